From an optimization exercise on the open Yosys and OpenROAD flow, aimed at small area; shortcuts taken in it are not production practice.
The RTL was checked by simulation tests, not by an equivalence proof against the original design.
Runs are listed by start time; runs that overlapped did not see each other's results, and the first one shown may already differ from the original design.
Not every run is shown, and edits may drop behaviour that the tests do not exercise.
Power and IR drop assume default switching activity. No driver is modelled on the clock port, so clocking that relies on it looks cheaper here than on a real chip.

### config.mk
export PLATFORM = sky130hd
export DESIGN_NAME = AXI_LITE_UART
export DESIGN_NICKNAME = AXI_LITE_UART
export VERILOG_FILES = /design/flow/design.v
export SDC_FILE = /design/flow/constraint.sdc
export NUM_CORES = 4
export LEC_CHECK = 0
export CAP_MARGIN = 20
export CORE_MARGIN = 2
export CORE_UTILIZATION = 40
export PLACE_DENSITY = 0.6
export SLEW_MARGIN = 20
### constraint.sdc
create_clock -name core_clock -period 10.0 [get_ports {clk}]
set_input_delay 2.0000 -clock core_clock [delete_from_list [all_inputs] [get_ports {clk}]]
set_output_delay 2.0000 -clock core_clock [all_outputs]
set_load 0.01 [all_outputs]
### design.v
`timescale 1ns/1ps
module BAUDGEN
(
	input			clk,
	input			a_resetn,
	input		[3:0]	baudrate,
	output	wire		b_tick
);
	reg	[15:0]	current_count;
	wire	[15:0]	next_count;
	reg	[15:0]	prescalar;
	always @(posedge clk or negedge a_resetn) begin
		if(~a_resetn)
			current_count <= 16'd0;
		else
			current_count <= next_count;
	end
	always @(*) begin
		case(baudrate)
			4'h0	: prescalar = 16'd650;	 
			4'h1	: prescalar = 16'd324;	 
			4'h2	: prescalar = 16'd216;	 
			4'h3	: prescalar = 16'd162;	 
			4'h4	: prescalar = 16'd107;	 
			4'h5	: prescalar = 16'd80; 	 
			4'h6	: prescalar = 16'd53; 	 
			4'h7	: prescalar = 16'd26; 	 
			4'h8	: prescalar = 16'd12; 	 
			4'h9	: prescalar = 16'd10; 	 
			4'ha	: prescalar = 16'd6;  	 
			default	: prescalar = 16'd650;	 
		endcase
	end
	assign next_count = (current_count < prescalar) ? (current_count + 16'd1) : 16'd0;
	assign b_tick = (current_count == prescalar) ? 1'b1 : 1'b0;
endmodule
`timescale 1ns/1ps
module FIFO #(parameter DWIDTH=8, AWIDTH=5)(
	input				clk,
	input				a_resetn,
	input				rd,
	input				wr,
	input		[DWIDTH - 1:0]	w_data,
	output	wire			empty,
	output	wire			full,
	output	reg	[DWIDTH - 1:0]	r_data
);
	reg	[AWIDTH-1:0]	wr_ptr;
	reg	[AWIDTH-1:0]	rd_ptr;
	enum reg [1:0] {EMPTY, PARTIAL, FULL} current_state, next_state;
	reg [DWIDTH - 1:0] fifo_mem [2**AWIDTH - 1:0];
	wire [AWIDTH - 1:0] wr_ptr_next, rd_ptr_next;
	wire mem_wr_valid;
	wire [DWIDTH - 1:0] mem_dout;
	always @(posedge clk or negedge a_resetn) begin
		if(~a_resetn)	current_state <= EMPTY;
		else	current_state <= next_state;
	end
	always @(*) begin
		case(current_state)
			EMPTY	:	next_state = (wr == 1'b1) ? PARTIAL : EMPTY;
			PARTIAL	:	begin
						if(wr == 1'b1 && rd == 1'b1)	next_state = PARTIAL;
						else if(wr == 1'b1)		next_state = (wr_ptr_next == rd_ptr) ? FULL : PARTIAL;
						else if(rd == 1'b1)		next_state = (rd_ptr_next == wr_ptr) ? EMPTY : PARTIAL;
						else				next_state = PARTIAL;
					end
			FULL	:	next_state = (rd == 1'b1) ? PARTIAL : FULL;
			default	:	next_state = EMPTY;
		endcase
	end
	always @(posedge clk or negedge a_resetn) begin
		if(~a_resetn)	wr_ptr <= 4'd0;
		else begin
			if(current_state != FULL)	wr_ptr <= (wr == 1'b1) ? wr_ptr_next : wr_ptr;
			else				wr_ptr <= wr_ptr;
		end
	end
	always @(posedge clk or negedge a_resetn) begin
		if(~a_resetn)	rd_ptr <= 4'd0;
		else begin
			if(current_state != EMPTY)	rd_ptr <= (rd == 1'b1) ? rd_ptr_next : rd_ptr;
			else				rd_ptr <= rd_ptr;
		end
	end
	assign wr_ptr_next = (wr_ptr == 2**AWIDTH - 1) ? 4'd0 : (wr_ptr + 4'd1);
	assign rd_ptr_next = (rd_ptr == 2**AWIDTH - 1) ? 4'd0 : (rd_ptr + 4'd1);
	assign full = (current_state == FULL) ? 1'b1 : 1'b0;
	assign empty = (current_state == EMPTY) ? 1'b1 : 1'b0;
	always @(posedge clk or negedge a_resetn) begin
		if(~a_resetn) r_data <= 8'd0;
		else	r_data <= (current_state != EMPTY && rd == 1'b1) ? mem_dout : r_data;
	end
	assign mem_wr_valid = (full == 1'b0 && wr == 1'b1) ? 1'b1 : 1'b0;
	assign mem_dout = fifo_mem[rd_ptr];
	always @(posedge clk) begin
		if(mem_wr_valid == 1'b1)
			fifo_mem[wr_ptr] <= w_data;
	end
endmodule
`timescale 1ns / 1ps
module UART_RX (
	input			clk,
	input			rx,
	input			b_tick,
	input			a_resetn,
	input		[1:0]	parity,
	output	reg		rx_done,
	output	reg	[7:0]	dout
);
	parameter metastable_tick_count	= 15;
	enum reg [2:0] {s_IDLE = 3'b000, s_RX_START_BIT = 3'b001, s_RX_DATA_BITS = 3'b010, s_RX_PARITY = 3'b011, s_RX_STOP_BIT = 3'b100} r_SM_Main;
	reg	[3:0]	r_Bit_Index;
	reg	[15:0]	b_tick_count;
	reg	[7:0]	r_Rx_Byte;
	reg		rx_byte_parity;
	reg		parity_flag;
	always @(posedge clk or negedge a_resetn) begin
		if (!a_resetn) begin
			r_SM_Main	<= s_IDLE;
			b_tick_count	<= 16'd0;
			r_Bit_Index	<= 4'd0;
			rx_done		<= 1'b0;
			dout		<= 8'd0;
			parity_flag	<= 1'b0;
			rx_byte_parity	<= 1'b0;
			r_Rx_Byte	<= 1'b0;
		end
		else begin
			case (r_SM_Main)
				s_IDLE :	 begin
						 	rx_done		<= 0;
						 	b_tick_count	<= 0;
						 	r_Bit_Index	<= 0;
							r_Rx_Byte	<= 0;
						 	if (rx == 1'b0)	r_SM_Main <= s_RX_START_BIT;
						 	else		r_SM_Main <= s_IDLE;
						 end
				s_RX_START_BIT : begin
						 	if (b_tick == 1'b1) begin
						 		if (b_tick_count == 7) begin
						 			b_tick_count	<= 0;
						 			r_SM_Main	<= s_RX_DATA_BITS;
						 		end
						 		else	b_tick_count	<= b_tick_count + 1;
						 	end
						 end
				s_RX_DATA_BITS : begin
						 	if (b_tick == 1'b1) begin
						 		if (b_tick_count < metastable_tick_count)
						 			b_tick_count	<= b_tick_count + 1;
						 		else begin
						 			b_tick_count <= 0;
						 			r_Rx_Byte <= {rx, r_Rx_Byte[7:1]};
									if (r_Bit_Index < 7)
										r_Bit_Index <= r_Bit_Index + 1;
						 			else begin
						 				if (parity != 2'b00)	r_SM_Main <= s_RX_PARITY;
						 				else			r_SM_Main <= s_RX_STOP_BIT;
										parity_flag <= 1'b1;
						 			end
						 		end
						 	end
						 end 
				s_RX_PARITY :	 begin	
						 	rx_byte_parity <= ^r_Rx_Byte;
						 	if (b_tick == 1'b1) begin
						 		if (b_tick_count < metastable_tick_count)
						 			b_tick_count <= b_tick_count + 1;
						 		else begin
						 			b_tick_count <= 0;
						 			if (parity == 2'b01) begin	 
						 				if ((rx_byte_parity == 1 && rx == 0) || (rx_byte_parity == 0 && rx == 1))
						 					parity_flag <= 1'b1;
						 				else
						 					parity_flag <= 1'b0;
						 			end
						 			else if (parity == 2'b10) begin	 
						 				if ((rx_byte_parity == 0 && rx == 0) || (rx_byte_parity == 1 && rx == 1))
						 					parity_flag <= 1'b1;
						 				else
						 					parity_flag <= 1'b0;
						 			end
									r_SM_Main <= s_RX_STOP_BIT;
						 		end
						 	end
						 end
				s_RX_STOP_BIT :	 begin
						 	if (b_tick == 1'b1) begin
						 		if (b_tick_count < metastable_tick_count)
						 			b_tick_count <= b_tick_count + 1;
						 		else begin
						 			b_tick_count <= 0;
						 			r_SM_Main <= s_IDLE;
						 			dout <= r_Rx_Byte;
									if (rx == 1 && parity_flag == 1'b1)
						 				rx_done	<= 1'b1;
						 		end
						 	end
						 end
				default :	 r_SM_Main <= s_IDLE;
			endcase
			end
	end
endmodule
`timescale 1ns/1ps
module UART_TX(	
	input			clk,
	input			a_resetn,
	input			tx_start,
	input			b_tick,
	input		[7:0]	d_in,
	input		[1:0]	parity,
	output	reg		tx_get_data,
	output	reg		tx
);
parameter metastable_tick_count = 15;
enum reg [2:0] {S_IDLE = 3'b000, S_Start_Bit = 3'b001, S_Data_Bit = 3'b010, S_Parity = 3'b011, S_Stop_Bit = 3'b100} r_SM_Current_State;
reg [2:0] r_bit_index;
reg [7:0] r_tx_data;
reg [15:0] b_tick_count;
reg [1:0] r_parity_buffer;
reg	  parity_count;
always@(posedge clk or negedge a_resetn)begin 
	if(~a_resetn)begin
		tx <= 1'b1;
		tx_get_data <= 1'b0;
		r_SM_Current_State <= S_IDLE;
		r_bit_index <= 3'd0;
		r_tx_data <= 8'd0;
		b_tick_count <= 16'd0;
		r_parity_buffer <= 2'd0;
		parity_count <= 1'b0;
	end
	else begin
		case (r_SM_Current_State)
			S_IDLE: begin
				tx <= 1'b1;  
				b_tick_count <= 0; 
				r_bit_index <= 0;
				if(tx_start == 1'b1 && b_tick == 1'b1)begin
					tx_get_data <= 1'b1;
					r_parity_buffer <= parity;  
					r_SM_Current_State <= S_Start_Bit;
				end
				else begin
					r_SM_Current_State <= S_IDLE;
				end
			end
			S_Start_Bit: begin
				tx_get_data <= 1'b0;
				r_tx_data <= d_in; 	 
				parity_count <= ^d_in;
				tx <= 1'b0; 	 
				if(b_tick == 1'b1) begin
					if(b_tick_count < metastable_tick_count)begin
						b_tick_count <= b_tick_count + 1;
						r_SM_Current_State <= S_Start_Bit;
					end
					else begin
						b_tick_count <= 0;
						r_SM_Current_State <= S_Data_Bit;
					end
				end
				else begin
					b_tick_count <= b_tick_count;
					r_SM_Current_State <= S_Start_Bit;
				end
			end
			S_Data_Bit: begin
				tx <= r_tx_data[0];
				if(b_tick == 1'b1)begin
					if(b_tick_count < metastable_tick_count)begin
						b_tick_count <= b_tick_count + 1;
						r_SM_Current_State <= S_Data_Bit; 
					end
					else begin
						b_tick_count <= 0;
						if(r_bit_index < 7)begin
							r_bit_index <= r_bit_index + 1;
							r_tx_data <= r_tx_data >> 1;
							r_SM_Current_State <= S_Data_Bit;
						end
						else if(r_parity_buffer == 2'b00) begin
							r_bit_index <= 0;
							r_SM_Current_State <= S_Stop_Bit;
						end
						else begin
							r_bit_index <= 0;
							r_SM_Current_State <= S_Parity;
						end
					end
				end
				else begin
					b_tick_count <= b_tick_count;
					r_SM_Current_State <= S_Data_Bit;
				end
			end
			S_Parity: begin
					if(r_parity_buffer == 2'b01)begin     
						if(!parity_count)begin
							tx <= 1'b1;    	
						end
						else if (parity_count) begin
							tx <= 1'b0;
						end
					end
					else if (r_parity_buffer == 2'b10) begin    
						if(!parity_count)begin
							tx <= 1'b0;    	
						end
						else if (parity_count) begin
							tx <= 1'b1;
						end 
					else begin
						b_tick_count <= 0;
						parity_count <= 0;
						r_SM_Current_State <= S_Stop_Bit;				
					end		
					end
					if(b_tick == 1'b1)begin
						if(b_tick_count < metastable_tick_count)begin
							b_tick_count <= b_tick_count + 1;
							r_SM_Current_State <= S_Parity; 
						end
						else begin
							b_tick_count <= 0;
							parity_count <= 0;
							r_SM_Current_State <= S_Stop_Bit;
						end
					end
					else begin
						b_tick_count <= b_tick_count;
						r_SM_Current_State <= S_Parity;					
					end
			end
			S_Stop_Bit: begin
				tx <= 1'b1;   
				if(b_tick == 1'b1)begin
					if(b_tick_count < metastable_tick_count)begin
						b_tick_count <= b_tick_count + 1;
						r_SM_Current_State <= S_Stop_Bit; 
					end
					else begin
						b_tick_count <= 0;
						r_SM_Current_State <= S_IDLE;
					end
				end
				else begin
						b_tick_count <= b_tick_count;
						r_SM_Current_State <= S_Stop_Bit;				
				end
			end
			default: 
				r_SM_Current_State <= S_IDLE;
		endcase
	end
end
endmodule
`timescale 1ns/1ps
module AXI_LITE_UART(
	input			clk,
	input			a_resetn,
	input		[15:0]	S_AXI_LITE_awaddr,
	input			S_AXI_LITE_awvalid,
	output	reg		S_AXI_LITE_awready,
	input		[31:0]	S_AXI_LITE_wdata,
	input		[3:0]	S_AXI_LITE_wstrb,
	input			S_AXI_LITE_wvalid,
	output	reg		S_AXI_LITE_wready,
	output	reg	[1:0]	S_AXI_LITE_bresp,
	output	reg		S_AXI_LITE_bvalid,
	input			S_AXI_LITE_bready,
	input		[15:0]	S_AXI_LITE_araddr,
	input			S_AXI_LITE_arvalid,
	output	reg		S_AXI_LITE_arready,
	output	reg	[31:0]	S_AXI_LITE_rdata,
	output	wire	[1:0]	S_AXI_LITE_rresp,
	output	reg		S_AXI_LITE_rvalid,
	input			S_AXI_LITE_rready,
	output	wire		Tx,
	input			Rx,
	output	wire		uart_interrupt
);
	reg	[7:0]	tx_byte;
	reg	[7:0]	rx_byte;
	reg	[3:0]	baudrate;	 
	reg	[1:0]	parity;		 
	wire	[3:0]	fifo_status;		 
	wire 		b_tick;
	wire		tx_fifo_rd;
	wire		tx_fifo_wr;
	wire		tx_fifo_empty;
	wire		tx_fifo_full;
	wire	[7:0]	tx_fifo_rdata;
	wire		rx_fifo_rd;
	wire		rx_fifo_wr;
	wire	[7:0]	rx_fifo_wdata;
	wire		rx_fifo_empty;
	wire		rx_fifo_full;
	enum reg [1:0] {W_IDLE = 2'b00, AW_STATE = 2'b01, W_STATE = 2'b10, RESP_STATE = 2'b11} S_AXI_LITE_wr_state;
	reg [15:0] wr_addr;
	always @(posedge clk or negedge a_resetn) begin
		if(~a_resetn) begin
			S_AXI_LITE_wr_state <= W_IDLE;
			wr_addr <= 16'd0;
		end
		else begin
			case(S_AXI_LITE_wr_state)
				W_IDLE		:	begin
								S_AXI_LITE_wr_state <= AW_STATE;
								wr_addr	<= 16'd0;
							end
				AW_STATE	:	begin
								if(S_AXI_LITE_awvalid && S_AXI_LITE_awready) begin
									S_AXI_LITE_wr_state <= W_STATE;
									wr_addr <= S_AXI_LITE_awaddr;
								end
							end
				W_STATE		:	begin
								if(S_AXI_LITE_wvalid && S_AXI_LITE_wready)
									S_AXI_LITE_wr_state <= RESP_STATE;
							end
				RESP_STATE	:	begin
								if(S_AXI_LITE_bvalid && S_AXI_LITE_bready)
									S_AXI_LITE_wr_state <= W_IDLE;
							end
				default		:	begin
								S_AXI_LITE_wr_state <= W_IDLE;
								wr_addr <= 16'd0;
							end
			endcase
		end
	end
	always @(*) begin
		S_AXI_LITE_awready = 1'b0;
		S_AXI_LITE_wready = 1'b0;
		S_AXI_LITE_bvalid = 1'b0;
		case(S_AXI_LITE_wr_state)
			AW_STATE	: S_AXI_LITE_awready = (S_AXI_LITE_awvalid) ? 1'b1 : 1'b0;
			W_STATE		: S_AXI_LITE_wready = (S_AXI_LITE_wvalid) ? 1'b1 : 1'b0;
			RESP_STATE	: S_AXI_LITE_bvalid = 1'b1;
		endcase
	end
	assign S_AXI_LITE_bresp = 2'b00;
	enum reg [1:0] {R_IDLE = 2'b00, AR_STATE = 2'b01, R_STATE = 2'b10} S_AXI_LITE_rd_state;
	reg [15:0] rd_addr;
	always @(posedge clk or negedge a_resetn) begin
		if(~a_resetn) begin
			S_AXI_LITE_rd_state <= R_IDLE;
			rd_addr <= 16'd0;
		end
		else begin
			case(S_AXI_LITE_rd_state)
				R_IDLE		:	S_AXI_LITE_rd_state <= AR_STATE;
				AR_STATE	:	begin
								if(S_AXI_LITE_arvalid && S_AXI_LITE_arready) begin
									S_AXI_LITE_rd_state <= R_STATE;
									rd_addr <= S_AXI_LITE_araddr;
								end
							end
				R_STATE		:	begin
								if(S_AXI_LITE_rvalid && S_AXI_LITE_rready)
									S_AXI_LITE_rd_state <= R_IDLE;
							end
				default		:	begin
								S_AXI_LITE_rd_state <= R_IDLE;
								rd_addr <= 16'd0;
							end
			endcase
		end
	end
	always @(*) begin
		S_AXI_LITE_arready = 1'b0;
		S_AXI_LITE_rvalid = 1'b0;
		if(rd_addr == 16'h0000)		S_AXI_LITE_rdata = {24'd0, tx_byte};
		else if(rd_addr == 16'h0004)	S_AXI_LITE_rdata = {24'd0, rx_byte};
		else if(rd_addr == 16'h0008)	S_AXI_LITE_rdata = {28'd0, baudrate};
		else if(rd_addr == 16'h000C)	S_AXI_LITE_rdata = {30'd0, parity};
		else if(rd_addr == 16'h0010)	S_AXI_LITE_rdata = {28'd0, fifo_status};
		else				S_AXI_LITE_rdata = 32'd0;
		case(S_AXI_LITE_rd_state)
			AR_STATE	: S_AXI_LITE_arready = (S_AXI_LITE_arvalid) ? 1'b1 : 1'b0;
			R_STATE		: S_AXI_LITE_rvalid = 1'b1;
		endcase
	end
	assign S_AXI_LITE_rresp = 2'b00;
	wire s_axi_lite_wr_pulse;
	wire s_axi_lite_rd_pulse;
	reg s_axi_lite_wvalid_delay;
	reg s_axi_lite_arvalid_delay;
	always @(posedge clk or negedge a_resetn) begin
		if(~a_resetn) begin
			s_axi_lite_wvalid_delay <= 1'b0;
			s_axi_lite_arvalid_delay <= 1'b0;
		end
		else begin
			s_axi_lite_wvalid_delay <= S_AXI_LITE_wvalid;
			s_axi_lite_arvalid_delay <= S_AXI_LITE_arvalid;
		end
	end
	assign s_axi_lite_wr_pulse = S_AXI_LITE_wvalid & (~s_axi_lite_wvalid_delay);
	assign s_axi_lite_rd_pulse = S_AXI_LITE_arvalid & (~s_axi_lite_arvalid_delay);
	assign tx_fifo_wr = (wr_addr == 16'h0000 && s_axi_lite_wr_pulse) ? 1'b1 : 1'b0;
	assign rx_fifo_rd = (S_AXI_LITE_araddr == 16'h0004 && s_axi_lite_rd_pulse) ? 1'b1 : 1'b0;
	always @(posedge clk or negedge a_resetn) begin
		if(~a_resetn)
			tx_byte <= 8'd0;
		else
			tx_byte <= (!tx_fifo_full && tx_fifo_wr) ? S_AXI_LITE_wdata[7:0] : tx_byte;
	end
	always @(posedge clk or negedge a_resetn) begin
		if(~a_resetn)
			baudrate <= 4'd0;
		else
			baudrate <= (wr_addr == 16'h0008 && S_AXI_LITE_wvalid) ? S_AXI_LITE_wdata[3:0] : baudrate;
	end
	always @(posedge clk or negedge a_resetn) begin
		if(~a_resetn)
			parity <= 2'd0;
		else
			parity <= (wr_addr == 16'h000C && S_AXI_LITE_wvalid) ? S_AXI_LITE_wdata[1:0] : parity;
	end
	assign fifo_status = {tx_fifo_full, tx_fifo_empty, rx_fifo_full, rx_fifo_empty};
	assign uart_interrupt = ~rx_fifo_empty;
	BAUDGEN baudgen_inst(
		.clk(clk),
		.a_resetn(a_resetn),
		.baudrate(baudrate),
		.b_tick(b_tick)
	);
	FIFO #(.DWIDTH(8), .AWIDTH(5))	tx_fifo_inst(
		.clk(clk),
		.a_resetn(a_resetn),
		.rd(tx_fifo_rd),
		.wr(tx_fifo_wr),
		.w_data(S_AXI_LITE_wdata[7:0]),
		.empty(tx_fifo_empty),
		.full(tx_fifo_full),
		.r_data(tx_fifo_rdata)
	);
	FIFO #(.DWIDTH(8), .AWIDTH(5))	rx_fifo_inst(
		.clk(clk),
		.a_resetn(a_resetn),
		.rd(rx_fifo_rd),
		.wr(rx_fifo_wr),
		.w_data(rx_fifo_wdata),
		.empty(rx_fifo_empty),
		.full(rx_fifo_full),
		.r_data(rx_byte)
	);
	UART_TX uart_tx_inst(
		.clk(clk),
		.a_resetn(a_resetn),
		.tx_start(~tx_fifo_empty),
		.b_tick(b_tick),
		.d_in(tx_fifo_rdata),
		.parity(parity),
		.tx_get_data(tx_fifo_rd),
		.tx(Tx)
	);
	UART_RX uart_rx_inst(
		.clk(clk),
		.a_resetn(a_resetn),
		.b_tick(b_tick),
		.rx(Rx),
		.parity(parity),
		.rx_done(rx_fifo_wr),
		.dout(rx_fifo_wdata)
	);
endmodule
### run.sh
#!/bin/bash
# synth_recipe.tcl (not shown) runs the flow's synth.tcl, then flattens the netlist and writes it again
# the make line also repeats each setting of config.mk as NAME=value (left out here)
make -C /OpenROAD-flow-scripts/flow DESIGN_CONFIG=/design/flow/config.mk WORK_HOME=/design/flow/orfs CLKGATE_MAP_FILE= SYNTH_SCRIPT=/design/flow/synth_recipe.tcl finish
==> impl_metrics.prom, run 1 <==
# TYPE chip_impl_metric gauge
chip_impl_metric{name="static-leakage-power",unit="nW"} 11.8
chip_impl_metric{name="globalRouteMet3Util",unit="%"} 3.47
chip_impl_metric{name="timing.critical_path.fanout_max",unit=""} 18
chip_impl_metric{name="count_of_h_tree_levels_built_during_cts",unit=""} 3
chip_impl_metric{name="drt_wl_total",unit="mm"} 64.6
chip_impl_metric{name="grt_start_max_net_pins",unit=""} 113
chip_impl_metric{name="internal_power",unit="W"} 0.00518
chip_impl_metric{name="viasPerCell",unit=""} 5.58
chip_impl_info{name="rsz0062_at_grt",value="no"} 1
chip_impl_metric{name="first_global_vias",unit=""} 16600
chip_impl_metric{name="synth_warnings",unit=""} 6
chip_impl_metric{name="clkSinkCount",unit=""} 697
chip_impl_metric{name="gr-usage-met2",unit="%"} 27.8
chip_impl_info{name="timing.hold.worst_endpoint",value="rx_fifo_inst.r_data[3]"} 1
chip_impl_metric{name="clock_power_share",unit="%"} 40.0
chip_impl_metric{name="syn2layout_area_growth",unit="%"} 13.7
chip_impl_metric{name="cts_hold_repair.buffers",unit=""} 0
chip_impl_metric{name="layout_min_cycle_time",unit="ns"} 5.71
chip_impl_info{name="criticalPathCategory",value="in -> out"} 1
chip_impl_metric{name="longest_individual_stage_delay_on_the_worst_path",unit="ns"} 0.66
chip_impl_metric{name="syn-instance-count",unit=""} 1884
chip_impl_info{name="worstReg2RegEnd",value="uart_rx_inst.b_tick_count[5]"} 1
chip_impl_metric{name="skew",unit="ns"} 0.0435
chip_impl_info{name="outcome",value="complete, no violations"} 1
chip_impl_info{name="worst_path_most_repeated_cell",value="clkdlybuf4s50_1"} 1
chip_impl_metric{name="worstMarginPinSlew",unit="ns"} 1.05
chip_impl_metric{name="cts_resized",unit=""} 0
chip_impl_metric{name="boundaryPins",unit=""} 119
chip_impl_metric{name="netlist_area_pre_place",unit="µm²"} 29600
chip_impl_metric{name="ys_ff_latch",unit=""} 697
chip_impl_info{name="end_kind",value="output port"} 1
chip_impl_metric{name="drt_first_iter_violations",unit=""} 1266
chip_impl_info{name="hold_wc_path_type",value="reg -> reg"} 1
chip_impl_info{name="synthFlopType",value="edfxtp_1"} 1
chip_impl_metric{name="grt_pass1_wl",unit="mm"} 99.3
chip_impl_metric{name="cts_inserted_buffers",unit=""} 74
chip_impl_metric{name="insertion_delay",unit="ns"} 0.64
chip_impl_metric{name="critPathArrivalTime",unit="ns"} 3.71
chip_impl_metric{name="peak_clock_frequency_supported_by_timing",unit="GHz"} 0.175
chip_impl_metric{name="vdd_ir_drop_max",unit="V"} 0.000126
chip_impl_metric{name="core_area",unit="µm²"} 73100
chip_impl_metric{name="placed_cell_area",unit="µm²"} 31100
chip_impl_metric{name="critical_path_required",unit="ns"} 8.00
chip_impl_metric{name="drt-wirelength-per-cell",unit="µm"} 21.7
chip_impl_metric{name="power_frac_comb",unit="%"} 11.1
chip_impl_info{name="busiest_metal_layer_after_global_routing",value="met2"} 1
chip_impl_info{name="cp-start-kind",value="input pin"} 1
chip_impl_metric{name="layout.filler_cells",unit=""} 6284
chip_impl_metric{name="post-route-drc-count",unit=""} 0
chip_impl_info{name="ctsRootBufferMaster",value="clkbuf_16"} 1
chip_impl_metric{name="antenna_found_initial",unit=""} 2
chip_impl_metric{name="max-clock-path-buffers",unit=""} 3
chip_impl_info{name="critical_path.slowest_cell",value="clkdlybuf4s50_1"} 1
chip_impl_metric{name="floorplan.die.height",unit="µm"} 276
chip_impl_metric{name="vias",unit=""} 16600
chip_impl_metric{name="io_buffer_count",unit=""} 62
chip_impl_metric{name="die_area",unit="µm²"} 76100
chip_impl_info{name="launching_point_of_the_worst_reg2reg_path",value="baudrate[1]"} 1
chip_impl_metric{name="period_share",unit="%"} 57.1
chip_impl_metric{name="report.final.slew_viol_count",unit=""} 0
chip_impl_metric{name="clk_pin_slew",unit="ns"} 0.05
chip_impl_metric{name="crit_buf_inv",unit=""} 2
chip_impl_metric{name="grt.overflow.total",unit=""} 0
chip_impl_info{name="cp_top_family",value="buffers and inverters"} 1
chip_impl_metric{name="async_flop_share",unit="%"} 26.5
chip_impl_metric{name="pwr-share-seq",unit="%"} 48.9
chip_impl_metric{name="final_cell_area",unit="µm²"} 33600
chip_impl_metric{name="sw_frac_of_total",unit="%"} 25.1
chip_impl_metric{name="worst_slew_margin_rel",unit="%"} 27.9
chip_impl_metric{name="detail_route.first_pass.iterations",unit=""} 21
chip_impl_metric{name="nNetsFinal",unit=""} 2077
chip_impl_metric{name="core.rowCount",unit=""} 99
chip_impl_metric{name="hold_depth",unit=""} 2
chip_impl_metric{name="reg2regPathDepth",unit=""} 10
chip_impl_metric{name="seq_area_frac_synth",unit="%"} 67.6
chip_impl_metric{name="start_util",unit="%"} 40.5
chip_impl_metric{name="dp.final_hpwl",unit="mm"} 40.5
chip_impl_metric{name="fp.dieW",unit="µm"} 276
chip_impl_metric{name="detail-route-antenna-nets",unit=""} 0
chip_impl_metric{name="grt.met1_usage",unit="%"} 23.5
chip_impl_info{name="min_from",value="rx_fifo_inst.r_data[3]"} 1
chip_impl_metric{name="grt_usage",unit="%"} 17.1
chip_impl_metric{name="finalSetupTns",unit="ns"} 0
chip_impl_info{name="clock_tree_from_tritoncts",value="done"} 1
chip_impl_metric{name="cts_setup_buffers",unit=""} 0
chip_impl_metric{name="power.net_switching",unit="W"} 0.00174
chip_impl_metric{name="finalWeightedCongestion",unit=""} 0.795
chip_impl_metric{name="final_hold_viol_count",unit=""} 0
chip_impl_info{name="crit_chain",value="clkdlybuf4s50_1 -> and2_1 -> clkdlybuf4s50_1"} 1
chip_impl_metric{name="number_of_flops_mapped_to_enable_cells_by_yosys",unit=""} 512
chip_impl_metric{name="maxCapViolations",unit=""} 0
chip_impl_metric{name="drive_gt1_share",unit="%"} 17.1
chip_impl_metric{name="setup.reg_to_reg.worst_slack",unit="ns"} 6.17
chip_impl_metric{name="setup_viol",unit=""} 0
chip_impl_metric{name="ys_types",unit=""} 72
chip_impl_metric{name="power_per_cell_area",unit="nW/µm²"} 206
chip_impl_metric{name="syn_area_per_cell",unit="µm²"} 15.7
-- worst max-delay path by stage --
stage,startpoint,slack (ns),endpoint,cells after the start
finish,S_AXI_LITE_awvalid,4.29,S_AXI_LITE_awready,3
global route,S_AXI_LITE_awvalid,4.25,S_AXI_LITE_awready,3
CTS,S_AXI_LITE_awvalid,4.31,S_AXI_LITE_awready,3
detailed placement,S_AXI_LITE_awvalid,4.31,S_AXI_LITE_awready,3
global placement,S_AXI_LITE_awvalid,4.36,S_AXI_LITE_awready,3
floorplan,S_AXI_LITE_arvalid,5.28,S_AXI_LITE_arready,3
-- metal layers --
layer | up-vias | part of all wire (%)
met5 | - | 0.020
met2 | 441 | 48
li1 | 7524 | -
met3 | 95 | 5.4
met4 | 2 | 2.2
met1 | 8583 | 44
-- cells in the final DEF (no fill, tap or decap), types with 7 or more instances in the layout --
cell type / n
o31ai_1: 18
o21a_1: 7
nor4_1: 18
mux4_2: 129
o22ai_1: 64
or3_1: 18
edfxtp_1: 512
clkinv_2: 11
inv_1: 28
nor3_1: 33
clkbuf_16: 75
nor2b_1: 17
buf_4: 19
mux2_2: 44
nand3b_1: 12
nand2_1: 88
clkinv_1: 12
a21oi_1: 41
nand2b_1: 23
dfrtp_1: 172
mux2i_1: 13
conb_1: 33
and3_1: 8
dfrtp_2: 9
xor2_1: 21
ha_1: 40
clkdlybuf4s50_1: 60
a22o_1: 42
o21ai_0: 63
nand4_1: 19
xnor2_1: 28
a21bo_2: 8
nand3_1: 38
or4_1: 26
clkbuf_1: 16
nor2_1: 127
-- power groups by stage --
stage          Sequential (W)  Combinational, W  Clock, W
6_report              0.00338          0.000770   0.00277
5_1_grt               0.00340          0.000858   0.00294
4_1_cts               0.00338          0.000779   0.00283
3_5_place_dp          0.00344          0.000774         0
3_3_place_gp          0.00343          0.000757         0
2_1_floorplan         0.00336          0.000580         0
-- registers in the layout, indices dropped and copies added, names as in the netlist, 5 cells and up --
signal	count
tx_fifo_inst.rd_ptr	5
rx_fifo_inst.rd_ptr	5
rx_fifo_inst.wr_ptr	5
tx_byte	8
tx_fifo_inst.wr_ptr	5
uart_tx_inst.r_tx_data	8
tx_fifo_inst.fifo_mem	256
rx_fifo_inst.r_data	8
uart_tx_inst.b_tick_count	16
rd_addr	16
uart_rx_inst.dout	8
uart_rx_inst.b_tick_count	16
baudgen_inst.current_count	16
tx_fifo_inst.r_data	8
wr_addr	16
rx_fifo_inst.fifo_mem	256
uart_rx_inst.r_Rx_Byte	8
-- kinds of logic after synthesis --
group	share of synthesized area (%)
XOR/XNOR	1.45
adder cells (fa/ha/maj)	1.87
multiplexers	11.9
AO/OA/AOI/OAI	6.71
flip-flops	67.6
buffers and inverters	2.22
other	0.0127
AND/OR/NAND/NOR	8.18
-- stage by stage --
stage,setup WS (ns),power (W),utilization (%),hold slack (ns),cells
2_1_floorplan,5.28,0.00394,-,0.437,1916
3_3_place_gp,4.36,0.00418,42.6,0.462,2844
3_5_place_dp,4.31,0.00421,42.6,0.471,2844
4_1_cts,4.31,0.00699,46.0,0.482,2981
5_1_grt,4.25,0.00720,46.0,0.506,2981
6_report,4.29,0.00692,46.0,0.477,2982
-- synthesized netlist by cell type, drive strengths merged, types with 6 or more instances --
library cell / instances / area [µm²]
clkbuf: 55 / 208
o211ai: 6 / 45.0
edfxtp: 512 / 15400
nand4: 19 / 119
nand2b: 23 / 144
nor4: 18 / 113
or3: 18 / 113
dfrtp: 184 / 4600
nor3: 34 / 170
or2: 7 / 43.8
o31ai: 18 / 135
mux2: 44 / 495
or4: 28 / 218
inv: 28 / 105
a21bo: 8 / 80.1
nand2: 88 / 330
nand3: 38 / 190
mux2i: 13 / 130
nor2: 127 / 477
xnor2: 28 / 245
and3: 8 / 50.1
mux4: 129 / 2910
o22ai: 64 / 400
a21oi: 43 / 219
or3b: 6 / 52.6
o21ai: 66 / 330
xor2: 21 / 184
a22o: 42 / 368
o21a: 7 / 52.6
and2: 6 / 37.5
ha: 40 / 500
buf: 58 / 344
nor2b: 17 / 106
nand3b: 12 / 90.1
-- worst reg2reg max path: stages, from the launching register on --
cell     delay, ns
dfrtp_1       0.50
inv_1         0.15
ha_1          0.34
nor2_1        0.06
a211o_1       0.28
ha_1          0.29
nand4_1       0.18
or4_4         0.68
maj3_2        0.54
or4_1         0.55
a21oi_1       0.17
-- layout make-up --
type,instances,area [µm²],area share [%]
inverters,28,105,0.312
flip-flops and latches,697,20000,59.5
multi-input cells,1078,9050,26.9
well taps,959,1200,3.57
diodes,1,2.50,0.00744
repair buffers,82,773,2.30
clock buffers,96,2010,5.96
clock inverters,41,478,1.42
==> run 2: changes to the inputs <==
==> design.v (replaced) <==
`timescale 1ns/1ps
module BAUDGEN (
	input			clk,
	input			a_resetn,
	input		[3:0]	baudrate,
	output	wire		b_tick
);
	reg [9:0] cnt;
	reg [9:0] presc;
	always @(*) begin
		case (baudrate)
			4'h1:	 presc = 10'd324;
			4'h2:	 presc = 10'd216;
			4'h3:	 presc = 10'd162;
			4'h4:	 presc = 10'd107;
			4'h5:	 presc = 10'd80;
			4'h6:	 presc = 10'd53;
			4'h7:	 presc = 10'd26;
			4'h8:	 presc = 10'd12;
			4'h9:	 presc = 10'd10;
			4'ha:	 presc = 10'd6;
			default: presc = 10'd650;
		endcase
	end
	assign b_tick = (cnt == presc);
	always @(posedge clk or negedge a_resetn)
		if (!a_resetn) cnt <= 10'd0;
		else cnt <= (cnt < presc) ? cnt + 10'd1 : 10'd0;
endmodule
`timescale 1ns/1ps
module UART_RX (
	input			clk,
	input			a_resetn,
	input			b_tick,
	input		[4:0]	ph,
	input			rx,
	input		[1:0]	parity,
	input			rd,
	output	reg	[7:0]	rx_byte,
	output	wire		empty,
	output	wire		full
);
	localparam [3:0] S_IDLE = 4'd0, S_START = 4'd1, S_D0 = 4'd2, S_D7 = 4'd9, S_PAR = 4'd10, S_STOP = 4'd11;
	reg [3:0] st;
	reg [3:0] cnt;
	reg [7:0] sh;
	reg acc;
	reg ok;
	reg done;
	wire bit_end = b_tick && (cnt == 4'd15);
	wire in_data = (st >= S_D0) && (st <= S_D7);
	always @(posedge clk or negedge a_resetn) begin
		if (!a_resetn) begin
			st <= S_IDLE;
			cnt <= 4'd8;
			done <= 1'b0;
			ok <= 1'b0;
		end else begin
			done <= (st == S_STOP) && bit_end && rx && ok;
			if (st == S_IDLE) begin
				cnt <= 4'd8;
				if (!rx) st <= S_START;
			end else if (b_tick) begin
				cnt <= cnt + 4'd1;
				if (cnt == 4'd15) begin
					if (st == S_D7) st <= (parity != 2'b00) ? S_PAR : S_STOP;
					else if (st == S_STOP) st <= S_IDLE;
					else st <= st + 4'd1;
				end
			end
			if ((st == S_D7) && bit_end) ok <= 1'b1;
			else if ((st == S_PAR) && bit_end) begin
				if (parity == 2'b01) ok <= acc ^ rx;
				else if (parity == 2'b10) ok <= !(acc ^ rx);
			end
		end
	end
	always @(posedge clk) begin
		if (st == S_IDLE) acc <= 1'b0;
		else if (in_data && bit_end) acc <= acc ^ rx;
		if (in_data && bit_end) sh <= {rx, sh[7:1]};
	end
	reg [4:0] head, tail;
	reg e;
	reg pend;	 
	reg [7:0] hbyte;	 
	wire one = (head == tail);
	wire [4:0] tail_inc = tail + 5'd1;
	wire [4:0] head_inc = head + 5'd1;
	assign empty = e;
	assign full = !e && (tail_inc == head);
	wire push = done && !full;
	wire pop = rd && !e;
	wire we = pend && (ph == tail);
	always @(posedge clk or negedge a_resetn) begin
		if (!a_resetn) begin
			head <= 5'd0;
			tail <= 5'd31;
			e <= 1'b1;
			pend <= 1'b0;
			rx_byte <= 8'd0;
		end else begin
			if (push) tail <= tail_inc;
			if (pop) head <= head_inc;
			if (push) e <= 1'b0;
			else if (pop && one) e <= 1'b1;
			if (push) pend <= 1'b1;
			else if (we) pend <= 1'b0;
			if (pop) rx_byte <= (pend && one) ? sh : hbyte;
		end
	end
	reg [255:0] ring;	 
	wire [7:0] din = we ? sh : ring[255 -: 8];
	always @(posedge clk)
		ring <= {ring[247:0], din};
	wire [127:0] taps;
	genvar j;
	generate for (j = 0; j < 16; j = j + 1) begin : g_tap
		if (j == 0) assign taps[7:0] = din;
		else assign taps[8*j +: 8] = ring[16*j-8 +: 8];
	end endgenerate
	wire [4:0] next_head = pop ? head_inc : head;
	wire [4:0] dpos = ph - next_head;
	always @(posedge clk)
		if (!dpos[0]) hbyte <= taps[8*dpos[4:1] +: 8];
endmodule
`timescale 1ns/1ps
module UART_TX (
	input			clk,
	input			a_resetn,
	input			b_tick,
	input		[2:0]	ph,
	input			wr,
	input		[7:0]	w_data,
	input		[1:0]	parity,
	output	wire	[7:0]	tx_byte,
	output	wire		empty,
	output	wire		full,
	output	reg		tx
);
	reg [4:0] head, tail;	 
	reg e;
	wire pop;
	wire [4:0] tail_inc = tail + 5'd1;
	wire [4:0] tail_dec = tail - 5'd1;
	wire one = (head == tail);
	assign empty = e;
	assign full = !e && (tail_inc == head);
	wire push = wr && !full;
	always @(posedge clk or negedge a_resetn) begin
		if (!a_resetn) begin
			head <= 5'd0;
			tail <= 5'd31;
			e <= 1'b1;
		end else begin
			if (push) tail <= tail_inc;
			if (pop) head <= head + 5'd1;
			if (push) e <= 1'b0;
			else if (pop && one) e <= 1'b1;
		end
	end
	reg [7:0] hold_a, hold_b;
	always @(posedge clk or negedge a_resetn) begin
		if (!a_resetn) begin
			hold_a <= 8'd0;
			hold_b <= 8'd0;
		end else if (push) begin
			if (tail_inc[0]) hold_b <= w_data;
			else hold_a <= w_data;
		end
	end
	assign tx_byte = tail[0] ? hold_b : hold_a;
	wire [4:0] slot_a = tail[0] ? tail_dec : tail;
	wire [4:0] slot_b = tail[0] ? tail : tail_dec;
	reg [255:0] ring;	 
	wire [31:0] din;	 
	genvar k;
	generate for (k = 0; k < 4; k = k + 1) begin : g_ring
		wire [4:0] slot = k[0] ? slot_b : slot_a;
		wire we = (slot[1:0] == k) && (ph == slot[4:2]);
		assign din[8*k +: 8] = we ? (k[0] ? hold_b : hold_a) : ring[64*k+56 +: 8];
		always @(posedge clk)
			ring[64*k +: 64] <= {ring[64*k +: 56], din[8*k +: 8]};
	end endgenerate
	wire pass = (ph == head[4:2]);
	wire [7:0] head_byte = din[8*head[1:0] +: 8];
	localparam [3:0] S_IDLE = 4'd0, S_START = 4'd1, S_D0 = 4'd2, S_D7 = 4'd9, S_PAR = 4'd10, S_STOP = 4'd11;
	reg [3:0] st;
	reg [3:0] cnt;
	reg get;
	reg [7:0] data;
	reg [1:0] pbuf;
	reg pbit;
	assign pop = get;
	wire bit_end = b_tick && (cnt == 4'd15);
	wire in_data = (st >= S_D0) && (st <= S_D7);
	wire cap = (st == S_IDLE) || (st == S_STOP) || get;
	always @(posedge clk or negedge a_resetn) begin
		if (!a_resetn) begin
			st <= S_IDLE;
			cnt <= 4'd0;
			get <= 1'b0;
			tx <= 1'b1;
		end else begin
			get <= (st == S_IDLE) && b_tick && !e;
			if (st == S_IDLE) begin
				if (b_tick && !e) st <= S_START;
			end else if (b_tick) begin
				cnt <= cnt + 4'd1;
				if (cnt == 4'd15) begin
					if (st == S_D7) st <= (pbuf != 2'b00) ? S_PAR : S_STOP;
					else if (st == S_STOP) st <= S_IDLE;
					else st <= st + 4'd1;
				end
			end
			case (st)
				S_START: tx <= 1'b0;
				S_PAR:	 tx <= (pbuf == 2'b11) ? tx : pbit;
				default: tx <= in_data ? data[0] : 1'b1;
			endcase
		end
	end
	always @(posedge clk) begin
		if (st == S_IDLE) pbuf <= parity;
		if (st == S_START) pbit <= (pbuf == 2'b01);
		else if (in_data && bit_end) pbit <= pbit ^ data[0];
		if (cap && (pass || one)) data <= pass ? head_byte : tx_byte;
		else if (in_data && bit_end) data <= {1'b0, data[7:1]};
	end
endmodule
`timescale 1ns/1ps
module AXI_LITE_UART(
	input			clk,
	input			a_resetn,
	input		[15:0]	S_AXI_LITE_awaddr,
	input			S_AXI_LITE_awvalid,
	output	wire		S_AXI_LITE_awready,
	input		[31:0]	S_AXI_LITE_wdata,
	input		[3:0]	S_AXI_LITE_wstrb,
	input			S_AXI_LITE_wvalid,
	output	wire		S_AXI_LITE_wready,
	output	wire	[1:0]	S_AXI_LITE_bresp,
	output	wire		S_AXI_LITE_bvalid,
	input			S_AXI_LITE_bready,
	input		[15:0]	S_AXI_LITE_araddr,
	input			S_AXI_LITE_arvalid,
	output	wire		S_AXI_LITE_arready,
	output	reg	[31:0]	S_AXI_LITE_rdata,
	output	wire	[1:0]	S_AXI_LITE_rresp,
	output	wire		S_AXI_LITE_rvalid,
	input			S_AXI_LITE_rready,
	output	wire		Tx,
	input			Rx,
	output	wire		uart_interrupt
);
	localparam [1:0] W_IDLE = 2'b00, W_AW = 2'b01, W_W = 2'b11, W_B = 2'b10;
	reg [1:0] ws;
	reg [1:0] wcode;	 
	always @(posedge clk or negedge a_resetn) begin
		if (!a_resetn)
			ws <= W_IDLE;
		else case (ws)
			W_IDLE:	ws <= W_AW;
			W_AW:	if (S_AXI_LITE_awvalid) ws <= W_W;
			W_W:	if (S_AXI_LITE_wvalid) ws <= W_B;
			W_B:	if (S_AXI_LITE_bready) ws <= W_IDLE;
		endcase
	end
	wire aw_ok = (S_AXI_LITE_awaddr[15:4] == 12'd0) && (S_AXI_LITE_awaddr[1:0] == 2'd0);
	always @(posedge clk)
		if (ws != W_W)
			wcode <= aw_ok ? S_AXI_LITE_awaddr[3:2] : 2'b01;
	assign S_AXI_LITE_awready = (ws == W_AW) && S_AXI_LITE_awvalid;
	assign S_AXI_LITE_wready  = (ws == W_W) && S_AXI_LITE_wvalid;
	assign S_AXI_LITE_bvalid  = (ws == W_B);
	assign S_AXI_LITE_bresp   = 2'b00;
	wire wr_tx   = S_AXI_LITE_wvalid && (wcode == 2'b00);
	wire wr_baud = S_AXI_LITE_wvalid && (wcode == 2'b10);
	wire wr_par  = S_AXI_LITE_wvalid && (wcode == 2'b11);
	localparam [1:0] R_IDLE = 2'b00, R_AR = 2'b01, R_AR2 = 2'b11, R_R = 2'b10;
	reg [1:0] rs;
	reg [2:0] rcode;	 
	always @(posedge clk or negedge a_resetn) begin
		if (!a_resetn)
			rs <= R_IDLE;
		else case (rs)
			R_IDLE:	rs <= S_AXI_LITE_arvalid ? R_AR2 : R_AR;
			R_AR:	if (S_AXI_LITE_arvalid) rs <= R_R;
			R_AR2:	rs <= R_R;
			R_R:	if (S_AXI_LITE_rready) rs <= R_IDLE;
		endcase
	end
	wire ar_ok = (S_AXI_LITE_araddr[15:5] == 11'd0) && (S_AXI_LITE_araddr[1:0] == 2'd0) &&
		     (!S_AXI_LITE_araddr[4] || S_AXI_LITE_araddr[3:2] == 2'd0);
	always @(posedge clk)
		if (rs != R_R)
			rcode <= ar_ok ? S_AXI_LITE_araddr[4:2] : 3'b111;
	assign S_AXI_LITE_arready = rs[0] && S_AXI_LITE_arvalid;
	assign S_AXI_LITE_rvalid  = (rs == R_R);
	assign S_AXI_LITE_rresp   = 2'b00;
	wire rd_rx = S_AXI_LITE_arvalid && (rs != R_AR2) && (S_AXI_LITE_araddr == 16'h0004);
	reg [3:0] baudrate;
	reg [1:0] parity;
	wire [7:0] tx_byte, rx_byte;
	wire tx_full, tx_empty, rx_full, rx_empty;
	always @(posedge clk or negedge a_resetn) begin
		if (!a_resetn) begin
			baudrate <= 4'd0;
			parity <= 2'd0;
		end else begin
			if (wr_baud) baudrate <= S_AXI_LITE_wdata[3:0];
			if (wr_par) parity <= S_AXI_LITE_wdata[1:0];
		end
	end
	always @(*) begin
		case (rcode)
			3'd0:	 S_AXI_LITE_rdata = {24'd0, tx_byte};
			3'd1:	 S_AXI_LITE_rdata = {24'd0, rx_byte};
			3'd2:	 S_AXI_LITE_rdata = {28'd0, baudrate};
			3'd3:	 S_AXI_LITE_rdata = {30'd0, parity};
			3'd4:	 S_AXI_LITE_rdata = {28'd0, tx_full, tx_empty, rx_full, rx_empty};
			default: S_AXI_LITE_rdata = 32'd0;
		endcase
	end
	assign uart_interrupt = !rx_empty;
	wire b_tick;
	BAUDGEN baudgen_inst(
		.clk(clk),
		.a_resetn(a_resetn),
		.baudrate(baudrate),
		.b_tick(b_tick)
	);
	reg [4:0] ph;
	always @(posedge clk or negedge a_resetn)
		if (!a_resetn) ph <= 5'd0;
		else ph <= ph + 5'd1;
	UART_TX uart_tx_inst(
		.clk(clk),
		.a_resetn(a_resetn),
		.b_tick(b_tick),
		.ph(ph[2:0]),
		.wr(wr_tx),
		.w_data(S_AXI_LITE_wdata[7:0]),
		.parity(parity),
		.tx_byte(tx_byte),
		.empty(tx_empty),
		.full(tx_full),
		.tx(Tx)
	);
	UART_RX uart_rx_inst(
		.clk(clk),
		.a_resetn(a_resetn),
		.b_tick(b_tick),
		.ph(ph),
		.rx(Rx),
		.parity(parity),
		.rd(rd_rx),
		.rx_byte(rx_byte),
		.empty(rx_empty),
		.full(rx_full)
	);
endmodule
==> run 2 against run 1 <==
  * Still clean on timing, DRC and antenna
  * Utilization is 1.0 points higher
  * Clock power is 16% lower
  * Clock-buffer cell count shrank 12
  * Non-clock buffer count shrank 7
  * Register-to-register slack lost 0.50 ns
  * Synthesized cell count decreased by 17%
  * Combinational power fell by 56%
  * Sequential power down about 20%
  * Largest power group unchanged
==> impl_metrics.prom, run 2 <==
# TYPE chip_impl_metric gauge
chip_impl_metric{name="count_of_h_tree_levels_built_during_cts",unit=""} 2
chip_impl_metric{name="power_per_cell_area",unit="nW/µm²"} 228
chip_impl_metric{name="placed_cell_area",unit="µm²"} 21500
chip_impl_metric{name="n_antenna_cell",unit=""} 0
chip_impl_metric{name="cts_setup_buffers",unit=""} 0
chip_impl_metric{name="netlist.area_leader.share",unit="%"} 50.7
chip_impl_info{name="hold_wc_path_type",value="reg -> reg"} 1
chip_impl_info{name="netlist_top_cells_count",value="dfxtp_1 (513), nand2_1 (95), dfrtp_1 (78), mux2_2 (69), nor2_1 (52)"} 1
chip_impl_metric{name="nNetsFinal",unit=""} 1753
chip_impl_metric{name="cts_hold_repair.buffers",unit=""} 0
chip_impl_metric{name="async_flop_share",unit="%"} 14.4
chip_impl_metric{name="netlist_area_pre_place",unit="µm²"} 20300
chip_impl_metric{name="pwr-share-seq",unit="%"} 50.4
chip_impl_metric{name="cts_inserted_buffers",unit=""} 60
chip_impl_metric{name="fin_worst_hold_slack",unit="ns"} 0.284
chip_impl_metric{name="skew",unit="ns"} 0.0449
chip_impl_metric{name="seq_area_frac_synth",unit="%"} 66.9
chip_impl_metric{name="insertion_delay",unit="ns"} 0.63
chip_impl_metric{name="sw_frac_of_total",unit="%"} 22.7
chip_impl_metric{name="worst_slew_margin_rel",unit="%"} 19.3
chip_impl_metric{name="power.net_switching",unit="W"} 0.00122
chip_impl_metric{name="setup_viol",unit=""} 0
chip_impl_metric{name="critPathArrivalTime",unit="ns"} 4.46
chip_impl_metric{name="timing.critical_path.fanout_max",unit=""} 18
chip_impl_metric{name="first_global_vias",unit=""} 11200
chip_impl_metric{name="clkSinkCount",unit=""} 637
chip_impl_metric{name="peak_clock_frequency_supported_by_timing",unit="GHz"} 0.155
chip_impl_metric{name="cts_resized",unit=""} 0
chip_impl_metric{name="layout_min_cycle_time",unit="ns"} 6.46
chip_impl_info{name="largestRegisters",value="uart_rx_inst.ring x256, uart_tx_inst.ring x256, baudgen_inst.cnt x10"} 1
chip_impl_metric{name="drt_wl_total",unit="mm"} 38.2
chip_impl_metric{name="drive_gt1_share",unit="%"} 14.8
chip_impl_metric{name="period_share",unit="%"} 64.6
chip_impl_metric{name="die_area",unit="µm²"} 52500
chip_impl_metric{name="syn-instance-count",unit=""} 1560
chip_impl_metric{name="grt_pass1_wl",unit="mm"} 61.3
chip_impl_info{name="clock_tree_from_tritoncts",value="done"} 1
chip_impl_metric{name="vdd_ir_drop_max",unit="V"} 0.000132
chip_impl_metric{name="finalSetupTns",unit="ns"} 0
chip_impl_metric{name="drt-wirelength-per-cell",unit="µm"} 16.2
chip_impl_metric{name="fp.dieW",unit="µm"} 229
chip_impl_metric{name="power_frac_comb",unit="%"} 6.3
chip_impl_metric{name="detail_route.first_pass.iterations",unit=""} 5
chip_impl_metric{name="static-leakage-power",unit="nW"} 9.60
chip_impl_info{name="rsz0062_at_grt",value="no"} 1
chip_impl_metric{name="report.power.total",unit="W"} 0.00537
chip_impl_metric{name="syn_area_per_cell",unit="µm²"} 13.0
chip_impl_info{name="end_kind",value="output port"} 1
chip_impl_metric{name="clock_power_share",unit="%"} 43.2
chip_impl_metric{name="syn2layout_area_growth",unit="%"} 16.3
chip_impl_metric{name="max-clock-path-buffers",unit=""} 3
chip_impl_metric{name="grt.overflow.total",unit=""} 0
chip_impl_metric{name="grt_usage",unit="%"} 14.6
chip_impl_metric{name="boundaryPins",unit=""} 119
chip_impl_metric{name="ys_ff_latch",unit=""} 637
chip_impl_info{name="dominant_cell_type_by_area_after_synthesis",value="dfxtp_1"} 1
chip_impl_info{name="mostFrequentLayoutCells",value="dfxtp_1 (513), nand2_1 (95), dfrtp_1 (78), mux2_2 (69), clkbuf_16 (63)"} 1
chip_impl_metric{name="drt_first_iter_violations",unit=""} 610
chip_impl_metric{name="viasPerCell",unit=""} 4.80
chip_impl_metric{name="critical_path_required",unit="ns"} 8.00
chip_impl_info{name="layout_commonest_cell",value="dfxtp_1"} 1
chip_impl_info{name="outcome",value="complete, no violations"} 1
chip_impl_info{name="synth.top_cells.by_area",value="dfxtp_1 (51%), dfrtp_1 (9.6%), edfxtp_1 (4.7%)"} 1
chip_impl_metric{name="maxCapViolations",unit=""} 0
chip_impl_metric{name="io_buffer_count",unit=""} 62
chip_impl_metric{name="clk_pin_slew",unit="ns"} 0.07
chip_impl_metric{name="final_hold_viol_count",unit=""} 0
chip_impl_metric{name="number_of_flops_mapped_to_enable_cells_by_yosys",unit=""} 32
chip_impl_metric{name="start_util",unit="%"} 40.5
chip_impl_metric{name="finalWeightedCongestion",unit=""} 0.780
chip_impl_metric{name="dp_cells",unit=""} 2241
chip_impl_info{name="cp-start-kind",value="flop"} 1
chip_impl_metric{name="detail-route-antenna-nets",unit=""} 0
chip_impl_metric{name="final_cell_area",unit="µm²"} 23600
chip_impl_metric{name="report.final.slew_viol_count",unit=""} 0
chip_impl_info{name="ctsRootBufferMaster",value="clkbuf_16"} 1
chip_impl_metric{name="vias",unit=""} 11300
chip_impl_metric{name="dp.final_hpwl",unit="mm"} 24.7
chip_impl_metric{name="worstMarginPinSlew",unit="ns"} 1.21
chip_impl_metric{name="ys_types",unit=""} 76
chip_impl_metric{name="grt_start_max_net_pins",unit=""} 53
chip_impl_metric{name="final_cells",unit=""} 2353
chip_impl_info{name="synthFlopType",value="dfxtp_1"} 1
chip_impl_metric{name="core_area",unit="µm²"} 50100
chip_impl_metric{name="post-route-drc-count",unit=""} 0
chip_impl_metric{name="floorplan.die.height",unit="µm"} 229
chip_impl_metric{name="internal_power",unit="W"} 0.00415
chip_impl_metric{name="antenna_found_initial",unit=""} 0
chip_impl_metric{name="synth_warnings",unit=""} 4
chip_impl_info{name="criticalPathCategory",value="reg -> out"} 1
chip_impl_info{name="synth_most_common_cell",value="dfxtp_1"} 1
chip_impl_metric{name="core.rowCount",unit=""} 82
run 2: changes by cell type after synthesis, moves of 25 or more:
cell / delta
dfrtp_1: -106
mux4_2: -113
o22ai_1: -55
a22o_1: -40
nor2_1: -75
dfxtp_1: +513
mux2i_1: +28
mux2_2: +25
edfxtp_1: -480
run 2: through the flow:
stage / util (%) / worst slack (ns)
after floorplan: - / 4.40
final: 47.1 / 3.54
after global routing: 47.1 / 3.33
after global placement: 42.9 / 3.43
after detailed placement: 42.9 / 3.38
after CTS: 47.0 / 3.51
run 2: area by class of cell:
cell class | count | area (µm²)
clock buffer | 84 | 1780
clock inverter | 27 | 318
fill | 4533 | 26500
inverter | 38 | 143
multi-input combinational | 820 | 6210
sequential | 637 | 13600
tap | 672 | 841
timing repair buffer | 75 | 723
run 2: power groups by stage:
stage	clock network [W]	registers, W	logic (W)
floorplan	0	0.00273	0.000251
global placement	0	0.00276	0.000327
detailed placement	0	0.00276	0.000341
CTS	0.00238	0.00271	0.000343
global route	0.00249	0.00272	0.000384
finish	0.00232	0.00271	0.000341
run 2: worst max-delay path: stages, from the launching register on:
cell             delay (ns)
dfstp_2                0.82
inv_1                  0.18
ha_1                   0.73
xor2_1                 0.20
or3_1                  0.39
nor4_2                 0.45
a31oi_1                0.14
o221ai_1               0.32
clkdlybuf4s50_1        0.61
run 2: metal layers:
layer / up-vias / GRT usage [%] / share of wire (%)
met5: - / 0 / 0
met4: 0 / 5.17 / 2.6
met3: 72 / 3.15 / 4.4
met2: 185 / 22.8 / 45
met1: 5534 / 20.2 / 48
li1: 5514 / - / -
run 2: kinds of logic (layout without fill, tap and decap cells):
kind of cell | after synthesis | count (layout) | synth area share (%)
mux | 127 | 127 | 7.69
compound gates | 201 | 201 | 7.15
xor+xnor | 72 | 72 | 3.11
buf+inv | 130 | 224 | 3.08
simple gates | 347 | 347 | 9.28
other cells | 1 | 28 | 0.0185
fa+ha+maj | 45 | 45 | 2.81
flops | 637 | 637 | 66.9
run 2: path summary, 6_finish.rpt:
path	startpoint	to	slack, ns	cells past startpoint
worst max-delay path	uart_tx_inst.tail[0]	S_AXI_LITE_rdata[3]	3.54	8
worst min register to register	uart_tx_inst.ring[158]	uart_tx_inst.ring[166]	0.28	0
min in group asynchronous	a_resetn	uart_rx_inst.cnt[2]	1.40	1
worst max register to register	rs[1]	uart_rx_inst.hbyte[1]	5.67	12
max in group asynchronous	a_resetn	uart_tx_inst.head[3]	7.55	2
worst min-delay path	uart_tx_inst.ring[158]	uart_tx_inst.ring[166]	0.28	0
==> run 3: changes to the inputs <==
--- a/design.v
+++ b/design.v
@@ -32,7 +32,6 @@
 	input			clk,
 	input			a_resetn,
 	input			b_tick,
-	input		[4:0]	ph,
 	input			rx,
 	input		[1:0]	parity,
 	input			rd,
@@ -80,28 +79,27 @@
 		else if (in_data && bit_end) acc <= acc ^ rx;
 		if (in_data && bit_end) sh <= {rx, sh[7:1]};
 	end
-	reg [4:0] head, tail;
+	reg [4:0] hp, tp;
 	reg e;
 	reg pend;	 
 	reg [7:0] hbyte;	 
-	wire one = (head == tail);
-	wire [4:0] tail_inc = tail + 5'd1;
-	wire [4:0] head_inc = head + 5'd1;
+	wire one = (hp == tp);
+	wire [4:0] hp_inc = hp + 5'd1;
 	assign empty = e;
-	assign full = !e && (tail_inc == head);
+	assign full = !e && (hp_inc == tp);
 	wire push = done && !full;
 	wire pop = rd && !e;
-	wire we = pend && (ph == tail);
+	wire we = pend && (tp == 5'd0);
 	always @(posedge clk or negedge a_resetn) begin
 		if (!a_resetn) begin
-			head <= 5'd0;
-			tail <= 5'd31;
+			hp <= 5'd0;
+			tp <= 5'd1;
 			e <= 1'b1;
 			pend <= 1'b0;
 			rx_byte <= 8'd0;
 		end else begin
-			if (push) tail <= tail_inc;
-			if (pop) head <= head_inc;
+			if (!pop) hp <= hp_inc;
+			if (!push) tp <= tp + 5'd1;
 			if (push) e <= 1'b0;
 			else if (pop && one) e <= 1'b1;
 			if (push) pend <= 1'b1;
@@ -119,17 +117,14 @@
 		if (j == 0) assign taps[7:0] = din;
 		else assign taps[8*j +: 8] = ring[16*j-8 +: 8];
 	end endgenerate
-	wire [4:0] next_head = pop ? head_inc : head;
-	wire [4:0] dpos = ph - next_head;
 	always @(posedge clk)
-		if (!dpos[0]) hbyte <= taps[8*dpos[4:1] +: 8];
+		if (hp[0] == pop) hbyte <= taps[8*hp[4:1] +: 8];
 endmodule
 `timescale 1ns/1ps
 module UART_TX (
 	input			clk,
 	input			a_resetn,
 	input			b_tick,
-	input		[2:0]	ph,
 	input			wr,
 	input		[7:0]	w_data,
 	input		[1:0]	parity,
@@ -138,52 +133,51 @@
 	output	wire		full,
 	output	reg		tx
 );
-	reg [4:0] head, tail;	 
+	reg [1:0] hk, tk;	 
+	reg [2:0] hd, td;
 	reg e;
 	wire pop;
-	wire [4:0] tail_inc = tail + 5'd1;
-	wire [4:0] tail_dec = tail - 5'd1;
-	wire one = (head == tail);
+	wire [2:0] hd_inc = hd + 3'd1;
+	wire [2:0] td_inc = td + 3'd1;
+	wire one = (hk == tk) && (hd == td);
 	assign empty = e;
-	assign full = !e && (tail_inc == head);
+	assign full = !e && (hk == tk + 2'd1) && (td == ((tk == 2'd3) ? hd_inc : hd));
 	wire push = wr && !full;
 	always @(posedge clk or negedge a_resetn) begin
 		if (!a_resetn) begin
-			head <= 5'd0;
-			tail <= 5'd31;
+			hk <= 2'd0;
+			hd <= 3'd0;
+			tk <= 2'd3;
+			td <= 3'd1;
 			e <= 1'b1;
 		end else begin
-			if (push) tail <= tail_inc;
-			if (pop) head <= head + 5'd1;
+			if (pop) hk <= hk + 2'd1;
+			if (!(pop && hk == 2'd3)) hd <= hd_inc;
+			if (push) tk <= tk + 2'd1;
+			if (!(push && tk == 2'd3)) td <= td_inc;
 			if (push) e <= 1'b0;
 			else if (pop && one) e <= 1'b1;
 		end
 	end
 	reg [7:0] hold_a, hold_b;
-	always @(posedge clk or negedge a_resetn) begin
-		if (!a_resetn) begin
-			hold_a <= 8'd0;
-			hold_b <= 8'd0;
-		end else if (push) begin
-			if (tail_inc[0]) hold_b <= w_data;
-			else hold_a <= w_data;
-		end
-	end
-	assign tx_byte = tail[0] ? hold_b : hold_a;
-	wire [4:0] slot_a = tail[0] ? tail_dec : tail;
-	wire [4:0] slot_b = tail[0] ? tail : tail_dec;
+	always @(posedge clk)
+		if (push && tk[0]) hold_a <= w_data;
+	always @(posedge clk or negedge a_resetn)
+		if (!a_resetn) hold_b <= 8'd0;
+		else if (push && !tk[0]) hold_b <= w_data;
+	assign tx_byte = tk[0] ? hold_b : hold_a;
 	reg [255:0] ring;	 
 	wire [31:0] din;	 
 	genvar k;
 	generate for (k = 0; k < 4; k = k + 1) begin : g_ring
-		wire [4:0] slot = k[0] ? slot_b : slot_a;
-		wire we = (slot[1:0] == k) && (ph == slot[4:2]);
+		wire we = (k == 3) ? ((tk == 2'd3 && td == 3'd0) || (tk == 2'd0 && td == 3'd7))
+				   : ((tk == k || tk == k + 1) && td == 3'd0);
 		assign din[8*k +: 8] = we ? (k[0] ? hold_b : hold_a) : ring[64*k+56 +: 8];
 		always @(posedge clk)
 			ring[64*k +: 64] <= {ring[64*k +: 56], din[8*k +: 8]};
 	end endgenerate
-	wire pass = (ph == head[4:2]);
-	wire [7:0] head_byte = din[8*head[1:0] +: 8];
+	wire pass = (hd == 3'd0);
+	wire [7:0] head_byte = din[8*hk +: 8];
 	localparam [3:0] S_IDLE = 4'd0, S_START = 4'd1, S_D0 = 4'd2, S_D7 = 4'd9, S_PAR = 4'd10, S_STOP = 4'd11;
 	reg [3:0] st;
 	reg [3:0] cnt;
@@ -330,15 +324,10 @@
 		.baudrate(baudrate),
 		.b_tick(b_tick)
 	);
-	reg [4:0] ph;
-	always @(posedge clk or negedge a_resetn)
-		if (!a_resetn) ph <= 5'd0;
-		else ph <= ph + 5'd1;
 	UART_TX uart_tx_inst(
 		.clk(clk),
 		.a_resetn(a_resetn),
 		.b_tick(b_tick),
-		.ph(ph[2:0]),
 		.wr(wr_tx),
 		.w_data(S_AXI_LITE_wdata[7:0]),
 		.parity(parity),
@@ -351,7 +340,6 @@
 		.clk(clk),
 		.a_resetn(a_resetn),
 		.b_tick(b_tick),
-		.ph(ph),
 		.rx(Rx),
 		.parity(parity),
 		.rd(rd_rx),
--- a/config.mk
+++ b/config.mk
@@ -8,5 +8,8 @@
 export CAP_MARGIN = 20
 export CORE_MARGIN = 2
 export CORE_UTILIZATION = 40
+export CTS_BUF_LIST = sky130_fd_sc_hd__clkbuf_16
+export CTS_CLUSTER_DIAMETER = 70
+export CTS_CLUSTER_SIZE = 25
 export PLACE_DENSITY = 0.6
 export SLEW_MARGIN = 20
==> run 3 against run 2 <==
  * Still clean
  * Clock skew decreased by 0.021 ns
  * Clock power decreased by 41%
  * Combinational power decreased by 4%
  * Utilization decreased by 2.2 points
  * Cell count decreased by 15%
  * Critical path depth decreased by 1
  * Sequential share of layout area increased by 6.9 points
  * Sequential power about the same
  * Hold slack improved by 0.031 ns
  * Critical endpoint unchanged
  * Largest power group unchanged
==> impl_metrics.prom, run 3 <==
# TYPE chip_impl_metric gauge
chip_impl_metric{name="clk_pin_slew",unit="ns"} 0.10
chip_impl_metric{name="finalWeightedCongestion",unit=""} 0.766
chip_impl_metric{name="fp.dieW",unit="µm"} 221
chip_impl_metric{name="dp_worst_setup_slack",unit="ns"} 4.76
chip_impl_metric{name="power_frac_comb",unit="%"} 7.5
chip_impl_metric{name="longest_individual_stage_delay_on_the_worst_path",unit="ns"} 0.83
chip_impl_metric{name="power.net_switching",unit="W"} 0.00102
chip_impl_metric{name="worstMarginPinSlew",unit="ns"} 1.00
chip_impl_metric{name="async_flop_share",unit="%"} 12.5
chip_impl_metric{name="hold_depth",unit=""} 0
chip_impl_metric{name="ys_types",unit=""} 67
chip_impl_metric{name="detail_route.first_pass.iterations",unit=""} 4
chip_impl_metric{name="final_ws_setup",unit="ns"} 4.50
chip_impl_info{name="synth_most_common_cell",value="dfxtp_1"} 1
chip_impl_metric{name="seq_area_frac_synth",unit="%"} 71.4
chip_impl_info{name="netlist_top_cells_count",value="dfxtp_1 (513), mux2_2 (76), dfrtp_1 (71), nand2_1 (50), ha_1 (45)"} 1
chip_impl_metric{name="antenna_found_initial",unit=""} 0
chip_impl_metric{name="maxCapViolations",unit=""} 0
chip_impl_metric{name="netlist_area_pre_place",unit="µm²"} 18800
chip_impl_metric{name="clock_power_share",unit="%"} 31.5
chip_impl_metric{name="max-clock-path-buffers",unit=""} 3
chip_impl_metric{name="report.final.slew_viol_count",unit=""} 0
chip_impl_metric{name="finalSetupTns",unit="ns"} 0
chip_impl_metric{name="worst_slew_margin_rel",unit="%"} 33.0
chip_impl_metric{name="drive_gt1_share",unit="%"} 12.8
chip_impl_info{name="synth.top_cells.by_area",value="dfxtp_1 (54%), dfrtp_1 (9.4%), edfxtp_1 (6.4%)"} 1
chip_impl_info{name="outcome",value="complete, no violations"} 1
chip_impl_metric{name="critPathArrivalTime",unit="ns"} 3.50
chip_impl_metric{name="boundaryPins",unit=""} 119
chip_impl_metric{name="layout.filler_cells",unit=""} 4099
chip_impl_metric{name="cts_resized",unit=""} 0
chip_impl_metric{name="clkSinkCount",unit=""} 632
chip_impl_metric{name="setup_viol",unit=""} 0
chip_impl_metric{name="grt.overflow.total",unit=""} 0
chip_impl_metric{name="drt_wl_total",unit="mm"} 31.3
chip_impl_metric{name="drt-wirelength-per-cell",unit="µm"} 15.6
chip_impl_metric{name="final_cell_area",unit="µm²"} 20900
chip_impl_metric{name="placed_cell_area",unit="µm²"} 20000
chip_impl_info{name="mostFrequentLayoutCells",value="dfxtp_1 (513), mux2_2 (76), dfrtp_1 (70), clkdlybuf4s50_1 (61), inv_1 (55)"} 1
chip_impl_metric{name="ys_ff_latch",unit=""} 632
chip_impl_info{name="clock_tree_from_tritoncts",value="done"} 1
chip_impl_metric{name="crit_buf_inv",unit=""} 2
chip_impl_metric{name="final_hold_viol_count",unit=""} 0
chip_impl_metric{name="skew",unit="ns"} 0.0238
chip_impl_metric{name="insertion_delay",unit="ns"} 0.60
chip_impl_info{name="layout_commonest_cell",value="dfxtp_1"} 1
chip_impl_metric{name="floorplan.die.height",unit="µm"} 221
chip_impl_metric{name="sw_frac_of_total",unit="%"} 23.2
chip_impl_metric{name="peak_clock_frequency_supported_by_timing",unit="GHz"} 0.182
chip_impl_metric{name="period_share",unit="%"} 55.0
chip_impl_metric{name="layout_min_cycle_time",unit="ns"} 5.50
chip_impl_info{name="synthFlopType",value="dfxtp_1"} 1
chip_impl_info{name="hold_wc_path_type",value="reg -> reg"} 1
chip_impl_metric{name="critical_path_required",unit="ns"} 8.00
chip_impl_metric{name="core.rowCount",unit=""} 79
chip_impl_metric{name="viasPerCell",unit=""} 4.60
chip_impl_metric{name="cts_hold_repair.buffers",unit=""} 0
chip_impl_info{name="critical_path.slowest_cell",value="dfstp_2"} 1
chip_impl_metric{name="number_of_flops_mapped_to_enable_cells_by_yosys",unit=""} 40
chip_impl_metric{name="syn2layout_area_growth",unit="%"} 10.9
chip_impl_info{name="cp-start-kind",value="flop"} 1
chip_impl_metric{name="grt_usage",unit="%"} 12.7
chip_impl_metric{name="detail-route-antenna-nets",unit=""} 0
chip_impl_info{name="end_kind",value="output port"} 1
chip_impl_metric{name="cts_setup_buffers",unit=""} 0
chip_impl_metric{name="grt_start_max_net_pins",unit=""} 73
chip_impl_metric{name="nNetsFinal",unit=""} 1497
chip_impl_metric{name="vias",unit=""} 9215
chip_impl_info{name="criticalPathCategory",value="reg -> out"} 1
chip_impl_metric{name="core_area",unit="µm²"} 46600
chip_impl_metric{name="count_of_h_tree_levels_built_during_cts",unit=""} 1
chip_impl_metric{name="syn-instance-count",unit=""} 1316
chip_impl_metric{name="timing.critical_path.fanout_max",unit=""} 13
chip_impl_info{name="timing.hold.worst_endpoint",value="uart_rx_inst.ring[168]"} 1
chip_impl_metric{name="static-leakage-power",unit="nW"} 8.51
chip_impl_metric{name="die_area",unit="µm²"} 48900
chip_impl_metric{name="first_global_vias",unit=""} 9335
chip_impl_metric{name="dp.final_hpwl",unit="mm"} 20.4
chip_impl_metric{name="syn_area_per_cell",unit="µm²"} 14.3
chip_impl_info{name="crit_chain",value="inv_1 -> ha_1 -> xor2_1 -> nor3_1 -> o211ai_2 -> o22ai_1 -> clkdlybuf4s50_1"} 1
chip_impl_info{name="dominant_cell_type_by_area_after_synthesis",value="dfxtp_1"} 1
chip_impl_metric{name="grt_pass1_wl",unit="mm"} 50.5
chip_impl_info{name="worstReg2RegEnd",value="uart_rx_inst.sh[5]"} 1
chip_impl_metric{name="setup.reg_to_reg.worst_slack",unit="ns"} 6.44
chip_impl_info{name="ctsRootBufferMaster",value="clkbuf_16"} 1
chip_impl_info{name="rsz0062_at_grt",value="no"} 1
chip_impl_info{name="largestRegisters",value="uart_rx_inst.ring x256, uart_tx_inst.ring x256, baudgen_inst.cnt x10"} 1
chip_impl_metric{name="reg2regPathDepth",unit=""} 9
chip_impl_metric{name="start_util",unit="%"} 40.5
chip_impl_metric{name="synth_warnings",unit=""} 4
chip_impl_metric{name="post-route-drc-count",unit=""} 0
chip_impl_metric{name="pwr-share-seq",unit="%"} 61.0
chip_impl_metric{name="io_buffer_count",unit=""} 62
chip_impl_metric{name="n_antenna_cell",unit=""} 0
chip_impl_metric{name="cts_inserted_buffers",unit=""} 31
chip_impl_metric{name="drt_first_iter_violations",unit=""} 444
chip_impl_metric{name="power_per_cell_area",unit="nW/µm²"} 210
chip_impl_info{name="launching_point_of_the_worst_reg2reg_path",value="baudrate[0]"} 1
chip_impl_metric{name="netlist.area_leader.share",unit="%"} 54.5
chip_impl_info{name="cp_top_family",value="flip-flops"} 1
chip_impl_info{name="min_from",value="uart_rx_inst.ring[160]"} 1
chip_impl_metric{name="internal_power",unit="W"} 0.00337
chip_impl_metric{name="vdd_ir_drop_max",unit="V"} 0.000216
-- run 3: cell types whose count changed after synthesis, moves of 10 or more --
cell,change
a21boi_0,-16
nand3_1,-15
and3_1,-11
nor3b_1,-11
nor2b_1,-14
o21ai_0,-14
o31ai_1,-10
xnor2_1,-18
a21oi_1,-20
clkbuf_1,-25
nand2_1,-45
nor2_1,-18
-- run 3: power groups by stage --
| stage | combinational [W] | sequential (W) | clock [W] |
|---|---|---|---|
| finish | 0.000328 | 0.00268 | 0.00138 |
| global route | 0.000373 | 0.00269 | 0.00151 |
| CTS | 0.000333 | 0.00268 | 0.00143 |
| detailed placement | 0.000330 | 0.00274 | 0 |
| global placement | 0.000322 | 0.00274 | 0 |
| floorplan | 0.000262 | 0.00270 | 0 |
-- run 3: how the worst max path moves through the flow --
stage	start	slack, ns	depth (start not counted)	end
3_5_place_dp	S_AXI_LITE_wvalid	4.76	3	S_AXI_LITE_wready
6_report	uart_tx_inst.tk[0]	4.50	7	S_AXI_LITE_rdata[3]
4_1_cts	uart_tx_inst.tk[0]	4.53	7	S_AXI_LITE_rdata[3]
5_1_grt	uart_rx_inst.hp[1]	4.36	6	S_AXI_LITE_rdata[1]
3_3_place_gp	S_AXI_LITE_wvalid	4.77	3	S_AXI_LITE_wready
2_1_floorplan	S_AXI_LITE_awvalid	5.78	2	S_AXI_LITE_awready
-- run 3: layer usage --
metal | up-vias | GRT usage [%] | part of all wire (%)
met5 | - | 0 | 0
met4 | 0 | 3.38 | 2.2
met3 | 50 | 1.90 | 2.7
met2 | 98 | 20.7 | 46
met1 | 4477 | 17.8 | 49
li1 | 4590 | - | -
-- run 3: area by class of cell --
cell class | instances | area (µm²) | area share [%]
Inverter | 44 | 165 | 0.790
Tap cell | 607 | 759 | 3.63
Timing Repair Buffer | 66 | 652 | 3.12
Clock buffer | 31 | 776 | 3.71
Clock inverter | 21 | 159 | 0.760
Multi-Input combinational cell | 601 | 4940 | 23.6
Sequential cell | 632 | 13500 | 64.4
-- run 3: through the flow --
| stage | cells | utilization [%] | hold WS [ns] | power, W |
|---|---|---|---|---|
| 2_1_floorplan | 1343 | - | 0.310 | 0.00296 |
| 3_3_place_gp | 1950 | 42.9 | 0.310 | 0.00306 |
| 3_5_place_dp | 1950 | 42.9 | 0.312 | 0.00307 |
| 4_1_cts | 2002 | 44.9 | 0.316 | 0.00444 |
| 5_1_grt | 2002 | 44.9 | 0.325 | 0.00458 |
| 6_report | 2002 | 44.9 | 0.316 | 0.00439 |
-- run 3: cell families after synthesis --
logic type      count (synthesis)  share of synthesized area (%)
flops                         632                           71.4
fa+ha+maj                      45                           2.99
xor+xnor                       49                           2.35
mux                           136                           9.32
other cells                     1                         0.0199
compound gates                135                           5.21
simple gates                  208                           5.78
buf+inv                       110                           2.93
==> run 4: changes to the inputs <==
--- a/design.v
+++ b/design.v
@@ -39,7 +39,7 @@
 	output	wire		empty,
 	output	wire		full
 );
-	localparam [3:0] S_IDLE = 4'd0, S_START = 4'd1, S_D0 = 4'd2, S_D7 = 4'd9, S_PAR = 4'd10, S_STOP = 4'd11;
+	localparam [3:0] S_PAR = 4'd0, S_STOP = 4'd1, S_IDLE = 4'd2, S_START = 4'd7, S_D7 = 4'd15;
 	reg [3:0] st;
 	reg [3:0] cnt;
 	reg [7:0] sh;
@@ -47,13 +47,12 @@
 	reg ok;
 	reg done;
 	wire bit_end = b_tick && (cnt == 4'd15);
-	wire in_data = (st >= S_D0) && (st <= S_D7);
+	wire in_data = st[3];
 	always @(posedge clk or negedge a_resetn) begin
 		if (!a_resetn) begin
 			st <= S_IDLE;
 			cnt <= 4'd8;
 			done <= 1'b0;
-			ok <= 1'b0;
 		end else begin
 			done <= (st == S_STOP) && bit_end && rx && ok;
 			if (st == S_IDLE) begin
@@ -62,16 +61,17 @@
 			end else if (b_tick) begin
 				cnt <= cnt + 4'd1;
 				if (cnt == 4'd15) begin
-					if (st == S_D7) st <= (parity != 2'b00) ? S_PAR : S_STOP;
-					else if (st == S_STOP) st <= S_IDLE;
+					if (st == S_D7 && parity == 2'b00) st <= S_STOP;
 					else st <= st + 4'd1;
 				end
 			end
-			if ((st == S_D7) && bit_end) ok <= 1'b1;
-			else if ((st == S_PAR) && bit_end) begin
-				if (parity == 2'b01) ok <= acc ^ rx;
-				else if (parity == 2'b10) ok <= !(acc ^ rx);
-			end
+		end
+	end
+	always @(posedge clk) begin
+		if ((st == S_D7) && bit_end) ok <= 1'b1;
+		else if ((st == S_PAR) && bit_end) begin
+			if (parity == 2'b01) ok <= acc ^ rx;
+			else if (parity == 2'b10) ok <= !(acc ^ rx);
 		end
 	end
 	always @(posedge clk) begin
@@ -178,7 +178,7 @@
 	end endgenerate
 	wire pass = (hd == 3'd0);
 	wire [7:0] head_byte = din[8*hk +: 8];
-	localparam [3:0] S_IDLE = 4'd0, S_START = 4'd1, S_D0 = 4'd2, S_D7 = 4'd9, S_PAR = 4'd10, S_STOP = 4'd11;
+	localparam [3:0] S_PAR = 4'd0, S_STOP = 4'd1, S_IDLE = 4'd2, S_START = 4'd7, S_D7 = 4'd15;
 	reg [3:0] st;
 	reg [3:0] cnt;
 	reg get;
@@ -187,7 +187,7 @@
 	reg pbit;
 	assign pop = get;
 	wire bit_end = b_tick && (cnt == 4'd15);
-	wire in_data = (st >= S_D0) && (st <= S_D7);
+	wire in_data = st[3];
 	wire cap = (st == S_IDLE) || (st == S_STOP) || get;
 	always @(posedge clk or negedge a_resetn) begin
 		if (!a_resetn) begin
@@ -202,8 +202,7 @@
 			end else if (b_tick) begin
 				cnt <= cnt + 4'd1;
 				if (cnt == 4'd15) begin
-					if (st == S_D7) st <= (pbuf != 2'b00) ? S_PAR : S_STOP;
-					else if (st == S_STOP) st <= S_IDLE;
+					if (st == S_D7 && pbuf == 2'b00) st <= S_STOP;
 					else st <= st + 4'd1;
 				end
 			end
==> flow/run.sh (new file) <==
#!/bin/bash
# The standard layout (standard.sh), with two changes:
#  - the port buffers are the smallest buffer cell (buf_1) instead of the one
#    buffer_ports picks by default;
#  - clock tree synthesis does not add dummy loads.
# make's full output goes to layout.log; ORFS keeps each step's log under orfs/logs.
set -euo pipefail
export BUFFER_PORTS_ARGS="-buffer_cell sky130_fd_sc_hd__buf_1"
export CTS_ARGS="-sink_clustering_enable -repair_clock_nets -sink_clustering_size 25 -sink_clustering_max_diameter 70 -buf_list sky130_fd_sc_hd__clkbuf_16 -dont_use_dummy_load"
bash standard.sh > layout.log 2>&1
==> standard.sh (new file) <==
#!/bin/bash
# synth_recipe.tcl (not shown) runs the flow's synth.tcl, then flattens the netlist and writes it again
# the make line also repeats each setting of config.mk as NAME=value (left out here)
make -C /OpenROAD-flow-scripts/flow DESIGN_CONFIG=/design/flow/config.mk WORK_HOME=/design/flow/orfs CLKGATE_MAP_FILE= SYNTH_SCRIPT=/design/flow/synth_recipe.tcl "${@:-finish}"
removed: run.sh
==> run 4 against run 3 <==
  * Critical path type unchanged
  * Hold slack worse by 0.018 ns
  * Cell count about the same
  * First-iteration DRC count down 2.5%
  * Clock power down 8%
  * Highest routed layer unchanged
  * Routed wire length up 4.6%
  * Total power down 4.5%
==> impl_metrics.prom, run 4 <==
# TYPE chip_impl_metric gauge
chip_impl_info{name="outcome",value="complete, no violations"} 1
chip_impl_info{name="cp_top_family",value="compound AO/OA/AOI/OAI gates"} 1
chip_impl_metric{name="nNetsFinal",unit=""} 1521
chip_impl_info{name="synth_most_common_cell",value="dfxtp_1"} 1
chip_impl_metric{name="clkSinkCount",unit=""} 632
chip_impl_metric{name="final_cell_area",unit="µm²"} 20400
chip_impl_metric{name="syn_area_per_cell",unit="µm²"} 14.1
chip_impl_metric{name="n_antenna_cell",unit=""} 0
chip_impl_metric{name="longest_individual_stage_delay_on_the_worst_path",unit="ns"} 0.63
chip_impl_metric{name="syn2layout_area_growth",unit="%"} 8.16
chip_impl_metric{name="first_global_vias",unit=""} 9535
chip_impl_info{name="cp-start-kind",value="flop"} 1
chip_impl_info{name="largestRegisters",value="uart_rx_inst.ring x256, uart_tx_inst.ring x256, baudgen_inst.cnt x10"} 1
chip_impl_metric{name="drive_gt1_share",unit="%"} 11.3
chip_impl_metric{name="report.power.total",unit="W"} 0.00419
chip_impl_metric{name="fp.dieW",unit="µm"} 221
chip_impl_metric{name="cts_resized",unit=""} 0
chip_impl_info{name="netlist_top_cells_count",value="dfxtp_1 (514), mux2_2 (71), dfrtp_1 (68), ha_1 (46), a21oi_1 (45)"} 1
chip_impl_metric{name="placed_cell_area",unit="µm²"} 19600
chip_impl_metric{name="static-leakage-power",unit="nW"} 8.28
chip_impl_metric{name="post-route-drc-count",unit=""} 0
chip_impl_metric{name="peak_clock_frequency_supported_by_timing",unit="GHz"} 0.177
chip_impl_metric{name="start_util",unit="%"} 40.5
chip_impl_metric{name="ys_ff_latch",unit=""} 632
chip_impl_metric{name="synthSimpleGateAreaFrac",unit="%"} 6.07
chip_impl_metric{name="netlist.area_leader.share",unit="%"} 54.5
chip_impl_metric{name="final_hold_viol_count",unit=""} 0
chip_impl_info{name="criticalPathCategory",value="reg -> out"} 1
chip_impl_metric{name="power_per_cell_area",unit="nW/µm²"} 205
chip_impl_metric{name="vdd_ir_drop_max",unit="V"} 0.000216
chip_impl_metric{name="boundaryPins",unit=""} 119
chip_impl_metric{name="cts_setup_buffers",unit=""} 0
chip_impl_info{name="hold_wc_path_type",value="reg -> reg"} 1
chip_impl_info{name="synthFlopType",value="dfxtp_1"} 1
chip_impl_metric{name="drt-wirelength-per-cell",unit="µm"} 16.3
chip_impl_metric{name="detail_route.first_pass.iterations",unit=""} 5
chip_impl_info{name="synth.top_cells.by_area",value="dfxtp_1 (55%), dfrtp_1 (9.0%), edfxtp_1 (6.4%)"} 1
chip_impl_metric{name="finalWeightedCongestion",unit=""} 0.818
chip_impl_metric{name="cts_hold_repair.buffers",unit=""} 0
chip_impl_metric{name="netlist_area_pre_place",unit="µm²"} 18900
chip_impl_info{name="layout_commonest_cell",value="dfxtp_1"} 1
chip_impl_metric{name="async_flop_share",unit="%"} 12.3
chip_impl_metric{name="vias",unit=""} 9455
chip_impl_metric{name="grt_usage",unit="%"} 13.2
chip_impl_metric{name="worstMarginPinSlew",unit="ns"} 0.963
chip_impl_metric{name="number_of_flops_mapped_to_enable_cells_by_yosys",unit=""} 40
chip_impl_metric{name="maxCapViolations",unit=""} 0
chip_impl_metric{name="skew",unit="ns"} 0.0544
chip_impl_metric{name="insertion_delay",unit="ns"} 0.60
chip_impl_metric{name="critical_path_required",unit="ns"} 8.00
chip_impl_metric{name="viasPerCell",unit=""} 4.72
chip_impl_metric{name="ys_types",unit=""} 77
chip_impl_metric{name="grt_start_max_net_pins",unit=""} 69
chip_impl_metric{name="synth-adder-area-share",unit="%"} 3.05
chip_impl_metric{name="antenna_found_initial",unit=""} 0
chip_impl_metric{name="synth_warnings",unit=""} 4
chip_impl_info{name="mostFrequentLayoutCells",value="dfxtp_1 (514), mux2_2 (71), dfrtp_1 (67), buf_1 (61), ha_1 (46)"} 1
chip_impl_metric{name="layout.filler_cells",unit=""} 4200
chip_impl_metric{name="syn-instance-count",unit=""} 1335
chip_impl_metric{name="core.rowCount",unit=""} 79
chip_impl_metric{name="setup_viol",unit=""} 0
chip_impl_info{name="dominant_cell_type_by_area_after_synthesis",value="dfxtp_1"} 1
chip_impl_metric{name="drt_wl_total",unit="mm"} 32.7
chip_impl_metric{name="report.final.slew_viol_count",unit=""} 0
chip_impl_metric{name="count_of_h_tree_levels_built_during_cts",unit=""} 1
chip_impl_metric{name="timing.critical_path.fanout_max",unit=""} 46
chip_impl_metric{name="core_area",unit="µm²"} 46600
chip_impl_metric{name="synth_mux_area_share",unit="%"} 8.18
chip_impl_metric{name="grt.overflow.total",unit=""} 0
chip_impl_metric{name="synth_xor_area_share",unit="%"} 2.27
chip_impl_info{name="end_kind",value="output port"} 1
chip_impl_metric{name="critPathArrivalTime",unit="ns"} 3.65
chip_impl_metric{name="floorplan.die.height",unit="µm"} 221
chip_impl_metric{name="drt_first_iter_violations",unit=""} 433
chip_impl_metric{name="layout_min_cycle_time",unit="ns"} 5.65
chip_impl_metric{name="dp.final_hpwl",unit="mm"} 21.8
chip_impl_metric{name="period_share",unit="%"} 56.5
chip_impl_metric{name="grt_pass1_wl",unit="mm"} 52.1
chip_impl_metric{name="io_buffer_count",unit=""} 62
chip_impl_metric{name="detail-route-antenna-nets",unit=""} 0
chip_impl_info{name="clock_tree_from_tritoncts",value="done"} 1
chip_impl_metric{name="finalSetupTns",unit="ns"} 0
chip_impl_info{name="critical_path.slowest_cell",value="buf_4"} 1
chip_impl_metric{name="worst_slew_margin_rel",unit="%"} 35.6
chip_impl_metric{name="synth_compound_area_share",unit="%"} 6.36
chip_impl_metric{name="seq_area_frac_synth",unit="%"} 71.3
chip_impl_metric{name="crit_buf_inv",unit=""} 2
chip_impl_info{name="main_combinational_cell_family_by_area_after_synthesis",value="multiplexers"} 1
chip_impl_info{name="crit_chain",value="buf_4 -> ha_1 -> nand3_2 -> a2111oi_4 -> o211ai_2 -> or3_1 -> a21oi_1 -> buf_1"} 1
chip_impl_metric{name="max-clock-path-buffers",unit=""} 3
chip_impl_metric{name="fin_worst_hold_slack",unit="ns"} 0.298
chip_impl_metric{name="clk_pin_slew",unit="ns"} 0.10
chip_impl_metric{name="cts_inserted_buffers",unit=""} 31
chip_impl_info{name="rsz0062_at_grt",value="no"} 1
chip_impl_info{name="ctsRootBufferMaster",value="clkbuf_16"} 1
chip_impl_metric{name="die_area",unit="µm²"} 48900
[run 4: final cells by class]
type | count | area, µm² | area share [%]
inverters | 42 | 158 | 0.772
repair buffers | 66 | 267 | 1.31
multi-input cells | 626 | 5000 | 24.5
clock buffers | 31 | 776 | 3.80
well taps | 607 | 759 | 3.72
flip-flops and latches | 632 | 13500 | 65.9
[run 4: stage by stage]
| step | setup WS, ns | util, % | instances |
|---|---|---|---|
| 6_report | 4.35 | 43.9 | 2004 |
| 5_1_grt | 4.13 | 43.9 | 2004 |
| 4_1_cts | 4.31 | 43.9 | 2004 |
| 3_5_place_dp | 4.97 | 42.2 | 1973 |
| 3_3_place_gp | 4.99 | 42.2 | 1973 |
| 2_1_floorplan | 5.71 | - | 1362 |
[run 4: where the power goes]
| group | internal [W] | switching, W |
|---|---|---|
| Combinational | 0.000114 | 0.000163 |
| Clock | 0.000549 | 0.000720 |
| Sequential | 0.00259 | 0.0000586 |
[run 4: routing by layer]
metal | routed length, µm | vias up | track usage, %
li1 | - | 4664 | -
met1 | 16600 | 4637 | 19.0
met2 | 14500 | 115 | 20.9
met3 | 998 | 39 | 2.08
met4 | 632 | 0 | 3.07
met5 | 0 | - | 0
[run 4: cell families (layout without fill, tap and decap cells)]
kind of cell	Yosys count	after routing
AND/OR/NAND/NOR	207	207
buffers and inverters	104	139
other	1	28
multiplexers	124	124
AO/OA/AOI/OAI	172	172
flip-flops	632	632
adder cells (fa/ha/maj)	46	46
XOR/XNOR	49	49
[run 4: final timing paths]
path,from,end,cells past startpoint,slack (ns)
worst max-delay path,uart_rx_inst.hp[1],S_AXI_LITE_rdata[1],8,4.35
worst min-delay path,uart_rx_inst.ring[183],uart_rx_inst.ring[191],0,0.30
worst max register to register,baudrate[1],uart_tx_inst.data[4],10,6.71
worst min register to register,uart_rx_inst.ring[183],uart_rx_inst.ring[191],0,0.30
max in group asynchronous,a_resetn,uart_rx_inst.hp[1],2,7.55
min in group asynchronous,a_resetn,uart_rx_inst.cnt[0],1,1.27
==> run 5: changes to the inputs <==
--- a/design.v
+++ b/design.v
@@ -83,6 +83,8 @@
 	reg e;
 	reg pend;	 
 	reg [7:0] hbyte;	 
+	reg hv;
+	reg rdl;	 
 	wire one = (hp == tp);
 	wire [4:0] hp_inc = hp + 5'd1;
 	assign empty = e;
@@ -90,12 +92,29 @@
 	wire push = done && !full;
 	wire pop = rd && !e;
 	wire we = pend && (tp == 5'd0);
+	reg [255:0] ring;	 
+	wire [7:0] din = we ? sh : ring[255 -: 8];
+	always @(posedge clk)
+		ring <= {ring[247:0], din};
+	wire [63:0] taps;
+	genvar j;
+	generate for (j = 0; j < 8; j = j + 1) begin : g_tap
+		if (j == 0) assign taps[7:0] = din;
+		else assign taps[8*j +: 8] = ring[32*j-8 +: 8];
+	end endgenerate
+	wire [2:0] sel = hp[4:2] + {2'b00, hp[1:0] == 2'b11};
+	wire [7:0] tap = taps[8*sel +: 8];
+	wire head_at_tap = (hp[1:0] == 2'b00);
+	wire next_at_tap = (hp[1:0] == 2'b01);
+	wire last_at_tap = (hp[1:0] == 2'b11);
 	always @(posedge clk or negedge a_resetn) begin
 		if (!a_resetn) begin
 			hp <= 5'd0;
 			tp <= 5'd1;
 			e <= 1'b1;
 			pend <= 1'b0;
+			hv <= 1'b0;
+			rdl <= 1'b0;
 			rx_byte <= 8'd0;
 		end else begin
 			if (!pop) hp <= hp_inc;
@@ -104,21 +123,21 @@
 			else if (pop && one) e <= 1'b1;
 			if (push) pend <= 1'b1;
 			else if (we) pend <= 1'b0;
-			if (pop) rx_byte <= (pend && one) ? sh : hbyte;
+			if (pop) hv <= next_at_tap;
+			else if (head_at_tap) hv <= 1'b1;
+			if (pop) begin
+				if (pend && one) rx_byte <= sh;
+				else if (hv) rx_byte <= hbyte;
+				else if (head_at_tap) rx_byte <= tap;
+				rdl <= !(pend && one) && !hv && !head_at_tap;
+			end else if (rdl && last_at_tap) begin
+				rx_byte <= tap;
+				rdl <= 1'b0;
+			end
 		end
 	end
-	reg [255:0] ring;	 
-	wire [7:0] din = we ? sh : ring[255 -: 8];
-	always @(posedge clk)
-		ring <= {ring[247:0], din};
-	wire [127:0] taps;
-	genvar j;
-	generate for (j = 0; j < 16; j = j + 1) begin : g_tap
-		if (j == 0) assign taps[7:0] = din;
-		else assign taps[8*j +: 8] = ring[16*j-8 +: 8];
-	end endgenerate
 	always @(posedge clk)
-		if (hp[0] == pop) hbyte <= taps[8*hp[4:1] +: 8];
+		if (pop ? next_at_tap : head_at_tap) hbyte <= tap;
 endmodule
 `timescale 1ns/1ps
 module UART_TX (
==> run 5 against run 4 <==
  * Fmax rose by 10%
  * Combinational power rose by 28%
  * Cell count fell by 0.60%
  * Hold slack improved by 0.013 ns
  * Utilization rose by 0.25 points
  * Routed wire length fell by 8.9%
  * Die area fell by 1.8%
  * Register-to-register slack got worse by 0.05 ns
  * Via count fell by 5.2%
  * Clock-buffer cell count did not move
  * First-iteration DRC count fell by 0.46%
  * Critical path depth rose by 2
==> impl_metrics.prom, run 5 <==
# TYPE chip_impl_metric gauge
chip_impl_info{name="outcome",value="complete, no violations"} 1
chip_impl_metric{name="nNetsFinal",unit=""} 1520
chip_impl_metric{name="worst_slew_margin_rel",unit="%"} 39.1
chip_impl_metric{name="grt.overflow.total",unit=""} 0
chip_impl_info{name="cp_top_family",value="buffers and inverters"} 1
chip_impl_info{name="synth.top_cells.by_area",value="dfxtp_1 (56%), dfrtp_1 (9.5%), edfxtp_1 (6.5%)"} 1
chip_impl_info{name="crit_chain",value="ha_1 -> ha_1 -> buf_4 -> xor2_1 -> nor4_1 -> nand3_1 -> nor3_1 -> a31oi_1 -> o22ai_1 -> buf_1"} 1
chip_impl_metric{name="finalSetupTns",unit="ns"} 0
chip_impl_info{name="mostFrequentLayoutCells",value="dfxtp_1 (514), dfrtp_1 (70), mux2_2 (67), buf_1 (61), nand2_1 (57)"} 1
chip_impl_metric{name="detail-route-antenna-nets",unit=""} 0
chip_impl_metric{name="io_buffer_count",unit=""} 62
chip_impl_metric{name="report.power.total",unit="W"} 0.00441
chip_impl_metric{name="syn2layout_area_growth",unit="%"} 8.49
chip_impl_metric{name="boundaryPins",unit=""} 119
chip_impl_metric{name="layout_min_cycle_time",unit="ns"} 5.11
chip_impl_info{name="rsz0062_at_grt",value="no"} 1
chip_impl_metric{name="finalWeightedCongestion",unit=""} 0.787
chip_impl_info{name="min_from",value="uart_tx_inst.ring[139]"} 1
chip_impl_metric{name="grt_usage",unit="%"} 12.5
chip_impl_info{name="netlist_top_cells_count",value="dfxtp_1 (514), dfrtp_1 (70), mux2_2 (67), nand2_1 (57), inv_1 (51)"} 1
chip_impl_metric{name="clkSinkCount",unit=""} 634
chip_impl_metric{name="cts_resized",unit=""} 0
chip_impl_metric{name="longest_individual_stage_delay_on_the_worst_path",unit="ns"} 0.45
chip_impl_info{name="synthFlopType",value="dfxtp_1"} 1
chip_impl_metric{name="antenna_found_initial",unit=""} 0
chip_impl_metric{name="critPathArrivalTime",unit="ns"} 3.11
chip_impl_metric{name="critical_path_required",unit="ns"} 8.00
chip_impl_metric{name="detail_route.first_pass.iterations",unit=""} 4
chip_impl_info{name="clock_tree_from_tritoncts",value="done"} 1
chip_impl_info{name="worstReg2RegEnd",value="uart_tx_inst.data[2]"} 1
chip_impl_info{name="synth_most_common_cell",value="dfxtp_1"} 1
chip_impl_metric{name="core.rowCount",unit=""} 78
chip_impl_metric{name="dp.final_hpwl",unit="mm"} 20.2
chip_impl_metric{name="floorplan.die.height",unit="µm"} 219
chip_impl_info{name="criticalPathCategory",value="reg -> out"} 1
chip_impl_metric{name="maxCapViolations",unit=""} 0
chip_impl_metric{name="setup_viol",unit=""} 0
chip_impl_metric{name="hold_depth",unit=""} 0
chip_impl_metric{name="count_of_h_tree_levels_built_during_cts",unit=""} 1
chip_impl_info{name="layout_commonest_cell",value="dfxtp_1"} 1
chip_impl_info{name="end_kind",value="output port"} 1
chip_impl_info{name="dominant_cell_type_by_area_after_synthesis",value="dfxtp_1"} 1
chip_impl_metric{name="reg2regPathDepth",unit=""} 9
chip_impl_metric{name="drt_wl_total",unit="mm"} 29.8
chip_impl_metric{name="core_area",unit="µm²"} 45600
chip_impl_metric{name="seq_area_frac_synth",unit="%"} 72.9
chip_impl_metric{name="max-clock-path-buffers",unit=""} 3
chip_impl_metric{name="grt_start_max_net_pins",unit=""} 56
chip_impl_metric{name="start_util",unit="%"} 40.7
chip_impl_info{name="launching_point_of_the_worst_reg2reg_path",value="baudrate[0]"} 1
chip_impl_metric{name="power_per_cell_area",unit="nW/µm²"} 219
chip_impl_metric{name="crit_buf_inv",unit=""} 2
chip_impl_metric{name="netlist_area_pre_place",unit="µm²"} 18500
chip_impl_metric{name="cts_inserted_buffers",unit=""} 31
chip_impl_metric{name="peak_clock_frequency_supported_by_timing",unit="GHz"} 0.196
chip_impl_metric{name="first_global_vias",unit=""} 8840
chip_impl_metric{name="drive_gt1_share",unit="%"} 10.9
chip_impl_metric{name="syn-instance-count",unit=""} 1320
chip_impl_metric{name="final_core_utilization",unit="%"} 44.1
chip_impl_metric{name="synth_warnings",unit=""} 4
chip_impl_info{name="critical_path.slowest_cell",value="dfrtp_1"} 1
chip_impl_metric{name="vdd_ir_drop_max",unit="V"} 0.000212
chip_impl_metric{name="insertion_delay",unit="ns"} 0.60
chip_impl_metric{name="number_of_flops_mapped_to_enable_cells_by_yosys",unit=""} 40
chip_impl_metric{name="final_hold_viol_count",unit=""} 0
chip_impl_metric{name="ys_types",unit=""} 60
chip_impl_metric{name="vias",unit=""} 8961
chip_impl_metric{name="netlist.area_leader.share",unit="%"} 55.5
chip_impl_metric{name="grt_pass1_wl",unit="mm"} 47.5
chip_impl_metric{name="fp.dieW",unit="µm"} 219
chip_impl_metric{name="skew",unit="ns"} 0.0421
chip_impl_metric{name="viasPerCell",unit=""} 4.50
chip_impl_info{name="worst_path_most_repeated_cell",value="ha_1"} 1
chip_impl_metric{name="n_antenna_cell",unit=""} 0
chip_impl_metric{name="dp_cells",unit=""} 1961
chip_impl_info{name="largestRegisters",value="uart_rx_inst.ring x256, uart_tx_inst.ring x256, baudgen_inst.cnt x10"} 1
chip_impl_metric{name="final_cells",unit=""} 1992
chip_impl_metric{name="timing.critical_path.fanout_max",unit=""} 34
chip_impl_metric{name="setup.reg_to_reg.worst_slack",unit="ns"} 6.66
chip_impl_metric{name="ys_ff_latch",unit=""} 634
chip_impl_metric{name="drt_first_iter_violations",unit=""} 431
chip_impl_metric{name="placed_cell_area",unit="µm²"} 19300
chip_impl_metric{name="static-leakage-power",unit="nW"} 8.08
chip_impl_metric{name="period_share",unit="%"} 51.1
chip_impl_metric{name="syn_area_per_cell",unit="µm²"} 14.0
chip_impl_info{name="hold_wc_path_type",value="reg -> reg"} 1
chip_impl_metric{name="clk_pin_slew",unit="ns"} 0.08
chip_impl_metric{name="cts_setup_buffers",unit=""} 0
chip_impl_metric{name="async_flop_share",unit="%"} 12.6
chip_impl_info{name="cp-start-kind",value="flop"} 1
chip_impl_metric{name="drt-wirelength-per-cell",unit="µm"} 15.0
chip_impl_metric{name="final_cell_area",unit="µm²"} 20100
chip_impl_info{name="timing.hold.worst_endpoint",value="uart_tx_inst.ring[147]"} 1
chip_impl_metric{name="post-route-drc-count",unit=""} 0
chip_impl_metric{name="report.final.slew_viol_count",unit=""} 0
chip_impl_metric{name="worstMarginPinSlew",unit="ns"} 0.913
chip_impl_metric{name="cts_hold_repair.buffers",unit=""} 0
chip_impl_info{name="ctsRootBufferMaster",value="clkbuf_16"} 1
chip_impl_metric{name="die_area",unit="µm²"} 48100
-- run 5: cell count changes in the layout (fill, tap and decap cells not counted), moves of 9 or more --
cell	change
o22ai_1	+9
o211ai_1	-12
inv_1	+10
o21ai_0	+9
nor2_1	+9
a22oi_1	-16
nand2_1	+14
-- run 5: power breakdown --
group / switching [W] / internal [W]
Sequential: 0.0000843 / 0.00270
Combinational: 0.000197 / 0.000157
Clock: 0.000718 / 0.000550
Total: 0.00100 / 0.00341
-- run 5: logic make-up after synthesis --
| family | count (synthesis) | synth area share (%) |
|---|---|---|
| AO/OA/AOI/OAI | 147 | 5.00 |
| buffers and inverters | 107 | 2.92 |
| other | 1 | 0.0202 |
| AND/OR/NAND/NOR | 208 | 5.51 |
| flip-flops | 634 | 72.9 |
| XOR/XNOR | 49 | 2.32 |
| adder cells (fa/ha/maj) | 50 | 3.38 |
| multiplexers | 124 | 7.97 |
-- run 5: cell type report --
cell class | count | area, µm²
Inverter | 51 | 191
Clock buffer | 31 | 776
Sequential cell | 634 | 13500
Fill cell | 4095 | 25500
Timing Repair Buffer | 70 | 294
Multi-Input combinational cell | 606 | 4580
Tap cell | 600 | 751
-- run 5: worst max-delay path by stage --
| stage | cells after the start | from | end | slack (ns) |
|---|---|---|---|---|
| 2_1_floorplan | 9 | uart_tx_inst.tk[0] | S_AXI_LITE_rdata[3] | 5.63 |
| 3_3_place_gp | 10 | uart_rx_inst.hp[0] | S_AXI_LITE_rdata[1] | 5.45 |
| 3_5_place_dp | 3 | S_AXI_LITE_wvalid | S_AXI_LITE_wready | 5.44 |
| 4_1_cts | 10 | uart_rx_inst.hp[0] | S_AXI_LITE_rdata[1] | 4.82 |
| 5_1_grt | 10 | uart_rx_inst.hp[0] | S_AXI_LITE_rdata[1] | 4.58 |
| 6_report | 10 | uart_rx_inst.hp[0] | S_AXI_LITE_rdata[1] | 4.89 |
-- run 5: metal layers --
layer	global-route usage [%]	vias to the layer above	part of all wire (%)
met3	2.00	39	2.7
met4	3.18	0	2.3
li1	-	4520	-
met1	18.0	4321	52
met5	0	-	0
met2	19.5	81	43
-- run 5: per-stage QoR --
step | worst slack, ns | hold slack [ns]
after CTS | 4.82 | 0.318
after global placement | 5.45 | 0.310
after floorplan | 5.63 | 0.310
after global routing | 4.58 | 0.312
final | 4.89 | 0.311
after detailed placement | 5.44 | 0.312
==> run 6: changes to the inputs <==
--- a/design.v
+++ b/design.v
@@ -187,27 +187,30 @@
 	assign tx_byte = tk[0] ? hold_b : hold_a;
 	reg [255:0] ring;	 
 	wire [31:0] din;	 
+	wire busy;
 	genvar k;
 	generate for (k = 0; k < 4; k = k + 1) begin : g_ring
-		wire we = (k == 3) ? ((tk == 2'd3 && td == 3'd0) || (tk == 2'd0 && td == 3'd7))
-				   : ((tk == k || tk == k + 1) && td == 3'd0);
-		assign din[8*k +: 8] = we ? (k[0] ? hold_b : hold_a) : ring[64*k+56 +: 8];
+		wire we_new = (tk == k) && (td == 3'd0) && !(busy && full);
+		wire we_old = (k == 3) ? (tk == 2'd0 && td == 3'd7) : (tk == k + 1 && td == 3'd0);
+		assign din[8*k +: 8] = (we_new || we_old) ? (k[0] ? hold_b : hold_a) : ring[64*k+56 +: 8];
 		always @(posedge clk)
 			ring[64*k +: 64] <= {ring[64*k +: 56], din[8*k +: 8]};
 	end endgenerate
-	wire pass = (hd == 3'd0);
-	wire [7:0] head_byte = din[8*hk +: 8];
 	localparam [3:0] S_PAR = 4'd0, S_STOP = 4'd1, S_IDLE = 4'd2, S_START = 4'd7, S_D7 = 4'd15;
 	reg [3:0] st;
 	reg [3:0] cnt;
 	reg get;
-	reg [7:0] data;
+	reg nbit;	 
 	reg [1:0] pbuf;
 	reg pbit;
 	assign pop = get;
+	assign busy = (st != S_IDLE);
 	wire bit_end = b_tick && (cnt == 4'd15);
 	wire in_data = st[3];
-	wire cap = (st == S_IDLE) || (st == S_STOP) || get;
+	wire [1:0] sk = hk - 2'd1;
+	wire spass = (hk == 2'd0) ? (hd == 3'd7) : (hd == 3'd0);
+	wire [7:0] sbyte = din[8*sk +: 8];
+	wire [2:0] nidx = st[2:0] + 3'd1;	 
 	always @(posedge clk or negedge a_resetn) begin
 		if (!a_resetn) begin
 			st <= S_IDLE;
@@ -228,16 +231,16 @@
 			case (st)
 				S_START: tx <= 1'b0;
 				S_PAR:	 tx <= (pbuf == 2'b11) ? tx : pbit;
-				default: tx <= in_data ? data[0] : 1'b1;
+				default: tx <= in_data ? ((cnt == 4'd0) ? nbit : tx) : 1'b1;
 			endcase
 		end
 	end
 	always @(posedge clk) begin
 		if (st == S_IDLE) pbuf <= parity;
 		if (st == S_START) pbit <= (pbuf == 2'b01);
-		else if (in_data && bit_end) pbit <= pbit ^ data[0];
-		if (cap && (pass || one)) data <= pass ? head_byte : tx_byte;
-		else if (in_data && bit_end) data <= {1'b0, data[7:1]};
+		else if (in_data && bit_end) pbit <= pbit ^ tx;
+		if (((st == S_START && !get) || (in_data && cnt != 4'd0)) && spass)
+			nbit <= sbyte[nidx];
 	end
 endmodule
 `timescale 1ns/1ps
==> run 6 against run 5 <==
  * Register-to-register slack worse by 1.1 ns
  * Sequential power is 6% lower
  * Synthesized cell count down 0.15%
  * Worst setup slack lost 0.40 ns
  * Critical path type unchanged
  * Critical endpoint is now S_AXI_LITE_rdata[3]
  * Global-route usage is 0.67 points higher
==> impl_metrics.prom, run 6 <==
# TYPE chip_impl_metric gauge
chip_impl_metric{name="setup_viol",unit=""} 0
chip_impl_metric{name="pwr-share-seq",unit="%"} 61.7
chip_impl_info{name="clock_tree_from_tritoncts",value="done"} 1
chip_impl_info{name="crit_chain",value="inv_1 -> ha_1 -> xor2_1 -> or3_1 -> a211oi_2 -> a21oi_1 -> o21ai_0 -> buf_1"} 1
chip_impl_metric{name="viasPerCell",unit=""} 4.57
chip_impl_metric{name="drt_first_iter_violations",unit=""} 459
chip_impl_metric{name="critPathArrivalTime",unit="ns"} 3.51
chip_impl_metric{name="sw_frac_of_total",unit="%"} 21.7
chip_impl_metric{name="maxCapViolations",unit=""} 0
chip_impl_metric{name="ff_latch_area",unit="µm²"} 13300
chip_impl_info{name="synth.top_cells.by_area",value="dfxtp_1 (56%), dfrtp_1 (9.5%), edfxtp_1 (5.4%)"} 1
chip_impl_info{name="end_kind",value="output port"} 1
chip_impl_metric{name="clock_power_share",unit="%"} 32.2
chip_impl_metric{name="grt.overflow.total",unit=""} 0
chip_impl_metric{name="first_global_vias",unit=""} 9049
chip_impl_metric{name="static-leakage-power",unit="nW"} 8.06
chip_impl_metric{name="ys_ff_latch",unit=""} 627
chip_impl_info{name="hold_wc_path_type",value="reg -> reg"} 1
chip_impl_info{name="cp_top_family",value="compound AO/OA/AOI/OAI gates"} 1
chip_impl_metric{name="boundaryPins",unit=""} 119
chip_impl_info{name="critical_path.slowest_cell",value="dfstp_2"} 1
chip_impl_metric{name="critical_path_required",unit="ns"} 8.00
chip_impl_metric{name="peak_clock_frequency_supported_by_timing",unit="GHz"} 0.182
chip_impl_metric{name="cp.depth",unit=""} 8
chip_impl_metric{name="syn2layout_area_growth",unit="%"} 9.37
chip_impl_metric{name="cts_inserted_buffers",unit=""} 36
chip_impl_metric{name="power_per_cell_area",unit="nW/µm²"} 212
chip_impl_metric{name="count_of_h_tree_levels_built_during_cts",unit=""} 2
chip_impl_metric{name="die_area",unit="µm²"} 47600
chip_impl_metric{name="dp.final_hpwl",unit="mm"} 21.1
chip_impl_metric{name="worst_slew_margin_rel",unit="%"} 32.3
chip_impl_metric{name="ys_types",unit=""} 79
chip_impl_info{name="min_from",value="uart_rx_inst.ring[114]"} 1
chip_impl_metric{name="detail_route.first_pass.iterations",unit=""} 4
chip_impl_metric{name="finalSetupTns",unit="ns"} 0
chip_impl_metric{name="cts_setup_buffers",unit=""} 0
chip_impl_metric{name="worstMarginPinSlew",unit="ns"} 1.01
chip_impl_metric{name="power.net_switching",unit="W"} 0.000925
chip_impl_metric{name="number_of_flops_mapped_to_enable_cells_by_yosys",unit=""} 33
chip_impl_metric{name="netlist.area_leader.share",unit="%"} 56.1
chip_impl_metric{name="io_buffer_count",unit=""} 62
chip_impl_metric{name="drt-wirelength-per-cell",unit="µm"} 15.3
chip_impl_metric{name="period_share",unit="%"} 55.1
chip_impl_metric{name="syn-instance-count",unit=""} 1318
chip_impl_info{name="rsz0062_at_grt",value="no"} 1
chip_impl_metric{name="core.rowCount",unit=""} 78
chip_impl_metric{name="longest_individual_stage_delay_on_the_worst_path",unit="ns"} 0.77
chip_impl_metric{name="core_area",unit="µm²"} 45300
chip_impl_metric{name="setup.reg_to_reg.worst_slack",unit="ns"} 5.58
chip_impl_info{name="synth_most_common_cell",value="dfxtp_1"} 1
chip_impl_metric{name="grt_usage",unit="%"} 13.1
chip_impl_metric{name="layout_min_cycle_time",unit="ns"} 5.51
chip_impl_metric{name="antenna_found_initial",unit=""} 1
chip_impl_metric{name="n_antenna_cell",unit=""} 0
chip_impl_metric{name="cts_resized",unit=""} 0
chip_impl_metric{name="grt_pass1_wl",unit="mm"} 49.0
chip_impl_metric{name="insertion_delay",unit="ns"} 0.55
chip_impl_info{name="mostFrequentLayoutCells",value="dfxtp_1 (514), nand2_1 (76), dfrtp_1 (70), buf_1 (61), mux2_2 (59)"} 1
chip_impl_metric{name="report.final.slew_viol_count",unit=""} 0
chip_impl_metric{name="final_hold_viol_count",unit=""} 0
chip_impl_metric{name="skew",unit="ns"} 0.0672
chip_impl_info{name="criticalPathCategory",value="reg -> out"} 1
chip_impl_info{name="timing.hold.worst_endpoint",value="uart_rx_inst.ring[122]"} 1
chip_impl_metric{name="fp.dieW",unit="µm"} 218
chip_impl_metric{name="finalWeightedCongestion",unit=""} 0.773
chip_impl_metric{name="timing.critical_path.fanout_max",unit=""} 14
chip_impl_metric{name="syn_area_per_cell",unit="µm²"} 13.9
chip_impl_metric{name="vdd_ir_drop_max",unit="V"} 0.000139
chip_impl_info{name="launching_point_of_the_worst_reg2reg_path",value="uart_tx_inst.tk[0]"} 1
chip_impl_info{name="largestRegisters",value="uart_rx_inst.ring x256, uart_tx_inst.ring x256, baudgen_inst.cnt x10"} 1
chip_impl_metric{name="synth_warnings",unit=""} 4
chip_impl_metric{name="async_flop_share",unit="%"} 12.8
chip_impl_info{name="worstReg2RegEnd",value="uart_tx_inst.nbit"} 1
chip_impl_metric{name="drt_wl_total",unit="mm"} 30.5
chip_impl_info{name="synthFlopType",value="dfxtp_1"} 1
chip_impl_info{name="netlist_top_cells_count",value="dfxtp_1 (514), nand2_1 (76), dfrtp_1 (70), mux2_2 (59), nor2_1 (58)"} 1
chip_impl_info{name="crit_path_start",value="uart_tx_inst.tk[0]"} 1
chip_impl_metric{name="vias",unit=""} 9114
chip_impl_metric{name="post-route-drc-count",unit=""} 0
chip_impl_metric{name="start_util",unit="%"} 40.5
chip_impl_metric{name="power_frac_comb",unit="%"} 6.1
chip_impl_metric{name="fin_worst_hold_slack",unit="ns"} 0.273
chip_impl_metric{name="multi_input_comb_area",unit="µm²"} 4650
chip_impl_metric{name="cts_hold_repair.buffers",unit=""} 0
chip_impl_info{name="outcome",value="complete, no violations"} 1
chip_impl_metric{name="clk_pin_slew",unit="ns"} 0.09
chip_impl_metric{name="hold_depth",unit=""} 0
chip_impl_metric{name="layout.filler_cells",unit=""} 4128
chip_impl_info{name="layout_commonest_cell",value="dfxtp_1"} 1
chip_impl_metric{name="clkSinkCount",unit=""} 627
chip_impl_metric{name="detail-route-antenna-nets",unit=""} 0
chip_impl_metric{name="seq_area_frac_synth",unit="%"} 72.5
chip_impl_metric{name="reg2regPathDepth",unit=""} 11
chip_impl_metric{name="internal_power",unit="W"} 0.00333
chip_impl_metric{name="grt_start_max_net_pins",unit=""} 57
chip_impl_info{name="cp-start-kind",value="flop"} 1
chip_impl_metric{name="drive_gt1_share",unit="%"} 10.6
chip_impl_metric{name="floorplan.die.height",unit="µm"} 218
chip_impl_metric{name="max-clock-path-buffers",unit=""} 3
chip_impl_metric{name="crit_buf_inv",unit=""} 2
chip_impl_metric{name="nNetsFinal",unit=""} 1525
chip_impl_metric{name="netlist_area_pre_place",unit="µm²"} 18300
chip_impl_info{name="dominant_cell_type_by_area_after_synthesis",value="dfxtp_1"} 1
chip_impl_info{name="ctsRootBufferMaster",value="clkbuf_16"} 1
## run 6: changes by cell type after synthesis, moves of 6 or more
cell and change:
o22a_1 -8, o31a_1 -6, mux4_2 +7, mux2_4 -6, inv_1 -6, nand2_1 +19
a211oi_1 +6, mux2i_1 -14, nor2_1 +12, a21oi_1 -22, o22ai_1 -8, mux2_2 -8
nor3_1 -8, edfxtp_1 -7
## run 6: routing by layer
| layer | up-vias | GRT usage, % | wire (µm) |
|---|---|---|---|
| met5 | - | 0 | 0 |
| met4 | 0 | 4.26 | 768 |
| met3 | 53 | 2.17 | 852 |
| met2 | 105 | 21.3 | 14100 |
| met1 | 4422 | 17.9 | 14800 |
| li1 | 4534 | - | - |
## run 6: worst reg2reg max path, delay by kind of cell, from the launching register on
kind            cells  cell delay, ns
compound gates      3            1.18
xor+xnor            1            0.16
fa+ha+maj           1            0.35
buf+inv             1            0.17
flops               1            0.77
mux                 1            0.41
simple gates        4            1.10
## run 6: cell type report
type,instances,area share (%)
well taps,600,3.74
clock buffers,36,4.49
repair buffers,70,1.47
flip-flops and latches,627,66.3
inverters,46,0.861
multi-input cells,616,23.2
## run 6: worst max path at each step
stage / endpoint / slack [ns]
after floorplan: S_AXI_LITE_rdata[1] / 5.63
after global placement: S_AXI_LITE_rdata[3] / 4.96
after detailed placement: S_AXI_LITE_rdata[3] / 4.96
after CTS: S_AXI_LITE_rdata[3] / 4.42
after global routing: S_AXI_LITE_rdata[3] / 4.31
final: S_AXI_LITE_rdata[3] / 4.49
## run 6: logic make-up after synthesis
family	after synthesis	synth area share [%]
compound gates	136	5.12
fa+ha+maj	52	3.55
flops	627	72.5
mux	103	7.17
simple gates	248	6.55
xor+xnor	49	2.34
buf+inv	102	2.78
other cells	1	0.0204
## run 6: stage by stage
stage,cell area [µm²],power [W],utilization [%],instances,worst slack (ns)
global route,20100,0.00444,44.3,1995,4.31
detailed placement,19200,0.00294,42.3,1959,4.96
finish,20100,0.00425,44.3,1995,4.49
floorplan,18400,0.00286,-,1345,5.63
global placement,19200,0.00293,42.3,1958,4.96
CTS,20100,0.00431,44.3,1995,4.42
## run 6: power by group through the flow
stage          Clock (W)  Sequential (W)  Combinational [W]
2_1_floorplan          0         0.00266           0.000201
3_3_place_gp           0         0.00268           0.000254
3_5_place_dp           0         0.00268           0.000263
4_1_cts          0.00142         0.00263           0.000265
5_1_grt          0.00151         0.00263           0.000296
6_report         0.00137         0.00263           0.000259
==> run 7: changes to the inputs <==
--- a/design.v
+++ b/design.v
@@ -42,7 +42,8 @@
 	localparam [3:0] S_PAR = 4'd0, S_STOP = 4'd1, S_IDLE = 4'd2, S_START = 4'd7, S_D7 = 4'd15;
 	reg [3:0] st;
 	reg [3:0] cnt;
-	reg [7:0] sh;
+	reg xb;	 
+	reg bp;	 
 	reg acc;
 	reg ok;
 	reg done;
@@ -77,11 +78,10 @@
 	always @(posedge clk) begin
 		if (st == S_IDLE) acc <= 1'b0;
 		else if (in_data && bit_end) acc <= acc ^ rx;
-		if (in_data && bit_end) sh <= {rx, sh[7:1]};
+		if (in_data && bit_end) xb <= rx;
 	end
 	reg [4:0] hp, tp;
 	reg e;
-	reg pend;	 
 	reg [7:0] hbyte;	 
 	reg hv;
 	reg rdl;	 
@@ -91,9 +91,11 @@
 	assign full = !e && (hp_inc == tp);
 	wire push = done && !full;
 	wire pop = rd && !e;
-	wire we = pend && (tp == 5'd0);
+	wire [2:0] widx = in_data ? st[2:0] - 3'd1 : 3'd7;
+	wire we = bp && (tp == 5'd1);
+	wire [7:0] wsel = we ? (8'd1 << widx) : 8'd0;
 	reg [255:0] ring;	 
-	wire [7:0] din = we ? sh : ring[255 -: 8];
+	wire [7:0] din = (ring[255 -: 8] & ~wsel) | ({8{xb}} & wsel);
 	always @(posedge clk)
 		ring <= {ring[247:0], din};
 	wire [63:0] taps;
@@ -112,7 +114,7 @@
 			hp <= 5'd0;
 			tp <= 5'd1;
 			e <= 1'b1;
-			pend <= 1'b0;
+			bp <= 1'b0;
 			hv <= 1'b0;
 			rdl <= 1'b0;
 			rx_byte <= 8'd0;
@@ -121,15 +123,14 @@
 			if (!push) tp <= tp + 5'd1;
 			if (push) e <= 1'b0;
 			else if (pop && one) e <= 1'b1;
-			if (push) pend <= 1'b1;
-			else if (we) pend <= 1'b0;
+			if (in_data && bit_end) bp <= 1'b1;
+			else if (we) bp <= 1'b0;
 			if (pop) hv <= next_at_tap;
 			else if (head_at_tap) hv <= 1'b1;
 			if (pop) begin
-				if (pend && one) rx_byte <= sh;
-				else if (hv) rx_byte <= hbyte;
+				if (hv) rx_byte <= hbyte;
 				else if (head_at_tap) rx_byte <= tap;
-				rdl <= !(pend && one) && !hv && !head_at_tap;
+				rdl <= !hv && !head_at_tap;
 			end else if (rdl && last_at_tap) begin
 				rx_byte <= tap;
 				rdl <= 1'b0;
@@ -137,7 +138,7 @@
 		end
 	end
 	always @(posedge clk)
-		if (pop ? next_at_tap : head_at_tap) hbyte <= tap;
+		if (pop ? next_at_tap : (head_at_tap && (!hv || e))) hbyte <= tap;
 endmodule
 `timescale 1ns/1ps
 module UART_TX (
==> run 7 against run 6 <==
  * First-iteration DRC count increased by 34%
  * Clock-buffer cell count shrank 2
  * Utilization is 0.17 points higher
  * Worst setup slack lost 0.041 ns
  * Global-route usage fell by 0.19 points
  * Fmax down 0.74%
  * Sequential share of layout area is essentially flat
  * Via count down 0.93%
  * Synthesized cell count did not move
  * Die area fell by 1.5%
  * Critical path depth decreased by 1
==> impl_metrics.prom, run 7 <==
# TYPE chip_impl_metric gauge
chip_impl_metric{name="viasPerCell",unit=""} 4.55
chip_impl_metric{name="detail_route.first_pass.iterations",unit=""} 5
chip_impl_info{name="launching_point_of_the_worst_reg2reg_path",value="uart_tx_inst.tk[0]"} 1
chip_impl_metric{name="syn_area_per_cell",unit="µm²"} 13.7
chip_impl_metric{name="fp.dieW",unit="µm"} 217
chip_impl_metric{name="cts_inserted_buffers",unit=""} 34
chip_impl_metric{name="period_share",unit="%"} 55.5
chip_impl_metric{name="core.rowCount",unit=""} 77
chip_impl_metric{name="finalSetupTns",unit="ns"} 0
chip_impl_metric{name="dp.final_hpwl",unit="mm"} 21.0
chip_impl_metric{name="syn2layout_area_growth",unit="%"} 9.30
chip_impl_metric{name="synth_compound_area_share",unit="%"} 4.90
chip_impl_metric{name="vdd_ir_drop_max",unit="V"} 0.000147
chip_impl_info{name="synth_most_common_cell",value="dfxtp_1"} 1
chip_impl_info{name="layout_commonest_cell",value="dfxtp_1"} 1
chip_impl_info{name="worstReg2RegEnd",value="uart_tx_inst.nbit"} 1
chip_impl_metric{name="cts_hold_repair.buffers",unit=""} 0
chip_impl_metric{name="layout_min_cycle_time",unit="ns"} 5.55
chip_impl_metric{name="setup_viol",unit=""} 0
chip_impl_metric{name="netlist.area_leader.share",unit="%"} 56.9
chip_impl_metric{name="grt.overflow.total",unit=""} 0
chip_impl_metric{name="skew",unit="ns"} 0.0689
chip_impl_metric{name="grt_usage",unit="%"} 12.9
chip_impl_metric{name="synth_mux_area_share",unit="%"} 6.89
chip_impl_metric{name="peak_clock_frequency_supported_by_timing",unit="GHz"} 0.180
chip_impl_metric{name="drt-wirelength-per-cell",unit="µm"} 15.2
chip_impl_metric{name="power_per_cell_area",unit="nW/µm²"} 218
chip_impl_metric{name="detail-route-antenna-nets",unit=""} 0
chip_impl_metric{name="async_flop_share",unit="%"} 12.9
chip_impl_metric{name="power.net_switching",unit="W"} 0.000942
chip_impl_metric{name="final_hold_viol_count",unit=""} 0
chip_impl_metric{name="synth_warnings",unit=""} 4
chip_impl_metric{name="boundaryPins",unit=""} 119
chip_impl_metric{name="critPathArrivalTime",unit="ns"} 3.55
chip_impl_metric{name="drive_gt1_share",unit="%"} 11.1
chip_impl_info{name="outcome",value="complete, no violations"} 1
chip_impl_metric{name="seq_area_frac_synth",unit="%"} 72.4
chip_impl_info{name="hold_wc_path_type",value="reg -> reg"} 1
chip_impl_info{name="criticalPathCategory",value="reg -> out"} 1
chip_impl_info{name="mostFrequentLayoutCells",value="dfxtp_1 (514), nand2_1 (81), nor2_1 (76), dfrtp_1 (70), mux2_2 (67)"} 1
chip_impl_metric{name="cts_setup_buffers",unit=""} 0
chip_impl_metric{name="max-clock-path-buffers",unit=""} 3
chip_impl_metric{name="die_area",unit="µm²"} 46900
chip_impl_metric{name="io_buffer_count",unit=""} 62
chip_impl_metric{name="floorplan.die.height",unit="µm"} 217
chip_impl_metric{name="worstMarginPinSlew",unit="ns"} 0.802
chip_impl_metric{name="pwr-share-seq",unit="%"} 62.8
chip_impl_metric{name="first_global_vias",unit=""} 8792
chip_impl_info{name="netlist_top_cells_count",value="dfxtp_1 (514), nand2_1 (81), nor2_1 (76), dfrtp_1 (70), mux2_2 (67)"} 1
chip_impl_info{name="clock_tree_from_tritoncts",value="done"} 1
chip_impl_metric{name="post-route-drc-count",unit=""} 0
chip_impl_metric{name="finalWeightedCongestion",unit=""} 0.811
chip_impl_metric{name="report.final.slew_viol_count",unit=""} 0
chip_impl_metric{name="report.power.total",unit="W"} 0.00431
chip_impl_metric{name="drt_first_iter_violations",unit=""} 616
chip_impl_metric{name="grt_start_max_net_pins",unit=""} 81
chip_impl_metric{name="number_of_flops_mapped_to_enable_cells_by_yosys",unit=""} 26
chip_impl_info{name="end_kind",value="output port"} 1
chip_impl_metric{name="ys_types",unit=""} 71
chip_impl_info{name="synthFlopType",value="dfxtp_1"} 1
chip_impl_info{name="setup.worst_path.end",value="S_AXI_LITE_rdata[3]"} 1
chip_impl_metric{name="count_of_h_tree_levels_built_during_cts",unit=""} 2
chip_impl_metric{name="insertion_delay",unit="ns"} 0.54
chip_impl_metric{name="timing.critical_path.fanout_max",unit=""} 15
chip_impl_info{name="ctsRootBufferMaster",value="clkbuf_16"} 1
chip_impl_metric{name="cts_resized",unit=""} 0
chip_impl_metric{name="ys_ff_latch",unit=""} 620
chip_impl_info{name="synth.top_cells.by_area",value="dfxtp_1 (57%), dfrtp_1 (9.7%), edfxtp_1 (4.3%)"} 1
chip_impl_metric{name="antenna_found_initial",unit=""} 1
chip_impl_metric{name="start_util",unit="%"} 40.7
chip_impl_metric{name="sw_frac_of_total",unit="%"} 21.8
chip_impl_info{name="rsz0062_at_grt",value="no"} 1
chip_impl_metric{name="final_ws_setup",unit="ns"} 4.45
chip_impl_metric{name="worst_slew_margin_rel",unit="%"} 46.3
chip_impl_metric{name="synthSimpleGateAreaFrac",unit="%"} 7.01
chip_impl_metric{name="syn-instance-count",unit=""} 1318
chip_impl_metric{name="drt_wl_total",unit="mm"} 30.1
chip_impl_metric{name="internal_power",unit="W"} 0.00337
chip_impl_info{name="crit_path_start",value="uart_tx_inst.tk[0]"} 1
chip_impl_metric{name="setup.reg_to_reg.worst_slack",unit="ns"} 5.72
chip_impl_metric{name="clk_pin_slew",unit="ns"} 0.09
chip_impl_metric{name="synth-adder-area-share",unit="%"} 3.67
chip_impl_metric{name="grt_pass1_wl",unit="mm"} 47.7
chip_impl_info{name="dominant_cell_type_by_area_after_synthesis",value="dfxtp_1"} 1
chip_impl_info{name="main_combinational_cell_family_by_area_after_synthesis",value="simple AND/OR/NAND/NOR gates"} 1
chip_impl_info{name="largestRegisters",value="uart_rx_inst.ring x256, uart_tx_inst.ring x256, baudgen_inst.cnt x10"} 1
chip_impl_metric{name="dp_worst_setup_slack",unit="ns"} 4.96
chip_impl_metric{name="reg2regPathDepth",unit=""} 10
chip_impl_info{name="cp-start-kind",value="flop"} 1
chip_impl_metric{name="core_area",unit="µm²"} 44400
chip_impl_metric{name="power_frac_comb",unit="%"} 6.6
chip_impl_metric{name="netlist_area_pre_place",unit="µm²"} 18100
chip_impl_metric{name="fin_worst_hold_slack",unit="ns"} 0.305
chip_impl_metric{name="static-leakage-power",unit="nW"} 7.98
chip_impl_metric{name="nNetsFinal",unit=""} 1523
chip_impl_metric{name="vias",unit=""} 9029
chip_impl_metric{name="clkSinkCount",unit=""} 620
chip_impl_metric{name="critical_path_required",unit="ns"} 8.00
chip_impl_metric{name="maxCapViolations",unit=""} 0
chip_impl_metric{name="synth_xor_area_share",unit="%"} 2.42
chip_impl_metric{name="clock_power_share",unit="%"} 30.6
run 7: cell types whose count changed after synthesis, moves of 7 or more:
cell	delta
nor2_1	+18
edfxtp_1	-7
mux2i_1	-13
o211ai_1	-7
a21oi_1	+9
o21ai_0	-11
mux2_2	+8
run 7: through the flow:
stage          instances  cell area [µm²]  util [%]
2_1_floorplan       1345            18200         -
3_3_place_gp        1950            18900      42.5
3_5_place_dp        1950            18900      42.5
4_1_cts             1984            19700      44.5
5_1_grt             1984            19800      44.5
6_report            1985            19800      44.5
run 7: how the worst min path moves through the flow:
stage / slack, ns / cells past startpoint / to / startpoint
global route: 0.32 / 0 / uart_tx_inst.ring[232] / uart_tx_inst.ring[224]
global placement: 0.31 / 0 / uart_tx_inst.ring[16] / uart_tx_inst.ring[8]
finish: 0.30 / 0 / uart_tx_inst.ring[203] / uart_tx_inst.ring[195]
detailed placement: 0.31 / 0 / uart_rx_inst.ring[168] / uart_rx_inst.ring[160]
floorplan: 0.31 / 0 / uart_rx_inst.ring[104] / uart_rx_inst.ring[96]
CTS: 0.31 / 0 / uart_tx_inst.ring[203] / uart_tx_inst.ring[195]
run 7: logic make-up after synthesis:
| logic type | after synthesis |
|---|---|
| buffers and inverters | 99 |
| and+or+nand+nor | 268 |
| other | 1 |
| AOI/OAI and AO/OA | 131 |
| DFF | 620 |
| muxes | 96 |
| adders and majority gates | 53 |
| xor gates and xnor gates | 50 |
run 7: worst max-delay path, stage by stage, from the launching register on:
cell and delay, ns:
dfstp_2 0.77, ha_1 0.50, mux2i_1 0.27, xnor2_1 0.11
nor4_1 0.68, a21oi_1 0.19, o21ai_0 0.32, buf_1 0.19
run 7: layout make-up:
cell class / instances / area [µm²]
Fill cell: 3987 / 24700
Sequential cell: 620 / 13100
Multi-Input combinational cell: 626 / 4620
Clock buffer: 34 / 851
Tap cell: 592 / 741
Timing Repair Buffer: 69 / 293
Inverter: 43 / 161
Antenna cell: 1 / 2.50
run 7: layer usage:
| layer | GRT usage (%) | vias up | part of all wire (%) |
|---|---|---|---|
| met4 | 3.26 | 0 | 1.9 |
| met3 | 2.25 | 46 | 2.9 |
| met2 | 21.2 | 110 | 46 |
| li1 | - | 4537 | - |
| met5 | 0 | - | 0 |
| met1 | 17.8 | 4336 | 49 |
run 7: power groups by stage:
stage               combinational [W]  clock, W  sequential (W)
finish                       0.000284   0.00132         0.00271
global route                 0.000326   0.00146         0.00273
CTS                          0.000293   0.00136         0.00271
detailed placement           0.000290         0         0.00277
global placement             0.000280         0         0.00276
floorplan                    0.000221         0         0.00274
==> run 8: changes to the inputs <==
==> flow/run.sh (replaced) <==
#!/bin/bash
# The standard layout (standard.sh), with two changes:
#  - the port buffers are the smallest buffer cell (buf_1) instead of the one
#    buffer_ports picks by default;
#  - clock tree synthesis does not add dummy loads.
# make's full output goes to layout.log; ORFS keeps each step's log under orfs/logs.
set -euo pipefail
export BUFFER_PORTS_ARGS="-buffer_cell sky130_fd_sc_hd__buf_1"
export CTS_ARGS="-sink_clustering_enable -repair_clock_nets -sink_clustering_size 28 -sink_clustering_max_diameter 80 -buf_list sky130_fd_sc_hd__clkbuf_16 -dont_use_dummy_load"
bash standard.sh > layout.log 2>&1
--- a/config.mk
+++ b/config.mk
@@ -9,7 +9,7 @@
 export CORE_MARGIN = 2
 export CORE_UTILIZATION = 40
 export CTS_BUF_LIST = sky130_fd_sc_hd__clkbuf_16
-export CTS_CLUSTER_DIAMETER = 70
-export CTS_CLUSTER_SIZE = 25
+export CTS_CLUSTER_DIAMETER = 80
+export CTS_CLUSTER_SIZE = 28
 export PLACE_DENSITY = 0.6
 export SLEW_MARGIN = 20
==> run 8 against run 7 <==
  * Still clean
  * Clock-buffer cell count shrank 7
  * Area after synthesis is the same
  * Hold slack lost 0.011 ns
  * Register-to-register slack gained 0.03 ns
  * Clock skew shrank 0.027 ns
  * Sequential share of layout area grew 0.59 points
  * Critical path depth is the same
  * Via count shrank 0.38%
  * Critical path type unchanged
  * Critical endpoint unchanged
  * Largest cell class unchanged
  * Largest power group unchanged
  * Highest routed layer unchanged
==> impl_metrics.prom, run 8 <==
# TYPE chip_impl_metric gauge
chip_impl_metric{name="vdd_ir_drop_max",unit="V"} 0.000170
chip_impl_info{name="criticalPathCategory",value="reg -> out"} 1
chip_impl_metric{name="period_share",unit="%"} 55.6
chip_impl_info{name="clock_tree_from_tritoncts",value="done"} 1
chip_impl_info{name="timing.hold.worst_endpoint",value="uart_tx_inst.ring[221]"} 1
chip_impl_info{name="layout_commonest_cell",value="dfxtp_1"} 1
chip_impl_metric{name="report.final.slew_viol_count",unit=""} 0
chip_impl_metric{name="vias",unit=""} 8995
chip_impl_metric{name="hold_depth",unit=""} 0
chip_impl_metric{name="skew",unit="ns"} 0.0414
chip_impl_info{name="min_from",value="uart_tx_inst.ring[213]"} 1
chip_impl_metric{name="insertion_delay",unit="ns"} 0.58
chip_impl_metric{name="worst_slew_margin_rel",unit="%"} 46.8
chip_impl_metric{name="final_cell_area",unit="µm²"} 19600
chip_impl_metric{name="number_of_flops_mapped_to_enable_cells_by_yosys",unit=""} 26
chip_impl_metric{name="first_global_vias",unit=""} 8701
chip_impl_metric{name="seq_area_frac_synth",unit="%"} 72.4
chip_impl_metric{name="drt_first_iter_violations",unit=""} 561
chip_impl_info{name="synth_most_common_cell",value="dfxtp_1"} 1
chip_impl_info{name="worstReg2RegEnd",value="uart_tx_inst.nbit"} 1
chip_impl_metric{name="count_of_h_tree_levels_built_during_cts",unit=""} 1
chip_impl_info{name="netlist_top_cells_count",value="dfxtp_1 (514), nand2_1 (81), nor2_1 (76), dfrtp_1 (70), mux2_2 (67)"} 1
chip_impl_metric{name="drt_wl_total",unit="mm"} 29.9
chip_impl_metric{name="grt_start_max_net_pins",unit=""} 81
chip_impl_info{name="cp_top_family",value="flip-flops"} 1
chip_impl_metric{name="crit_buf_inv",unit=""} 1
chip_impl_metric{name="layout.filler_cells",unit=""} 3995
chip_impl_metric{name="core.rowCount",unit=""} 77
chip_impl_metric{name="maxCapViolations",unit=""} 0
chip_impl_metric{name="critical_path_required",unit="ns"} 8.00
chip_impl_metric{name="dp.final_hpwl",unit="mm"} 21.0
chip_impl_metric{name="start_util",unit="%"} 40.7
chip_impl_metric{name="finalSetupTns",unit="ns"} 0
chip_impl_metric{name="drive_gt1_share",unit="%"} 10.7
chip_impl_metric{name="syn-instance-count",unit=""} 1318
chip_impl_metric{name="grt.overflow.total",unit=""} 0
chip_impl_metric{name="core_area",unit="µm²"} 44400
chip_impl_metric{name="power_per_cell_area",unit="nW/µm²"} 212
chip_impl_metric{name="critPathArrivalTime",unit="ns"} 3.56
chip_impl_metric{name="setup_viol",unit=""} 0
chip_impl_metric{name="drt-wirelength-per-cell",unit="µm"} 15.1
chip_impl_metric{name="clkSinkCount",unit=""} 620
chip_impl_metric{name="static-leakage-power",unit="nW"} 7.89
chip_impl_metric{name="async_flop_share",unit="%"} 12.9
chip_impl_info{name="synthFlopType",value="dfxtp_1"} 1
chip_impl_metric{name="grt_pass1_wl",unit="mm"} 47.3
chip_impl_info{name="dominant_cell_type_by_area_after_synthesis",value="dfxtp_1"} 1
chip_impl_info{name="crit_chain",value="ha_1 -> mux2i_1 -> xnor2_1 -> nor4_1 -> a21oi_1 -> o21ai_0 -> buf_1"} 1
chip_impl_metric{name="ys_types",unit=""} 71
chip_impl_metric{name="nNetsFinal",unit=""} 1516
chip_impl_metric{name="boundaryPins",unit=""} 119
chip_impl_metric{name="cts_resized",unit=""} 0
chip_impl_metric{name="max-clock-path-buffers",unit=""} 3
chip_impl_metric{name="peak_clock_frequency_supported_by_timing",unit="GHz"} 0.180
chip_impl_metric{name="cp.depth",unit=""} 7
chip_impl_metric{name="io_buffer_count",unit=""} 62
chip_impl_metric{name="ys_ff_latch",unit=""} 620
chip_impl_info{name="rsz0062_at_grt",value="no"} 1
chip_impl_metric{name="viasPerCell",unit=""} 4.55
chip_impl_info{name="cp-start-kind",value="flop"} 1
chip_impl_metric{name="cts_inserted_buffers",unit=""} 27
chip_impl_info{name="synth.top_cells.by_area",value="dfxtp_1 (57%), dfrtp_1 (9.7%), edfxtp_1 (4.3%)"} 1
chip_impl_metric{name="netlist.area_leader.share",unit="%"} 56.9
chip_impl_metric{name="synth_warnings",unit=""} 4
chip_impl_info{name="mostFrequentLayoutCells",value="dfxtp_1 (514), nand2_1 (81), nor2_1 (76), dfrtp_1 (70), mux2_2 (67)"} 1
chip_impl_metric{name="timing.critical_path.fanout_max",unit=""} 15
chip_impl_info{name="ctsRootBufferMaster",value="clkbuf_16"} 1
chip_impl_metric{name="final_hold_viol_count",unit=""} 0
chip_impl_metric{name="reg2regPathDepth",unit=""} 10
chip_impl_metric{name="syn_area_per_cell",unit="µm²"} 13.7
chip_impl_metric{name="die_area",unit="µm²"} 46900
chip_impl_info{name="critical_path.slowest_cell",value="dfstp_2"} 1
chip_impl_info{name="end_kind",value="output port"} 1
chip_impl_metric{name="floorplan.die.height",unit="µm"} 217
chip_impl_metric{name="syn2layout_area_growth",unit="%"} 8.34
chip_impl_metric{name="cts_setup_buffers",unit=""} 0
chip_impl_info{name="hold_wc_path_type",value="reg -> reg"} 1
chip_impl_info{name="launching_point_of_the_worst_reg2reg_path",value="uart_tx_inst.tk[0]"} 1
chip_impl_metric{name="cts_hold_repair.buffers",unit=""} 0
chip_impl_metric{name="fp.dieW",unit="µm"} 217
chip_impl_metric{name="netlist_area_pre_place",unit="µm²"} 18100
chip_impl_info{name="outcome",value="complete, no violations"} 1
chip_impl_metric{name="dp_cells",unit=""} 1950
chip_impl_metric{name="longest_individual_stage_delay_on_the_worst_path",unit="ns"} 0.75
chip_impl_metric{name="antenna_found_initial",unit=""} 1
chip_impl_metric{name="placed_cell_area",unit="µm²"} 18900
chip_impl_metric{name="layout_min_cycle_time",unit="ns"} 5.56
chip_impl_info{name="largestRegisters",value="uart_rx_inst.ring x256, uart_tx_inst.ring x256, baudgen_inst.cnt x10"} 1
chip_impl_metric{name="post-route-drc-count",unit=""} 0
chip_impl_metric{name="final_cells",unit=""} 1978
chip_impl_metric{name="grt_usage",unit="%"} 12.8
chip_impl_metric{name="worstMarginPinSlew",unit="ns"} 0.796
chip_impl_metric{name="clk_pin_slew",unit="ns"} 0.10
chip_impl_metric{name="finalWeightedCongestion",unit=""} 0.811
chip_impl_metric{name="detail_route.first_pass.iterations",unit=""} 5
chip_impl_metric{name="setup.reg_to_reg.worst_slack",unit="ns"} 5.75
chip_impl_metric{name="detail-route-antenna-nets",unit=""} 0
run 8: cell counts after synthesis:
Identical to the previous run, type by type.
run 8: layout make-up:
class,count,area [µm²],area share [%]
Multi-Input combinational cell,626,4620,23.6
Sequential cell,620,13100,66.8
Tap cell,592,741,3.78
Clock buffer,27,676,3.45
Antenna cell,1,2.50,0.0128
Inverter,43,161,0.824
Timing Repair Buffer,69,293,1.50
run 8: worst max path at each step:
stage	start	end	slack, ns
after floorplan	uart_rx_inst.hp[0]	S_AXI_LITE_rdata[1]	5.31
after global routing	uart_tx_inst.tk[0]	S_AXI_LITE_rdata[3]	4.17
after CTS	uart_tx_inst.tk[0]	S_AXI_LITE_rdata[3]	4.34
after detailed placement	uart_tx_inst.tk[0]	S_AXI_LITE_rdata[3]	4.96
after global placement	uart_tx_inst.tk[0]	S_AXI_LITE_rdata[3]	4.96
final	uart_tx_inst.tk[0]	S_AXI_LITE_rdata[3]	4.44
run 8: through the flow:
step | util, % | power [W] | hold slack, ns | setup slack, ns
2_1_floorplan | - | 0.00296 | 0.310 | 5.31
3_3_place_gp | 42.5 | 0.00304 | 0.310 | 4.96
3_5_place_dp | 42.5 | 0.00306 | 0.312 | 4.96
4_1_cts | 44.1 | 0.00421 | 0.302 | 4.34
5_1_grt | 44.1 | 0.00435 | 0.301 | 4.17
6_report | 44.1 | 0.00416 | 0.294 | 4.44
run 8: cell families after synthesis:
| kind of cell | Yosys count | share of synthesized area [%] |
|---|---|---|
| other cells | 1 | 0.0207 |
| fa+ha+maj | 53 | 3.67 |
| compound gates | 131 | 4.90 |
| mux | 96 | 6.89 |
| xor+xnor | 50 | 2.42 |
| simple gates | 268 | 7.01 |
| flops | 620 | 72.4 |
| buf+inv | 99 | 2.69 |
run 8: worst reg2reg max path, delay by kind of cell, from the launching register on:
kind | cells | cell delay, ns
and+or+nand+nor | 3 | 1.32
DFF | 1 | 0.75
AOI/OAI and AO/OA | 3 | 0.72
muxes | 2 | 0.60
adders and majority gates | 1 | 0.51
xor gates and xnor gates | 1 | 0.11
run 8: layer usage:
metal  GRT usage [%]  part of all wire [%]
met1            17.5                    49
met2            21.1                    46
met3            2.20                   2.8
met4            3.01                   2.1
met5               0                     0
run 8: power by group:
part	leakage, nW	total [W]	internal (W)	switching (W)
combinational	2.13	0.000284	0.000129	0.000156
sequential	5.43	0.00271	0.00263	0.0000760
clock	0.333	0.00116	0.000483	0.000682
total	7.89	0.00416	0.00324	0.000913
==> run 9: changes to the inputs <==
==> flow/run.sh (replaced) <==
#!/bin/bash
# The standard layout (standard.sh), with two changes:
#  - the port buffers are the smallest buffer cell (buf_1) instead of the one
#    buffer_ports picks by default;
#  - clock tree synthesis does not add dummy loads.
# make's full output goes to layout.log; ORFS keeps each step's log under orfs/logs.
set -euo pipefail
export BUFFER_PORTS_ARGS="-buffer_cell sky130_fd_sc_hd__buf_1"
export CTS_ARGS="-sink_clustering_enable -repair_clock_nets -sink_clustering_size 30 -sink_clustering_max_diameter 80 -buf_list sky130_fd_sc_hd__clkbuf_16 -dont_use_dummy_load"
bash standard.sh > layout.log 2>&1
--- a/config.mk
+++ b/config.mk
@@ -7,9 +7,9 @@
 export LEC_CHECK = 0
 export CAP_MARGIN = 20
 export CORE_MARGIN = 2
-export CORE_UTILIZATION = 40
+export CORE_UTILIZATION = 55
 export CTS_BUF_LIST = sky130_fd_sc_hd__clkbuf_16
 export CTS_CLUSTER_DIAMETER = 80
-export CTS_CLUSTER_SIZE = 28
-export PLACE_DENSITY = 0.6
+export CTS_CLUSTER_SIZE = 30
+export PLACE_DENSITY = 0.8
 export SLEW_MARGIN = 20
==> run 9 against run 8 <==
  * Total power is 1.0% lower
  * Critical path depth unchanged
  * First-iteration DRC count up 4.5%
  * Still clean on timing, DRC and antenna
==> impl_metrics.prom, run 9 <==
# TYPE chip_impl_metric gauge
chip_impl_info{name="outcome",value="complete, no violations"} 1
chip_impl_metric{name="grt_usage",unit="%"} 17.8
chip_impl_metric{name="die_area",unit="µm²"} 34300
chip_impl_info{name="largestRegisters",value="uart_rx_inst.ring x256, uart_tx_inst.ring x256, baudgen_inst.cnt x10"} 1
chip_impl_metric{name="clk_pin_slew",unit="ns"} 0.10
chip_impl_info{name="end_kind",value="output port"} 1
chip_impl_metric{name="pwr-share-seq",unit="%"} 65.9
chip_impl_metric{name="n_antenna_cell",unit=""} 0
chip_impl_metric{name="power_frac_comb",unit="%"} 6.8
chip_impl_metric{name="power.net_switching",unit="W"} 0.000902
chip_impl_metric{name="vdd_ir_drop_max",unit="V"} 0.000186
chip_impl_metric{name="post-route-drc-count",unit=""} 0
chip_impl_metric{name="core_area",unit="µm²"} 32500
chip_impl_metric{name="finalSetupTns",unit="ns"} 0
chip_impl_info{name="dominant_cell_type_by_area_after_synthesis",value="dfxtp_1"} 1
chip_impl_metric{name="longest_individual_stage_delay_on_the_worst_path",unit="ns"} 0.79
chip_impl_metric{name="gr-usage-met2",unit="%"} 30.0
chip_impl_metric{name="skew",unit="ns"} 0.0417
chip_impl_metric{name="syn-instance-count",unit=""} 1318
chip_impl_metric{name="cts_resized",unit=""} 0
chip_impl_metric{name="final_core_utilization",unit="%"} 59.5
chip_impl_metric{name="period_share",unit="%"} 55.0
chip_impl_metric{name="number_of_flops_mapped_to_enable_cells_by_yosys",unit=""} 26
chip_impl_metric{name="cts_inserted_buffers",unit=""} 25
chip_impl_metric{name="cts_setup_buffers",unit=""} 0
chip_impl_metric{name="clock_power_share",unit="%"} 27.4
chip_impl_metric{name="synth_warnings",unit=""} 4
chip_impl_info{name="min_from",value="uart_rx_inst.ring[138]"} 1
chip_impl_metric{name="grt.met1_usage",unit="%"} 24.0
chip_impl_metric{name="syn2layout_area_growth",unit="%"} 6.84
chip_impl_metric{name="drt_wl_total",unit="mm"} 29.9
chip_impl_info{name="hold_wc_path_type",value="reg -> reg"} 1
chip_impl_metric{name="ys_types",unit=""} 71
chip_impl_metric{name="floorplan.die.height",unit="µm"} 185
chip_impl_metric{name="final_hold_viol_count",unit=""} 0
chip_impl_info{name="netlist_top_cells_count",value="dfxtp_1 (514), nand2_1 (81), nor2_1 (76), dfrtp_1 (70), mux2_2 (67)"} 1
chip_impl_metric{name="netlist.area_leader.share",unit="%"} 56.9
chip_impl_metric{name="critical_path_required",unit="ns"} 8.00
chip_impl_metric{name="detail_route.first_pass.iterations",unit=""} 5
chip_impl_metric{name="max-clock-path-buffers",unit=""} 3
chip_impl_metric{name="boundaryPins",unit=""} 119
chip_impl_info{name="clock_tree_from_tritoncts",value="done"} 1
chip_impl_metric{name="seq_area_frac_synth",unit="%"} 72.4
chip_impl_metric{name="dp.final_hpwl",unit="mm"} 20.9
chip_impl_metric{name="grt.overflow.total",unit=""} 0
chip_impl_metric{name="core.rowCount",unit=""} 66
chip_impl_metric{name="timing.critical_path.fanout_max",unit=""} 15
chip_impl_metric{name="vias",unit=""} 9182
chip_impl_info{name="rsz0062_at_grt",value="no"} 1
chip_impl_metric{name="setup_viol",unit=""} 0
chip_impl_metric{name="grt_pass1_wl",unit="mm"} 47.9
chip_impl_metric{name="async_flop_share",unit="%"} 12.9
chip_impl_info{name="synthFlopType",value="dfxtp_1"} 1
chip_impl_metric{name="antenna_found_initial",unit=""} 0
chip_impl_metric{name="static-leakage-power",unit="nW"} 7.85
chip_impl_metric{name="sw_frac_of_total",unit="%"} 21.9
chip_impl_info{name="synth.top_cells.by_area",value="dfxtp_1 (57%), dfrtp_1 (9.7%), edfxtp_1 (4.3%)"} 1
chip_impl_metric{name="peak_clock_frequency_supported_by_timing",unit="GHz"} 0.182
chip_impl_metric{name="report.power.total",unit="W"} 0.00411
chip_impl_info{name="crit_path_start",value="uart_tx_inst.tk[0]"} 1
chip_impl_metric{name="syn_area_per_cell",unit="µm²"} 13.7
chip_impl_metric{name="critPathArrivalTime",unit="ns"} 3.50
chip_impl_metric{name="maxCapViolations",unit=""} 0
chip_impl_metric{name="globalRouteMet3Util",unit="%"} 2.77
chip_impl_info{name="ctsRootBufferMaster",value="clkbuf_16"} 1
chip_impl_metric{name="drive_gt1_share",unit="%"} 10.3
chip_impl_metric{name="count_of_h_tree_levels_built_during_cts",unit=""} 1
chip_impl_metric{name="layout_min_cycle_time",unit="ns"} 5.50
chip_impl_metric{name="io_buffer_count",unit=""} 62
chip_impl_metric{name="clkSinkCount",unit=""} 620
chip_impl_metric{name="insertion_delay",unit="ns"} 0.56
chip_impl_metric{name="report.final.slew_viol_count",unit=""} 0
chip_impl_info{name="cp-start-kind",value="flop"} 1
chip_impl_info{name="crit_chain",value="ha_1 -> mux2i_1 -> xnor2_1 -> nor4_1 -> a21oi_1 -> o21ai_0 -> buf_1"} 1
chip_impl_metric{name="drt_first_iter_violations",unit=""} 586
chip_impl_metric{name="finalWeightedCongestion",unit=""} 0.897
chip_impl_metric{name="power_per_cell_area",unit="nW/µm²"} 213
chip_impl_metric{name="grt_start_max_net_pins",unit=""} 44
chip_impl_metric{name="drt-wirelength-per-cell",unit="µm"} 16.4
chip_impl_metric{name="cts_hold_repair.buffers",unit=""} 0
chip_impl_info{name="busiest_metal_layer_after_global_routing",value="met2"} 1
chip_impl_metric{name="nNetsFinal",unit=""} 1511
chip_impl_metric{name="worst_slew_margin_rel",unit="%"} 34.5
chip_impl_info{name="mostFrequentLayoutCells",value="dfxtp_1 (514), nand2_1 (81), nor2_1 (76), dfrtp_1 (70), mux2_2 (67)"} 1
chip_impl_metric{name="worstMarginPinSlew",unit="ns"} 0.976
chip_impl_metric{name="netlist_area_pre_place",unit="µm²"} 18100
chip_impl_metric{name="fp.dieW",unit="µm"} 185
chip_impl_metric{name="start_util",unit="%"} 55.7
chip_impl_metric{name="first_global_vias",unit=""} 9167
chip_impl_info{name="synth_most_common_cell",value="dfxtp_1"} 1
chip_impl_info{name="criticalPathCategory",value="reg -> out"} 1
chip_impl_metric{name="viasPerCell",unit=""} 5.04
chip_impl_metric{name="detail-route-antenna-nets",unit=""} 0
chip_impl_info{name="layout_commonest_cell",value="dfxtp_1"} 1
chip_impl_metric{name="internal_power",unit="W"} 0.00321
chip_impl_info{name="launching_point_of_the_worst_reg2reg_path",value="uart_tx_inst.tk[0]"} 1
chip_impl_info{name="critical_path.slowest_cell",value="dfstp_2"} 1
chip_impl_metric{name="ys_ff_latch",unit=""} 620
[run 9: cell types whose count changed in the layout (fill, tap and decap cells not counted), sizes merged]
cell,previous run,this run
diode,1,0
buf,68,65
clkbuf,28,26
[run 9: cell type report]
class                           instances  area (µm²)
Clock buffer                           25         626
Fill cell                            2475       13100
Inverter                               43         161
Multi-Input combinational cell        626        4620
Sequential cell                       620       13100
Tap cell                              442         553
Timing Repair Buffer                   66         267
[run 9: path summary, 6_finish.rpt]
| path | to | slack [ns] | cells after the start |
|---|---|---|---|
| min | uart_rx_inst.ring[146] | 0.28 | 0 |
| min reg2reg | uart_rx_inst.ring[146] | 0.28 | 0 |
| min in group asynchronous | rs[0] | 1.45 | 1 |
| max | S_AXI_LITE_rdata[3] | 4.50 | 7 |
| max in group asynchronous | uart_rx_inst.st[1] | 7.50 | 2 |
| max reg2reg | uart_tx_inst.nbit | 5.72 | 10 |
[run 9: metal layers]
layer  vias to the layer above  share of wire, %
li1                       4507                 -
met1                      4414                45
met2                       201                48
met3                        60               4.3
met4                         0               2.5
met5                         -                 0
[run 9: cell families (layout without fill, tap and decap cells)]
logic type,Yosys count,count (layout),share of synthesized area [%]
AO/OA/AOI/OAI,131,131,4.90
XOR/XNOR,50,50,2.42
adder cells (fa/ha/maj),53,53,3.67
buffers and inverters,99,134,2.69
flip-flops,620,620,72.4
multiplexers,96,96,6.89
other,1,28,0.0207
AND/OR/NAND/NOR,268,268,7.01
[run 9: metrics by stage]
stage / cell area, µm² / std cells / worst slack, ns / hold slack [ns]
6_report: 19300 / 1822 / 4.50 / 0.284
5_1_grt: 19300 / 1822 / 4.31 / 0.297
4_1_cts: 19300 / 1822 / 4.49 / 0.291
3_5_place_dp: 18700 / 1797 / 5.10 / 0.312
3_3_place_gp: 18700 / 1797 / 5.11 / 0.310
2_1_floorplan: 18200 / 1345 / 5.31 / 0.310
[run 9: critical path: cells and delay by family, from the launching register on]
family          cells  cell delay [ns]
mux                 1             0.27
fa+ha+maj           1             0.49
simple gates        1             0.67
compound gates      2             0.46
xor+xnor            1             0.12
buf+inv             1             0.18
flops               1             0.79
[run 9: power groups by stage]
stage	Combinational, W	Clock [W]	Sequential [W]
after floorplan	0.000221	0	0.00274
after global placement	0.000268	0	0.00276
after detailed placement	0.000279	0	0.00277
after CTS	0.000282	0.00116	0.00271
after global routing	0.000316	0.00124	0.00273
final	0.000278	0.00113	0.00271
==> run 10: changes to the inputs <==
--- a/design.v
+++ b/design.v
@@ -91,11 +91,9 @@
 	assign full = !e && (hp_inc == tp);
 	wire push = done && !full;
 	wire pop = rd && !e;
-	wire [2:0] widx = in_data ? st[2:0] - 3'd1 : 3'd7;
 	wire we = bp && (tp == 5'd1);
-	wire [7:0] wsel = we ? (8'd1 << widx) : 8'd0;
 	reg [255:0] ring;	 
-	wire [7:0] din = (ring[255 -: 8] & ~wsel) | ({8{xb}} & wsel);
+	wire [7:0] din = we ? {xb, ring[255 -: 7]} : ring[255 -: 8];
 	always @(posedge clk)
 		ring <= {ring[247:0], din};
 	wire [63:0] taps;
==> run 10 against run 9 <==
  * Still clean
  * First-iteration DRC count decreased by 15%
  * Clock-buffer cell count decreased by 1
  * Global-route usage decreased by 0.28 points
  * Register-to-register slack improved by 0.27 ns
  * Sequential share of layout area increased by 0.24 points
  * Fmax increased by 0.87%
  * Largest cell class unchanged
  * Highest routed layer unchanged
==> impl_metrics.prom, run 10 <==
# TYPE chip_impl_metric gauge
chip_impl_metric{name="fp.dieW",unit="µm"} 185
chip_impl_metric{name="vias",unit=""} 9033
chip_impl_metric{name="period_share",unit="%"} 54.6
chip_impl_metric{name="drt_wl_total",unit="mm"} 29.7
chip_impl_metric{name="met2RoutedLength",unit="mm"} 14.2
chip_impl_metric{name="layout_min_cycle_time",unit="ns"} 5.46
chip_impl_metric{name="first_global_vias",unit=""} 9087
chip_impl_metric{name="critPathArrivalTime",unit="ns"} 3.46
chip_impl_metric{name="insertion_delay",unit="ns"} 0.56
chip_impl_metric{name="cts_inserted_buffers",unit=""} 24
chip_impl_metric{name="drt_first_iter_violations",unit=""} 499
chip_impl_info{name="dominant_cell_type_by_area_after_synthesis",value="dfxtp_1"} 1
chip_impl_info{name="criticalPathCategory",value="reg -> out"} 1
chip_impl_info{name="synth_most_common_cell",value="dfxtp_1"} 1
chip_impl_metric{name="final_hold_viol_count",unit=""} 0
chip_impl_metric{name="post-route-drc-count",unit=""} 0
chip_impl_metric{name="grt_usage",unit="%"} 17.5
chip_impl_info{name="largestRegisters",value="uart_rx_inst.ring x256, uart_tx_inst.ring x256, baudgen_inst.cnt x10"} 1
chip_impl_metric{name="placed_cell_area",unit="µm²"} 18600
chip_impl_info{name="outcome",value="complete, no violations"} 1
chip_impl_metric{name="setup_viol",unit=""} 0
chip_impl_metric{name="syn2layout_area_growth",unit="%"} 6.60
chip_impl_metric{name="dp.final_hpwl",unit="mm"} 20.2
chip_impl_info{name="synthFlopType",value="dfxtp_1"} 1
chip_impl_metric{name="viasPerCell",unit=""} 5.01
chip_impl_metric{name="netlist.area_leader.share",unit="%"} 57.0
chip_impl_metric{name="finalWeightedCongestion",unit=""} 0.828
chip_impl_metric{name="finalSetupTns",unit="ns"} 0
chip_impl_info{name="layout_commonest_cell",value="dfxtp_1"} 1
chip_impl_metric{name="io_buffer_count",unit=""} 62
chip_impl_metric{name="vdd_ir_drop_max",unit="V"} 0.000220
chip_impl_metric{name="cts_setup_buffers",unit=""} 0
chip_impl_metric{name="final_cell_area",unit="µm²"} 19200
chip_impl_metric{name="cts_hold_repair.buffers",unit=""} 0
chip_impl_metric{name="count_of_h_tree_levels_built_during_cts",unit=""} 1
chip_impl_info{name="clock_tree_from_tritoncts",value="done"} 1
chip_impl_metric{name="synth_warnings",unit=""} 4
chip_impl_metric{name="antenna_found_initial",unit=""} 0
chip_impl_info{name="netlist_top_cells_count",value="dfxtp_1 (514), dfrtp_1 (70), nand2_1 (68), mux2_2 (62), nor2_1 (62)"} 1
chip_impl_metric{name="core.rowCount",unit=""} 66
chip_impl_metric{name="grt.overflow.total",unit=""} 0
chip_impl_metric{name="sw_frac_of_total",unit="%"} 21.6
chip_impl_metric{name="core_area",unit="µm²"} 32500
chip_impl_metric{name="nNetsFinal",unit=""} 1492
chip_impl_metric{name="grt_start_max_net_pins",unit=""} 81
chip_impl_metric{name="power_frac_comb",unit="%"} 6.3
chip_impl_metric{name="number_of_flops_mapped_to_enable_cells_by_yosys",unit=""} 26
chip_impl_metric{name="maxCapViolations",unit=""} 0
chip_impl_metric{name="clock_power_share",unit="%"} 28.0
chip_impl_metric{name="internal_power",unit="W"} 0.00307
chip_impl_metric{name="ys_ff_latch",unit=""} 620
chip_impl_info{name="synth.top_cells.by_area",value="dfxtp_1 (57%), dfrtp_1 (9.7%), edfxtp_1 (4.3%)"} 1
chip_impl_metric{name="pwr-share-seq",unit="%"} 65.7
chip_impl_info{name="rsz0062_at_grt",value="no"} 1
chip_impl_metric{name="critical_path_required",unit="ns"} 8.00
chip_impl_metric{name="syn_area_per_cell",unit="µm²"} 13.9
chip_impl_info{name="mostFrequentLayoutCells",value="dfxtp_1 (514), dfrtp_1 (70), nand2_1 (68), nor2_1 (62), mux2_2 (62)"} 1
chip_impl_metric{name="worst_slew_margin_rel",unit="%"} 30.5
chip_impl_metric{name="timing.critical_path.fanout_max",unit=""} 18
chip_impl_metric{name="clk_pin_slew",unit="ns"} 0.10
chip_impl_metric{name="boundaryPins",unit=""} 119
chip_impl_metric{name="floorplan.die.height",unit="µm"} 185
chip_impl_metric{name="report.final.slew_viol_count",unit=""} 0
chip_impl_metric{name="start_util",unit="%"} 55.6
chip_impl_metric{name="static-leakage-power",unit="nW"} 7.74
chip_impl_metric{name="power_per_cell_area",unit="nW/µm²"} 204
chip_impl_metric{name="die_area",unit="µm²"} 34300
chip_impl_metric{name="async_flop_share",unit="%"} 12.9
chip_impl_info{name="ctsRootBufferMaster",value="clkbuf_16"} 1
chip_impl_info{name="hold_wc_path_type",value="reg -> reg"} 1
chip_impl_metric{name="clkSinkCount",unit=""} 620
chip_impl_metric{name="seq_area_frac_synth",unit="%"} 72.5
chip_impl_metric{name="grt_pass1_wl",unit="mm"} 47.2
chip_impl_metric{name="power.net_switching",unit="W"} 0.000848
chip_impl_metric{name="skew",unit="ns"} 0.0308
chip_impl_metric{name="max-clock-path-buffers",unit=""} 3
chip_impl_info{name="cp-start-kind",value="flop"} 1
chip_impl_info{name="highest_routing_layer_actually_used",value="met4"} 1
chip_impl_metric{name="n_antenna_cell",unit=""} 0
chip_impl_metric{name="drt-wirelength-per-cell",unit="µm"} 16.5
chip_impl_metric{name="netlist_area_pre_place",unit="µm²"} 18000
chip_impl_metric{name="peak_clock_frequency_supported_by_timing",unit="GHz"} 0.183
chip_impl_metric{name="cts_resized",unit=""} 0
chip_impl_metric{name="met3_length",unit="µm"} 879
chip_impl_info{name="end_kind",value="output port"} 1
chip_impl_metric{name="routedLengthMet1",unit="mm"} 13.7
chip_impl_metric{name="detail-route-antenna-nets",unit=""} 0
chip_impl_metric{name="syn-instance-count",unit=""} 1301
chip_impl_metric{name="worstMarginPinSlew",unit="ns"} 1.04
chip_impl_metric{name="drive_gt1_share",unit="%"} 9.91
chip_impl_metric{name="ys_types",unit=""} 76
chip_impl_metric{name="detail_route.first_pass.iterations",unit=""} 5
## run 10: worst paths after layout
| check | from | to | slack, ns | depth (start not counted) |
|---|---|---|---|---|
| worst max-delay path | uart_rx_inst.hp[0] | S_AXI_LITE_rdata[1] | 4.54 | 9 |
| worst min-delay path | uart_tx_inst.ring[222] | uart_tx_inst.ring[230] | 0.32 | 0 |
| worst max register to register | uart_tx_inst.tk[0] | uart_tx_inst.nbit | 5.99 | 11 |
| worst min register to register | uart_tx_inst.ring[222] | uart_tx_inst.ring[230] | 0.32 | 0 |
| max in group asynchronous | a_resetn | baudgen_inst.cnt[5] | 8.01 | 1 |
| min in group asynchronous | a_resetn | rs[0] | 1.46 | 1 |
## run 10: power by group through the flow
stage	combinational [W]	clock, W	sequential [W]
6_report	0.000246	0.00110	0.00258
5_1_grt	0.000276	0.00120	0.00258
4_1_cts	0.000249	0.00112	0.00257
3_5_place_dp	0.000248	0	0.00263
3_3_place_gp	0.000234	0	0.00263
2_1_floorplan	0.000191	0	0.00261
## run 10: logic make-up (layout without fill, tap and decap cells)
group | Yosys count | count (layout) | share of synthesized area (%)
AO/OA/AOI/OAI | 137 | 137 | 5.02
XOR/XNOR | 48 | 48 | 2.37
adder cells (fa/ha/maj) | 52 | 52 | 3.60
buffers and inverters | 94 | 128 | 2.62
flip-flops | 620 | 620 | 72.5
multiplexers | 100 | 100 | 7.11
other | 1 | 28 | 0.0208
AND/OR/NAND/NOR | 249 | 249 | 6.76
## run 10: final cells by class
class,count,area (µm²)
Timing Repair Buffer,64,253
Tap cell,442,553
Sequential cell,620,13100
Inverter,40,150
Multi-Input combinational cell,614,4600
Clock buffer,24,601
Fill cell,2446,13200
## run 10: worst max-delay path, stage by stage (launching register included)
cell     delay [ns]
dfrtp_1        0.49
ha_1           0.29
ha_1           0.98
xor2_1         0.13
nor4_1         0.20
nand3_1        0.17
nand2_1        0.10
o21ai_0        0.08
o32ai_1        0.23
buf_1          0.22
## run 10: layer usage
layer,up-vias,global-route usage [%]
met3,57,2.16
li1,4451,-
met4,0,5.75
met1,4361,23.3
met5,-,0
met2,164,29.9
## run 10: through the flow
stage | hold slack, ns | setup slack (ns) | util, % | total power [W] | instances
detailed placement | 0.312 | 5.11 | 57.4 | 0.00288 | 1779
global placement | 0.310 | 5.14 | 57.4 | 0.00286 | 1779
CTS | 0.317 | 4.50 | 59.3 | 0.00394 | 1803
floorplan | 0.310 | 5.66 | - | 0.00281 | 1328
global route | 0.319 | 4.20 | 59.3 | 0.00406 | 1804
finish | 0.319 | 4.54 | 59.3 | 0.00392 | 1804
==> run 11: changes to the inputs <==
--- a/design.v
+++ b/design.v
@@ -42,26 +42,30 @@
 	localparam [3:0] S_PAR = 4'd0, S_STOP = 4'd1, S_IDLE = 4'd2, S_START = 4'd7, S_D7 = 4'd15;
 	reg [3:0] st;
 	reg [3:0] cnt;
+	function [3:0] cnt_next(input [3:0] c);
+		cnt_next = {c[2:0], c[3] ^ c[2] ^ (c[2:0] == 3'b000)};
+	endfunction
+	localparam [3:0] C_FIRST = 4'd0, C_MID = 4'd10, C_LAST = 4'd8;
 	reg xb;	 
 	reg bp;	 
 	reg acc;
 	reg ok;
 	reg done;
-	wire bit_end = b_tick && (cnt == 4'd15);
+	wire bit_end = b_tick && (cnt == C_LAST);
 	wire in_data = st[3];
 	always @(posedge clk or negedge a_resetn) begin
 		if (!a_resetn) begin
 			st <= S_IDLE;
-			cnt <= 4'd8;
+			cnt <= C_MID;
 			done <= 1'b0;
 		end else begin
 			done <= (st == S_STOP) && bit_end && rx && ok;
 			if (st == S_IDLE) begin
-				cnt <= 4'd8;
+				cnt <= C_MID;
 				if (!rx) st <= S_START;
 			end else if (b_tick) begin
-				cnt <= cnt + 4'd1;
-				if (cnt == 4'd15) begin
+				cnt <= cnt_next(cnt);
+				if (cnt == C_LAST) begin
 					if (st == S_D7 && parity == 2'b00) st <= S_STOP;
 					else st <= st + 4'd1;
 				end
@@ -198,13 +202,17 @@
 	localparam [3:0] S_PAR = 4'd0, S_STOP = 4'd1, S_IDLE = 4'd2, S_START = 4'd7, S_D7 = 4'd15;
 	reg [3:0] st;
 	reg [3:0] cnt;
+	function [3:0] cnt_next(input [3:0] c);
+		cnt_next = {c[2:0], c[3] ^ c[2] ^ (c[2:0] == 3'b000)};
+	endfunction
+	localparam [3:0] C_FIRST = 4'd0, C_MID = 4'd10, C_LAST = 4'd8;
 	reg get;
 	reg nbit;	 
 	reg [1:0] pbuf;
 	reg pbit;
 	assign pop = get;
 	assign busy = (st != S_IDLE);
-	wire bit_end = b_tick && (cnt == 4'd15);
+	wire bit_end = b_tick && (cnt == C_LAST);
 	wire in_data = st[3];
 	wire [1:0] sk = hk - 2'd1;
 	wire spass = (hk == 2'd0) ? (hd == 3'd7) : (hd == 3'd0);
@@ -213,7 +221,7 @@
 	always @(posedge clk or negedge a_resetn) begin
 		if (!a_resetn) begin
 			st <= S_IDLE;
-			cnt <= 4'd0;
+			cnt <= C_FIRST;
 			get <= 1'b0;
 			tx <= 1'b1;
 		end else begin
@@ -221,8 +229,8 @@
 			if (st == S_IDLE) begin
 				if (b_tick && !e) st <= S_START;
 			end else if (b_tick) begin
-				cnt <= cnt + 4'd1;
-				if (cnt == 4'd15) begin
+				cnt <= cnt_next(cnt);
+				if (cnt == C_LAST) begin
 					if (st == S_D7 && pbuf == 2'b00) st <= S_STOP;
 					else st <= st + 4'd1;
 				end
@@ -230,7 +238,7 @@
 			case (st)
 				S_START: tx <= 1'b0;
 				S_PAR:	 tx <= (pbuf == 2'b11) ? tx : pbit;
-				default: tx <= in_data ? ((cnt == 4'd0) ? nbit : tx) : 1'b1;
+				default: tx <= in_data ? ((cnt == C_FIRST) ? nbit : tx) : 1'b1;
 			endcase
 		end
 	end
@@ -238,7 +246,7 @@
 		if (st == S_IDLE) pbuf <= parity;
 		if (st == S_START) pbit <= (pbuf == 2'b01);
 		else if (in_data && bit_end) pbit <= pbit ^ tx;
-		if (((st == S_START && !get) || (in_data && cnt != 4'd0)) && spass)
+		if (((st == S_START && !get) || (in_data && cnt != C_FIRST)) && spass)
 			nbit <= sbyte[nidx];
 	end
 endmodule
==> run 11 against run 10 <==
  * Cell count decreased by 0.61%
  * Cell area about the same
  * Non-clock buffer count up 3
  * Worst setup slack improved by 0.44 ns
  * Critical path depth increased by 1
  * Clock skew is 0.021 ns higher
  * Area after synthesis shrank 0.21%
  * Clock-buffer cell count rose by 1
  * Largest power group unchanged
  * First-iteration DRC count increased by 20%
  * Utilization up 0.21 points
  * Die area shrank 0.20%
==> impl_metrics.prom, run 11 <==
# TYPE chip_impl_metric gauge
chip_impl_metric{name="clkSinkCount",unit=""} 620
chip_impl_info{name="netlist_top_cells_count",value="dfxtp_1 (514), dfrtp_1 (69), nand2_1 (65), mux2_2 (57)"} 1
chip_impl_metric{name="netlist.area_leader.share",unit="%"} 57.1
chip_impl_metric{name="static-leakage-power",unit="nW"} 7.93
chip_impl_metric{name="netlist_area_pre_place",unit="µm²"} 18000
chip_impl_metric{name="seq_area_frac_synth",unit="%"} 72.7
chip_impl_metric{name="setup.reg_to_reg.worst_slack",unit="ns"} 6.02
chip_impl_metric{name="syn-instance-count",unit=""} 1283
chip_impl_metric{name="vdd_ir_drop_max",unit="V"} 0.000189
chip_impl_metric{name="core.rowCount",unit=""} 66
chip_impl_info{name="synth.top_cells.by_area",value="dfxtp_1 (57%), dfrtp_1 (9.6%), edfxtp_1 (4.3%)"} 1
chip_impl_metric{name="report.final.slew_viol_count",unit=""} 0
chip_impl_metric{name="ys_types",unit=""} 77
chip_impl_metric{name="vias",unit=""} 9020
chip_impl_metric{name="grt_usage",unit="%"} 17.8
chip_impl_metric{name="final_core_utilization",unit="%"} 59.5
chip_impl_metric{name="timing.critical_path.fanout_max",unit=""} 18
chip_impl_metric{name="syn2layout_area_growth",unit="%"} 6.93
chip_impl_metric{name="sw_frac_of_total",unit="%"} 22.0
chip_impl_metric{name="post-route-drc-count",unit=""} 0
chip_impl_metric{name="floorplan.die.height",unit="µm"} 185
chip_impl_metric{name="antenna_found_initial",unit=""} 2
chip_impl_metric{name="internal_power",unit="W"} 0.00325
chip_impl_metric{name="clock_power_share",unit="%"} 27.0
chip_impl_metric{name="drive_gt1_share",unit="%"} 10.2
chip_impl_metric{name="power_per_cell_area",unit="nW/µm²"} 216
chip_impl_metric{name="drt-wirelength-per-cell",unit="µm"} 16.6
chip_impl_metric{name="insertion_delay",unit="ns"} 0.57
chip_impl_metric{name="fp.dieW",unit="µm"} 185
chip_impl_metric{name="drt_first_iter_violations",unit=""} 598
chip_impl_metric{name="period_share",unit="%"} 50.2
chip_impl_metric{name="syn_area_per_cell",unit="µm²"} 14.0
chip_impl_metric{name="grt_start_max_net_pins",unit=""} 81
chip_impl_info{name="launching_point_of_the_worst_reg2reg_path",value="uart_tx_inst.hk[0]"} 1
chip_impl_info{name="criticalPathCategory",value="reg -> out"} 1
chip_impl_metric{name="power.net_switching",unit="W"} 0.000917
chip_impl_metric{name="peak_clock_frequency_supported_by_timing",unit="GHz"} 0.199
chip_impl_metric{name="grt.overflow.total",unit=""} 0
chip_impl_info{name="worstReg2RegEnd",value="uart_tx_inst.nbit"} 1
chip_impl_metric{name="finalWeightedCongestion",unit=""} 0.843
chip_impl_metric{name="critical_path_required",unit="ns"} 8.00
chip_impl_metric{name="skew",unit="ns"} 0.0518
chip_impl_metric{name="cts_hold_repair.buffers",unit=""} 0
chip_impl_info{name="crit_path_start",value="uart_rx_inst.hp[0]"} 1
chip_impl_info{name="end_kind",value="output port"} 1
chip_impl_metric{name="first_global_vias",unit=""} 9060
chip_impl_metric{name="io_buffer_count",unit=""} 62
chip_impl_metric{name="maxCapViolations",unit=""} 0
chip_impl_metric{name="pwr-share-seq",unit="%"} 65.9
chip_impl_info{name="synthFlopType",value="dfxtp_1"} 1
chip_impl_metric{name="viasPerCell",unit=""} 5.03
chip_impl_info{name="outcome",value="complete, no violations"} 1
chip_impl_info{name="clock_tree_from_tritoncts",value="done"} 1
chip_impl_info{name="rsz0062_at_grt",value="no"} 1
chip_impl_metric{name="power_frac_comb",unit="%"} 7.1
chip_impl_metric{name="max-clock-path-buffers",unit=""} 3
chip_impl_metric{name="number_of_flops_mapped_to_enable_cells_by_yosys",unit=""} 26
chip_impl_metric{name="async_flop_share",unit="%"} 12.9
chip_impl_metric{name="cts_setup_buffers",unit=""} 0
chip_impl_metric{name="worstMarginPinSlew",unit="ns"} 1.01
chip_impl_info{name="cp-start-kind",value="flop"} 1
chip_impl_metric{name="start_util",unit="%"} 55.6
chip_impl_metric{name="synth_warnings",unit=""} 4
chip_impl_info{name="ctsRootBufferMaster",value="clkbuf_16"} 1
chip_impl_metric{name="layout_min_cycle_time",unit="ns"} 5.02
chip_impl_metric{name="grt_pass1_wl",unit="mm"} 47.7
chip_impl_metric{name="worst_slew_margin_rel",unit="%"} 32.4
chip_impl_info{name="dominant_cell_type_by_area_after_synthesis",value="dfxtp_1"} 1
chip_impl_metric{name="final_hold_viol_count",unit=""} 0
chip_impl_metric{name="ys_ff_latch",unit=""} 620
chip_impl_metric{name="reg2regPathDepth",unit=""} 11
chip_impl_metric{name="n_antenna_cell",unit=""} 0
chip_impl_metric{name="die_area",unit="µm²"} 34200
chip_impl_metric{name="detail-route-antenna-nets",unit=""} 0
chip_impl_metric{name="detail_route.first_pass.iterations",unit=""} 5
chip_impl_info{name="largestRegisters",value="uart_rx_inst.ring x256, uart_tx_inst.ring x256, baudgen_inst.cnt x10"} 1
chip_impl_metric{name="critPathArrivalTime",unit="ns"} 3.02
chip_impl_metric{name="core_area",unit="µm²"} 32400
chip_impl_metric{name="setup_viol",unit=""} 0
chip_impl_metric{name="dp.final_hpwl",unit="mm"} 20.4
chip_impl_info{name="layout_commonest_cell",value="dfxtp_1"} 1
chip_impl_metric{name="cts_inserted_buffers",unit=""} 25
chip_impl_info{name="mostFrequentLayoutCells",value="dfxtp_1 (514), dfrtp_1 (69), nand2_1 (65), buf_1 (61), mux2_2 (57)"} 1
chip_impl_metric{name="clk_pin_slew",unit="ns"} 0.11
chip_impl_info{name="synth_most_common_cell",value="dfxtp_1"} 1
chip_impl_info{name="hold_wc_path_type",value="reg -> reg"} 1
chip_impl_metric{name="boundaryPins",unit=""} 119
chip_impl_info{name="setup.worst_path.end",value="S_AXI_LITE_rdata[1]"} 1
chip_impl_metric{name="cts_resized",unit=""} 0
chip_impl_metric{name="finalSetupTns",unit="ns"} 0
chip_impl_metric{name="count_of_h_tree_levels_built_during_cts",unit=""} 1
chip_impl_metric{name="drt_wl_total",unit="mm"} 29.7
chip_impl_metric{name="nNetsFinal",unit=""} 1481
[run 11: changes by cell type after synthesis, moves of 5 or more]
cell     before  now
o31ai_1       7    2
nor3_1       28   22
nor2_1       62   52
mux2i_1      21   26
nand3_1      22   28
mux2_2       62   57
[run 11: critical path, stage by stage, from the launching register on]
cell	delay, ns
dfrtp_1	0.46
ha_1	0.27
ha_1	0.30
buf_4	0.25
xor2_1	0.20
nor4_1	0.20
nand3_1	0.17
inv_1	0.08
a21oi_1	0.06
o32ai_1	0.22
buf_1	0.25
[run 11: worst min-delay path by stage]
stage | startpoint | end | slack (ns) | depth (start not counted)
after floorplan | uart_rx_inst.ring[96] | uart_rx_inst.ring[104] | 0.31 | 0
after global placement | uart_tx_inst.ring[143] | uart_tx_inst.ring[151] | 0.31 | 0
after detailed placement | uart_rx_inst.ring[145] | uart_rx_inst.ring[153] | 0.31 | 0
after CTS | uart_rx_inst.ring[50] | uart_rx_inst.ring[58] | 0.27 | 0
after global routing | uart_rx_inst.ring[50] | uart_rx_inst.ring[58] | 0.27 | 0
final | uart_rx_inst.ring[50] | uart_rx_inst.ring[58] | 0.27 | 0
[run 11: cell type report]
type / instances / area, µm²
clock buffers: 25 / 626
fillers: 2496 / 13100
inverters: 42 / 158
multi-input cells: 597 / 4560
flip-flops and latches: 620 / 13100
well taps: 442 / 553
repair buffers: 67 / 278
[run 11: logic make-up after synthesis]
group | synth area share [%]
compound gates | 4.92
mux | 7.61
xor+xnor | 2.04
fa+ha+maj | 3.61
other cells | 0.0208
simple gates | 6.54
buf+inv | 2.60
flops | 72.7
[run 11: metal layers]
| metal | track usage, % | vias up | share of wire [%] |
|---|---|---|---|
| met3 | 2.91 | 62 | 3.9 |
| li1 | - | 4421 | - |
| met4 | 5.14 | 4 | 2.9 |
| met2 | 29.9 | 179 | 47 |
| met5 | 0 | - | 0.11 |
| met1 | 23.8 | 4354 | 46 |
[run 11: stage by stage]
stage | hold slack [ns] | setup slack, ns | cells | power [W] | cell area [µm²]
floorplan | 0.310 | 5.67 | 1310 | 0.00300 | 18100
global placement | 0.310 | 5.48 | 1768 | 0.00307 | 18600
detailed placement | 0.312 | 5.32 | 1768 | 0.00310 | 18600
CTS | 0.272 | 4.94 | 1793 | 0.00420 | 19300
global route | 0.273 | 4.78 | 1793 | 0.00434 | 19300
finish | 0.274 | 4.98 | 1793 | 0.00416 | 19300
[run 11: power by group through the flow]
stage               logic, W  registers (W)  clock network, W
finish              0.000296        0.00274           0.00112
global route        0.000334        0.00276           0.00124
CTS                 0.000297        0.00275           0.00115
detailed placement  0.000297        0.00280                 0
global placement    0.000282        0.00279                 0
floorplan           0.000230        0.00277                 0

## what the ideal ports hide
Ports are ideal in the flow. The routed layouts listed here were re-timed in OpenROAD. Step 1: set_driving_cell puts a clkbuf_16 on clk and a buf_2 on each other input, an assumption about the parent block. Step 2 also shifts input and output timing later by t, the mid clock arrival at the registers, as if the neighbouring blocks saw the same clock. Slacks: ideal / step 1 / step 2; pairs: ideal / step 1.
| run | t, ns | slack for setup (ns) | worst setup path at the end | cell pins on the clock port's net |
|---|---|---|---|---|
| run 1 | 0.682 | 4.295 / 4.265 / 4.265 | input to output | 1 |
| run 2 | 0.663 | 3.542 / 3.488 / 3.322 | input to register | 1 |
| run 3 | 0.647 | 4.504 / 4.447 / 4.738 | input to output | 1 |
| run 4 | 0.626 | 4.353 / 4.304 / 4.930 | register to output | 1 |
| run 5 | 0.627 | 4.888 / 4.835 / 5.427 | input to output | 1 |
| run 6 | 0.575 | 4.491 / 4.435 / 5.009 | register to output | 1 |
| run 7 | 0.555 | 4.450 / 4.399 / 4.954 | register to output | 1 |
| run 8 | 0.617 | 4.437 / 4.387 / 5.004 | register to output | 1 |
| run 9 | 0.593 | 4.496 / 4.446 / 5.039 | register to output | 1 |
| run 10 | 0.591 | 4.543 / 4.496 / 5.088 | register to output | 1 |
| run 11 | 0.587 | 4.984 / 4.935 / 5.382 | input to register | 1 |
After both steps setup and hold are still met in every run listed. For run 2, which loses most, drivers alone change the setup slack by -0.054 ns; drivers and shift together by -0.220 ns.
